This design comes from an exercise in tuning for small area, a short achievable clock period and few clock cycles on the open sky130 flow, not from production work. RTL that was checked went through simulation tests only; none was proved equivalent to the original. Runs are listed by start time; runs that overlapped did not see each other's results, and the first one shown may already differ from the original design. Some runs may be left out. An edit can pass the tests and still lose a function that they never use. Only the layout flow was run in runs 3 to 7, 9 and 10; the RTL was not checked for function there.

==> design/flow/design.v <==
`timescale 1ns / 1ps
module multiplier(
    input sys_clk,
    input rst_n,
    input enable,
    input is_unsign,
    input mul_low,
    input[31:0] a,
    input[31:0] b,
    output[31:0] result,
    output reg done
);
    reg [63:0] re_unsign;
    reg [63:0] re_sign;
    always @(posedge sys_clk) begin
        if (enable) begin
            re_sign   <= $signed(a) * $signed(b);
            re_unsign <= a * b;
        end
    end
    assign result = is_unsign ? (mul_low ? re_unsign[31:0] : re_unsign[63:32]) : (mul_low ? re_sign[31:0] : re_sign[63:32]);
    always @(posedge sys_clk) begin
        if (!rst_n) begin
            done <= 0;
        end else begin
            done <= enable && !done;
        end
    end
endmodule
`timescale 1ns/1ps
module mdivider (
    input sys_clk,
    input rst_n,
    input [31:0] divisor,
    input [31:0] dividend,
    input enable,
    input unsign,
    input mod,
    output [31:0] result,
    output done
);
    reg [5:0]  cnt;
    reg        busy;
    reg        fin;
    reg [31:0] quo;
    reg [31:0] rem;
    reg [31:0] dsr;
    reg        neg_q;
    reg        neg_r;
    reg        by_zero;
    reg [31:0] raw_dividend;
    wire        a_neg = !unsign && dividend[31];
    wire        b_neg = !unsign && divisor[31];
    wire [31:0] a_abs = a_neg ? -dividend : dividend;
    wire [31:0] b_abs = b_neg ? -divisor : divisor;
    wire [32:0] rem_sh = {rem, quo[31]};
    wire [32:0] diff   = rem_sh - {1'b0, dsr};
    always @(posedge sys_clk) begin
        if (!rst_n || !enable) begin
            cnt  <= 0;
            busy <= 0;
            fin  <= 0;
        end else if (!busy && !fin) begin
            busy    <= 1;
            cnt     <= 0;
            quo     <= a_abs;
            rem     <= 0;
            dsr     <= b_abs;
            neg_q   <= a_neg ^ b_neg;
            neg_r   <= a_neg;
            by_zero <= divisor == 0;
            raw_dividend <= dividend;
        end else if (busy) begin
            if (diff[32]) begin
                rem <= rem_sh[31:0];
                quo <= {quo[30:0], 1'b0};
            end else begin
                rem <= diff[31:0];
                quo <= {quo[30:0], 1'b1};
            end
            cnt <= cnt + 1;
            if (cnt == 6'd31) begin
                busy <= 0;
                fin  <= 1;
            end
        end
    end
    wire [31:0] q_out = by_zero ? 32'hFFFFFFFF : (neg_q ? -quo : quo);
    wire [31:0] r_out = by_zero ? raw_dividend : (neg_r ? -rem : rem);
    wire [63:0] dout  = {q_out, r_out};
    assign result = mod ? dout[31:0] : dout[63:32];
    assign done   = fin;
endmodule
`timescale 1ns / 1ps
module execute(
    input sys_clk,
    input rst_n,
    input [31:0] ins,    
    input [31:0] reg1,   
    input [31:0] reg2,   
    input [31:0] immd,
    input [31:0] next_pc,
    input        alu_src,  
    input       is_link,
    input       is_jump,
    input       is_branch,
    input       is_load_store,
    output reg [31:0] result,
    output reg  do_jump,
    output reg [31:0] j_addr,
    output      stall,             
    input       out_stall          
);
    wire [5:0]  opcode   = ins[31:26];        
    wire [4:0]  rt_id    = ins[20:16];
    wire R_op            = opcode == 6'b0;
    wire [4:0] ins_shamt = ins[10:6];      
    wire [5:0] func      = ins[5:0];            
    wire is_regimm_op    = opcode == 6'b000001;
    wire is_special3     = opcode == 6'b011111;
    wire is_set_op       = opcode[5:1] == 5'b00101 || (R_op && (func[5:1] == 5'b10101));
    wire is_shift        = opcode == 0 && func[5:3] == 3'b000;
    wire calc_addr       = is_load_store;
    wire is_def          = opcode[5:3] == 3'b001 || (R_op && (func[5:3] == 3'b100)) || calc_addr;
    wire is_aui          = opcode == 6'b001111;
    wire [2:0]  def_exe = calc_addr ? 3'b001 : (R_op ? func[2:0] : opcode[2:0]);
    wire [31:0] op2     = alu_src ? immd : reg2;
    wire [31:0] inv_op2 = ~op2 + 1;
    reg [31:0] result_mux;
    always @* begin
        casex (def_exe)
            3'b00x: result_mux = reg1 + op2;   
            3'b01x: result_mux = reg1 + inv_op2;  
            3'b100: result_mux = reg1 & op2;
            3'b101: result_mux = reg1 | op2;
            3'b110: result_mux = reg1 ^ op2;
            3'b111: result_mux = is_aui ? ({immd[15:0], 16'b0} + reg1) : ~ (reg1 | op2);
        endcase
    end
    wire is_special_Rop = R_op && (func == 6'b110101 || func == 6'b110111);
    reg [31:0] special_Rop;
    always @* begin
        if (func[1] ^ (reg2 == 0)) begin
            special_Rop = reg1;
        end else 
            special_Rop = 32'b0;
    end
    reg slt_result;
    always @* begin
        if (R_op) begin
            if (func[0] == 1)  
                slt_result = $unsigned(reg1) < $unsigned(reg2);  
            else
                slt_result = $signed(reg1) < $signed(reg2);      
        end else begin
            if (opcode[0] == 1)  
                slt_result = $unsigned(reg1) < $unsigned(immd);  
            else
                slt_result = $signed(reg1) < $signed(immd);      
        end
    end
    reg [31:0] shift_out;
    wire [4:0] real_shamt = func[5:2] == 4'b0000 ? ins_shamt : reg1[4:0];
    always @* begin
        case (func[1:0])
            2'b00: shift_out = reg2 << real_shamt;   
            2'b01: shift_out = func[5:2] == 4'b0001 ? (reg1 << (ins_shamt[1:0] + 1)) + reg2 : 32'b0;  
            2'b10: shift_out = $unsigned(reg2) >> real_shamt;   
            2'b11: shift_out = $signed(reg2) >>> real_shamt;  
        endcase
    end
    reg [31:0] special3_out;
    wire [4:0] ins_lsb = ins[10:6];
    wire [4:0] ins_msb = ins[15:11];
    integer i;
    always @* begin
        if (func == 6'b000100) begin
            for(i=0;i<32;i=i+1) begin
                if (i < ins_lsb) special3_out[i] = reg2[i];
                else if (i <= ins_msb && i >= ins_lsb) special3_out[i] = reg1[i-ins_lsb];
                else special3_out[i] = reg2[i];
            end
        end else if (func == 6'b000000) begin
            for(i=0;i<32;i=i+1) begin
                if (i <= ins_msb) special3_out[i] = reg1[i + ins_lsb];
                else special3_out[i] = 1'b0;
            end
        end else if (func == 6'b100000) begin
            case (ins_shamt)
                5'b10000 : special3_out = {{24{reg2[7]}}, reg2[7:0]};       
                5'b11000 : special3_out = {{16{reg2[15]}}, reg2[15:0]};     
                default  : special3_out = 32'b0;
            endcase
        end else 
            special3_out = 32'b0;
    end
    wire is_mul         = R_op && func[5:1] == 5'b01100;
    wire mul_unsign     = func[0];
    wire mul_low        = ins_shamt == 5'b00010;
    wire [31:0] mul_out;
    wire        mul_done;
    multiplier mult(
        .sys_clk(sys_clk),
        .rst_n(rst_n),
        .enable(is_mul && !mul_div_done),
        .is_unsign(mul_unsign),
        .mul_low(mul_low),
        .a(reg1),
        .b(reg2),
        .result(mul_out),
        .done(mul_done)
    );
    wire is_div_mod     = R_op && func[5:1] == 5'b01101;
    wire is_div_unsign  = func[0] == 1;
    wire is_mod         = ins_shamt == 5'b00011;
    wire [31:0] div_out;
    wire        div_done;
    mdivider divider(
        .sys_clk(sys_clk),
        .rst_n(rst_n),
        .divisor(reg2),
        .dividend(reg1),
        .enable(is_div_mod && !mul_div_done),
        .unsign(is_div_unsign),
        .mod(is_mod),
        .result(div_out),
        .done(div_done)
    );
    reg         mul_div_done;
    reg [31:0]  mul_div_result;
    always @(posedge sys_clk) begin
        if (!rst_n) begin
           mul_div_done <= 0;
           mul_div_result <= 0; 
        end else begin 
            if (is_mul || is_div_mod) begin
                if (!mul_div_done) begin
                    mul_div_done <= (is_mul && mul_done) || (is_div_mod && div_done);
                    mul_div_result <= is_mul ? mul_out : div_out;
                end else begin
                    if (out_stall) begin
                        mul_div_done <= mul_div_done;
                        mul_div_result <= mul_div_result;
                    end else begin
                        mul_div_done <= 0;
                        mul_div_result <= 0; 
                    end
                end
            end else begin
                mul_div_done <= 0;
                mul_div_result <= 0;
            end
        end
    end
    assign stall = (is_mul || is_div_mod) && !mul_div_done;
    always @* begin
        if (is_set_op)
            result = {31'b0, slt_result};
        else if (is_mul || is_div_mod)
            result = mul_div_result;
        else if (is_def)
            result = result_mux;
        else if (is_shift)
            result = shift_out;
        else if (is_link)
            result = next_pc + 4;
        else if (is_branch)
            result = 0;
        else if (is_special3)
            result = special3_out;
        else if (is_special_Rop)
            result = special_Rop;
        else
            result = 0;
    end
    reg do_branch;
    always @* begin
        if (is_regimm_op) begin
            case (rt_id)
                5'b00000: do_branch = $signed(reg1) < 0;         
                5'b00001: do_branch = $signed(reg1) >= 0;        
                5'b10001: do_branch = 1;                         
                default:  do_branch = 0;                         
            endcase
        end else begin
            case (opcode[1:0])
                2'b00: do_branch = reg1 == reg2;
                2'b01: do_branch = ~(reg1 == reg2);
                2'b10: do_branch = $signed(reg1) <= 0;           
                2'b11: do_branch = $signed(reg1) > 0;            
            endcase
        end
    end
    wire is_jr = R_op && func[5:1] == 5'b00100;
    wire [25:0] ins_j_addr = ins[25:0];
    wire [31:0] jump_addr_ext = {next_pc[31:28], ins_j_addr[25:0] , 2'b0};
    wire [31:0] branch_addr_ext = next_pc + {immd[29:0] , 2'b0};
    always @* begin
        if (is_jump) begin
            do_jump = 1;
            if (is_jr)
                j_addr = reg1;
            else
                j_addr = jump_addr_ext;
        end else if (is_branch && do_branch) begin
            do_jump = 1;
            j_addr = branch_addr_ext;
        end else begin
            do_jump = 0;
            j_addr = 0;
        end
    end
endmodule
`timescale 1ns / 1ps
module idecoder(
    input sys_clk,
    input rst_n,
    input [31:0] ins_i,
    input is_stalling,
    input reg_write_i,
    input [4:0] reg_write_id_i,
    input [31:0] reg_write_data_i,
    output [31:0] ext_immd,
    output is_link,
    output is_jump,         
    output is_branch,       
    output is_sync_ins,
    output [31:0] reg_read1,
    output [31:0] reg_read2,
    output mem_to_reg,   
    output mem_write,    
    output alu_src,      
    output reg_write,    
    output [4:0] reg_dst_id,
    output insert_bubble,
    input id_ex_mem_read,
    input [4:0] id_ex_reg_dst_id
);
    wire [5:0] opcode = ins_i[31:26];        
    wire [4:0] shift_amt = ins_i[10:6];      
    wire [5:0] func = ins_i[5:0];            
    wire R_op = opcode == 6'b0;
    wire J_op = opcode == 6'h2 || opcode == 6'h3;
    wire I_op = !(R_op || J_op);
    wire [4:0] _real_rt_id = ins_i[20:16];
    assign is_jump = opcode[5:1] == 5'b00001 || (R_op && func[5:1]==5'b00100);
    wire is_regimm_op = opcode == 6'b000001;
    wire special_link = is_regimm_op && (_real_rt_id[4:1] == 4'b1000);                       
    wire special_branch = is_regimm_op && (_real_rt_id == 5'b10001 || _real_rt_id == 5'b00001);    
    assign is_link = opcode == 6'h3 || (R_op && func==6'b001001) || special_link;        
    assign is_branch = opcode[5:2] == 4'b0001 || special_branch;
    wire [4:0] rs_id = ins_i[25:21];         
    wire [4:0] rt_id = (opcode == 6'h3 || special_link) ? 5'b11111 : _real_rt_id;  
    wire [4:0] rd_id = ins_i[15:11];         
    assign is_sync_ins = R_op && func == 6'b001111;
    wire is_special3_bshfl = opcode == 6'b011111 && func == 6'b100000;
    wire reg_dst = R_op || is_special3_bshfl;
    assign reg_dst_id = reg_dst ? rd_id : rt_id;
    assign alu_src = I_op & opcode[5:2] != 4'b0001;
    wire zero_ext = opcode[5:2]==4'b0011;
    assign ext_immd = zero_ext ? {16'b0, ins_i[15:0]} : {{16{ins_i[15]}}, ins_i[15:0]};
    assign mem_to_reg = opcode[5:3]==3'b100;  
    assign mem_write = opcode[5:2]==4'b1010 || opcode==6'b101110 || opcode[5:3]==3'b111;
    reg _reg_write_r;
    reg _reg_write_i;
    always @* begin
        casez(func)
            6'b000zzz : _reg_write_r = 1;    
            6'b0010zz : _reg_write_r = 1;    
            6'b0110zz : _reg_write_r = 1;    
            6'b10zzzz : _reg_write_r = 1;    
            6'b1101z1 : _reg_write_r = 1;    
            default   : _reg_write_r = 0;
        endcase
        casez(opcode)
            6'b000011 : _reg_write_i = 1;    
            6'b001zzz : _reg_write_i = 1;    
            6'b100zzz : _reg_write_i = 1;    
            6'b011111 : _reg_write_i = 1;    
            default   : _reg_write_i = 0;
        endcase
    end
    assign reg_write = (R_op && _reg_write_r) || _reg_write_i || special_link;
    reg [31:0] register [0:31];
    wire fwd_rs      = reg_write_i && reg_write_id_i != 5'b0 && reg_write_id_i == rs_id; 
    wire fwd_rt      = reg_write_i && reg_write_id_i != 5'b0 && reg_write_id_i == rt_id; 
    assign reg_read1 = fwd_rs ? reg_write_data_i : register[rs_id];
    assign reg_read2 = fwd_rt ? reg_write_data_i : register[rt_id];
    integer i;
    always @(posedge sys_clk) begin
        if (!rst_n) begin
            for (i = 0; i<32; i=i+1) begin
                register[i] <= 32'h0;
            end 
        end else begin
            register[0] <= 32'b0;
            for (i = 1; i<32; i=i+1) begin
                if (reg_write_i && i==reg_write_id_i && !is_stalling)
                    register[i] <= reg_write_data_i;
                else
                    register[i] <= register[i];
            end
        end
    end
    assign insert_bubble = id_ex_mem_read && id_ex_reg_dst_id != 5'b0 
            && (id_ex_reg_dst_id == rs_id || id_ex_reg_dst_id == rt_id)
            && !(mem_write && rt_id == id_ex_reg_dst_id);
endmodule
`timescale 1ns/1ps
module id_ex(
    input sys_clk,
    input rst_n,
    input id_ex_stall,
    input id_ex_bubble,
    input [31:0]    di_pc,
    input [31:0]    di_next_pc,
    input [31:0]    di_ins,
    input [31:0]    di_ext_immd,
    input           di_is_link,
    input           di_is_jump,
    input           di_is_branch,
    input           di_is_sync,
    input [31:0]    di_reg_read1,
    input [31:0]    di_reg_read2,
    input           di_mem_to_reg,
    input           di_mem_write,
    input           di_alu_src,
    input           di_reg_write,
    input [4:0]     di_reg_dst_id,
    output [31:0]   eo_ins,
    output [31:0]   eo_reg1,
    output [31:0]   eo_reg2,
    output [31:0]   eo_immd,
    output [31:0]   eo_next_pc,
    output          eo_alu_src,
    output          eo_is_link,
    output          eo_is_jump,
    output          eo_is_branch,
    output          eo_is_load_store,
    output          eo_mem_to_reg,
    output          eo_mem_write,
    output          eo_reg_write,
    output [4:0]    eo_reg_dst_id,
    output          eo_is_sync,
    input           fwd_ex_reg_write,
    input [4:0]     fwd_ex_reg_dst_id,
    input [31:0]    fwd_ex_result,
    input           fwd_mem_reg_write,
    input [4:0]     fwd_mem_reg_dst_id,
    input [31:0]    fwd_mem_result
);
    reg   [31:0]    reg_pc;
    reg   [31:0]    reg_next_pc;
    reg   [31:0]    reg_ins;
    reg   [31:0]    reg_ext_immd;
    reg             reg_is_sync;
    reg             reg_is_link;
    reg             reg_is_jump;
    reg             reg_is_branch;
    reg   [31:0]    reg_reg_read1;
    reg   [31:0]    reg_reg_read2;
    reg             reg_mem_to_reg;
    reg             reg_mem_write;
    reg             reg_alu_src;
    reg             reg_reg_write;
    reg   [4:0]     reg_reg_dst_id;
    always @(posedge sys_clk) begin
        if (!rst_n || (id_ex_bubble && !id_ex_stall)) begin
            reg_pc <= 0;
            reg_next_pc <= 0;
            reg_ins <= 0;
            reg_ext_immd <= 0;
            reg_is_sync <= 0;
            reg_is_link <= 0;
            reg_is_jump <= 0;
            reg_is_branch <= 0;
            reg_reg_read1 <= 0;
            reg_reg_read2 <= 0;
            reg_mem_to_reg <= 0;
            reg_mem_write <= 0;
            reg_alu_src <= 0;
            reg_reg_write <= 0;
            reg_reg_dst_id <= 0;
        end else begin
            if (id_ex_stall) begin 
                reg_pc          <= reg_pc        ;
                reg_next_pc     <= reg_next_pc   ;
                reg_ins         <= reg_ins       ;
                reg_ext_immd    <= reg_ext_immd  ;
                reg_is_sync     <= reg_is_sync   ;
                reg_is_link     <= reg_is_link   ;
                reg_is_jump     <= reg_is_jump   ;
                reg_is_branch   <= reg_is_branch ;
                reg_reg_read1   <= reg_reg_read1 ;
                reg_reg_read2   <= reg_reg_read2 ;
                reg_mem_to_reg  <= reg_mem_to_reg;
                reg_mem_write   <= reg_mem_write ;
                reg_alu_src     <= reg_alu_src   ;
                reg_reg_write   <= reg_reg_write ;
                reg_reg_dst_id  <= reg_reg_dst_id;
            end else begin
                reg_pc          <= di_pc;
                reg_next_pc     <= di_next_pc;
                reg_ins         <= di_ins;
                reg_ext_immd    <= di_ext_immd;
                reg_is_sync     <= di_is_sync;
                reg_is_link     <= di_is_link;
                reg_is_jump     <= di_is_jump   ;
                reg_is_branch   <= di_is_branch ;
                reg_reg_read1   <= di_reg_read1;
                reg_reg_read2   <= di_reg_read2;
                reg_mem_to_reg  <= di_mem_to_reg;
                reg_mem_write   <= di_mem_write;
                reg_alu_src     <= di_alu_src;
                reg_reg_write   <= di_reg_write;
                reg_reg_dst_id  <= di_reg_dst_id;
            end
        end
    end
    assign eo_ins    = reg_ins;
    assign eo_reg1   = forward_a_ex ? fwd_ex_result : { forward_a_mem ? fwd_mem_result : reg_reg_read1};
    assign eo_reg2   = forward_b_ex ? fwd_ex_result : { forward_b_mem ? fwd_mem_result : reg_reg_read2};
    assign eo_immd   = reg_ext_immd;
    assign eo_next_pc     = reg_next_pc;
    assign eo_is_link = reg_is_link;
    assign eo_is_jump = reg_is_jump;
    assign eo_is_branch = reg_is_branch;
    assign eo_is_load_store = reg_mem_to_reg || reg_mem_write;  
    assign eo_mem_to_reg    = reg_mem_to_reg;
    assign eo_mem_write     = reg_mem_write ;
    assign eo_alu_src       = reg_alu_src   ;
    assign eo_reg_write     = reg_reg_write ;
    assign eo_reg_dst_id    = reg_reg_dst_id;
    assign eo_is_sync       = reg_is_sync   ;
    wire [4:0] rs_id = reg_ins[25:21];
    wire forward_a_ex = fwd_ex_reg_write 
                            && fwd_ex_reg_dst_id != 5'b0 
                            && rs_id == fwd_ex_reg_dst_id;
    wire forward_a_mem = fwd_mem_reg_write
                            && fwd_mem_reg_dst_id != 5'b0
                            && rs_id == fwd_mem_reg_dst_id;
    wire [4:0] rt_id = reg_ins[20:16];
    wire forward_b_ex = fwd_ex_reg_write 
                            && fwd_ex_reg_dst_id != 5'b0 
                            && rt_id == fwd_ex_reg_dst_id;
    wire forward_b_mem = fwd_mem_reg_write
                            && fwd_mem_reg_dst_id != 5'b0
                            && rt_id == fwd_mem_reg_dst_id;
endmodule
`timescale 1ns/1ps
module ex_mem(
    input sys_clk, 
    input rst_n,
    input ex_mem_stall,
    input [31:0]    ei_result,
    input [31:0]    ei_ins,
    input           ei_is_sync      ,
    input [31:0]    ei_reg_read2    ,
    input           ei_mem_to_reg   ,    
    input           ei_mem_write    ,    
    input           ei_reg_write    ,
    input [4:0]     ei_reg_dst_id   ,
    output          mo_mem_read      ,   
    output          mo_mem_write     ,
    output [31:0]   mo_ex_result     ,   
    output [31:0]   mo_mem_write_data,
    output [1:0]    mo_mem_write_type,
    output          mo_is_sync_ins   ,
    output [4:0]    mo_sync_type     ,
    output [5:0]    mo_opcode       ,
    output          mo_reg_write    ,
    output [4:0]    mo_reg_dst_id   ,
    output          fwd_ex_reg_write,
    output [4:0]    fwd_ex_reg_dst_id,
    output [31:0]   fwd_ex_result,
    input           fwd_mem_reg_write,
    input [4:0]     fwd_mem_reg_dst_id,
    input [31:0]    fwd_mem_result
);
    wire [5:0]  ins_opcode      = ei_ins[31:26];
    wire [4:0]  ins_sync_type   = ei_ins[10:6];
    wire [4:0]  ins_rt_id       = ei_ins[20:16];
    reg [5:0]   reg_opcode      ;
    reg [4:0]   reg_rt_id       ;
    reg [31:0]  reg_result      ;
    reg [31:0]  reg_reg_read2   ;
    reg         reg_mem_to_reg  ;
    reg         reg_mem_write   ;
    reg         reg_reg_write   ;
    reg [4:0]   reg_reg_dst_id  ;
    reg         reg_is_sync     ;
    reg [4:0]   reg_sync_type   ;
    always @(posedge sys_clk) begin
        if (!rst_n) begin
            reg_opcode     <= 0;
            reg_rt_id       <= 0;
            reg_result     <= 0;
            reg_reg_read2  <= 0;
            reg_mem_to_reg <= 0;
            reg_mem_write  <= 0;
            reg_reg_write  <= 0;
            reg_reg_dst_id <= 0;
            reg_is_sync    <= 0;
            reg_sync_type  <= 0;
        end else begin
            if (ex_mem_stall) begin
                reg_opcode     <= reg_opcode     ;
                reg_rt_id      <= reg_rt_id      ;
                reg_result     <= reg_result     ;
                reg_reg_read2  <= reg_reg_read2  ;
                reg_mem_to_reg <= reg_mem_to_reg ;
                reg_mem_write  <= reg_mem_write  ;
                reg_reg_write  <= reg_reg_write  ;
                reg_reg_dst_id <= reg_reg_dst_id ;
                reg_is_sync    <= reg_is_sync   ;
                reg_sync_type  <= reg_sync_type;
            end else begin
                reg_opcode     <= ins_opcode    ;
                reg_rt_id      <= ins_rt_id     ;
                reg_result     <= ei_result     ;
                reg_reg_read2  <= ei_reg_read2  ;
                reg_mem_to_reg <= ei_mem_to_reg ;
                reg_mem_write  <= ei_mem_write  ;
                reg_reg_write  <= ei_reg_write  ;
                reg_reg_dst_id <= ei_reg_dst_id ;
                reg_is_sync    <= ei_is_sync    ;
                reg_sync_type  <= ins_sync_type ;
            end
        end
    end
    assign mo_mem_read      = reg_mem_to_reg;
    assign mo_mem_write     = reg_mem_write;
    assign mo_ex_result     = reg_result;
    assign mo_mem_write_data = foward_mem ? fwd_mem_result : reg_reg_read2;
    assign mo_mem_write_type = reg_opcode[1:0];
    assign mo_is_sync_ins   = reg_is_sync;
    assign mo_sync_type     = reg_sync_type;
    assign mo_opcode        = reg_opcode;
    assign mo_reg_write     = reg_reg_write;
    assign mo_reg_dst_id    = reg_reg_dst_id;
    assign fwd_ex_reg_write = reg_reg_write;
    assign fwd_ex_reg_dst_id = reg_reg_dst_id;
    assign fwd_ex_result    = reg_result;
    assign foward_mem = fwd_mem_reg_write
                        && fwd_mem_reg_dst_id != 5'b0
                        && reg_rt_id == fwd_mem_reg_dst_id
                        && reg_mem_write;
endmodule
`timescale 1ns/1ps
module mem_wb(
    input sys_clk,
    input rst_n,
    input mem_wb_stall,
    input [5:0]     mi_opcode,
    input           mi_mem_to_reg,
    input [31:0]    mi_ex_result,
    input           mi_reg_write,
    input [4:0]     mi_reg_dst_id,
    input [31:0]    mi_mem_read_data,
    output          wbo_reg_write,
    output [4:0]    wbo_reg_dst_id,
    output [31:0]   wbo_reg_wdata,
    output          fwd_mem_reg_write,
    output [4:0]    fwd_mem_reg_dst_id,
    output [31:0]   fwd_mem_result
);
    reg [5:0]       reg_opcode;
    reg             reg_mem_to_reg;
    reg [31:0]      reg_ex_result;
    reg             reg_reg_write;
    reg [4:0]       reg_reg_dst_id;
    reg [31:0]      reg_mem_read_data;
    always @(posedge sys_clk) begin
        if (!rst_n) begin
            reg_opcode          <= 0;
            reg_mem_to_reg      <= 0;
            reg_ex_result       <= 0;
            reg_reg_write       <= 0;
            reg_reg_dst_id      <= 0;
            reg_mem_read_data   <= 0;
        end else begin
            if (mem_wb_stall) begin
                reg_opcode          <= reg_opcode       ;
                reg_mem_to_reg      <= reg_mem_to_reg   ;
                reg_ex_result       <= reg_ex_result    ;
                reg_reg_write       <= reg_reg_write    ;
                reg_reg_dst_id      <= reg_reg_dst_id   ;
                reg_mem_read_data   <= reg_mem_read_data;
            end else begin
                reg_opcode          <= mi_opcode       ;
                reg_mem_to_reg      <= mi_mem_to_reg   ;
                reg_ex_result       <= mi_ex_result    ;
                reg_reg_write       <= mi_reg_write    ;
                reg_reg_dst_id      <= mi_reg_dst_id   ;
                reg_mem_read_data   <= mi_mem_read_data;
            end
        end
    end
    assign wbo_reg_write    = reg_reg_write;
    assign wbo_reg_dst_id   = reg_reg_dst_id;
    assign wbo_reg_wdata    = reg_mem_to_reg ? wb_ext_data : reg_ex_result;
    assign fwd_mem_reg_write    = reg_reg_write;
    assign fwd_mem_reg_dst_id   = reg_reg_dst_id;
    assign fwd_mem_result       = wbo_reg_wdata;
    reg [31:0] wb_ext_data;    
    wire [7:0] wb_byte_extra = reg_mem_read_data[reg_ex_result[1:0] * 8+:8];
    wire [15:0] wb_hw_extra = reg_mem_read_data[reg_ex_result[1] * 16+:16];
    always @* begin
        case(reg_opcode[2:0])
            3'b000: wb_ext_data = {{24{wb_byte_extra[7]}}, wb_byte_extra[7:0]};      
            3'b001: wb_ext_data = {{16{wb_hw_extra[15]}}, wb_hw_extra[15:0]};        
            3'b011: wb_ext_data = reg_mem_read_data;                                        
            3'b100: wb_ext_data = {24'b0, wb_byte_extra[7:0]};                       
            3'b101: wb_ext_data = {16'b0, wb_hw_extra[15:0]};                        
            default:wb_ext_data = reg_mem_read_data;
        endcase
    end
endmodule
`timescale 1ns / 1ps
module ifetch(
    input sys_clk,
    input rst_n,
    input do_jump,
    input [31:0] jump_addr,
    input stall,
    output global_stall,
    input fetch_bubble,
    output [31:0] ins_out,
    output [31:0] pc_out,
    output [31:0] next_pc_out,
    output [31:0] imem_addr,
    input  [31:0] imem_rdata
);
    reg [31:0] pc;
    assign imem_addr    = pc;
    assign ins_out      = imem_rdata;
    assign pc_out       = pc;
    assign next_pc_out  = pc + 4;
    assign global_stall = stall;
    always @(posedge sys_clk) begin
        if (!rst_n) begin
            pc <= 32'hFFFFE000;
        end else begin
            if (pc == 32'h00008000) begin
                pc <= 32'HFFFFE000;
            end else begin
                if (global_stall || fetch_bubble) 
                    pc <= pc;
                else if (do_jump) 
                    pc <= jump_addr;
                else
                    pc <= next_pc_out;
            end
        end
    end
endmodule
`timescale 1ns / 1ps
module cpu_core(
    input           clk,
    input           rst_n,
    output [31:0]   imem_addr,
    input  [31:0]   imem_rdata,
    output [31:0]   dmem_addr,
    output          dmem_we,
    output [3:0]    dmem_wstrb,
    output [31:0]   dmem_wdata,
    input  [31:0]   dmem_rdata
);
    wire sys_clk = clk;
    wire e_stall;
    wire global_stall;
    wire [31:0] f_ins;
    wire [31:0] f_pc;
    wire [31:0] f_next_pc;
    wire [31:0] d_ext_immd; 
    wire d_is_link;
    wire d_is_jump;      
    wire d_is_branch;
    wire d_is_sync;
    wire [31:0] d_reg_read1;
    wire [31:0] d_reg_read2;
    wire d_mem_to_reg;
    wire d_mem_write;
    wire d_alu_src;
    wire d_reg_write;
    wire [4:0] d_reg_dst_id;
    wire [31:0]   e_result;
    wire          e_do_jump;
    wire [31:0]   e_j_addr;
    wire          wb_reg_write;
    wire [4:0]    wb_reg_dst_id;
    wire [31:0]   wb_reg_wdata;
    wire          id_ex_mem_read;
    wire [4:0]    id_ex_reg_dst_id;
    wire          insert_bubble;
    ifetch fetch(
        .sys_clk(sys_clk),
        .rst_n(rst_n),
        .fetch_bubble(insert_bubble),
        .do_jump(e_do_jump),
        .jump_addr(e_j_addr),
        .stall(e_stall),
        .global_stall(global_stall),
        .ins_out(f_ins),
        .pc_out(f_pc),
        .next_pc_out(f_next_pc),
        .imem_addr(imem_addr),
        .imem_rdata(imem_rdata)
    );
    idecoder decoder(
        .sys_clk(sys_clk),
        .rst_n(rst_n),
        .ins_i(f_ins),
        .is_stalling(global_stall),
        .reg_write_i(wb_reg_write),
        .reg_write_id_i(wb_reg_dst_id),
        .reg_write_data_i(wb_reg_wdata),
        .ext_immd(d_ext_immd),
        .is_link(d_is_link),
        .is_jump(d_is_jump),
        .is_branch(d_is_branch),
        .is_sync_ins(d_is_sync),
        .reg_read1(d_reg_read1),
        .reg_read2(d_reg_read2),
        .mem_to_reg(d_mem_to_reg),
        .mem_write(d_mem_write),
        .alu_src(d_alu_src),
        .reg_write(d_reg_write),
        .reg_dst_id(d_reg_dst_id),
        .insert_bubble(insert_bubble),
        .id_ex_mem_read(id_ex_mem_read),
        .id_ex_reg_dst_id(id_ex_reg_dst_id)
    );
    wire [31:0]   ex_ins;
    wire [31:0]   ex_reg1;
    wire [31:0]   ex_reg2;
    wire [31:0]   ex_immd;
    wire [31:0]   ex_next_pc;
    wire          ex_alu_src;
    wire          ex_is_link;
    wire          ex_is_jump;
    wire          ex_is_branch;
    wire          ex_is_load_store;
    wire          eo_mem_to_reg;
    wire          eo_mem_write;
    wire          eo_reg_write;
    wire [4:0]    eo_reg_dst_id;
    wire          eo_is_sync;
    wire          fwd_ex_reg_write;
    wire [4:0]    fwd_ex_reg_dst_id;
    wire [31:0]   fwd_ex_result;
    wire          fwd_mem_reg_write;
    wire [4:0]    fwd_mem_reg_dst_id;
    wire [31:0]   fwd_mem_result;
    assign        id_ex_mem_read    = eo_mem_to_reg;
    assign        id_ex_reg_dst_id  = eo_reg_dst_id;
    id_ex id_exi(
        .sys_clk(sys_clk),
        .rst_n(rst_n),
        .id_ex_stall(global_stall),
        .id_ex_bubble(insert_bubble),
        .di_pc(f_pc),
        .di_next_pc(f_next_pc),
        .di_ins(f_ins),
        .di_ext_immd(d_ext_immd),
        .di_is_link(d_is_link),
        .di_is_jump(d_is_jump),
        .di_is_branch(d_is_branch),
        .di_is_sync(d_is_sync),
        .di_reg_read1(d_reg_read1),
        .di_reg_read2(d_reg_read2),
        .di_mem_to_reg(d_mem_to_reg),
        .di_mem_write(d_mem_write),
        .di_alu_src(d_alu_src),
        .di_reg_write(d_reg_write),
        .di_reg_dst_id(d_reg_dst_id),
        .eo_ins(ex_ins),
        .eo_reg1(ex_reg1),
        .eo_reg2(ex_reg2),
        .eo_immd(ex_immd),
        .eo_next_pc(ex_next_pc),
        .eo_alu_src(ex_alu_src),
        .eo_is_link(ex_is_link),
        .eo_is_jump(ex_is_jump),
        .eo_is_branch(ex_is_branch),
        .eo_is_load_store(ex_is_load_store),
        .eo_mem_to_reg(eo_mem_to_reg),
        .eo_mem_write(eo_mem_write),
        .eo_reg_write(eo_reg_write),
        .eo_reg_dst_id(eo_reg_dst_id),
        .eo_is_sync(eo_is_sync),
        .fwd_ex_reg_write(fwd_ex_reg_write),
        .fwd_ex_reg_dst_id(fwd_ex_reg_dst_id),
        .fwd_ex_result(fwd_ex_result),
        .fwd_mem_reg_write(fwd_mem_reg_write),
        .fwd_mem_reg_dst_id(fwd_mem_reg_dst_id),
        .fwd_mem_result(fwd_mem_result)        
    );
    execute ex(
        .sys_clk(sys_clk),
        .rst_n(rst_n),
        .ins(ex_ins),
        .reg1(ex_reg1),
        .reg2(ex_reg2),
        .immd(ex_immd),
        .next_pc(ex_next_pc),
        .alu_src(ex_alu_src),
        .is_link(ex_is_link),
        .is_jump(ex_is_jump),
        .is_branch(ex_is_branch),
        .is_load_store(ex_is_load_store),
        .result(e_result),
        .do_jump(e_do_jump),
        .j_addr(e_j_addr),
        .stall(e_stall),
        .out_stall(global_stall)
    );
    wire          mo_mem_read      ;
    wire          mo_mem_write     ;
    wire [31:0]   mo_ex_result     ;
    wire [31:0]   mo_mem_write_data;
    wire [1:0]    mo_mem_write_type;
    wire          mo_is_sync_ins   ;
    wire [4:0]    mo_sync_type     ;
    wire [5:0]    mo_opcode       ;
    wire          mo_reg_write    ;
    wire [4:0]    mo_reg_dst_id   ;
    ex_mem ex_memi(
        .sys_clk(sys_clk),
        .rst_n(rst_n),
        .ex_mem_stall(global_stall),
        .ei_result(e_result),
        .ei_ins(ex_ins),
        .ei_is_sync(eo_is_sync),
        .ei_reg_read2(ex_reg2),
        .ei_mem_to_reg(eo_mem_to_reg),
        .ei_mem_write(eo_mem_write),
        .ei_reg_write(eo_reg_write),
        .ei_reg_dst_id(eo_reg_dst_id),
        .mo_mem_read(mo_mem_read),
        .mo_mem_write(mo_mem_write),
        .mo_ex_result(mo_ex_result),
        .mo_mem_write_data(mo_mem_write_data),
        .mo_mem_write_type(mo_mem_write_type),
        .mo_is_sync_ins(mo_is_sync_ins),
        .mo_sync_type(mo_sync_type),
        .mo_opcode(mo_opcode),
        .mo_reg_write(mo_reg_write),
        .mo_reg_dst_id(mo_reg_dst_id),
        .fwd_ex_reg_write(fwd_ex_reg_write),
        .fwd_ex_reg_dst_id(fwd_ex_reg_dst_id),
        .fwd_ex_result(fwd_ex_result),
        .fwd_mem_reg_write(fwd_mem_reg_write),
        .fwd_mem_reg_dst_id(fwd_mem_reg_dst_id),
        .fwd_mem_result(fwd_mem_result)    
    );
    wire [31:0] mem_data_out = dmem_rdata;
    mem_wb mem_wbi(
        .sys_clk(sys_clk),
        .rst_n(rst_n),
        .mem_wb_stall(global_stall),
        .mi_opcode(mo_opcode),
        .mi_mem_to_reg(mo_mem_read),
        .mi_ex_result(mo_ex_result),
        .mi_reg_write(mo_reg_write),
        .mi_reg_dst_id(mo_reg_dst_id),
        .mi_mem_read_data(mem_data_out),
        .wbo_reg_write(wb_reg_write),
        .wbo_reg_dst_id(wb_reg_dst_id),
        .wbo_reg_wdata(wb_reg_wdata),
        .fwd_mem_reg_write(fwd_mem_reg_write),
        .fwd_mem_reg_dst_id(fwd_mem_reg_dst_id),
        .fwd_mem_result(fwd_mem_result)    
    );
    reg [3:0]   w_type;
    reg [31:0]  w_word;
    always @* begin
        casex ({mo_mem_write_type, mo_ex_result[1:0]})
            4'b0000 : w_type = 4'b0001;
            4'b0001 : w_type = 4'b0010;
            4'b0010 : w_type = 4'b0100;
            4'b0011 : w_type = 4'b1000;
            4'b010x : w_type = 4'b0011;
            4'b011x : w_type = 4'b1100;
            4'b10xx : w_type = 4'b0000;
            4'b11xx : w_type = 4'b1111;
            default : w_type = 4'b0000;
        endcase
        casex ({mo_mem_write_type, mo_ex_result[1:0]})
            4'b0000 : w_word = {24'b0, mo_mem_write_data[7:0]};
            4'b0001 : w_word = {16'b0, mo_mem_write_data[7:0], 8'b0};
            4'b0010 : w_word = {8'b0, mo_mem_write_data[7:0], 16'b0};
            4'b0011 : w_word = {mo_mem_write_data[7:0], 24'b0};
            4'b010x : w_word = {16'b0, mo_mem_write_data[15:0]};
            4'b011x : w_word = {mo_mem_write_data[15:0], 16'b0};
            4'b10xx : w_word = 32'b0;
            4'b11xx : w_word = mo_mem_write_data;
            default : w_word = 32'b0;
        endcase
    end
    assign dmem_addr  = mo_ex_result;
    assign dmem_we    = mo_mem_write;
    assign dmem_wstrb = w_type;
    assign dmem_wdata = w_word;
endmodule
==> design/flow/run.sh <==
#!/bin/bash
# synth_recipe.tcl (not shown) runs the flow's synth.tcl, then flattens the netlist and writes it again
# the make line also repeats each setting of config.mk as NAME=value (left out here)
make -C /OpenROAD-flow-scripts/flow DESIGN_CONFIG=/design/flow/config.mk WORK_HOME=/design/flow/orfs CLKGATE_MAP_FILE= SYNTH_SCRIPT=/design/flow/synth_recipe.tcl finish
==> design/flow/config.mk <==
export PLATFORM = sky130hd
export DESIGN_NAME = cpu_core
export DESIGN_NICKNAME = cpu_core
export VERILOG_FILES = /design/flow/design.v
export SDC_FILE = /design/flow/constraint.sdc
export NUM_CORES = 8
export LEC_CHECK = 0
export CAP_MARGIN = 20
export CORE_MARGIN = 2
export CORE_UTILIZATION = 30
export PLACE_DENSITY = 0.5
export SLEW_MARGIN = 20
==> design/flow/constraint.sdc <==
create_clock -name core_clock -period 13.0 [get_ports {clk}]
set_input_delay 2.6000 -clock core_clock [delete_from_list [all_inputs] [get_ports {clk}]]
set_output_delay 2.6000 -clock core_clock [all_outputs]
set_load 0.01 [all_outputs]
==> results.yml, run 1 <==
place:
  port_buffers: 166
  placed_cells: 25239
  place_congestion: 1.05
  hpwl_mm: 659
  dp_slack_ps: 1350
critical_path:
  critPathBufInv: 6
  crit_family: "adder cells"
  start_kind: "register"
  crit_required_ps: 13700
  critPathKind: "register to register"
  max_stage_delay_ps: 880
  path_common_cell: "fa_1"
  r2r_cells: 31
  worstSetupEndpointType: "register"
  critPathArrivalTime_ps: 12780
  worstSetupPathDepth: 31
  path_max_fanout: 37
  cp_slowest_cell: "a211oi_2"
min_path:
  min_path_cells: 1
  min_path_type: "register to register"
synth:
  syn_area_um2: 156000
  ys_seq_area_share_pct: 22.4
  yosys_register_bits: 1618
  async_reset_ff_share_pct: 0
  synth_area_per_cell_um2: 8.24
  synth_edf_count: 257
  ys_types: 117
  synthCells: 18902
  synth_fp_nets: 21164
  ys_warn_count: 11
  ys.flop_type: "dfxtp_1"
layout:
  layout.cells.non_filler: 25681
  multiInputGateArea_um2: 110000
  final_common_cell: "nand2_1"
  seq_area_um2: 35000
  drive_gt1_share_pct: 8.22
  reg_top3: "decoder.register (992), ex.mult.re_unsign (64), ex.mult.re_sign (62)"
  largest_reg_flops: 992
  nets: 20785
  regMostFlops: "decoder.register"
  final_cell_mix: "nand2_1 (3472), inv_1 (1847), fa_1 (1478)"
  syn_to_final_growth_pct: 12.0
  num-fill-cells: 54326
clock_tree:
  cts-buffers-inserted: 196
  hold_buffers: 0
  cts_tree: "done"
  clock-sinks: 1618
  insertion_delay_ps: 1100
  ctsResizeCount: 0
  htreeDepth: 4
  clockBufferDepth: 4
  path_clk_slew_ps: 60
  post_cts_buffers: 0
  clockRootBuffer: "clkbuf_16"
sta:
  hold_ws_ps: 414
  fin_crit_ps: 12070
  rsz0062_at_grt: "false"
  fin_crit_sh_pct: 92.9
  fin_worst_skew_ps: 138
  max_freq_ghz: 0.0828
  slew_headroom_pct: 6.10
  fin_tns_setup_ps: 0
  worst_slack_ps: 925
  hold_violations: 0
  maxSlewViolCount: 0
  setup_violations: 0
  tightestPinTransition_ps: 1410
global_route:
  grt_overflow_total: 0
  grt_usage_pct: 34.7
  grt_pass1_wl_mm: 1280
  antenna_found_initial: 123
  grt_pass1_vias: 150836
  grt_max_degree: 155
die:
  pin_count: 167
  die_h_um: 725
  start_util_pct: 30.1
  die_w_um: 725
  die-area_um2: 525000
  core_area_um2: 517000
  num_rows: 264
routing:
  avgViaCountPerCell: 6.18
  drc: 0
  drt_iter0_drc: 24728
  vias: 158596
  routedWlPerCell_um: 36.9
  drtPass1Iterations: 10
  wl_mm: 947
  ant_nets: 0
outcome:
  status: "complete, no violations"
flow_run:
  cap_violations: 0
==> worst paths after layout <==
| check | start | endpoint | slack, ps |
|---|---|---|---|
| setup / recovery | mem_wbi.reg_ex_result[1] | ex.mult.re_sign[57] | 930 |
| hold / removal | ex.mult.done | ex.mult.done | 410 |
| setup reg to reg | mem_wbi.reg_ex_result[1] | ex.mult.re_sign[57] | 930 |
| hold reg to reg | ex.mult.done | ex.mult.done | 410 |
==> cell usage after synthesis, types with 61 or more instances <==
| cell type | n | area [um2] |
|---|---|---|
| nor3_1 | 261 | 1310 |
| a31oi_1 | 108 | 676 |
| mux4_2 | 104 | 2340 |
| and3_1 | 66 | 413 |
| nor2_1 | 1450 | 5440 |
| nand2_1 | 3498 | 13100 |
| fa_1 | 1478 | 29600 |
| o211a_1 | 79 | 791 |
| a21oi_1 | 661 | 3310 |
| o22ai_1 | 74 | 463 |
| nand2b_1 | 77 | 482 |
| nand3_1 | 293 | 1470 |
| ha_1 | 718 | 8980 |
| xor2_1 | 150 | 1310 |
| clkbuf_1 | 1147 | 4310 |
| a21boi_0 | 1071 | 8040 |
| a211oi_1 | 187 | 1400 |
| edfxtp_1 | 257 | 7720 |
| o21bai_1 | 61 | 458 |
| a22oi_1 | 371 | 2790 |
| nor4_1 | 65 | 407 |
| dfxtp_1 | 1361 | 27200 |
| buf_2 | 68 | 340 |
| a22o_1 | 262 | 2290 |
| mux2i_1 | 294 | 2940 |
| o211ai_1 | 105 | 788 |
| xnor2_1 | 332 | 2910 |
| a21o_1 | 161 | 1210 |
| o21ai_0 | 584 | 2920 |
| a221oi_1 | 315 | 2760 |
| nand4_1 | 177 | 1110 |
| a222oi_1 | 84 | 841 |
| buf_1 | 169 | 634 |
| inv_1 | 1852 | 6950 |
==> metal layers <==
layer	global-route usage, %	part of all wire, %	up-vias
met5	0.327	0.042	-
met4	26.1	9.4	62
met3	13.6	14	3699
met2	49.3	40	12057
met1	42.2	37	78984
li1	-	-	63794
==> logic make-up after synthesis <==
group | count (synthesis) | share of synthesized area (%)
AO/OA/AOI/OAI | 4699 | 21.8
buffers and inverters | 3293 | 8.03
multiplexers | 439 | 3.69
adder cells (fa/ha/maj) | 2196 | 24.8
XOR/XNOR | 482 | 2.71
flip-flops | 1618 | 22.4
AND/OR/NAND/NOR | 6175 | 16.6
==> worst reg2reg max path, delay by kind of cell, from the launching register on <==
family	cells	cell delay, ps
compound gates	11	3050
mux	2	680
fa+ha+maj	9	4440
buf+inv	6	1920
flops	1	850
simple gates	3	780
==> final cells by class <==
type                    count  share of cell area (%)
well taps                6916                    4.96
diodes                     84                   0.121
clock inverters            89                   0.631
inverters                1894                    4.08
multi-input cells       13991                    63.1
flip-flops and latches   1618                    20.1
clock buffers             267                    3.18
repair buffers            822                    3.82
==> metrics by stage <==
stage,area (um2),util (%)
global placement,167000,32.4
CTS,174000,33.7
detailed placement,167000,32.4
finish,174000,33.7
floorplan,156000,-
global route,174000,33.7
Testbench counts, summed over its fixed seeds: cycles 108,697.
Power of run 1 is not shown: the default activity estimate is doubtful for this run.
==> run 2, diff against run 1 <==
==> design/flow/design.v (replaced) <==
`timescale 1ns / 1ps
module md_unit(
    input             clk,
    input             rst_n,
    input             req,       
    input             is_mul,    
    input             uns,       
    input             hi,        
    input      [31:0] a,
    input      [31:0] b,
    output            done,
    output     [31:0] md_out
);
    localparam IDLE = 2'd0, SETUP = 2'd1, ITER = 2'd2, DONE = 2'd3;
    reg [1:0]  phase;
    reg [63:0] P;        
    reg [32:0] X;        
    reg [32:0] Y;        
    reg [4:0]  cnt;
    reg        neg;      
    assign done = (phase == DONE);
    wire [32:0] ax = {~uns & a[31], a};
    wire [32:0] bx = {~uns & b[31], b};
    function [4:0] top_pair;    
        input [32:0] v;
        reg   [36:0] w;
        integer m;
        reg [3:0] idx;
        reg nz;
        begin
            w = {v[32], v[32], v[32], v, 1'b0};
            idx = 4'd0; nz = 1'b0;
            for (m = 0; m < 9; m = m + 1)
                if (!(w[4*m+4 -: 5] == 5'b00000 || w[4*m+4 -: 5] == 5'b11111)) begin
                    idx = m; nz = 1'b1;
                end
            top_pair = {nz, idx};
        end
    endfunction
    wire [4:0] ta = top_pair(ax);
    wire [4:0] tb = top_pair(bx);
    wire       mzero = ~ta[4] | ~tb[4];
    wire       swap  = ta[3:0] < tb[3:0];      
    wire [36:0] yw = {Y[32], Y[32], Y[32], Y, 1'b0};
    wire [4:0]  dw = yw[{cnt[3:0], 2'b00} +: 5];
    function signed [35:0] booth;    
        input [2:0]  t;
        input [32:0] x;
        reg signed [35:0] xs;
        begin
            xs = {{3{x[32]}}, x};
            case (t)
                3'b001, 3'b010: booth = xs;
                3'b011:         booth = xs <<< 1;
                3'b100:         booth = -(xs <<< 1);
                3'b101, 3'b110: booth = -xs;
                default:        booth = 36'sd0;
            endcase
        end
    endfunction
    wire signed [35:0] pp_lo = booth(dw[2:0], X);
    wire signed [35:0] pp_hi = booth(dw[4:2], X);
    wire [63:0] pnext = {P[59:0], 4'b0}
                      + {{28{pp_lo[35]}}, pp_lo}
                      + {{26{pp_hi[35]}}, pp_hi, 2'b0};
    wire        sa_neg = ~uns & a[31];
    wire        sb_neg = ~uns & b[31];
    wire [31:0] a_abs  = sa_neg ? -a : a;
    wire [31:0] b_abs  = sb_neg ? -b : b;
    function [5:0] clz32;
        input [31:0] v;
        integer k;
        reg found;
        begin
            clz32 = 6'd32; found = 1'b0;
            for (k = 31; k >= 0; k = k - 1)
                if (!found && v[k]) begin
                    clz32 = 31 - k; found = 1'b1;
                end
        end
    endfunction
    wire [5:0]  zr = clz32(P[63:32]);
    wire [5:0]  zd = clz32(X[31:0]);
    wire [5:0]  kd = zd - zr;                  
    wire        dsmall = zd < zr;              
    wire [31:0] d_al = X[31:0] << kd[4:0];
    wire [32:0] diff = {1'b0, P[63:32]} - {1'b0, X[31:0]};
    always @(posedge clk) begin
        if (!rst_n) begin
            phase <= IDLE;
        end else begin
            case (phase)
                IDLE: if (req) begin
                    if (is_mul) begin
                        P   <= 64'b0;
                        X   <= swap ? bx : ax;
                        Y   <= swap ? ax : bx;
                        cnt <= {1'b0, swap ? ta[3:0] : tb[3:0]};
                        neg <= 1'b0;
                        phase <= mzero ? DONE : ITER;
                    end else begin
                        P   <= {a_abs, (b == 32'b0) ? 32'hFFFFFFFF : 32'b0};
                        X   <= {1'b0, b_abs};
                        neg <= (b == 32'b0) ? (hi & sa_neg) : (hi ? sa_neg : (sa_neg ^ sb_neg));
                        phase <= (b == 32'b0) ? DONE : SETUP;
                    end
                end
                SETUP: begin
                    X   <= {1'b0, d_al};
                    cnt <= kd[4:0];
                    phase <= dsmall ? DONE : ITER;
                end
                ITER: begin
                    if (is_mul) begin
                        P <= pnext;
                    end else begin
                        P[31:0] <= {P[30:0], ~diff[32]};
                        if (!diff[32]) P[63:32] <= diff[31:0];
                        X <= {1'b0, 1'b0, X[31:1]};
                    end
                    cnt <= cnt - 5'd1;
                    if (cnt == 5'd0) phase <= DONE;
                end
                default: phase <= IDLE;
            endcase
        end
    end
    wire        sel_hi = hi;
    wire [31:0] v = sel_hi ? P[63:32] : P[31:0];
    assign md_out = neg ? -v : v;
endmodule
`timescale 1ns / 1ps
module alu(
    input      [31:0] a,         
    input      [31:0] b,         
    input      [31:0] op2,       
    input      [4:0]  sa,        
    input      [4:0]  rdf,       
    input             sub,       
    input             lsa,       
    input             slt_u,     
    input      [1:0]  lop,       
    input             sh_var,    
    input             sh_left,   
    input             sh_srca,   
    input             sh_ext,    
    input             sh_ins,    
    input             sh_sra,    
    input             sel_nez,   
    input             s_add,
    input             s_slt,
    input             s_log,
    input             s_sh,
    input             s_seb,
    input             s_seh,
    input             s_sel,
    input             s_imm,
    input             s_md,
    input      [31:0] md_out,
    output     [31:0] result
);
    reg [31:0] a_add;
    always @* begin
        if (lsa)
            case (sa[1:0])
                2'd0: a_add = {a[30:0], 1'b0};
                2'd1: a_add = {a[29:0], 2'b0};
                2'd2: a_add = {a[28:0], 3'b0};
                default: a_add = {a[27:0], 4'b0};
            endcase
        else
            a_add = a;
    end
    wire [31:0] b_add = sub ? ~op2 : op2;
    wire [32:0] sum   = {1'b0, a_add} + {1'b0, b_add} + {32'b0, sub};
    wire        lt    = slt_u ? ~sum[32] : ((a[31] ^ op2[31]) ? a[31] : sum[31]);
    reg [31:0] lres;
    always @* begin
        case (lop)
            2'b00: lres = a & op2;
            2'b01: lres = a | op2;
            2'b10: lres = a ^ op2;
            default: lres = ~(a | op2);
        endcase
    end
    wire [31:0] rx  = sh_srca ? a : b;
    wire [4:0]  m   = sh_var ? a[4:0] : sa;
    wire [4:0]  mr  = sh_left ? ~m : m;
    wire [31:0] r0  = mr[0] ? {rx[0],     rx[31:1]}  : rx;
    wire [31:0] r1  = mr[1] ? {r0[1:0],   r0[31:2]}  : r0;
    wire [31:0] r2  = mr[2] ? {r1[3:0],   r1[31:4]}  : r1;
    wire [31:0] r3  = mr[3] ? {r2[7:0],   r2[31:8]}  : r2;
    wire [31:0] r4  = mr[4] ? {r3[15:0],  r3[31:16]} : r3;
    wire [31:0] rot = sh_left ? {r4[0], r4[31:1]} : r4;
    wire [4:0]  nm = ~m;
    reg  [31:0] tm, tr, tm_rev;
    integer i;
    always @* begin
        for (i = 0; i < 32; i = i + 1) begin
            tm[i] = (i <= nm);
            tr[i] = (i <= rdf);
        end
        for (i = 0; i < 32; i = i + 1)
            tm_rev[i] = tm[31 - i];
    end
    wire [31:0] mask = sh_ins ? (tr & tm_rev) : sh_ext ? tr : sh_left ? tm_rev : tm;
    wire [31:0] fill = sh_ins ? b : (sh_sra ? {32{b[31]}} : 32'b0);
    wire [31:0] shres = (rot & mask) | (fill & ~mask);
    wire        bz   = (b == 32'b0);
    wire        selc = sel_nez ? ~bz : bz;
    assign result = ({32{s_add}} & sum[31:0])
                  | ({32{s_slt}} & {31'b0, lt})
                  | ({32{s_log}} & lres)
                  | ({32{s_sh}}  & shres)
                  | ({32{s_seb}} & {{24{b[7]}}, b[7:0]})
                  | ({32{s_seh}} & {{16{b[15]}}, b[15:0]})
                  | ({32{s_sel & selc}} & a)
                  | ({32{s_imm}} & op2)
                  | ({32{s_md}}  & md_out);
endmodule
`timescale 1ns / 1ps
module regfile(
    input             clk,
    input             rst_n,
    input             we,
    input      [4:0]  wa,
    input      [31:0] wd,
    input      [4:0]  ra1,
    input      [4:0]  ra2,
    output     [31:0] rd1,
    output     [31:0] rd2
);
    reg [31:0] r [1:31];
    wire [31:0] wdg = rst_n ? wd : 32'b0;
    integer i;
    always @(posedge clk) begin
        for (i = 1; i < 32; i = i + 1)
            if (!rst_n || (we && wa == i))
                r[i] <= wdg;
    end
    assign rd1 = (ra1 == 5'd0) ? 32'b0 : r[ra1];
    assign rd2 = (ra2 == 5'd0) ? 32'b0 : r[ra2];
endmodule
`timescale 1ns / 1ps
module cpu_core(
    input           clk,
    input           rst_n,
    output [31:0]   imem_addr,
    input  [31:0]   imem_rdata,
    output [31:0]   dmem_addr,
    output          dmem_we,
    output [3:0]    dmem_wstrb,
    output [31:0]   dmem_wdata,
    input  [31:0]   dmem_rdata
);
    wire stall;              
    wire adv = ~stall;       
    reg  [31:0] pc;
    assign imem_addr = pc;
    wire [31:0] ins = imem_rdata;
    wire [5:0]  op  = ins[31:26];
    wire [4:0]  rs  = ins[25:21];
    wire [4:0]  rt  = ins[20:16];
    wire [4:0]  rd  = ins[15:11];
    wire [4:0]  sa  = ins[10:6];
    wire [5:0]  fn  = ins[5:0];
    wire R      = (op == 6'b000000);
    wire J      = (op[5:1] == 5'b00001);
    wire REGIMM = (op == 6'b000001);
    wire SP3    = (op == 6'b011111);
    wire nal_bal = REGIMM && (rt[4:1] == 4'b1000);
    wire bshfl  = SP3 && (fn == 6'b100000);
    reg wr_r, wr_i;
    always @* begin
        casez (fn)
            6'b000???: wr_r = 1'b1;
            6'b0010??: wr_r = 1'b1;
            6'b0110??: wr_r = 1'b1;
            6'b10????: wr_r = 1'b1;
            6'b1101?1: wr_r = 1'b1;
            default:   wr_r = 1'b0;
        endcase
        casez (op)
            6'b000011: wr_i = 1'b1;
            6'b001???: wr_i = 1'b1;
            6'b100???: wr_i = 1'b1;
            6'b011111: wr_i = 1'b1;
            default:   wr_i = 1'b0;
        endcase
    end
    wire [4:0] dst  = (R || bshfl) ? rd : ((op == 6'b000011 || nal_bal) ? 5'd31 : rt);
    wire       d_rw = ((R && wr_r) || wr_i || nal_bal) && (dst != 5'd0);
    wire d_load  = (op[5:3] == 3'b100);
    wire d_store = (op[5:2] == 4'b1010) || (op == 6'b101110) || (op[5:3] == 3'b111);
    wire d_set   = (op[5:1] == 5'b00101) || (R && fn[5:1] == 5'b10101);
    wire d_md    = R && (fn[5:2] == 4'b0110);
    wire d_ismul = ~fn[1];
    wire d_def   = (op[5:3] == 3'b001) || (R && fn[5:3] == 3'b100) || d_load || d_store;
    wire d_shift = R && (fn[5:3] == 3'b000);
    wire d_link  = (op == 6'b000011) || (R && fn == 6'b001001) || nal_bal;
    wire d_sel   = R && (fn == 6'b110101 || fn == 6'b110111);
    wire d_lsa   = R && (fn == 6'b000101);
    wire [2:0] dexe  = (d_load || d_store) ? 3'b001 : (R ? fn[2:0] : op[2:0]);
    wire d_aui   = (op == 6'b001111);
    wire d_logic = dexe[2] && !(dexe == 3'b111 && d_aui);
    wire s_slt = d_set;
    wire s_md  = !d_set && d_md;
    wire s_def = !d_set && !d_md && d_def;
    wire s_add = s_def && !d_logic;
    wire s_log = s_def && d_logic;
    wire s_shf = !d_set && !d_md && !d_def && d_shift;
    wire s_lnk = !d_set && !d_md && !d_def && !d_shift && d_link;
    wire br_or_above = d_set || d_md || d_def || d_shift || d_link
                     || (op[5:2] == 4'b0001) || (REGIMM && (rt == 5'b10001 || rt == 5'b00001));
    wire s_sp3 = !br_or_above && SP3;
    wire s_sel = !br_or_above && !SP3 && d_sel;
    wire sp3_ext = (fn == 6'b000000);
    wire sp3_ins = (fn == 6'b000100);
    wire sp3_seb = bshfl && (sa == 5'b10000);
    wire sp3_seh = bshfl && (sa == 5'b11000);
    wire x_add = s_add || (s_shf && d_lsa);
    wire x_sh  = (s_shf && !d_lsa && fn[1:0] != 2'b01) || (s_sp3 && (sp3_ext || sp3_ins));
    wire x_seb = s_sp3 && sp3_seb;
    wire x_seh = s_sp3 && sp3_seh;
    wire [31:0] pc4 = pc + 32'd4;
    wire [31:0] pc8 = pc + 32'd8;
    wire [31:0] sext = {{16{ins[15]}}, ins[15:0]};
    wire [31:0] zext = {16'b0, ins[15:0]};
    wire        alu_src = (op[5:3] == 3'b001) || op[5] || s_lnk;
    wire [31:0] d_imm = s_lnk ? pc8 :
                        d_aui ? {ins[15:0], 16'b0} :
                        (op[5:2] == 4'b0011) ? zext : sext;
    wire d_beq  = (op == 6'b000100);
    wire d_bne  = (op == 6'b000101);
    wire d_blez = (op == 6'b000110);
    wire d_bgtz = (op == 6'b000111);
    wire d_bgez = REGIMM && (rt == 5'b00001);
    wire d_jr   = R && (fn[5:1] == 5'b00100);
    wire d_jmp  = J || (REGIMM && rt == 5'b10001);    
    wire [31:0] d_target = J ? {pc4[31:28], ins[25:0], 2'b00}
                             : pc4 + {sext[29:0], 2'b00};
    wire        wb_rw;
    wire [4:0]  wb_dst;
    wire [31:0] wb_wd;
    wire [31:0] rf1, rf2;
    regfile rf(
        .clk(clk), .rst_n(rst_n),
        .we(wb_rw), .wa(wb_dst), .wd(wb_wd),
        .ra1(rs), .ra2(rt), .rd1(rf1), .rd2(rf2)
    );
    reg         ex_rw, ex_load;
    reg  [4:0]  ex_dst;
    reg         mm_rw;
    reg  [4:0]  mm_dst;
    wire a1 = ex_rw && ex_dst == rs;
    wire a2 = !a1 && mm_rw && mm_dst == rs;
    wire a3 = !a1 && !a2 && wb_rw && wb_dst == rs;
    wire b1 = ex_rw && ex_dst == rt;
    wire b2 = !b1 && mm_rw && mm_dst == rt;
    wire b3 = !b1 && !b2 && wb_rw && wb_dst == rt;
    wire uses_rt = R || (op[5:1] == 5'b00010) || SP3;
    wire ld_rs   = ex_load && ex_rw && ex_dst == rs && !J;
    wire ld_rt   = ex_load && ex_rw && ex_dst == rt;
    wire bubble  = ld_rs || (ld_rt && uses_rt && !d_store);
    wire d_sdfwd = d_store && ld_rt;           
    reg [31:0] e_rs, e_rt, e_imm, e_target;
    reg [4:0]  e_sa, e_rd;
    reg        e_a1, e_a2, e_a3, e_b1, e_b2, e_b3, e_isrc;
    reg        e_sub, e_lsa, e_sltu, e_shvar, e_shleft, e_shsrca, e_shext, e_shins, e_shsra, e_selnez;
    reg [1:0]  e_lop;
    reg        e_s_add, e_s_slt, e_s_log, e_s_sh, e_s_seb, e_s_seh, e_s_sel, e_s_imm, e_s_md;
    reg        e_md, e_mul, e_uns, e_hi;
    reg        e_beq, e_bne, e_blez, e_bgtz, e_bgez, e_jr, e_jmp;
    reg        e_store, e_sdfwd;
    reg [2:0]  e_ltype;
    always @(posedge clk) begin
        if (!rst_n || (adv && bubble)) begin
            ex_rw <= 1'b0; ex_load <= 1'b0; ex_dst <= 5'd0;
            e_s_md <= 1'b0; e_md <= 1'b0;
            e_beq <= 1'b0; e_bne <= 1'b0; e_blez <= 1'b0; e_bgtz <= 1'b0; e_bgez <= 1'b0;
            e_jr <= 1'b0; e_jmp <= 1'b0;
            e_store <= 1'b0;
        end else if (adv) begin
            ex_rw <= d_rw; ex_load <= d_load; ex_dst <= dst;
            e_s_md <= s_md; e_md <= d_md;
            e_beq <= d_beq; e_bne <= d_bne; e_blez <= d_blez; e_bgtz <= d_bgtz; e_bgez <= d_bgez;
            e_jr <= d_jr; e_jmp <= d_jmp;
            e_store <= d_store;
        end
    end
    always @(posedge clk) begin
        if (adv) begin
            e_rs <= rf1; e_rt <= rf2; e_imm <= d_imm; e_target <= d_target;
            e_sa <= sa; e_rd <= rd;
            e_a1 <= a1; e_a2 <= a2; e_a3 <= a3;
            e_b1 <= b1 && !alu_src; e_b2 <= b2 && !alu_src; e_b3 <= b3 && !alu_src;
            e_isrc <= alu_src;
            e_sub <= (dexe[2:1] == 2'b01) || d_set;
            e_lsa <= d_lsa;
            e_sltu <= R ? fn[0] : op[0];
            e_shvar <= R && (fn[5:2] != 4'b0000);
            e_shleft <= R ? (fn[1:0] == 2'b00) : sp3_ins;
            e_shsrca <= !R;
            e_shext <= !R && sp3_ext;
            e_shins <= !R && sp3_ins;
            e_shsra <= R && fn[1:0] == 2'b11;
            e_selnez <= fn[1];
            e_lop <= dexe[1:0];
            e_s_add <= x_add; e_s_slt <= s_slt; e_s_log <= s_log; e_s_sh <= x_sh;
            e_s_seb <= x_seb; e_s_seh <= x_seh; e_s_sel <= s_sel; e_s_imm <= s_lnk;
            e_mul <= d_ismul; e_uns <= fn[0];
            e_hi <= d_ismul ? (sa != 5'd2) : (sa == 5'd3);
            e_sdfwd <= d_sdfwd;
            e_ltype <= op[2:0];
        end
    end
    reg  [31:0] m_res;       
    reg  [31:0] w_wd;        
    reg  [31:0] w2_wd;       
    wire [31:0] A = ({32{e_a1}} & m_res) | ({32{e_a2}} & w_wd) | ({32{e_a3}} & w2_wd)
                  | ({32{~(e_a1 | e_a2 | e_a3)}} & e_rs);
    wire [31:0] B = ({32{e_b1}} & m_res) | ({32{e_b2}} & w_wd) | ({32{e_b3}} & w2_wd)
                  | ({32{~(e_b1 | e_b2 | e_b3 | e_isrc)}} & e_rt);
    wire [31:0] OP2 = B | ({32{e_isrc}} & e_imm);
    reg         e_sd_b1, e_sd_b2, e_sd_b3;
    always @(posedge clk) if (adv) begin
        e_sd_b1 <= b1; e_sd_b2 <= b2; e_sd_b3 <= b3;
    end
    wire [31:0] SD = ({32{e_sd_b1}} & m_res) | ({32{e_sd_b2}} & w_wd) | ({32{e_sd_b3}} & w2_wd)
                   | ({32{~(e_sd_b1 | e_sd_b2 | e_sd_b3)}} & e_rt);
    wire        md_done;
    wire [31:0] md_out;
    md_unit md(
        .clk(clk), .rst_n(rst_n),
        .req(e_md), .is_mul(e_mul), .uns(e_uns), .hi(e_hi),
        .a(A), .b(SD),
        .done(md_done), .md_out(md_out)
    );
    assign stall = e_md && !md_done;
    wire [31:0] e_result;
    alu alu0(
        .a(A), .b(SD), .op2(OP2), .sa(e_sa), .rdf(e_rd),
        .sub(e_sub), .lsa(e_lsa), .slt_u(e_sltu), .lop(e_lop),
        .sh_var(e_shvar), .sh_left(e_shleft), .sh_srca(e_shsrca), .sh_ext(e_shext),
        .sh_ins(e_shins), .sh_sra(e_shsra), .sel_nez(e_selnez),
        .s_add(e_s_add), .s_slt(e_s_slt), .s_log(e_s_log), .s_sh(e_s_sh),
        .s_seb(e_s_seb), .s_seh(e_s_seh), .s_sel(e_s_sel), .s_imm(e_s_imm),
        .s_md(e_s_md), .md_out(md_out),
        .result(e_result)
    );
    wire a_zero = (A == 32'b0);
    wire eq     = (A == SD);
    wire taken  = e_jmp || e_jr
               || (e_beq && eq) || (e_bne && !eq)
               || (e_blez && (A[31] || a_zero))
               || (e_bgtz && !A[31] && !a_zero)
               || (e_bgez && !A[31]);
    wire [31:0] jtarget = e_jr ? A : e_target;
    always @(posedge clk) begin
        if (!rst_n)
            pc <= 32'hFFFFE000;
        else if (pc == 32'h00008000)
            pc <= 32'hFFFFE000;
        else if (adv && !bubble)
            pc <= taken ? jtarget : pc4;
    end
    reg        m_load, m_store, m_sdfwd;
    reg [31:0] m_sd;
    reg [2:0]  m_ltype;
    always @(posedge clk) begin
        if (!rst_n) begin
            mm_rw <= 1'b0; m_load <= 1'b0; m_store <= 1'b0;
        end else if (adv) begin
            mm_rw <= ex_rw; m_load <= ex_load; m_store <= e_store;
        end
    end
    always @(posedge clk) if (adv) begin
        mm_dst <= ex_dst; m_res <= e_result; m_sd <= SD; m_sdfwd <= e_sdfwd; m_ltype <= e_ltype;
    end
    wire [31:0] sdata = m_sdfwd ? w_wd : m_sd;
    reg  [3:0]  strb;
    reg  [31:0] wword;
    always @* begin
        casez ({m_ltype[1:0], m_res[1:0]})
            4'b0000: begin strb = 4'b0001; wword = {24'b0, sdata[7:0]};        end
            4'b0001: begin strb = 4'b0010; wword = {16'b0, sdata[7:0], 8'b0};  end
            4'b0010: begin strb = 4'b0100; wword = {8'b0, sdata[7:0], 16'b0};  end
            4'b0011: begin strb = 4'b1000; wword = {sdata[7:0], 24'b0};        end
            4'b010?: begin strb = 4'b0011; wword = {16'b0, sdata[15:0]};       end
            4'b011?: begin strb = 4'b1100; wword = {sdata[15:0], 16'b0};       end
            4'b11??: begin strb = 4'b1111; wword = sdata;                      end
            default: begin strb = 4'b0000; wword = 32'b0;                      end
        endcase
    end
    assign dmem_addr  = m_res;
    assign dmem_we    = m_store;
    assign dmem_wstrb = strb;
    assign dmem_wdata = wword;
    wire [7:0]  lbyte = m_res[1] ? (m_res[0] ? dmem_rdata[31:24] : dmem_rdata[23:16])
                                 : (m_res[0] ? dmem_rdata[15:8]  : dmem_rdata[7:0]);
    wire [15:0] lhalf = m_res[1] ? dmem_rdata[31:16] : dmem_rdata[15:0];
    reg  [31:0] ldata;
    always @* begin
        case (m_ltype)
            3'b000:  ldata = {{24{lbyte[7]}}, lbyte};
            3'b001:  ldata = {{16{lhalf[15]}}, lhalf};
            3'b100:  ldata = {24'b0, lbyte};
            3'b101:  ldata = {16'b0, lhalf};
            default: ldata = dmem_rdata;
        endcase
    end
    reg        w_rw;
    reg [4:0]  w_dst;
    always @(posedge clk) begin
        if (!rst_n) begin
            w_rw <= 1'b0;
        end else if (adv) begin
            w_rw <= mm_rw;
        end
    end
    always @(posedge clk) if (adv) begin
        w_dst <= mm_dst; w_wd <= m_load ? ldata : m_res;
        w2_wd <= w_wd;
    end
    assign wb_rw  = w_rw;
    assign wb_dst = w_dst;
    assign wb_wd  = w_wd;
endmodule
==> results.yml, run 2 <==
synth:
  synth_edf_count: 1445
  synthCells: 9373
  ys_warn_count: 37
  synth_mux_area_share_pct: 4.90
  yosys.area_share.simple_pct: 11.6
  ys_seq_area_share_pct: 46.4
  async_reset_ff_share_pct: 0
  synth_area_per_cell_um2: 10.2
  synth_top_family_by_area: "compound AO/OA/AOI/OAI gates"
  synth_top_cells_by_area: "edfxtp_1 (45%), a21oi_1 (3.7%), a22oi_1 (3.2%)"
  synth_adder_area_share_pct: 4.49
  synth_top_area_share_pct: 45.2
  ys.flop_type: "edfxtp_1"
  synth_fp_nets: 9745
  synth.most_common_cell: "edfxtp_1"
  yosys_register_bits: 1500
  synthXorXnorAreaFrac_pct: 3.92
  synth_common_cells: "edfxtp_1 (1445), nand2_1 (748), a21oi_1 (712)"
  yosysTopAreaCell: "edfxtp_1"
  ys_types: 107
  syn_area_um2: 95900
  synth_compound_area_share_pct: 23.8
sta:
  max_freq_ghz: 0.117
  fin_tns_setup_ps: 0
  hold_violations: 0
  slew_headroom_pct: 15.2
  fin_crit_sh_pct: 66.0
  maxSlewViolCount: 0
  tightestPinTransition_ps: 1270
  hold_ws_ps: 420
  setup_violations: 0
  fin_worst_skew_ps: 159
  rsz0062_at_grt: "false"
  fin_crit_ps: 8570
layout:
  postLayoutCellArea_um2: 110000
  multiInputGateArea_um2: 47800
  reg_top3: "rf.r (992), md.P (64)"
  largest_reg_flops: 992
  seq_area_um2: 44500
  nets: 9758
  final_cell_mix: "edfxtp_1 (1445), nand2_1 (748), a21oi_1 (711)"
  drive_gt1_share_pct: 11.0
  regMostFlops: "rf.r"
  final_common_cell: "edfxtp_1"
  num-fill-cells: 31944
  syn_to_final_growth_pct: 14.5
routing:
  avgViaCountPerCell: 6.80
  top_layer: "met5"
  wl_met3_mm: 71.2
  drc: 0
  wl_met2_mm: 243
  ant_nets: 0
  wl_mm: 578
  drt_iter0_drc: 18250
  drtPass1Iterations: 10
  met1_length_mm: 211
  vias: 93323
  routedWlPerCell_um: 42.1
critical_path:
  cp_slowest_cell: "nor3_1"
  path_common_cell: "nand4_1"
  crit_chain: "nor4_2 > nand4_1 > nor3_1 > nand4_1 > or3_1 > nand4b_1 > nor2_2 > o21bai_1 > a21oi_1 > nor3_1 > a31oi_4 > buf_4 > fa_1 > inv_1 > ha_1 > and2_1 > nand4_1 > nor2_1 > nand2_1 > o31ai_1 > o21ai_0 > a21oi_1 > nand2_1 > a211o_1"
  worstSetupEndpointType: "register"
  start_kind: "register"
  max_stage_delay_ps: 850
  critPathKind: "register to register"
  path_max_fanout: 26
  critPathArrivalTime_ps: 9160
  crit_required_ps: 13580
global_route:
  grt_pass1_wl_mm: 768
  grt_usage_pct: 34.2
  grt_max_degree: 131
  grt_overflow_total: 0
  antenna_found_initial: 52
  grt_pass1_vias: 86824
place:
  place_congestion: 1.06
  postPlaceCellArea_um2: 104000
  port_buffers: 166
  hpwl_mm: 386
clock_tree:
  cts_tree: "done"
  htreeDepth: 4
  hold_buffers: 0
  clockRootBuffer: "clkbuf_16"
  insertion_delay_ps: 980
  clockBufferDepth: 4
  clock-sinks: 1500
  cts-buffers-inserted: 177
  post_cts_buffers: 0
  ctsResizeCount: 0
  path_clk_slew_ps: 60
die:
  die-area_um2: 324000
  start_util_pct: 30.2
  die_w_um: 569
  core_area_um2: 318000
  die_h_um: 569
  num_rows: 207
  pin_count: 167
outcome:
  status: "complete, no violations"
min_path:
  min_path_type: "register to register"
flow_run:
  cap_violations: 0
==> run 2: changes by cell type after synthesis, sizes merged, moves of 116 or more <==
cell and delta:
nand2 -2748, inv -1474, fa -1414, dfxtp -1306, edfxtp +1188, a21boi -1047, nor2 -805, clkbuf -552
ha -476, o21ai -130, a211oi -116
==> run 2: routing by layer <==
layer  vias to the layer above  GRT usage, %
met5                         -        0.0446
met4                        24          25.8
met3                      2163          10.3
met2                      8086          50.3
met1                     46440          42.2
li1                      36610             -
==> run 2: logic make-up (layout without fill, tap and decap cells) <==
logic type,after synthesis,count (layout)
AOI/OAI and AO/OA,3231,3231
and+or+nand+nor,2401,2401
DFF,1500,1500
buffers and inverters,1179,1325
xor gates and xnor gates,427,427
muxes,329,329
adders and majority gates,306,306
other,0,31
==> run 2: stage by stage <==
stage                     utilization [%]  std cells  worst slack, ps
after floorplan                         -       9373             2700
after global routing                 34.5      13702             3950
after detailed placement             32.7      13386             4810
after CTS                            34.5      13698             4610
final                                34.5      13730             4430
after global placement               32.7      13386             4790
==> run 2: final timing paths <==
| check | end | cells past startpoint | slack [ps] | from |
|---|---|---|---|---|
| hold reg to reg | m_sdfwd | 0 | 420 | e_sdfwd |
| hold / removal | m_sdfwd | 0 | 420 | e_sdfwd |
| setup reg to reg | md.P[56] | 24 | 4430 | md.X[11] |
| setup / recovery | md.P[56] | 24 | 4430 | md.X[11] |
==> run 2: worst max-delay path: cells and delay by family (launching register included) <==
kind	cells	cell delay, ps
simple gates	13	4390
compound gates	7	1810
fa+ha+maj	2	800
flops	1	640
buf+inv	2	530
==> run 2: cell type report <==
cell class                 count  share of cell area (%)
tap                         4180                    4.76
clock buffer                 207                    4.22
timing repair buffer         584                    4.38
inverter                     429                    1.47
clock inverter               105                    1.03
multi-input combinational   6694                    43.6
sequential                  1500                    40.5
antenna                       31                  0.0706
Testbench counts for the RTL of run 2, summed over its fixed seeds: cycles 84,440.
Power of run 2 is not shown: the default activity estimate is doubtful for this run.
==> run 3, diff against run 2 <==
--- a/design/flow/design.v
+++ b/design/flow/design.v
@@ -147,3 +147,3 @@
     input             sh_ins,    
-    input             sh_sra,    
+    input      [1:0]  sh_fill,   
     input             sel_nez,   
@@ -153,4 +153,2 @@
     input             s_sh,
-    input             s_seb,
-    input             s_seh,
     input             s_sel,
@@ -206,3 +204,12 @@
     wire [31:0] mask = sh_ins ? (tr & tm_rev) : sh_ext ? tr : sh_left ? tm_rev : tm;
-    wire [31:0] fill = sh_ins ? b : (sh_sra ? {32{b[31]}} : 32'b0);
+    reg         fbit;
+    always @* begin
+        case (sh_fill)
+            2'b00: fbit = 1'b0;
+            2'b01: fbit = b[31];
+            2'b10: fbit = b[7];
+            default: fbit = b[15];
+        endcase
+    end
+    wire [31:0] fill = sh_ins ? b : {32{fbit}};
     wire [31:0] shres = (rot & mask) | (fill & ~mask);
@@ -214,4 +221,2 @@
                   | ({32{s_sh}}  & shres)
-                  | ({32{s_seb}} & {{24{b[7]}}, b[7:0]})
-                  | ({32{s_seh}} & {{16{b[15]}}, b[15:0]})
                   | ({32{s_sel & selc}} & a)
@@ -321,5 +326,3 @@
     wire x_add = s_add || (s_shf && d_lsa);
-    wire x_sh  = (s_shf && !d_lsa && fn[1:0] != 2'b01) || (s_sp3 && (sp3_ext || sp3_ins));
-    wire x_seb = s_sp3 && sp3_seb;
-    wire x_seh = s_sp3 && sp3_seh;
+    wire x_sh  = (s_shf && !d_lsa && fn[1:0] != 2'b01) || (s_sp3 && (sp3_ext || sp3_ins || sp3_seb || sp3_seh));
     wire [31:0] pc4 = pc + 32'd4;
@@ -360,6 +363,6 @@
     wire b3 = !b1 && !b2 && wb_rw && wb_dst == rt;
-    wire uses_rt = R || (op[5:1] == 5'b00010) || SP3;
-    wire ld_rs   = ex_load && ex_rw && ex_dst == rs && !J;
-    wire ld_rt   = ex_load && ex_rw && ex_dst == rt;
-    wire bubble  = ld_rs || (ld_rt && uses_rt && !d_store);
+    wire [4:0] rt_id = (op == 6'b000011 || nal_bal) ? 5'd31 : rt;
+    wire ldh     = ex_load && ex_rw;
+    wire ld_rt   = ldh && ex_dst == rt_id;
+    wire bubble  = ldh && (ex_dst == rs || ex_dst == rt_id) && !(d_store && ld_rt);
     wire d_sdfwd = d_store && ld_rt;           
@@ -368,5 +371,6 @@
     reg        e_a1, e_a2, e_a3, e_b1, e_b2, e_b3, e_isrc;
-    reg        e_sub, e_lsa, e_sltu, e_shvar, e_shleft, e_shsrca, e_shext, e_shins, e_shsra, e_selnez;
+    reg        e_sub, e_lsa, e_sltu, e_shvar, e_shleft, e_shsrca, e_shext, e_shins, e_selnez;
+    reg [1:0]  e_fill;
     reg [1:0]  e_lop;
-    reg        e_s_add, e_s_slt, e_s_log, e_s_sh, e_s_seb, e_s_seh, e_s_sel, e_s_imm, e_s_md;
+    reg        e_s_add, e_s_slt, e_s_log, e_s_sh, e_s_sel, e_s_imm, e_s_md;
     reg        e_md, e_mul, e_uns, e_hi;
@@ -393,3 +397,4 @@
             e_rs <= rf1; e_rt <= rf2; e_imm <= d_imm; e_target <= d_target;
-            e_sa <= sa; e_rd <= rd;
+            e_sa <= bshfl ? 5'd0 : sa;
+            e_rd <= sp3_seh ? 5'd15 : (sp3_seb ? 5'd7 : rd);
             e_a1 <= a1; e_a2 <= a2; e_a3 <= a3;
@@ -402,6 +407,6 @@
             e_shleft <= R ? (fn[1:0] == 2'b00) : sp3_ins;
-            e_shsrca <= !R;
-            e_shext <= !R && sp3_ext;
+            e_shsrca <= !R && !bshfl;
+            e_shext <= !R && (sp3_ext || bshfl);
             e_shins <= !R && sp3_ins;
-            e_shsra <= R && fn[1:0] == 2'b11;
+            e_fill <= R ? {1'b0, fn[1:0] == 2'b11} : {bshfl, bshfl && sa[3]};
             e_selnez <= fn[1];
@@ -409,3 +414,3 @@
             e_s_add <= x_add; e_s_slt <= s_slt; e_s_log <= s_log; e_s_sh <= x_sh;
-            e_s_seb <= x_seb; e_s_seh <= x_seh; e_s_sel <= s_sel; e_s_imm <= s_lnk;
+            e_s_sel <= s_sel; e_s_imm <= s_lnk;
             e_mul <= d_ismul; e_uns <= fn[0];
@@ -444,5 +449,5 @@
         .sh_var(e_shvar), .sh_left(e_shleft), .sh_srca(e_shsrca), .sh_ext(e_shext),
-        .sh_ins(e_shins), .sh_sra(e_shsra), .sel_nez(e_selnez),
+        .sh_ins(e_shins), .sh_fill(e_fill), .sel_nez(e_selnez),
         .s_add(e_s_add), .s_slt(e_s_slt), .s_log(e_s_log), .s_sh(e_s_sh),
-        .s_seb(e_s_seb), .s_seh(e_s_seh), .s_sel(e_s_sel), .s_imm(e_s_imm),
+        .s_sel(e_s_sel), .s_imm(e_s_imm),
         .s_md(e_s_md), .md_out(md_out),
@@ -472,7 +477,7 @@
             mm_rw <= 1'b0; m_load <= 1'b0; m_store <= 1'b0;
-        end else if (adv) begin
-            mm_rw <= ex_rw; m_load <= ex_load; m_store <= e_store;
+        end else begin
+            mm_rw <= ex_rw && adv; m_load <= ex_load && adv; m_store <= e_store && adv;
         end
     end
-    always @(posedge clk) if (adv) begin
+    always @(posedge clk) begin
         mm_dst <= ex_dst; m_res <= e_result; m_sd <= SD; m_sdfwd <= e_sdfwd; m_ltype <= e_ltype;
@@ -516,3 +521,3 @@
             w_rw <= 1'b0;
-        end else if (adv) begin
+        end else begin
             w_rw <= mm_rw;
@@ -520,3 +525,3 @@
     end
-    always @(posedge clk) if (adv) begin
+    always @(posedge clk) begin
         w_dst <= mm_dst; w_wd <= m_load ? ldata : m_res;
--- a/design/flow/config.mk
+++ b/design/flow/config.mk
@@ -9,4 +9,5 @@
 export CORE_MARGIN = 2
-export CORE_UTILIZATION = 30
-export PLACE_DENSITY = 0.5
+export CORE_UTILIZATION = 50
+export PLACE_DENSITY = 0.65
+export SETUP_SLACK_MARGIN = 5
 export SLEW_MARGIN = 20
==> results.yml, run 3 <==
global_route:
  grt_pass1_vias: 84339
  grtUsageMet1_pct: 60.1
  grt_overflow_total: 0
  antenna_found_initial: 38
  grt_pass1_wl_mm: 657
  grt_max_degree: 109
  grt_busiest_layer: "met2"
  met3_usage_pct: 23.6
  gr-usage-met2_pct: 65.1
  grt_usage_pct: 48.8
layout:
  num-fill-cells: 15952
  nets: 9623
  reg_top3: "rf.r (992), md.P (64)"
  drive_gt1_share_pct: 9.73
  final_common_cell: "edfxtp_1"
  regMostFlops: "rf.r"
  syn_to_final_growth_pct: 11.8
  final_cell_mix: "edfxtp_1 (1302), a21oi_1 (746), nand2_1 (678)"
  seq_area_um2: 43000
  largest_reg_flops: 992
  multiInputGateArea_um2: 47300
synth:
  syn_area_um2: 93600
  synth_common_cells: "edfxtp_1 (1302), a21oi_1 (747), nor2_1 (698)"
  yosysTopAreaCell: "edfxtp_1"
  synth_top_cells_by_area: "edfxtp_1 (42%), dfxtp_1 (4.2%), a21oi_1 (4.0%)"
  synthCells: 9309
  ys_warn_count: 37
  yosys_register_bits: 1499
  synth_fp_nets: 9681
  ys.flop_type: "edfxtp_1"
  ys_seq_area_share_pct: 46.0
  ys_types: 94
  synth_area_per_cell_um2: 10.1
  async_reset_ff_share_pct: 0
  synth_top_area_share_pct: 41.8
  synth_edf_count: 1302
  synth.most_common_cell: "edfxtp_1"
routing:
  avgViaCountPerCell: 7.76
  wl_mm: 484
  drtPass1Iterations: 14
  routedWlPerCell_um: 40.7
  vias: 92305
  ant_nets: 0
  drt_iter0_drc: 22353
  drc: 0
flow_run:
  cap_violations: 0
sta:
  fin_crit_ps: 7960
  fin_crit_sh_pct: 61.2
  slew_headroom_pct: 9.46
  setup_violations: 0
  maxSlewViolCount: 0
  rsz0062_at_grt: "false"
  tightestPinTransition_ps: 1350
  hold_violations: 0
  fin_worst_skew_ps: 56.8
  fin_tns_setup_ps: 0
  max_freq_ghz: 0.126
place:
  hpwl_mm: 317
  port_buffers: 166
  place_congestion: 1.12
clock_tree:
  cts-buffers-inserted: 161
  htreeDepth: 4
  cts_tree: "done"
  hold_buffers: 0
  insertion_delay_ps: 880
  clock-sinks: 1499
  clockBufferDepth: 3
  clockRootBuffer: "clkbuf_16"
  path_clk_slew_ps: 60
critical_path:
  path_max_fanout: 37
  critPathKind: "register to register"
  crit_required_ps: 13730
  max_stage_delay_ps: 890
  critPathArrivalTime_ps: 8690
  crit_chain: "buf_4 > a222oi_1 > nand2_1 > buf_4 > inv_1 > nor2_1 > mux2_2 > fa_1 > a21o_1 > a21o_1 > a2111oi_1 > o211ai_1 > a311o_1 > a221oi_1 > o31ai_1 > and3_1 > o21ai_0 > a21oi_1 > o311ai_0"
  worstSetupEndpointType: "register"
  start_kind: "register"
  cp_slowest_cell: "a2111oi_1"
  r2r_cells: 19
die:
  die_h_um: 437
  die-area_um2: 191000
  core_area_um2: 186000
  start_util_pct: 50.4
  die_w_um: 437
  pin_count: 167
  num_rows: 158
outcome:
  status: "complete, no violations"
min_path:
  min_path_type: "register to register"
  min_path_cells: 0
## run 3: per-layer routing
metal	part of all wire, %	wire length [um]
met5	0.086	415
met3	18	85300
met2	38	185000
met1	34	164000
met4	10	49000
## run 3: timing repair
| action | CTS | global route |
|---|---|---|
| pin swaps | 1 | 1 |
| gates resized for setup | 3 | 3 |
| cloned | 1 | 0 |
| endpoints found under the setup margin | 21 | 13 |
| setup buffers | 5 | 12 |
## run 3: through the flow
| step | hold WS (ps) | instances | instance area (um2) | utilization, % | worst slack (ps) |
|---|---|---|---|---|---|
| 3_5_place_dp | 331 | 11545 | 99000 | 53.3 | 4060 |
| 2_1_floorplan | 323 | 9309 | 93600 | - | 5540 |
| 4_1_cts | 324 | 11849 | 104000 | 56.2 | 5090 |
| 6_report | 324 | 11899 | 105000 | 56.3 | 5040 |
| 3_3_place_gp | 326 | 11543 | 99000 | 53.3 | 4290 |
| 5_1_grt | 347 | 11869 | 105000 | 56.3 | 5000 |
## run 3: cells by family (layout without fill, tap and decap cells)
family / count (synthesis) / after routing / share of synthesized area (%)
buffers and inverters: 1154 / 1230 / 4.73
muxes: 348 / 348 / 5.05
DFF: 1499 / 1499 / 46.0
other: 0 / 33 / 0
and+or+nand+nor: 2396 / 2396 / 11.9
xor gates and xnor gates: 428 / 428 / 4.01
adders and majority gates: 306 / 306 / 4.61
AOI/OAI and AO/OA: 3178 / 3179 / 23.7
## run 3: layout make-up
type,count,area share (%)
diodes,33,0.0790
well taps,2480,2.97
repair buffers,503,4.05
inverters,429,1.55
clock inverters,91,0.928
clock buffers,207,4.08
flip-flops and latches,1499,41.2
multi-input cells,6657,45.2
## run 3: final timing paths
check / endpoint / startpoint / slack [ps]
worst min-delay path: m_ltype[1] / e_ltype[1] / 320
worst min register to register: m_ltype[1] / e_ltype[1] / 320
worst max-delay path: m_res[0] / e_a1 / 5040
worst max register to register: m_res[0] / e_a1 / 5040
## run 3: critical path, delay by kind of cell (launching register included)
family | cells | cell delay (ps)
muxes | 1 | 370
AOI/OAI and AO/OA | 11 | 4630
DFF | 1 | 350
and+or+nand+nor | 3 | 590
adders and majority gates | 1 | 440
buffers and inverters | 3 | 1400
Power of run 3 is not shown: the default activity estimate is doubtful for this run.
==> run 4, diff against run 3 <==
==> design/flow/design.v (replaced) <==
`timescale 1ns / 1ps
module md_unit(
    input             clk,
    input             rst_n,
    input             req,       
    input             is_mul,    
    input             uns,       
    input             hi,        
    input      [31:0] a,
    input      [31:0] b,
    output            done,
    output     [31:0] md_out
);
    localparam IDLE = 2'd0, SETUP = 2'd1, ITER = 2'd2, DONE = 2'd3;
    reg [1:0]  phase;
    reg [63:0] P;        
    reg [31:0] X;        
    reg [4:0]  cnt;
    reg        swp;      
    assign done = (phase == DONE);
    wire [32:0] ax = {~uns & a[31], a};
    wire [32:0] bx = {~uns & b[31], b};
    function [4:0] top_pair;    
        input [32:0] v;
        reg   [36:0] w;
        integer m;
        reg [3:0] idx;
        reg nz;
        begin
            w = {v[32], v[32], v[32], v, 1'b0};
            idx = 4'd0; nz = 1'b0;
            for (m = 0; m < 9; m = m + 1)
                if (!(w[4*m+4 -: 5] == 5'b00000 || w[4*m+4 -: 5] == 5'b11111)) begin
                    idx = m; nz = 1'b1;
                end
            top_pair = {nz, idx};
        end
    endfunction
    wire [4:0] ta = top_pair(ax);
    wire [4:0] tb = top_pair(bx);
    wire       mzero = ~ta[4] | ~tb[4];
    wire       swap  = ta[3:0] < tb[3:0];      
    wire [32:0] x  = swp ? bx : ax;
    wire [32:0] y  = swp ? ax : bx;
    wire [36:0] yw = {y[32], y[32], y[32], y, 1'b0};
    wire [4:0]  dw = yw[{cnt[3:0], 2'b00} +: 5];
    function [34:0] brow;
        input [2:0]  t;
        input [32:0] xv;
        reg one, two, ng;
        reg [34:0] mag;
        begin
            one = t[1] ^ t[0];
            two = (t[2] & ~t[1] & ~t[0]) | (~t[2] & t[1] & t[0]);
            ng  = t[2] & ~(t[1] & t[0]);
            mag = one ? {xv[32], xv[32], xv} : (two ? {xv[32], xv, 1'b0} : 35'b0);
            brow = mag ^ {35{ng}};
        end
    endfunction
    wire        ng_lo = dw[2] & ~(dw[1] & dw[0]);
    wire        ng_hi = dw[4] & ~(dw[3] & dw[2]);
    wire [34:0] r_lo  = brow(dw[2:0], x);
    wire [34:0] r_hi  = brow(dw[4:2], x);
    wire [63:0] pnext = {P[59:0], 1'b0, ng_hi, 1'b0, ng_lo}
                      + {{29{r_lo[34]}}, r_lo}
                      + {{27{r_hi[34]}}, r_hi, 2'b00};
    wire        a_neg = ~uns & a[31];
    wire        b_neg = ~uns & b[31];
    wire        bz    = (b == 32'b0);
    wire [31:0] a_abs = a_neg ? -a : a;
    wire [31:0] b_abs = b_neg ? -b : b;
    function [5:0] clz32;
        input [31:0] v;
        integer k;
        reg found;
        begin
            clz32 = 6'd32; found = 1'b0;
            for (k = 31; k >= 0; k = k - 1)
                if (!found && v[k]) begin
                    clz32 = 31 - k; found = 1'b1;
                end
        end
    endfunction
    wire [5:0]  zr = clz32(P[63:32]);
    wire [5:0]  zd = clz32(X);
    wire [5:0]  kd = zd - zr;                  
    wire        dsmall = zd < zr;              
    wire [31:0] d_al = X << kd[4:0];
    wire [32:0] diff = {1'b0, P[63:32]} - {1'b0, X};
    always @(posedge clk) begin
        if (!rst_n) begin
            phase <= IDLE;
        end else begin
            case (phase)
                IDLE: if (req) begin
                    if (is_mul) begin
                        P   <= 64'b0;
                        swp <= swap;
                        cnt <= {1'b0, swap ? ta[3:0] : tb[3:0]};
                        phase <= mzero ? DONE : ITER;
                    end else begin
                        P   <= {a_abs, bz ? 32'hFFFFFFFF : 32'b0};
                        X   <= b_abs;
                        phase <= bz ? DONE : SETUP;
                    end
                end
                SETUP: begin
                    X   <= d_al;
                    cnt <= kd[4:0];
                    phase <= dsmall ? DONE : ITER;
                end
                ITER: begin
                    if (is_mul) begin
                        P <= pnext;
                    end else begin
                        P[31:0] <= {P[30:0], ~diff[32]};
                        if (!diff[32]) P[63:32] <= diff[31:0];
                        X <= {1'b0, X[31:1]};
                    end
                    cnt <= cnt - 5'd1;
                    if (cnt == 5'd0) phase <= DONE;
                end
                default: phase <= IDLE;
            endcase
        end
    end
    wire neg = ~is_mul & (hi ? a_neg : ((a_neg ^ b_neg) & ~bz));
    wire [31:0] v = hi ? P[63:32] : P[31:0];
    assign md_out = neg ? -v : v;
endmodule
`timescale 1ns / 1ps
module alu(
    input      [31:0] a,         
    input      [31:0] b,         
    input      [4:0]  sa,        
    input      [4:0]  rdf,       
    input             sub,       
    input             lsa,       
    input             slt_u,     
    input      [1:0]  lop,       
    input             sh_var,    
    input             sh_left,   
    input             sh_srca,   
    input             sh_ext,    
    input             sh_ins,    
    input      [1:0]  sh_fill,   
    input             sel_nez,   
    input             s_add,
    input             s_slt,
    input             s_log,
    input             s_sh,
    input             s_sel,
    input             s_imm,
    input             kill,
    output     [31:0] sum_out,   
    output     [31:0] result
);
    reg [31:0] a_add;
    always @* begin
        if (lsa)
            case (sa[1:0])
                2'd0: a_add = {a[30:0], 1'b0};
                2'd1: a_add = {a[29:0], 2'b0};
                2'd2: a_add = {a[28:0], 3'b0};
                default: a_add = {a[27:0], 4'b0};
            endcase
        else
            a_add = a;
    end
    wire [31:0] b_add = sub ? ~b : b;
    wire [32:0] sum   = {1'b0, a_add} + {1'b0, b_add} + {32'b0, sub};
    wire        lt    = slt_u ? ~sum[32] : ((a[31] ^ b[31]) ? a[31] : sum[31]);
    reg [31:0] lres;
    always @* begin
        case (lop)
            2'b00: lres = a & b;
            2'b01: lres = a | b;
            2'b10: lres = a ^ b;
            default: lres = ~(a | b);
        endcase
    end
    wire [31:0] rx  = sh_srca ? a : b;
    wire [4:0]  m   = sh_var ? a[4:0] : sa;
    wire [4:0]  mr  = sh_left ? ~m : m;
    wire [31:0] r0  = mr[0] ? {rx[0],     rx[31:1]}  : rx;
    wire [31:0] r1  = mr[1] ? {r0[1:0],   r0[31:2]}  : r0;
    wire [31:0] r2  = mr[2] ? {r1[3:0],   r1[31:4]}  : r1;
    wire [31:0] r3  = mr[3] ? {r2[7:0],   r2[31:8]}  : r2;
    wire [31:0] r4  = mr[4] ? {r3[15:0],  r3[31:16]} : r3;
    wire [31:0] rot = sh_left ? {r4[0], r4[31:1]} : r4;
    wire [4:0]  nm = ~m;
    reg  [31:0] tm, tr, tm_rev;
    integer i;
    always @* begin
        for (i = 0; i < 32; i = i + 1) begin
            tm[i] = (i <= nm);
            tr[i] = (i <= rdf);
        end
        for (i = 0; i < 32; i = i + 1)
            tm_rev[i] = tm[31 - i];
    end
    wire [31:0] mask = sh_ins ? (tr & tm_rev) : sh_ext ? tr : sh_left ? tm_rev : tm;
    reg         fbit;
    always @* begin
        case (sh_fill)
            2'b00: fbit = 1'b0;
            2'b01: fbit = b[31];
            2'b10: fbit = b[7];
            default: fbit = b[15];
        endcase
    end
    wire [31:0] fill = sh_ins ? b : {32{fbit}};
    wire [31:0] shres = (rot & mask) | (fill & ~mask);
    wire        bz   = (b == 32'b0);
    wire        selc = sel_nez ? ~bz : bz;
    assign sum_out = sum[31:0];
    assign result = ({32{s_add & ~kill}} & sum[31:0])
                  | ({32{s_slt & ~kill}} & {31'b0, lt})
                  | ({32{s_log & ~kill}} & lres)
                  | ({32{s_sh  & ~kill}} & shres)
                  | ({32{s_sel & ~kill & selc}} & a)
                  | ({32{s_imm & ~kill}} & b);
endmodule
`timescale 1ns / 1ps
module regfile(
    input             clk,
    input             rst_n,
    input             we,
    input      [4:0]  wa,
    input      [31:0] wd,
    input      [4:0]  ra1,
    input      [4:0]  ra2,
    output     [31:0] rd1,
    output     [31:0] rd2
);
    reg [31:0] r [1:31];
    wire [31:0] wdg = rst_n ? wd : 32'b0;
    integer i;
    always @(posedge clk) begin
        for (i = 1; i < 32; i = i + 1)
            if (!rst_n || (we && wa == i))
                r[i] <= wdg;
    end
    assign rd1 = (ra1 == 5'd0) ? 32'b0 : r[ra1];
    assign rd2 = (ra2 == 5'd0) ? 32'b0 : r[ra2];
endmodule
`timescale 1ns / 1ps
module cpu_core(
    input           clk,
    input           rst_n,
    output [31:0]   imem_addr,
    input  [31:0]   imem_rdata,
    output [31:0]   dmem_addr,
    output          dmem_we,
    output [3:0]    dmem_wstrb,
    output [31:0]   dmem_wdata,
    input  [31:0]   dmem_rdata
);
    wire stall;              
    wire adv = ~stall;       
    reg  [31:0] pc;
    assign imem_addr = pc;
    wire [31:0] ins = imem_rdata;
    wire [5:0]  op  = ins[31:26];
    wire [4:0]  rs  = ins[25:21];
    wire [4:0]  rt  = ins[20:16];
    wire [4:0]  rd  = ins[15:11];
    wire [4:0]  sa  = ins[10:6];
    wire [5:0]  fn  = ins[5:0];
    wire R      = (op == 6'b000000);
    wire J      = (op[5:1] == 5'b00001);
    wire REGIMM = (op == 6'b000001);
    wire SP3    = (op == 6'b011111);
    wire nal_bal = REGIMM && (rt[4:1] == 4'b1000);
    wire bshfl  = SP3 && (fn == 6'b100000);
    reg wr_r, wr_i;
    always @* begin
        casez (fn)
            6'b000???: wr_r = 1'b1;
            6'b0010??: wr_r = 1'b1;
            6'b0110??: wr_r = 1'b1;
            6'b10????: wr_r = 1'b1;
            6'b1101?1: wr_r = 1'b1;
            default:   wr_r = 1'b0;
        endcase
        casez (op)
            6'b000011: wr_i = 1'b1;
            6'b001???: wr_i = 1'b1;
            6'b100???: wr_i = 1'b1;
            6'b011111: wr_i = 1'b1;
            default:   wr_i = 1'b0;
        endcase
    end
    wire [4:0] dst  = (R || bshfl) ? rd : ((op == 6'b000011 || nal_bal) ? 5'd31 : rt);
    wire       d_rw = ((R && wr_r) || wr_i || nal_bal) && (dst != 5'd0);
    wire d_load  = (op[5:3] == 3'b100);
    wire d_store = (op[5:2] == 4'b1010) || (op == 6'b101110) || (op[5:3] == 3'b111);
    wire d_set   = (op[5:1] == 5'b00101) || (R && fn[5:1] == 5'b10101);
    wire d_md    = R && (fn[5:2] == 4'b0110);
    wire d_ismul = ~fn[1];
    wire d_def   = (op[5:3] == 3'b001) || (R && fn[5:3] == 3'b100) || d_load || d_store;
    wire d_shift = R && (fn[5:3] == 3'b000);
    wire d_link  = (op == 6'b000011) || (R && fn == 6'b001001) || nal_bal;
    wire d_sel   = R && (fn == 6'b110101 || fn == 6'b110111);
    wire d_lsa   = R && (fn == 6'b000101);
    wire [2:0] dexe  = (d_load || d_store) ? 3'b001 : (R ? fn[2:0] : op[2:0]);
    wire d_aui   = (op == 6'b001111);
    wire d_logic = dexe[2] && !(dexe == 3'b111 && d_aui);
    wire s_slt = d_set;
    wire s_def = !d_set && !d_md && d_def;
    wire s_add = s_def && !d_logic;
    wire s_log = s_def && d_logic;
    wire s_shf = !d_set && !d_md && !d_def && d_shift;
    wire s_lnk = !d_set && !d_md && !d_def && !d_shift && d_link;
    wire br_or_above = d_set || d_md || d_def || d_shift || d_link
                     || (op[5:2] == 4'b0001) || (REGIMM && (rt == 5'b10001 || rt == 5'b00001));
    wire s_sp3 = !br_or_above && SP3;
    wire s_sel = !br_or_above && !SP3 && d_sel;
    wire sp3_ext = (fn == 6'b000000);
    wire sp3_ins = (fn == 6'b000100);
    wire sp3_seb = bshfl && (sa == 5'b10000);
    wire sp3_seh = bshfl && (sa == 5'b11000);
    wire x_add = s_add || (s_shf && d_lsa);
    wire x_sh  = (s_shf && !d_lsa && fn[1:0] != 2'b01) || (s_sp3 && (sp3_ext || sp3_ins || sp3_seb || sp3_seh));
    wire [31:0] pc4 = pc + 32'd4;
    wire [31:0] pc8 = pc + 32'd8;
    wire [31:0] sext = {{16{ins[15]}}, ins[15:0]};
    wire [31:0] zext = {16'b0, ins[15:0]};
    wire        alu_src = (op[5:3] == 3'b001) || op[5] || s_lnk;
    wire [31:0] d_imm = s_lnk ? pc8 :
                        d_aui ? {ins[15:0], 16'b0} :
                        (op[5:2] == 4'b0011) ? zext : sext;
    wire d_beq  = (op == 6'b000100);
    wire d_bne  = (op == 6'b000101);
    wire d_blez = (op == 6'b000110);
    wire d_bgtz = (op == 6'b000111);
    wire d_bgez = REGIMM && (rt == 5'b00001);
    wire d_jr   = R && (fn[5:1] == 5'b00100);
    wire d_jmp  = J || (REGIMM && rt == 5'b10001);    
    wire [31:0] d_target = J ? {pc4[31:28], ins[25:0], 2'b00}
                             : pc4 + {sext[29:0], 2'b00};
    reg         ex_rw;
    reg  [4:0]  ex_dst;
    wire [31:0] wbv;                  
    wire [31:0] rf1, rf2;
    regfile rf(
        .clk(clk), .rst_n(rst_n),
        .we(ex_rw && adv), .wa(ex_dst), .wd(wbv),
        .ra1(rs), .ra2(rt), .rd1(rf1), .rd2(rf2)
    );
    wire byp1 = ex_rw && ex_dst == rs;
    wire byp2 = ex_rw && ex_dst == rt;
    wire [31:0] rsv = byp1 ? wbv : rf1;
    wire [31:0] rtv = byp2 ? wbv : rf2;
    reg         ex_load;
    reg         e_md;
    wire [4:0]  rt_id = (op == 6'b000011 || nal_bal) ? 5'd31 : rt;
    wire        ldh   = ex_load && ex_rw && !e_md;
    wire        wrap  = (pc == 32'h00008000);
    wire        drop  = wrap && ldh && (ex_dst == rs || ex_dst == rt_id)
                      && !(d_store && ex_dst == rt_id);
    reg [31:0] e_a, e_b;
    reg        e_mul, e_uns, e_hi;
    always @(posedge clk) begin
        if (!rst_n) begin
            ex_rw <= 1'b0; ex_dst <= 5'd0; e_md <= 1'b0;
        end else if (adv) begin
            ex_rw <= d_rw && !drop; ex_dst <= dst; e_md <= d_md && !drop;
        end
    end
    always @(posedge clk) if (adv) begin
        e_a <= rsv;
        e_b <= alu_src ? d_imm : rtv;
        e_mul <= d_ismul; e_uns <= fn[0];
        e_hi <= d_ismul ? (sa != 5'd2) : (sa == 5'd3);
    end
    reg [31:0] e_c, e_target;
    reg [4:0]  e_sa, e_rd;
    reg        e_sub, e_lsa, e_sltu, e_shvar, e_shleft, e_shsrca, e_shext, e_shins, e_selnez;
    reg [1:0]  e_fill, e_lop;
    reg        e_s_add, e_s_slt, e_s_log, e_s_sh, e_s_sel, e_s_imm;
    reg        e_beq, e_bne, e_blez, e_bgtz, e_bgez, e_jr, e_jmp, e_store;
    reg [2:0]  e_ltype;
    always @(posedge clk) begin
        if (!rst_n) begin
            ex_load <= 1'b0;
            e_beq <= 1'b0; e_bne <= 1'b0; e_blez <= 1'b0; e_bgtz <= 1'b0; e_bgez <= 1'b0;
            e_jr <= 1'b0; e_jmp <= 1'b0; e_store <= 1'b0;
        end else begin
            ex_load <= d_load;
            e_beq <= d_beq && !drop; e_bne <= d_bne && !drop; e_blez <= d_blez && !drop;
            e_bgtz <= d_bgtz && !drop; e_bgez <= d_bgez && !drop;
            e_jr <= d_jr && !drop; e_jmp <= d_jmp && !drop; e_store <= d_store && !drop;
        end
    end
    always @(posedge clk) begin
        e_c <= rtv; e_target <= d_target;
        e_sa <= bshfl ? 5'd0 : sa;
        e_rd <= sp3_seh ? 5'd15 : (sp3_seb ? 5'd7 : rd);
        e_sub <= (dexe[2:1] == 2'b01) || d_set;
        e_lsa <= d_lsa;
        e_sltu <= R ? fn[0] : op[0];
        e_shvar <= R && (fn[5:2] != 4'b0000);
        e_shleft <= R ? (fn[1:0] == 2'b00) : sp3_ins;
        e_shsrca <= !R && !bshfl;
        e_shext <= !R && (sp3_ext || bshfl);
        e_shins <= !R && sp3_ins;
        e_fill <= R ? {1'b0, fn[1:0] == 2'b11} : {bshfl, bshfl && sa[3]};
        e_selnez <= fn[1];
        e_lop <= dexe[1:0];
        e_s_add <= x_add; e_s_slt <= s_slt; e_s_log <= s_log; e_s_sh <= x_sh;
        e_s_sel <= s_sel; e_s_imm <= s_lnk;
        e_ltype <= op[2:0];
    end
    wire        md_done;
    wire [31:0] md_out;
    md_unit md(
        .clk(clk), .rst_n(rst_n),
        .req(e_md), .is_mul(e_mul), .uns(e_uns), .hi(e_hi),
        .a(e_a), .b(e_b),
        .done(md_done), .md_out(md_out)
    );
    assign stall = e_md && !md_done;
    wire [31:0] alu_out, addr;
    alu alu0(
        .a(e_a), .b(e_b), .sa(e_sa), .rdf(e_rd),
        .sub(e_sub), .lsa(e_lsa), .slt_u(e_sltu), .lop(e_lop),
        .sh_var(e_shvar), .sh_left(e_shleft), .sh_srca(e_shsrca), .sh_ext(e_shext),
        .sh_ins(e_shins), .sh_fill(e_fill), .sel_nez(e_selnez),
        .s_add(e_s_add & ~ex_load), .s_slt(e_s_slt), .s_log(e_s_log), .s_sh(e_s_sh),
        .s_sel(e_s_sel), .s_imm(e_s_imm), .kill(e_md),
        .sum_out(addr), .result(alu_out)
    );
    wire a_zero = (e_a == 32'b0);
    wire eq     = (e_a == e_b);
    wire taken  = !e_md && (e_jmp || e_jr
               || (e_beq && eq) || (e_bne && !eq)
               || (e_blez && (e_a[31] || a_zero))
               || (e_bgtz && !e_a[31] && !a_zero)
               || (e_bgez && !e_a[31]));
    wire [31:0] jtarget = e_jr ? e_a : e_target;
    always @(posedge clk) begin
        if (!rst_n)
            pc <= 32'hFFFFE000;
        else if (wrap)
            pc <= 32'hFFFFE000;
        else if (adv)
            pc <= taken ? jtarget : pc4;
    end
    reg  [3:0]  strb;
    reg  [31:0] wword;
    always @* begin
        casez ({e_ltype[1:0], addr[1:0]})
            4'b0000: begin strb = 4'b0001; wword = {24'b0, e_c[7:0]};        end
            4'b0001: begin strb = 4'b0010; wword = {16'b0, e_c[7:0], 8'b0};  end
            4'b0010: begin strb = 4'b0100; wword = {8'b0, e_c[7:0], 16'b0};  end
            4'b0011: begin strb = 4'b1000; wword = {e_c[7:0], 24'b0};        end
            4'b010?: begin strb = 4'b0011; wword = {16'b0, e_c[15:0]};       end
            4'b011?: begin strb = 4'b1100; wword = {e_c[15:0], 16'b0};       end
            4'b11??: begin strb = 4'b1111; wword = e_c;                      end
            default: begin strb = 4'b0000; wword = 32'b0;                    end
        endcase
    end
    assign dmem_addr  = addr;
    assign dmem_we    = e_store && !e_md;
    assign dmem_wstrb = strb;
    assign dmem_wdata = wword;
    wire [7:0]  lbyte = addr[1] ? (addr[0] ? dmem_rdata[31:24] : dmem_rdata[23:16])
                                : (addr[0] ? dmem_rdata[15:8]  : dmem_rdata[7:0]);
    wire [15:0] lhalf = addr[1] ? dmem_rdata[31:16] : dmem_rdata[15:0];
    reg  [31:0] ldata;
    always @* begin
        case (e_ltype)
            3'b000:  ldata = {{24{lbyte[7]}}, lbyte};
            3'b001:  ldata = {{16{lhalf[15]}}, lhalf};
            3'b100:  ldata = {24'b0, lbyte};
            3'b101:  ldata = {16'b0, lhalf};
            default: ldata = dmem_rdata;
        endcase
    end
    assign wbv = ({32{e_md}} & md_out)
               | ({32{ex_load & ~e_md}} & ldata)
               | alu_out;
endmodule
==> results.yml, run 4 <==
outcome:
  status: "complete, no violations"
synth:
  synth_compound_area_share_pct: 23.4
  synth_top_cells_by_area: "edfxtp_1 (42%), a21oi_1 (3.7%), ha_1 (3.7%)"
  ys_types: 101
  synth_common_cells: "edfxtp_1 (1161), a21oi_1 (624), o21ai_0 (559)"
  async_reset_ff_share_pct: 0
  synth.most_common_cell: "edfxtp_1"
  yosys_register_bits: 1307
  syn_area_um2: 83500
  ys.flop_type: "edfxtp_1"
  ys_seq_area_share_pct: 45.3
  synth_mux_area_share_pct: 6.11
  synth_edf_count: 1161
  synth_fp_nets: 8532
  yosys.area_share.simple_pct: 11.7
  synth_top_family_by_area: "compound AO/OA/AOI/OAI gates"
  synthCells: 8158
  synth_top_area_share_pct: 41.8
  synthXorXnorAreaFrac_pct: 4.21
  synth_area_per_cell_um2: 10.2
  synth_adder_area_share_pct: 5.18
  yosysTopAreaCell: "edfxtp_1"
  ys_warn_count: 37
routing:
  vias: 81321
  routedWlPerCell_um: 41.5
  avgViaCountPerCell: 7.76
  wl_mm: 435
  ant_nets: 0
  drt_iter0_drc: 17759
  drtPass1Iterations: 14
  drc: 0
sta:
  maxSlewViolCount: 0
  setup_violations: 0
  max_freq_ghz: 0.126
  fin_tns_setup_ps: 0
  slew_headroom_pct: 7.99
  fin_crit_sh_pct: 60.9
  hold_violations: 0
  fin_crit_ps: 7910
  hold_ws_ps: 554
  rsz0062_at_grt: "true"
  fin_worst_skew_ps: 55.7
  tightestPinTransition_ps: 1370
layout:
  regMostFlops: "rf.r"
  num-fill-cells: 14250
  seq_area_um2: 37800
  final_cell_mix: "edfxtp_1 (1161), a21oi_1 (622), nand2_1 (545)"
  multiInputGateArea_um2: 43600
  reg_top3: "rf.r (992), md.P (64)"
  layout.cells.non_filler: 10478
  drive_gt1_share_pct: 10.9
  nets: 8517
  largest_reg_flops: 992
  syn_to_final_growth_pct: 12.7
  final_common_cell: "edfxtp_1"
critical_path:
  critPathKind: "register to primary output"
  crit_required_ps: 10400
  start_kind: "register"
  worstSetupEndpointType: "primary output"
  path_max_fanout: 42
  critPathArrivalTime_ps: 5310
clock_tree:
  clockRootBuffer: "clkbuf_16"
  path_clk_slew_ps: 60
  clock-sinks: 1307
  cts-buffers-inserted: 142
  htreeDepth: 4
  insertion_delay_ps: 850
  hold_buffers: 0
  clockBufferDepth: 3
  cts_tree: "done"
global_route:
  grt_pass1_vias: 74295
  grt_pass1_wl_mm: 590
  grt_overflow_total: 0
  grt_usage_pct: 49.5
  grt_max_degree: 97
  antenna_found_initial: 36
die:
  start_util_pct: 50.5
  die_h_um: 413
  num_rows: 149
  core_area_um2: 165000
  pin_count: 167
  die-area_um2: 170000
  die_w_um: 413
flow_run:
  cap_violations: 0
place:
  hpwl_mm: 285
  placed_cells: 10173
  place_congestion: 1.10
  port_buffers: 166
min_path:
  min_path_type: "register to register"
[run 4: cell type report]
cell class / instances / area share, %
tap: 2189 / 2.91
clock buffer: 164 / 3.94
multi-input combinational: 5971 / 46.3
inverter: 239 / 0.967
timing repair buffer: 481 / 4.40
sequential: 1307 / 40.1
clock inverter: 98 / 1.26
antenna: 28 / 0.0744
timing repair inverter: 1 / 0.00532
[run 4: final timing paths]
| path | startpoint | endpoint | slack [ps] | cells after the start |
|---|---|---|---|---|
| worst max-delay path | e_sa[1] | dmem_addr[25] | 5090 | 16 |
| worst min-delay path | e_target[0] | pc[0] | 550 | 2 |
| worst max register to register | md.cnt[1] | md.P[45] | 5210 | 24 |
| worst min register to register | e_target[0] | pc[0] | 550 | 2 |
[run 4: what timing repair did]
item                                    4_1_cts  5_1_grt
pin swaps                                     0        2
gates resized for setup                      32       27
gates cloned                                  1        3
buffers inserted                              4        4
endpoints found under the setup margin       49       34
[run 4: worst max-delay path, stage by stage (launching register included)]
cell,delay (ps)
dfxtp_2,340
buf_12,260
mux2i_1,300
mux2i_1,110
nand2_1,70
o21ai_0,100
ha_1,430
a21o_1,220
a21o_1,190
a21o_1,170
a21o_1,170
a21oi_1,230
nor2_1,140
or3_1,470
nand2_1,110
xnor2_1,400
clkdlybuf4s50_1,700
[run 4: cell families after synthesis]
| logic type | Yosys count |
|---|---|
| compound gates | 2850 |
| simple gates | 2017 |
| flops | 1307 |
| buf+inv | 880 |
| xor+xnor | 400 |
| mux | 396 |
| fa+ha+maj | 308 |
[run 4: routing by layer]
layer | part of all wire (%) | up-vias | GRT usage (%)
met5 | 0.13 | - | 1.13
met4 | 9.3 | 41 | 35.4
met3 | 15 | 2365 | 18.9
met2 | 41 | 7978 | 70.2
met1 | 35 | 39041 | 61.5
li1 | - | 31896 | -
[run 4: stage by stage]
| step | cell area, um2 | util, % | setup slack (ps) |
|---|---|---|---|
| 4_1_cts | 93800 | 56.7 | 5020 |
| 3_3_place_gp | 88700 | 53.6 | 4050 |
| 6_report | 94100 | 56.9 | 5090 |
| 3_5_place_dp | 88700 | 53.7 | 4010 |
| 5_1_grt | 94100 | 56.9 | 4970 |
| 2_1_floorplan | 83500 | - | 5080 |
Power of run 4 is not shown: the default activity estimate is doubtful for this run.
==> run 5, diff against run 4 <==
==> design/flow/flow/run.sh (new file) <==
#!/bin/bash
set -euo pipefail
bash standard.sh SETUP_SLACK_MARGIN=7.5 finish > run_standard.log 2>&1
==> design/flow/standard.sh (new file) <==
#!/bin/bash
# synth_recipe.tcl (not shown) runs the flow's synth.tcl, then flattens the netlist and writes it again
# the make line also repeats each setting of config.mk as NAME=value (left out here)
make -C /OpenROAD-flow-scripts/flow DESIGN_CONFIG=/design/flow/config.mk WORK_HOME=/design/flow/orfs CLKGATE_MAP_FILE= SYNTH_SCRIPT=/design/flow/synth_recipe.tcl "${@:-finish}"
removed: design/flow/run.sh
==> results.yml, run 5 <==
outcome:
  status: "complete, no violations"
critical_path:
  crit_required_ps: 10400
  critPathKind: "register to primary output"
  worstSetupEndpointType: "primary output"
  start_kind: "register"
  path_max_fanout: 14
  critPathArrivalTime_ps: 4520
sta:
  setup_violations: 0
  maxSlewViolCount: 0
  max_freq_ghz: 0.140
  fin_tns_setup_ps: 0
  hold_violations: 0
  slew_headroom_pct: 7.98
  fin_crit_sh_pct: 54.8
  fin_crit_ps: 7120
  tightestPinTransition_ps: 1370
  rsz0062_at_grt: "true"
  fin_worst_skew_ps: 92.2
layout:
  nets: 8966
  final_common_cell: "edfxtp_1"
  largest_reg_flops: 992
  syn_to_final_growth_pct: 22.0
  reg_top3: "rf.r (992), md.P (64)"
  fin_util_pct: 61.6
  regMostFlops: "rf.r"
  drive_gt1_share_pct: 21.1
  num-fill-cells: 13314
  final_cell_mix: "edfxtp_1 (1161), buf_4 (583), a21oi_1 (559)"
synth:
  ys_warn_count: 37
  synthXorXnorAreaFrac_pct: 4.21
  synth_mux_area_share_pct: 6.11
  synth_area_per_cell_um2: 10.2
  synth_top_cells_by_area: "edfxtp_1 (42%), a21oi_1 (3.7%), ha_1 (3.7%)"
  ys_seq_area_share_pct: 45.3
  synth_fp_nets: 8532
  yosys.area_share.simple_pct: 11.7
  ys_types: 101
  synth_edf_count: 1161
  syn_area_um2: 83500
  yosys_register_bits: 1307
  synthCells: 8158
  yosysTopAreaCell: "edfxtp_1"
  ys.flop_type: "edfxtp_1"
  synth_compound_area_share_pct: 23.4
  synth_common_cells: "edfxtp_1 (1161), a21oi_1 (624), o21ai_0 (559)"
  synth.most_common_cell: "edfxtp_1"
  synth_adder_area_share_pct: 5.18
  synth_top_family_by_area: "compound AO/OA/AOI/OAI gates"
  synth_top_area_share_pct: 41.8
  async_reset_ff_share_pct: 0
clock_tree:
  cts_tree: "done"
  clock-sinks: 1307
  path_clk_slew_ps: 60
  insertion_delay_ps: 860
  clockRootBuffer: "clkbuf_16"
  htreeDepth: 4
  cts-buffers-inserted: 144
  clockBufferDepth: 3
routing:
  drt_iter0_drc: 17859
  routedWlPerCell_um: 41.6
  drtPass1Iterations: 14
  avgViaCountPerCell: 7.75
  ant_nets: 0
  wl_mm: 455
  vias: 84701
  drc: 0
global_route:
  grtUsageMet1_pct: 62.3
  gr-usage-met2_pct: 72.3
  grt_pass1_wl_mm: 612
  antenna_found_initial: 44
  grt_overflow_total: 0
  grt_busiest_layer: "met2"
  grt_pass1_vias: 77238
  met3_usage_pct: 21.3
  grt_usage_pct: 51.5
  grt_max_degree: 84
die:
  core_area_um2: 165000
  start_util_pct: 50.5
  pin_count: 167
  num_rows: 149
  die_w_um: 413
  die_h_um: 413
  die-area_um2: 170000
place:
  hpwl_mm: 283
  port_buffers: 166
  place_congestion: 1.12
flow_run:
  cap_violations: 0
min_path:
  min_path_type: "register to register"
-- run 5: cell counts after synthesis --
Identical to the previous run, type by type.
-- run 5: repair_timing --
item,CTS,global route
gates resized for setup,783,332
setup endpoints to repair,1127,555
pin swaps,178,165
buffers inserted,275,166
hold buffers,0,0
hold endpoints to repair,0,0
gates cloned,24,2
-- run 5: logic make-up (layout without fill, tap and decap cells) --
group / Yosys count / after routing
fa+ha+maj: 308 / 308
compound gates: 2850 / 2850
buf+inv: 880 / 1424
simple gates: 2017 / 2023
flops: 1307 / 1307
other cells: 0 / 35
mux: 396 / 396
xor+xnor: 400 / 400
-- run 5: path summary, 6_finish.rpt --
| path | cells past startpoint | slack (ps) | start | to |
|---|---|---|---|---|
| min | 2 | 520 | e_target[1] | pc[1] |
| max | 13 | 5880 | e_a[23] | dmem_addr[31] |
| max reg2reg | 27 | 5970 | e_a[0] | md.P[43] |
| min reg2reg | 2 | 520 | e_target[1] | pc[1] |
-- run 5: critical path: stages, from the launching register on --
cell and delay, ps:
edfxtp_1 320, buf_4 380, inv_1 310, o21ai_1 410
ha_1 370, or2_2 330, a21oi_1 210, a21oi_2 90
and2_1 210, nand3_1 190, nor4_2 80, o41ai_1 310
nor2b_4 300, buf_6 140
-- run 5: layout make-up --
cell class	count	area (um2)	area share (%)
multi-input cells	5977	46900	46.0
well taps	2189	2740	2.69
repair buffers	922	8480	8.33
inverters	239	957	0.940
clock inverters	89	1030	1.01
diodes	35	87.6	0.0860
repair inverters	1	8.76	0.00860
clock buffers	173	3850	3.78
flip-flops and latches	1307	37800	37.1
-- run 5: through the flow --
stage	instance area, um2	setup WS [ps]	instances	hold WS, ps
floorplan	84200	6340	8158	496
detailed placement	89100	4890	10168	529
finish	102000	5880	10932	524
global route	102000	5830	10903	569
CTS	99100	6000	10729	523
global placement	89100	4870	10166	518
-- run 5: layer usage --
| metal | up-vias | part of all wire, % |
|---|---|---|
| li1 | 32831 | - |
| met1 | 40387 | 33 |
| met2 | 8733 | 40 |
| met3 | 2704 | 16 |
| met4 | 46 | 11 |
| met5 | - | 0.085 |
Power of run 5 is not shown: the default activity estimate is doubtful for this run.
==> run 6, diff against run 5 <==
--- a/design/flow/design.v
+++ b/design/flow/design.v
@@ -10,2 +10,3 @@
     input      [31:0] b,
+    input             hold,      
     output            done,
@@ -19,3 +20,4 @@
     reg        swp;      
-    assign done = (phase == DONE);
+    wire fast = (phase == IDLE) && !hold && (is_mul ? mzero : bz);
+    assign done = (phase == DONE) || fast;
     wire [32:0] ax = {~uns & a[31], a};
@@ -43,5 +45,8 @@
     wire [32:0] x  = swp ? bx : ax;
-    wire [32:0] y  = swp ? ax : bx;
-    wire [36:0] yw = {y[32], y[32], y[32], y, 1'b0};
-    wire [4:0]  dw = yw[{cnt[3:0], 2'b00} +: 5];
+    wire        first = (phase == IDLE);
+    wire [32:0] yn = (first ? swap : swp) ? ax : bx;
+    wire [3:0]  in = first ? (swap ? ta[3:0] : tb[3:0]) : (cnt[3:0] - 4'd1);
+    wire [36:0] yw = {yn[32], yn[32], yn[32], yn, 1'b0};
+    wire [4:0]  dwn = yw[{in, 2'b00} +: 5];
+    reg  [4:0]  dw;
     function [34:0] brow;
@@ -63,5 +68,10 @@
     wire [34:0] r_hi  = brow(dw[4:2], x);
-    wire [63:0] pnext = {P[59:0], 1'b0, ng_hi, 1'b0, ng_lo}
-                      + {{29{r_lo[34]}}, r_lo}
-                      + {{27{r_hi[34]}}, r_hi, 2'b00};
+    wire [41:0] plow  = {2'b00, P[35:0], 1'b0, ng_hi, 1'b0, ng_lo}
+                      + {{7{r_lo[34]}}, r_lo}
+                      + {{5{r_hi[34]}}, r_hi, 2'b00};
+    wire [23:0] p_up  = P[59:36];
+    wire [23:0] p_inc = p_up + 24'd1;
+    wire [23:0] p_dec = p_up - 24'd1;
+    wire [23:0] pnup  = plow[41] ? p_dec : (plow[40] ? p_inc : p_up);
+    wire [63:0] pnext = {pnup, plow[39:0]};
     wire        a_neg = ~uns & a[31];
@@ -94,3 +104,3 @@
             case (phase)
-                IDLE: if (req) begin
+                IDLE: if (req && !fast) begin
                     if (is_mul) begin
@@ -99,2 +109,3 @@
                         cnt <= {1'b0, swap ? ta[3:0] : tb[3:0]};
+                        dw  <= dwn;
                         phase <= mzero ? DONE : ITER;
@@ -113,3 +124,4 @@
                     if (is_mul) begin
-                        P <= pnext;
+                        P  <= pnext;
+                        dw <= dwn;
                     end else begin
@@ -128,3 +140,3 @@
     wire [31:0] v = hi ? P[63:32] : P[31:0];
-    assign md_out = neg ? -v : v;
+    assign md_out = fast ? (is_mul ? 32'b0 : (hi ? a : 32'hFFFFFFFF)) : (neg ? -v : v);
 endmodule
@@ -243,4 +255,12 @@
     end
-    assign rd1 = (ra1 == 5'd0) ? 32'b0 : r[ra1];
-    assign rd2 = (ra2 == 5'd0) ? 32'b0 : r[ra2];
+    reg [31:0] o1, o2;
+    always @* begin
+        o1 = 32'b0; o2 = 32'b0;
+        for (i = 1; i < 32; i = i + 1) begin
+            o1 = o1 | ({32{ra1 == i}} & r[i]);
+            o2 = o2 | ({32{ra2 == i}} & r[i]);
+        end
+    end
+    assign rd1 = o1;
+    assign rd2 = o2;
 endmodule
@@ -376,3 +396,3 @@
     end
-    reg [31:0] e_c, e_target;
+    reg [31:0] e_target;              
     reg [4:0]  e_sa, e_rd;
@@ -396,3 +416,3 @@
     always @(posedge clk) begin
-        e_c <= rtv; e_target <= d_target;
+        e_target <= d_store ? rtv : d_target;
         e_sa <= bshfl ? 5'd0 : sa;
@@ -419,3 +439,3 @@
         .req(e_md), .is_mul(e_mul), .uns(e_uns), .hi(e_hi),
-        .a(e_a), .b(e_b),
+        .a(e_a), .b(e_b), .hold(wrap),
         .done(md_done), .md_out(md_out)
@@ -453,9 +473,9 @@
         casez ({e_ltype[1:0], addr[1:0]})
-            4'b0000: begin strb = 4'b0001; wword = {24'b0, e_c[7:0]};        end
-            4'b0001: begin strb = 4'b0010; wword = {16'b0, e_c[7:0], 8'b0};  end
-            4'b0010: begin strb = 4'b0100; wword = {8'b0, e_c[7:0], 16'b0};  end
-            4'b0011: begin strb = 4'b1000; wword = {e_c[7:0], 24'b0};        end
-            4'b010?: begin strb = 4'b0011; wword = {16'b0, e_c[15:0]};       end
-            4'b011?: begin strb = 4'b1100; wword = {e_c[15:0], 16'b0};       end
-            4'b11??: begin strb = 4'b1111; wword = e_c;                      end
+            4'b0000: begin strb = 4'b0001; wword = {24'b0, e_target[7:0]};        end
+            4'b0001: begin strb = 4'b0010; wword = {16'b0, e_target[7:0], 8'b0};  end
+            4'b0010: begin strb = 4'b0100; wword = {8'b0, e_target[7:0], 16'b0};  end
+            4'b0011: begin strb = 4'b1000; wword = {e_target[7:0], 24'b0};        end
+            4'b010?: begin strb = 4'b0011; wword = {16'b0, e_target[15:0]};       end
+            4'b011?: begin strb = 4'b1100; wword = {e_target[15:0], 16'b0};       end
+            4'b11??: begin strb = 4'b1111; wword = e_target;                      end
             default: begin strb = 4'b0000; wword = 32'b0;                    end
==> design/flow/flow/run.sh (replaced) <==
#!/bin/bash
set -euo pipefail
bash standard.sh SETUP_SLACK_MARGIN=8 MATCH_CELL_FOOTPRINT=0 \
  "BUFFER_PORTS_ARGS=-buffer_cell sky130_fd_sc_hd__buf_4" finish > run_standard.log 2>&1
==> results.yml, run 6 <==
global_route:
  grt_overflow_total: 0
  grt_usage_pct: 53.5
  antenna_found_initial: 41
  grt_pass1_vias: 77519
  grt_max_degree: 97
  grt_pass1_wl_mm: 630
sta:
  fin_tns_setup_ps: 0
  slew_headroom_pct: 18.9
  fin_crit_sh_pct: 53.0
  hold_ws_ps: 559
  fin_crit_ps: 6890
  worst_slack_ps: 6110
  hold_violations: 0
  max_freq_ghz: 0.145
  setup_violations: 0
  tightestPinTransition_ps: 1210
  maxSlewViolCount: 0
  rsz0062_at_grt: "true"
  fin_worst_skew_ps: 49.5
clock_tree:
  clockBufferDepth: 3
  htreeDepth: 4
  path_clk_slew_ps: 70
  cts-buffers-inserted: 140
  clock-sinks: 1280
  cts_tree: "done"
  insertion_delay_ps: 860
  clockRootBuffer: "clkbuf_16"
  hold_buffers: 0
synth:
  synth_area_per_cell_um2: 10.1
  syn_area_um2: 83300
  synth_top_cells_by_area: "edfxtp_1 (42%), mux2i_1 (3.8%), a221oi_1 (3.5%)"
  yosys_register_bits: 1280
  async_reset_ff_share_pct: 0
  ys.flop_type: "edfxtp_1"
  ys_types: 107
  ys_warn_count: 5
  synth_top_area_share_pct: 42.0
  synth_common_cells: "edfxtp_1 (1166), nand2_1 (634), clkbuf_1 (556)"
  synth.most_common_cell: "edfxtp_1"
  yosysTopAreaCell: "edfxtp_1"
  synth_fp_nets: 8599
  synth_edf_count: 1166
  synthCells: 8266
  ys_seq_area_share_pct: 44.8
routing:
  drt_iter0_drc: 19579
  ant_nets: 0
  drc: 0
  vias: 86496
  drtPass1Iterations: 15
  wl_mm: 473
  routedWlPerCell_um: 43.4
  avgViaCountPerCell: 7.93
place:
  port_buffers: 166
  place_congestion: 1.10
  hpwl_mm: 297
  dp_slack_ps: 6000
  placed_cells: 10247
layout:
  regMostFlops: "rf.r"
  syn_to_final_growth_pct: 20.7
  final_cell_mix: "edfxtp_1 (1166), buf_4 (646), nand2_1 (611)"
  reg_top3: "rf.r (992), md.P (64)"
  layout.cells.non_filler: 10901
  final_common_cell: "edfxtp_1"
  largest_reg_flops: 992
  nets: 8914
  drive_gt1_share_pct: 21.8
critical_path:
  max_stage_delay_ps: 560
  path_max_fanout: 6
  cp_slowest_cell: "edfxtp_1"
  worstSetupEndpointType: "primary output"
  crit_required_ps: 10400
  critPathArrivalTime_ps: 4290
  crit_chain: "buf_4 > clkinvlp_4 > o21ai_2 > ha_4 > a21o_1 > a21o_1 > a21oi_2 > a2bb2oi_2 > o21ai_4 > o41ai_4 > inv_1 > a31oi_2 > xnor2_2 > buf_4"
  start_kind: "register"
  critPathKind: "register to primary output"
die:
  core_area_um2: 165000
  die_w_um: 412
  die_h_um: 412
  pin_count: 167
  die-area_um2: 170000
  start_util_pct: 50.4
  num_rows: 149
outcome:
  status: "complete, no violations"
flow_run:
  cap_violations: 0
min_path:
  min_path_type: "register to register"
-- run 6: per-layer routing --
layer,vias to the layer above,GRT usage [%],part of all wire (%)
li1,33056,-,-
met1,41069,65.2,33
met2,9430,72.9,39
met3,2896,25.1,18
met4,45,40.4,10
met5,-,1.78,0.16
-- run 6: kinds of logic (layout without fill, tap and decap cells) --
kind of cell / Yosys count / count (layout) / share of synthesized area, %
buf+inv: 924 / 1341 / 4.31
simple gates: 2123 / 2128 / 12.1
xor+xnor: 398 / 398 / 4.21
mux: 432 / 432 / 6.36
compound gates: 2842 / 2843 / 23.9
fa+ha+maj: 267 / 267 / 4.38
flops: 1280 / 1280 / 44.8
other cells: 0 / 23 / 0
-- run 6: through the flow --
step | utilization [%] | cell area [um2]
after floorplan | - | 84000
after global placement | 53.5 | 88400
after detailed placement | 53.6 | 88500
after CTS | 58.9 | 97300
after global routing | 60.8 | 101000
final | 60.9 | 101000
-- run 6: repair_timing --
item                                    4_1_cts  5_1_grt
pin swaps                                   113      159
cloned                                       21        4
buffers inserted                            200      156
endpoints found under the hold margin         0        0
endpoints found under the setup margin     2229     1972
gates resized for setup                     564      417
-- run 6: critical path, delay by kind of cell (launching register included) --
family          cells  cell delay, ps
flops               1             560
xor+xnor            1             150
compound gates      8            1770
fa+ha+maj           1             250
buf+inv             4             720
-- run 6: area by class of cell --
cell class	instances	area, um2
diodes	23	57.6
inverters	246	1040
well taps	2189	2740
repair buffers	844	7870
clock buffers	172	3760
fillers	13695	64600
clock inverters	78	946
multi-input cells	6068	46800
flip-flops and latches	1280	37300
repair inverters	1	8.76
-- run 6: worst paths after layout --
kind / end / slack (ps) / cells past startpoint / from
worst min-delay path: md.phase[0] / 560 / 2 / md.phase[0]
worst max-delay path: dmem_addr[27] / 6110 / 14 / e_a[8]
worst min register to register: md.phase[0] / 560 / 2 / md.phase[0]
worst max register to register: md.P[59] / 7030 / 22 / e_a[10]
Power of run 6 is not shown: the default activity estimate is doubtful for this run.
==> run 7, diff against run 6 <==
--- a/design/flow/design.v
+++ b/design/flow/design.v
@@ -1,2 +1,35 @@
 `timescale 1ns / 1ps
+module bkadd #(parameter N = 32) (
+    input  [N-1:0] a,
+    input  [N-1:0] b,
+    input          cin,
+    output [N-1:0] s
+);
+    localparam L = $clog2(N);
+    reg [N-1:0] G, P;
+    integer i, lv, st;
+    always @* begin
+        G = a & b;
+        P = a ^ b;
+        G[0] = G[0] | (P[0] & cin);
+        for (lv = 0; lv < L; lv = lv + 1) begin
+            st = 1 << lv;
+            for (i = 0; i < N; i = i + 1)
+                if ((i % (2*st)) == 2*st-1) begin
+                    G[i] = G[i] | (P[i] & G[i-st]);
+                    P[i] = P[i] & P[i-st];
+                end
+        end
+        for (lv = L-2; lv >= 0; lv = lv - 1) begin
+            st = 1 << lv;
+            for (i = 0; i < N; i = i + 1)
+                if (i >= 3*st-1 && (i % (2*st)) == st-1) begin
+                    G[i] = G[i] | (P[i] & G[i-st]);
+                    P[i] = P[i] & P[i-st];
+                end
+        end
+    end
+    assign s = (a ^ b) ^ {G[N-2:0], cin};
+endmodule
+`timescale 1ns / 1ps
 module md_unit(
@@ -17,3 +50,3 @@
     reg [63:0] P;        
-    reg [31:0] X;        
+    reg [32:0] X;        
     reg [4:0]  cnt;
@@ -24,2 +57,3 @@
     wire [32:0] bx = {~uns & b[31], b};
+    wire        bz = (b == 32'b0);
     function [4:0] top_pair;    
@@ -42,5 +76,5 @@
     wire [4:0] tb = top_pair(bx);
-    wire       mzero = ~ta[4] | ~tb[4];
+    wire       mzero = (a == 32'b0) | bz;       
     wire       swap  = ta[3:0] < tb[3:0];      
-    wire [32:0] x  = swp ? bx : ax;
+    wire [32:0] x  = X;
     wire        first = (phase == IDLE);
@@ -78,5 +112,5 @@
     wire        b_neg = ~uns & b[31];
-    wire        bz    = (b == 32'b0);
-    wire [31:0] a_abs = a_neg ? -a : a;
-    wire [31:0] b_abs = b_neg ? -b : b;
+    wire [31:0] a_abs, b_abs;
+    bkadd #(32) abs_a(.a(a ^ {32{a_neg}}), .b(32'b0), .cin(a_neg), .s(a_abs));
+    bkadd #(32) abs_b(.a(b ^ {32{b_neg}}), .b(32'b0), .cin(b_neg), .s(b_abs));
     function [5:0] clz32;
@@ -94,7 +128,8 @@
     wire [5:0]  zr = clz32(P[63:32]);
-    wire [5:0]  zd = clz32(X);
+    wire [5:0]  zd = clz32(X[31:0]);
     wire [5:0]  kd = zd - zr;                  
     wire        dsmall = zd < zr;              
-    wire [31:0] d_al = X << kd[4:0];
-    wire [32:0] diff = {1'b0, P[63:32]} - {1'b0, X};
+    wire [31:0] d_al = X[31:0] << kd[4:0];
+    wire [32:0] diff;                
+    bkadd #(33) sub_d(.a({1'b0, P[63:32]}), .b({1'b1, ~X[31:0]}), .cin(1'b1), .s(diff));
     always @(posedge clk) begin
@@ -108,2 +143,3 @@
                         swp <= swap;
+                        X   <= swap ? bx : ax;
                         cnt <= {1'b0, swap ? ta[3:0] : tb[3:0]};
@@ -113,3 +149,3 @@
                         P   <= {a_abs, bz ? 32'hFFFFFFFF : 32'b0};
-                        X   <= b_abs;
+                        X   <= {1'b0, b_abs};
                         phase <= bz ? DONE : SETUP;
@@ -118,3 +154,3 @@
                 SETUP: begin
-                    X   <= d_al;
+                    X   <= {1'b0, d_al};
                     cnt <= kd[4:0];
@@ -129,3 +165,3 @@
                         if (!diff[32]) P[63:32] <= diff[31:0];
-                        X <= {1'b0, X[31:1]};
+                        X <= {2'b0, X[31:1]};
                     end
@@ -140,3 +176,5 @@
     wire [31:0] v = hi ? P[63:32] : P[31:0];
-    assign md_out = fast ? (is_mul ? 32'b0 : (hi ? a : 32'hFFFFFFFF)) : (neg ? -v : v);
+    wire [31:0] vn;
+    bkadd #(32) neg_v(.a(v ^ {32{neg}}), .b(32'b0), .cin(neg), .s(vn));
+    assign md_out = fast ? (is_mul ? 32'b0 : (hi ? a : 32'hFFFFFFFF)) : vn;
 endmodule
@@ -359,7 +397,8 @@
     wire d_jmp  = J || (REGIMM && rt == 5'b10001);    
-    wire [31:0] d_target = J ? {pc4[31:28], ins[25:0], 2'b00}
-                             : pc4 + {sext[29:0], 2'b00};
-    reg         ex_rw;
-    reg  [4:0]  ex_dst;
-    wire [31:0] wbv;                  
+    wire [31:0] br_target;
+    bkadd #(32) tgt(.a(pc4), .b({sext[29:0], 2'b00}), .cin(1'b0), .s(br_target));
+    wire [31:0] d_target = J ? {pc4[31:28], ins[25:0], 2'b00} : br_target;
+    reg         m_rw;
+    reg  [4:0]  m_dst;
+    wire [31:0] m_wd;                 
     wire [31:0] rf1, rf2;
@@ -367,17 +406,21 @@
         .clk(clk), .rst_n(rst_n),
-        .we(ex_rw && adv), .wa(ex_dst), .wd(wbv),
+        .we(m_rw), .wa(m_dst), .wd(m_wd),
         .ra1(rs), .ra2(rt), .rd1(rf1), .rd2(rf2)
     );
-    wire byp1 = ex_rw && ex_dst == rs;
-    wire byp2 = ex_rw && ex_dst == rt;
-    wire [31:0] rsv = byp1 ? wbv : rf1;
-    wire [31:0] rtv = byp2 ? wbv : rf2;
-    reg         ex_load;
-    reg         e_md;
-    wire [4:0]  rt_id = (op == 6'b000011 || nal_bal) ? 5'd31 : rt;
-    wire        ldh   = ex_load && ex_rw && !e_md;
-    wire        wrap  = (pc == 32'h00008000);
-    wire        drop  = wrap && ldh && (ex_dst == rs || ex_dst == rt_id)
-                      && !(d_store && ex_dst == rt_id);
+    wire byp1 = m_rw && m_dst == rs;
+    wire byp2 = m_rw && m_dst == rt;
+    wire [31:0] rsv = byp1 ? m_wd : rf1;
+    wire [31:0] rtv = byp2 ? m_wd : rf2;
+    reg         ex_rw, ex_load, e_md;
+    reg  [4:0]  ex_dst;
+    wire fwa = ex_rw && ex_dst == rs;
+    wire fwb = ex_rw && ex_dst == rt;
+    wire [4:0]  rt_id  = (op == 6'b000011 || nal_bal) ? 5'd31 : rt;
+    wire        ldh    = ex_load && ex_rw && !e_md;
+    wire        bubble = ldh && (ex_dst == rs || ex_dst == rt_id)
+                       && !(d_store && ex_dst == rt_id);
+    wire        wrap   = (pc == 32'h00008000);
+    wire        kill   = bubble;      
     reg [31:0] e_a, e_b;
+    reg        e_fa, e_fb;
     reg        e_mul, e_uns, e_hi;
@@ -387,3 +430,3 @@
         end else if (adv) begin
-            ex_rw <= d_rw && !drop; ex_dst <= dst; e_md <= d_md && !drop;
+            ex_rw <= d_rw && !kill; ex_dst <= dst; e_md <= d_md && !kill;
         end
@@ -393,2 +436,4 @@
         e_b <= alu_src ? d_imm : rtv;
+        e_fa <= fwa;
+        e_fb <= fwb && !alu_src;
         e_mul <= d_ismul; e_uns <= fn[0];
@@ -397,2 +442,3 @@
     reg [31:0] e_target;              
+    reg        e_fc;                  
     reg [4:0]  e_sa, e_rd;
@@ -409,6 +455,6 @@
         end else begin
-            ex_load <= d_load;
-            e_beq <= d_beq && !drop; e_bne <= d_bne && !drop; e_blez <= d_blez && !drop;
-            e_bgtz <= d_bgtz && !drop; e_bgez <= d_bgez && !drop;
-            e_jr <= d_jr && !drop; e_jmp <= d_jmp && !drop; e_store <= d_store && !drop;
+            ex_load <= d_load && !kill;
+            e_beq <= d_beq && !kill; e_bne <= d_bne && !kill; e_blez <= d_blez && !kill;
+            e_bgtz <= d_bgtz && !kill; e_bgez <= d_bgez && !kill;
+            e_jr <= d_jr && !kill; e_jmp <= d_jmp && !kill; e_store <= d_store && !kill;
         end
@@ -417,2 +463,3 @@
         e_target <= d_store ? rtv : d_target;
+        e_fc <= fwb;
         e_sa <= bshfl ? 5'd0 : sa;
@@ -434,2 +481,6 @@
     end
+    reg  [31:0] m_res;
+    wire [31:0] A  = e_fa ? m_res : e_a;
+    wire [31:0] B  = e_fb ? m_res : e_b;
+    wire [31:0] SD = e_fc ? m_wd : e_target;
     wire        md_done;
@@ -439,3 +490,3 @@
         .req(e_md), .is_mul(e_mul), .uns(e_uns), .hi(e_hi),
-        .a(e_a), .b(e_b), .hold(wrap),
+        .a(A), .b(B), .hold(wrap),
         .done(md_done), .md_out(md_out)
@@ -445,3 +496,3 @@
     alu alu0(
-        .a(e_a), .b(e_b), .sa(e_sa), .rdf(e_rd),
+        .a(A), .b(B), .sa(e_sa), .rdf(e_rd),
         .sub(e_sub), .lsa(e_lsa), .slt_u(e_sltu), .lop(e_lop),
@@ -449,3 +500,3 @@
         .sh_ins(e_shins), .sh_fill(e_fill), .sel_nez(e_selnez),
-        .s_add(e_s_add & ~ex_load), .s_slt(e_s_slt), .s_log(e_s_log), .s_sh(e_s_sh),
+        .s_add(e_s_add), .s_slt(e_s_slt), .s_log(e_s_log), .s_sh(e_s_sh),
         .s_sel(e_s_sel), .s_imm(e_s_imm), .kill(e_md),
@@ -453,10 +504,11 @@
     );
-    wire a_zero = (e_a == 32'b0);
-    wire eq     = (e_a == e_b);
+    wire [31:0] e_res = ({32{e_md}} & md_out) | alu_out;
+    wire a_zero = (A == 32'b0);
+    wire eq     = (A == B);
     wire taken  = !e_md && (e_jmp || e_jr
                || (e_beq && eq) || (e_bne && !eq)
-               || (e_blez && (e_a[31] || a_zero))
-               || (e_bgtz && !e_a[31] && !a_zero)
-               || (e_bgez && !e_a[31]));
-    wire [31:0] jtarget = e_jr ? e_a : e_target;
+               || (e_blez && (A[31] || a_zero))
+               || (e_bgtz && !A[31] && !a_zero)
+               || (e_bgez && !A[31]));
+    wire [31:0] jtarget = e_jr ? A : e_target;
     always @(posedge clk) begin
@@ -466,5 +518,18 @@
             pc <= 32'hFFFFE000;
-        else if (adv)
+        else if (adv && !bubble)
             pc <= taken ? jtarget : pc4;
     end
+    reg        m_load, m_store;
+    reg [31:0] m_sd;
+    reg [2:0]  m_ltype;
+    always @(posedge clk) begin
+        if (!rst_n) begin
+            m_rw <= 1'b0; m_load <= 1'b0; m_store <= 1'b0;
+        end else if (adv) begin
+            m_rw <= ex_rw; m_load <= ex_load && !e_md; m_store <= e_store && !e_md;
+        end
+    end
+    always @(posedge clk) if (adv) begin
+        m_dst <= ex_dst; m_res <= e_res; m_sd <= SD; m_ltype <= e_ltype;
+    end
     reg  [3:0]  strb;
@@ -472,23 +537,23 @@
     always @* begin
-        casez ({e_ltype[1:0], addr[1:0]})
-            4'b0000: begin strb = 4'b0001; wword = {24'b0, e_target[7:0]};        end
-            4'b0001: begin strb = 4'b0010; wword = {16'b0, e_target[7:0], 8'b0};  end
-            4'b0010: begin strb = 4'b0100; wword = {8'b0, e_target[7:0], 16'b0};  end
-            4'b0011: begin strb = 4'b1000; wword = {e_target[7:0], 24'b0};        end
-            4'b010?: begin strb = 4'b0011; wword = {16'b0, e_target[15:0]};       end
-            4'b011?: begin strb = 4'b1100; wword = {e_target[15:0], 16'b0};       end
-            4'b11??: begin strb = 4'b1111; wword = e_target;                      end
-            default: begin strb = 4'b0000; wword = 32'b0;                    end
+        casez ({m_ltype[1:0], m_res[1:0]})
+            4'b0000: begin strb = 4'b0001; wword = {24'b0, m_sd[7:0]};        end
+            4'b0001: begin strb = 4'b0010; wword = {16'b0, m_sd[7:0], 8'b0};  end
+            4'b0010: begin strb = 4'b0100; wword = {8'b0, m_sd[7:0], 16'b0};  end
+            4'b0011: begin strb = 4'b1000; wword = {m_sd[7:0], 24'b0};        end
+            4'b010?: begin strb = 4'b0011; wword = {16'b0, m_sd[15:0]};       end
+            4'b011?: begin strb = 4'b1100; wword = {m_sd[15:0], 16'b0};       end
+            4'b11??: begin strb = 4'b1111; wword = m_sd;                      end
+            default: begin strb = 4'b0000; wword = 32'b0;                     end
         endcase
     end
-    assign dmem_addr  = addr;
-    assign dmem_we    = e_store && !e_md;
+    assign dmem_addr  = m_res;
+    assign dmem_we    = m_store;
     assign dmem_wstrb = strb;
     assign dmem_wdata = wword;
-    wire [7:0]  lbyte = addr[1] ? (addr[0] ? dmem_rdata[31:24] : dmem_rdata[23:16])
-                                : (addr[0] ? dmem_rdata[15:8]  : dmem_rdata[7:0]);
-    wire [15:0] lhalf = addr[1] ? dmem_rdata[31:16] : dmem_rdata[15:0];
+    wire [7:0]  lbyte = m_res[1] ? (m_res[0] ? dmem_rdata[31:24] : dmem_rdata[23:16])
+                                 : (m_res[0] ? dmem_rdata[15:8]  : dmem_rdata[7:0]);
+    wire [15:0] lhalf = m_res[1] ? dmem_rdata[31:16] : dmem_rdata[15:0];
     reg  [31:0] ldata;
     always @* begin
-        case (e_ltype)
+        case (m_ltype)
             3'b000:  ldata = {{24{lbyte[7]}}, lbyte};
@@ -500,5 +565,3 @@
     end
-    assign wbv = ({32{e_md}} & md_out)
-               | ({32{ex_load & ~e_md}} & ldata)
-               | alu_out;
+    assign m_wd = m_load ? ldata : m_res;
 endmodule
==> results.yml, run 7 <==
sta:
  fin_crit_ps: 5540
  hold_violations: 0
  setup_violations: 0
  maxSlewViolCount: 0
  fin_crit_sh_pct: 42.6
  max_freq_ghz: 0.180
  rsz0062_at_grt: "true"
  fin_tns_setup_ps: 0
  hold_ws_ps: 413
  fin_worst_skew_ps: 65.9
  tightestPinTransition_ps: 1410
  slew_headroom_pct: 5.31
synth:
  synth_area_per_cell_um2: 10.2
  ys.flop_type: "edfxtp_1"
  yosys_register_bits: 1359
  synth.most_common_cell: "edfxtp_1"
  ys_types: 104
  ys_seq_area_share_pct: 45.7
  synth_fp_nets: 8864
  async_reset_ff_share_pct: 0
  synth_top_cells_by_area: "edfxtp_1 (43%), a22oi_1 (4.0%), ha_1 (3.9%)"
  synth_edf_count: 1241
  synth_common_cells: "edfxtp_1 (1241), nor2_1 (658), nand2_1 (627)"
  synth_top_area_share_pct: 43.0
  ys_warn_count: 7
  syn_area_um2: 86700
  synthCells: 8461
  yosysTopAreaCell: "edfxtp_1"
critical_path:
  crit_required_ps: 13550
  r2r_cells: 27
  path_max_fanout: 6
  start_kind: "register"
  r2r-end: "md.P[58]"
  worstSetupEndpointType: "register"
  critPathArrivalTime_ps: 6090
  critPathKind: "register to register"
  reg2reg_from: "md.dw[1]"
  rrSetupSlack_ps: 7460
die:
  die_w_um: 420
  num_rows: 152
  start_util_pct: 50.4
  die-area_um2: 177000
  core_area_um2: 172000
  die_h_um: 420
  pin_count: 167
routing:
  avgViaCountPerCell: 7.82
  drt_iter0_drc: 20392
  vias: 88195
  routedWlPerCell_um: 42.0
  ant_nets: 0
  wl_mm: 474
  drc: 0
  drtPass1Iterations: 13
outcome:
  status: "complete, no violations"
layout:
  num-fill-cells: 14135
  syn_to_final_growth_pct: 21.3
  drive_gt1_share_pct: 23.2
  regMostFlops: "rf.r"
  final_common_cell: "edfxtp_1"
  seq_area_um2: 39700
  final_cell_mix: "edfxtp_1 (1241), buf_4 (712), nand2_1 (598)"
  largest_reg_flops: 992
  reg_top3: "rf.r (992), md.P (64), md.X (33)"
  multiInputGateArea_um2: 48200
  postLayoutCellArea_um2: 105000
  nets: 9223
place:
  port_buffers: 166
  hpwl_mm: 297
  place_congestion: 1.13
  postPlaceCellArea_um2: 92100
min_path:
  min_path_cells: 0
  min_from: "e_ltype[0]"
  min_path_type: "register to register"
  hold_end: "m_ltype[0]"
global_route:
  grt_pass1_wl_mm: 636
  grt_overflow_total: 0
  grt_max_degree: 117
  grt_pass1_vias: 80532
  grt_usage_pct: 51.5
  antenna_found_initial: 28
clock_tree:
  cts-buffers-inserted: 149
  insertion_delay_ps: 850
  clock-sinks: 1359
  htreeDepth: 4
  clockBufferDepth: 3
  cts_tree: "done"
  path_clk_slew_ps: 80
  clockRootBuffer: "clkbuf_16"
flow_run:
  cap_violations: 0
## run 7: changes by cell type after synthesis, sizes merged, moves of 32 or more
cell / delta
a22oi: +137
nor2: +128
edfxtp: +75
a22o: -72
o21ai: -70
o21a: -51
a221oi: -48
mux2i: -47
a211oi: +46
ha: +41
clkbuf: +32
## run 7: what timing repair did
item                       4_1_cts  5_1_grt
setup endpoints to repair      491      378
resized for setup              526      396
hold buffers                     0        0
setup buffers                  190      193
cloned                          22       10
pin swaps                      192      159
## run 7: critical path, stage by stage (launching register included)
cell	delay, ps
edfxtp_1	400
buf_6	170
buf_6	130
buf_6	110
and3b_2	240
buf_12	140
o21ba_4	220
buf_4	180
buf_4	150
a22oi_2	130
xnor2_1	120
fa_2	370
ha_2	200
a21o_1	170
a21o_1	180
a21oi_1	140
o21ai_0	110
a21oi_1	240
o21bai_2	130
o41ai_4	400
a41oi_4	70
buf_12	170
buf_12	120
a211oi_4	380
clkbuf_16	240
nand2_4	50
mux2i_1	200
nand3_1	100
## run 7: how the worst max path moves through the flow
stage	startpoint	to	slack, ps	depth (start not counted)
final	md.dw[1]	md.P[58]	7460	27
after global placement	e_fa	m_res[31]	6070	23
after CTS	imem_rdata[0]	e_target[31]	7480	21
after floorplan	imem_rdata[0]	e_target[31]	7300	20
after global routing	md.dw[2]	md.P[58]	7260	21
after detailed placement	e_fa	m_res[31]	6020	23
## run 7: through the flow
stage,worst slack [ps],util (%),std cells
after floorplan,7300,-,8461
after global placement,6070,53.6,10560
after detailed placement,6020,53.6,10560
after CTS,7480,59.1,11046
after global routing,7260,61.1,11259
final,7460,61.1,11281
## run 7: area by class of cell
class / count / area share [%]
Antenna cell: 28 / 0.0667
Clock buffer: 173 / 3.75
Clock inverter: 101 / 1.26
Inverter: 278 / 1.07
Multi-Input combinational cell: 6143 / 45.8
Sequential cell: 1359 / 37.7
Tap cell: 2310 / 2.75
Timing Repair Buffer: 888 / 7.54
Timing Repair inverter: 1 / 0.00476
## run 7: kinds of logic after synthesis
kind of cell | synth area share, %
muxes | 6.30
AOI/OAI and AO/OA | 22.1
adders and majority gates | 5.47
and+or+nand+nor | 11.9
xor gates and xnor gates | 4.22
buffers and inverters | 4.33
DFF | 45.7
## run 7: metal layers
metal  global-route usage, %  up-vias  wire length, um
met5                    1.03        -              545
met4                    42.4       30            51800
met3                    21.9     2950            81700
met2                    70.3     9663           186000
met1                    62.8    41850           154000
li1                        -    33702                -
Power of run 7 is not shown: the default activity estimate is doubtful for this run.
==> run 8, diff against run 7 <==
--- a/design/flow/design.v
+++ b/design/flow/design.v
@@ -1,35 +1,2 @@
 `timescale 1ns / 1ps
-module bkadd #(parameter N = 32) (
-    input  [N-1:0] a,
-    input  [N-1:0] b,
-    input          cin,
-    output [N-1:0] s
-);
-    localparam L = $clog2(N);
-    reg [N-1:0] G, P;
-    integer i, lv, st;
-    always @* begin
-        G = a & b;
-        P = a ^ b;
-        G[0] = G[0] | (P[0] & cin);
-        for (lv = 0; lv < L; lv = lv + 1) begin
-            st = 1 << lv;
-            for (i = 0; i < N; i = i + 1)
-                if ((i % (2*st)) == 2*st-1) begin
-                    G[i] = G[i] | (P[i] & G[i-st]);
-                    P[i] = P[i] & P[i-st];
-                end
-        end
-        for (lv = L-2; lv >= 0; lv = lv - 1) begin
-            st = 1 << lv;
-            for (i = 0; i < N; i = i + 1)
-                if (i >= 3*st-1 && (i % (2*st)) == st-1) begin
-                    G[i] = G[i] | (P[i] & G[i-st]);
-                    P[i] = P[i] & P[i-st];
-                end
-        end
-    end
-    assign s = (a ^ b) ^ {G[N-2:0], cin};
-endmodule
-`timescale 1ns / 1ps
 module md_unit(
@@ -50,3 +17,3 @@
     reg [63:0] P;        
-    reg [32:0] X;        
+    reg [31:0] X;        
     reg [4:0]  cnt;
@@ -78,3 +45,3 @@
     wire       swap  = ta[3:0] < tb[3:0];      
-    wire [32:0] x  = X;
+    wire [32:0] x  = swp ? bx : ax;
     wire        first = (phase == IDLE);
@@ -112,5 +79,4 @@
     wire        b_neg = ~uns & b[31];
-    wire [31:0] a_abs, b_abs;
-    bkadd #(32) abs_a(.a(a ^ {32{a_neg}}), .b(32'b0), .cin(a_neg), .s(a_abs));
-    bkadd #(32) abs_b(.a(b ^ {32{b_neg}}), .b(32'b0), .cin(b_neg), .s(b_abs));
+    wire [31:0] a_abs = a_neg ? -a : a;
+    wire [31:0] b_abs = b_neg ? -b : b;
     function [5:0] clz32;
@@ -128,8 +94,7 @@
     wire [5:0]  zr = clz32(P[63:32]);
-    wire [5:0]  zd = clz32(X[31:0]);
+    wire [5:0]  zd = clz32(X);
     wire [5:0]  kd = zd - zr;                  
     wire        dsmall = zd < zr;              
-    wire [31:0] d_al = X[31:0] << kd[4:0];
-    wire [32:0] diff;                
-    bkadd #(33) sub_d(.a({1'b0, P[63:32]}), .b({1'b1, ~X[31:0]}), .cin(1'b1), .s(diff));
+    wire [31:0] d_al = X << kd[4:0];
+    wire [32:0] diff = {1'b0, P[63:32]} - {1'b0, X};
     always @(posedge clk) begin
@@ -143,3 +108,2 @@
                         swp <= swap;
-                        X   <= swap ? bx : ax;
                         cnt <= {1'b0, swap ? ta[3:0] : tb[3:0]};
@@ -149,3 +113,3 @@
                         P   <= {a_abs, bz ? 32'hFFFFFFFF : 32'b0};
-                        X   <= {1'b0, b_abs};
+                        X   <= b_abs;
                         phase <= bz ? DONE : SETUP;
@@ -154,3 +118,3 @@
                 SETUP: begin
-                    X   <= {1'b0, d_al};
+                    X   <= d_al;
                     cnt <= kd[4:0];
@@ -165,3 +129,3 @@
                         if (!diff[32]) P[63:32] <= diff[31:0];
-                        X <= {2'b0, X[31:1]};
+                        X <= {1'b0, X[31:1]};
                     end
@@ -176,5 +140,3 @@
     wire [31:0] v = hi ? P[63:32] : P[31:0];
-    wire [31:0] vn;
-    bkadd #(32) neg_v(.a(v ^ {32{neg}}), .b(32'b0), .cin(neg), .s(vn));
-    assign md_out = fast ? (is_mul ? 32'b0 : (hi ? a : 32'hFFFFFFFF)) : vn;
+    assign md_out = fast ? (is_mul ? 32'b0 : (hi ? a : 32'hFFFFFFFF)) : (neg ? -v : v);
 endmodule
@@ -397,5 +359,4 @@
     wire d_jmp  = J || (REGIMM && rt == 5'b10001);    
-    wire [31:0] br_target;
-    bkadd #(32) tgt(.a(pc4), .b({sext[29:0], 2'b00}), .cin(1'b0), .s(br_target));
-    wire [31:0] d_target = J ? {pc4[31:28], ins[25:0], 2'b00} : br_target;
+    wire [31:0] d_target = J ? {pc4[31:28], ins[25:0], 2'b00}
+                             : pc4 + {sext[29:0], 2'b00};
     reg         m_rw;
==> results.yml, run 8 <==
outcome:
  status: "complete, no violations"
routing:
  vias: 87639
  drtPass1Iterations: 15
  routedWlPerCell_um: 43.6
  avgViaCountPerCell: 7.94
  drt_iter0_drc: 19915
  drc: 0
  wl_mm: 481
  ant_nets: 0
synth:
  synth_top_family_by_area: "compound AO/OA/AOI/OAI gates"
  synthXorXnorAreaFrac_pct: 4.14
  syn_area_um2: 85400
  yosys.area_share.simple_pct: 12.5
  ys_warn_count: 5
  synth_top_cells_by_area: "edfxtp_1 (44%), a22oi_1 (4.6%), a21oi_1 (3.5%)"
  synth.most_common_cell: "edfxtp_1"
  synth_edf_count: 1240
  synth_compound_area_share_pct: 23.2
  ys_types: 106
  ys.flop_type: "edfxtp_1"
  synth_adder_area_share_pct: 4.27
  ys_seq_area_share_pct: 46.4
  synth_common_cells: "edfxtp_1 (1240), nor2_1 (742), a21oi_1 (590)"
  yosysTopAreaCell: "edfxtp_1"
  synth_mux_area_share_pct: 5.36
  synth_top_area_share_pct: 43.6
  yosys_register_bits: 1358
  synth_area_per_cell_um2: 10.2
  synthCells: 8409
  synth_fp_nets: 8742
  async_reset_ff_share_pct: 0
critical_path:
  crit_required_ps: 13580
  start_kind: "register"
  crit_family: "compound AO/OA/AOI/OAI gates"
  max_stage_delay_ps: 600
  cp_slowest_cell: "fa_1"
  path_max_fanout: 4
  critPathKind: "register to register"
  critPathArrivalTime_ps: 6640
  worstSetupEndpointType: "register"
  critPathBufInv: 10
sta:
  fin_tns_setup_ps: 0
  hold_violations: 0
  max_freq_ghz: 0.165
  setup_violations: 0
  rsz0062_at_grt: "true"
  maxSlewViolCount: 0
  fin_crit_ps: 6050
  tightestPinTransition_ps: 1370
  slew_headroom_pct: 7.90
  fin_worst_skew_ps: 51.8
  fin_crit_sh_pct: 46.6
clock_tree:
  insertion_delay_ps: 870
  cts-buffers-inserted: 147
  clockRootBuffer: "clkbuf_16"
  clockBufferDepth: 3
  clock-sinks: 1358
  path_clk_slew_ps: 70
  htreeDepth: 4
  cts_tree: "done"
die:
  core_area_um2: 169000
  num_rows: 151
  die_w_um: 417
  pin_count: 167
  start_util_pct: 50.4
  die-area_um2: 174000
  die_h_um: 417
place:
  port_buffers: 166
  place_congestion: 1.10
  hpwl_mm: 306
layout:
  reg_top3: "rf.r (992), md.P (64)"
  num-fill-cells: 13966
  syn_to_final_growth_pct: 19.6
  final_cell_mix: "edfxtp_1 (1240), nor2_1 (629), buf_4 (627)"
  regMostFlops: "rf.r"
  largest_reg_flops: 992
  multiInputGateArea_um2: 46800
  drive_gt1_share_pct: 20.9
  seq_area_um2: 39600
  final_common_cell: "edfxtp_1"
  nets: 8999
global_route:
  grt_max_degree: 77
  grt_pass1_wl_mm: 645
  grt_pass1_vias: 78848
  antenna_found_initial: 31
  grt_usage_pct: 53.3
  grt_overflow_total: 0
min_path:
  min_path_type: "register to register"
flow_run:
  cap_violations: 0
run 8: final timing paths:
path	slack, ps	endpoint	from	cells past startpoint
setup / recovery	6950	md.P[61]	e_fa	30
hold / removal	400	m_ltype[1]	e_ltype[1]	0
setup reg to reg	6950	md.P[61]	e_fa	30
hold reg to reg	400	m_ltype[1]	e_ltype[1]	0
run 8: area by class of cell:
class                      count  share of cell area (%)
multi-input combinational   6173                    45.8
sequential                  1358                    38.8
timing repair buffer         773                    6.70
clock buffer                 170                    3.76
tap                         2218                    2.72
clock inverter                97                    1.17
inverter                     211                   0.900
antenna                       32                  0.0784
timing repair inverter         2                  0.0123
run 8: worst register-to-register path: cells and delay by family (launching register included):
kind,cells,cell delay [ps]
buffers and inverters,10,1460
AO/OA/AOI/OAI,11,1800
XOR/XNOR,2,190
AND/OR/NAND/NOR,4,890
multiplexers,1,190
adder cells (fa/ha/maj),2,830
flip-flops,1,430
run 8: metal layers:
layer | global-route usage (%) | up-vias | part of all wire, %
li1 | - | 33385 | -
met1 | 63.1 | 41513 | 32
met2 | 73.2 | 9738 | 39
met3 | 23.2 | 2981 | 17
met4 | 46.6 | 22 | 12
met5 | 1.28 | - | 0.081
run 8: per-stage QoR:
step | util (%) | setup slack [ps] | hold slack, ps | cells | cell area, um2
floorplan | - | 7390 | 386 | 8409 | 86100
global placement | 53.6 | 5870 | 388 | 10431 | 90800
detailed placement | 53.6 | 5840 | 389 | 10435 | 90800
CTS | 58.9 | 7100 | 402 | 10908 | 99900
global route | 60.2 | 6800 | 418 | 11007 | 102000
finish | 60.2 | 6950 | 403 | 11034 | 102000
run 8: cells by family (layout without fill, tap and decap cells):
logic type	after synthesis	in the layout
flip-flops	1358	1358
adder cells (fa/ha/maj)	267	267
XOR/XNOR	400	400
AO/OA/AOI/OAI	2860	2863
other	0	32
multiplexers	354	354
buffers and inverters	881	1253
AND/OR/NAND/NOR	2289	2289
run 8: repair_timing:
action	4_1_cts	5_1_grt
hold buffers	0	0
buffers inserted	186	86
endpoints found under the setup margin	929	620
cloned	20	2
pin swaps	128	125
gates resized for setup	503	271
Testbench counts for the RTL of run 8, summed over its fixed seeds: cycles 83,165.
Power of run 8 is not shown: the default activity estimate is doubtful for this run.
==> run 9, diff against run 8 <==
==> design/flow/design.v: back to that of run 7 <==
==> design/flow/flow/run.sh (replaced) <==
#!/bin/bash
set -euo pipefail
bash standard.sh SETUP_SLACK_MARGIN=7.3 MATCH_CELL_FOOTPRINT=0 \
  "BUFFER_PORTS_ARGS=-buffer_cell sky130_fd_sc_hd__buf_2" finish > run_standard.log 2>&1
--- a/design/flow/config.mk
+++ b/design/flow/config.mk
@@ -7,7 +7,8 @@
 export LEC_CHECK = 0
-export CAP_MARGIN = 20
+export CAP_MARGIN = 5
 export CORE_MARGIN = 2
 export CORE_UTILIZATION = 50
+export CTS_BUF_LIST = sky130_fd_sc_hd__clkbuf_4 sky130_fd_sc_hd__clkbuf_8
 export PLACE_DENSITY = 0.65
 export SETUP_SLACK_MARGIN = 5
-export SLEW_MARGIN = 20
+export SLEW_MARGIN = 5
==> results.yml, run 9 <==
outcome:
  status: "complete, but fails checks"
  violations: "max-capacitance violations, max-slew violations"
critical_path:
  worstSetupEndpointType: "register"
  crit_required_ps: 13670
  reg2reg_from: "e_fb"
  path_max_fanout: 18
  r2r_cells: 16
  start_kind: "primary input"
  critPathKind: "primary input to register"
  r2r-end: "m_res[4]"
  critPathArrivalTime_ps: 6690
  rrSetupSlack_ps: 7240
layout:
  nets: 9015
  syn_to_final_growth_pct: 13.7
  final_cell_mix: "edfxtp_1 (1241), nand2_1 (620), nor2_1 (585)"
  largest_reg_flops: 992
  reg_top3: "rf.r (992), md.P (64), md.X (33)"
  regMostFlops: "rf.r"
  final_common_cell: "edfxtp_1"
  drive_gt1_share_pct: 17.5
routing:
  wl_mm: 473
  drtPass1Iterations: 14
  routedWlPerCell_um: 42.5
  ant_nets: 0
  vias: 86536
  avgViaCountPerCell: 7.78
  drc: 0
  drt_iter0_drc: 19161
clock_tree:
  path_clk_slew_ps: 60
  cts-buffers-inserted: 224
  clock-sinks: 1359
  clockBufferDepth: 3
  clockRootBuffer: "clkbuf_8"
  hold_buffers: 0
  cts_tree: "done"
  htreeDepth: 4
  insertion_delay_ps: 1020
min_path:
  min_from: "e_ltype[2]"
  min_path_type: "register to register"
  hold_end: "m_ltype[2]"
  min_path_cells: 0
sta:
  tightestPinTransition_ps: 1590
  rsz0062_at_grt: "true"
  setup_violations: 0
  hold_violations: 0
  fin_crit_ps: 6020
  fin_tns_setup_ps: 0
  maxSlewViolCount: 2
  slew_headroom_pct: -7.02
  max_freq_ghz: 0.166
  fin_crit_sh_pct: 46.3
  fin_worst_skew_ps: 72.5
die:
  core_area_um2: 172000
  die_h_um: 420
  die-area_um2: 177000
  pin_count: 167
  die_w_um: 420
  start_util_pct: 50.4
  num_rows: 152
place:
  hpwl_mm: 297
  port_buffers: 166
  place_congestion: 1.07
synth:
  synth_top_area_share_pct: 43.0
  synth_edf_count: 1241
  ys.flop_type: "edfxtp_1"
  synth_area_per_cell_um2: 10.2
  synth_top_cells_by_area: "edfxtp_1 (43%), a22oi_1 (4.0%), ha_1 (3.9%)"
  syn_area_um2: 86700
  synthCells: 8461
  yosys_register_bits: 1359
  synth.most_common_cell: "edfxtp_1"
  ys_types: 104
  synth_common_cells: "edfxtp_1 (1241), nor2_1 (658), nand2_1 (627)"
  ys_warn_count: 7
  yosysTopAreaCell: "edfxtp_1"
  async_reset_ff_share_pct: 0
  ys_seq_area_share_pct: 45.7
  synth_fp_nets: 8864
flow_run:
  cap_violations: 1
global_route:
  grt_overflow_total: 0
  antenna_found_initial: 39
  grt_pass1_vias: 78769
  grt_max_degree: 84
  grt_usage_pct: 51.7
  grt_pass1_wl_mm: 635
[run 9: cell types whose count changed in the layout (fill, tap and decap cells not counted), sizes merged, moves of 29 or more]
| cell | change |
|---|---|
| a21oi | -64 |
| a22oi | -62 |
| buf | -151 |
| clkbuf | +120 |
| fa | +29 |
| ha | +41 |
| inv | +73 |
| mux2i | +41 |
| nand2 | +54 |
| nand3 | +33 |
| nor2 | -84 |
| o21ai | +40 |
| xor2 | +37 |
[run 9: final cells by class]
| class | instances | area, um2 |
|---|---|---|
| clock buffer | 298 | 3710 |
| fill | 14941 | 73400 |
| multi-input combinational | 6135 | 45500 |
| antenna | 23 | 57.6 |
| sequential | 1359 | 39600 |
| clock inverter | 110 | 1020 |
| tap | 2310 | 2890 |
| inverter | 278 | 1090 |
| timing repair buffer | 614 | 4580 |
[run 9: worst max-delay path, cell delays in order]
cell	delay (ps)
buf_2	430
or2_2	430
nor2_4	60
buf_4	330
buf_4	380
a22o_1	290
a221oi_1	240
nand4_1	160
nor3_1	320
nand3_1	670
o21ai_0	440
o21ai_0	280
[run 9: layer usage]
metal / global-route usage, % / wire [um] / vias up
met4: 40.6 / 48800 / 40
met1: 64.3 / 159000 / 41496
li1: - / - / 33263
met3: 20.5 / 77300 / 2589
met2: 71.2 / 187000 / 9148
met5: 0 / 345 / -
[run 9: worst max-delay path by stage]
stage / slack, ps / cells past startpoint / startpoint / to
floorplan: 7260 / 20 / imem_rdata[0] / e_target[31]
global placement: 5770 / 23 / e_fb / m_res[29]
detailed placement: 5630 / 23 / e_fb / m_res[29]
CTS: 7290 / 7 / m_res[1] / dmem_wdata[28]
global route: 7220 / 23 / pc[11] / e_target[31]
finish: 6980 / 12 / imem_rdata[16] / e_b[24]
[run 9: kinds of logic after synthesis]
logic type	count (synthesis)	synth area share, %
xor+xnor	416	4.22
flops	1359	45.7
fa+ha+maj	337	5.47
mux	417	6.30
buf+inv	974	4.33
simple gates	2208	11.9
compound gates	2750	22.1
[run 9: timing repair]
action / CTS / global route
pin swaps: 22 / 66
gates cloned: 6 / 8
gates resized for setup: 104 / 145
endpoints found under the setup margin: 177 / 153
buffers inserted: 58 / 48
[run 9: stage by stage]
stage          utilization, %  std cells  instance area, um2  setup WS [ps]  hold WS [ps]
2_1_floorplan               -       8461               86800           7260           386
3_3_place_gp             53.2      10575               91500           5770           387
3_5_place_dp             53.2      10575               91500           5630           397
4_1_cts                  56.6      11047               97300           7290           406
5_1_grt                  57.3      11107               98500           7220           411
6_report                 57.3      11127               98500           6980           407
Power of run 9 is not shown: the default activity estimate is doubtful for this run.
==> run 10, diff against run 9 <==
--- a/design/flow/design.v
+++ b/design/flow/design.v
@@ -1,35 +1,2 @@
 `timescale 1ns / 1ps
-module bkadd #(parameter N = 32) (
-    input  [N-1:0] a,
-    input  [N-1:0] b,
-    input          cin,
-    output [N-1:0] s
-);
-    localparam L = $clog2(N);
-    reg [N-1:0] G, P;
-    integer i, lv, st;
-    always @* begin
-        G = a & b;
-        P = a ^ b;
-        G[0] = G[0] | (P[0] & cin);
-        for (lv = 0; lv < L; lv = lv + 1) begin
-            st = 1 << lv;
-            for (i = 0; i < N; i = i + 1)
-                if ((i % (2*st)) == 2*st-1) begin
-                    G[i] = G[i] | (P[i] & G[i-st]);
-                    P[i] = P[i] & P[i-st];
-                end
-        end
-        for (lv = L-2; lv >= 0; lv = lv - 1) begin
-            st = 1 << lv;
-            for (i = 0; i < N; i = i + 1)
-                if (i >= 3*st-1 && (i % (2*st)) == st-1) begin
-                    G[i] = G[i] | (P[i] & G[i-st]);
-                    P[i] = P[i] & P[i-st];
-                end
-        end
-    end
-    assign s = (a ^ b) ^ {G[N-2:0], cin};
-endmodule
-`timescale 1ns / 1ps
 module md_unit(
@@ -43,4 +10,13 @@
     input      [31:0] b,
-    input             hold,      
-    output            done,
+    input      [4:0]  dst,
+    input             rw,
+    input             cancel,    
+    output            fast,      
+    output     [31:0] fast_out,
+    output            busy,
+    output reg [4:0]  q_dst,
+    output reg        q_rw,
+    input             wr_ok,
+    output            wr,        
+    output            ready,     
     output     [31:0] md_out
@@ -51,6 +27,10 @@
     reg [32:0] X;        
+    reg [32:0] Y;        
     reg [4:0]  cnt;
-    reg        swp;      
-    wire fast = (phase == IDLE) && !hold && (is_mul ? mzero : bz);
-    assign done = (phase == DONE) || fast;
+    reg        mul_q, hi_q, neg_q;
+    assign fast     = is_mul ? mzero : bz;
+    assign fast_out = is_mul ? 32'b0 : (hi ? a : 32'hFFFFFFFF);
+    assign busy     = (phase != IDLE);
+    assign wr       = (phase == DONE) && wr_ok;
+    assign ready    = (phase == DONE);
     wire [32:0] ax = {~uns & a[31], a};
@@ -80,3 +60,3 @@
     wire        first = (phase == IDLE);
-    wire [32:0] yn = (first ? swap : swp) ? ax : bx;
+    wire [32:0] yn = first ? (swap ? ax : bx) : Y;
     wire [3:0]  in = first ? (swap ? ta[3:0] : tb[3:0]) : (cnt[3:0] - 4'd1);
@@ -112,5 +92,4 @@
     wire        b_neg = ~uns & b[31];
-    wire [31:0] a_abs, b_abs;
-    bkadd #(32) abs_a(.a(a ^ {32{a_neg}}), .b(32'b0), .cin(a_neg), .s(a_abs));
-    bkadd #(32) abs_b(.a(b ^ {32{b_neg}}), .b(32'b0), .cin(b_neg), .s(b_abs));
+    wire [31:0] a_abs = a_neg ? -a : a;
+    wire [31:0] b_abs = b_neg ? -b : b;
     function [5:0] clz32;
@@ -132,4 +111,3 @@
     wire [31:0] d_al = X[31:0] << kd[4:0];
-    wire [32:0] diff;                
-    bkadd #(33) sub_d(.a({1'b0, P[63:32]}), .b({1'b1, ~X[31:0]}), .cin(1'b1), .s(diff));
+    wire [32:0] diff = {1'b0, P[63:32]} - {1'b0, X[31:0]};    
     always @(posedge clk) begin
@@ -140,13 +118,19 @@
                 IDLE: if (req && !fast) begin
+                    mul_q <= is_mul;
+                    hi_q  <= hi;
+                    q_dst <= dst;
+                    q_rw  <= rw;
                     if (is_mul) begin
                         P   <= 64'b0;
-                        swp <= swap;
                         X   <= swap ? bx : ax;
+                        Y   <= swap ? ax : bx;
                         cnt <= {1'b0, swap ? ta[3:0] : tb[3:0]};
                         dw  <= dwn;
-                        phase <= mzero ? DONE : ITER;
+                        neg_q <= 1'b0;
+                        phase <= ITER;
                     end else begin
-                        P   <= {a_abs, bz ? 32'hFFFFFFFF : 32'b0};
+                        P   <= {a_abs, 32'b0};
                         X   <= {1'b0, b_abs};
-                        phase <= bz ? DONE : SETUP;
+                        neg_q <= hi ? a_neg : (a_neg ^ b_neg);
+                        phase <= SETUP;
                     end
@@ -159,3 +143,3 @@
                 ITER: begin
-                    if (is_mul) begin
+                    if (mul_q) begin
                         P  <= pnext;
@@ -170,11 +154,9 @@
                 end
-                default: phase <= IDLE;
+                default: if (wr_ok) phase <= IDLE;
             endcase
+            if (phase != IDLE && cancel) q_rw <= 1'b0;
         end
     end
-    wire neg = ~is_mul & (hi ? a_neg : ((a_neg ^ b_neg) & ~bz));
-    wire [31:0] v = hi ? P[63:32] : P[31:0];
-    wire [31:0] vn;
-    bkadd #(32) neg_v(.a(v ^ {32{neg}}), .b(32'b0), .cin(neg), .s(vn));
-    assign md_out = fast ? (is_mul ? 32'b0 : (hi ? a : 32'hFFFFFFFF)) : vn;
+    wire [31:0] v = hi_q ? P[63:32] : P[31:0];
+    assign md_out = neg_q ? -v : v;
 endmodule
@@ -316,4 +298,2 @@
 );
-    wire stall;              
-    wire adv = ~stall;       
     reg  [31:0] pc;
@@ -397,4 +377,3 @@
     wire d_jmp  = J || (REGIMM && rt == 5'b10001);    
-    wire [31:0] br_target;
-    bkadd #(32) tgt(.a(pc4), .b({sext[29:0], 2'b00}), .cin(1'b0), .s(br_target));
+    wire [31:0] br_target = pc4 + {sext[29:0], 2'b00};
     wire [31:0] d_target = J ? {pc4[31:28], ins[25:0], 2'b00} : br_target;
@@ -403,2 +382,7 @@
     wire [31:0] m_wd;                 
+    wire        md_wr;
+    wire [4:0]  md_dst;
+    wire        md_busy;
+    wire        md_qrw;
+    wire [31:0] md_out;
     wire [31:0] rf1, rf2;
@@ -406,19 +390,32 @@
         .clk(clk), .rst_n(rst_n),
-        .we(m_rw), .wa(m_dst), .wd(m_wd),
+        .we(m_rw || (md_wr && md_qrw)), .wa(md_wr ? md_dst : m_dst), .wd(md_wr ? md_out : m_wd),
         .ra1(rs), .ra2(rt), .rd1(rf1), .rd2(rf2)
     );
-    wire byp1 = m_rw && m_dst == rs;
-    wire byp2 = m_rw && m_dst == rt;
-    wire [31:0] rsv = byp1 ? m_wd : rf1;
-    wire [31:0] rtv = byp2 ? m_wd : rf2;
+    wire        md_ready;
+    wire byp1  = m_rw && m_dst == rs;
+    wire byp2  = m_rw && m_dst == rt;
+    wire bypq1 = md_ready && md_qrw && md_dst == rs;
+    wire bypq2 = md_ready && md_qrw && md_dst == rt;
+    wire [31:0] rsv = byp1 ? m_wd : (bypq1 ? md_out : rf1);
+    wire [31:0] rtv = byp2 ? m_wd : (bypq2 ? md_out : rf2);
     reg         ex_rw, ex_load, e_md;
     reg  [4:0]  ex_dst;
-    wire fwa = ex_rw && ex_dst == rs;
-    wire fwb = ex_rw && ex_dst == rt;
+    wire        e_fast;               
+    wire        e_rw_now = ex_rw && !(e_md && !e_fast);
+    wire fwa = e_rw_now && ex_dst == rs;
+    wire fwb = e_rw_now && ex_dst == rt;
     wire [4:0]  rt_id  = (op == 6'b000011 || nal_bal) ? 5'd31 : rt;
-    wire        ldh    = ex_load && ex_rw && !e_md;
-    wire        bubble = ldh && (ex_dst == rs || ex_dst == rt_id)
+    wire        ldh    = ex_load && ex_rw;
+    wire        ld_use = ldh && (ex_dst == rs || ex_dst == rt_id)
                        && !(d_store && ex_dst == rt_id);
+    wire        pend = md_busy || (e_md && !e_fast);
+    wire [4:0]  pdst = md_busy ? md_dst : ex_dst;
+    wire        prw  = md_busy ? md_qrw : ex_rw;
+    wire        md_hz = pend && (d_md || (prw && (rs == pdst || rt == pdst) && !md_ready));
+    wire        waw   = pend && prw && d_rw && dst == pdst;
     wire        wrap   = (pc == 32'h00008000);
-    wire        kill   = bubble;      
+    wire        drop   = wrap && (ld_use || e_md);
+    wire        hold   = !drop && (ld_use || md_hz);    
+    wire        kill   = drop || hold;                   
+    wire        cancel = waw && !kill;
     reg [31:0] e_a, e_b;
@@ -426,17 +423,2 @@
     reg        e_mul, e_uns, e_hi;
-    always @(posedge clk) begin
-        if (!rst_n) begin
-            ex_rw <= 1'b0; ex_dst <= 5'd0; e_md <= 1'b0;
-        end else if (adv) begin
-            ex_rw <= d_rw && !kill; ex_dst <= dst; e_md <= d_md && !kill;
-        end
-    end
-    always @(posedge clk) if (adv) begin
-        e_a <= rsv;
-        e_b <= alu_src ? d_imm : rtv;
-        e_fa <= fwa;
-        e_fb <= fwb && !alu_src;
-        e_mul <= d_ismul; e_uns <= fn[0];
-        e_hi <= d_ismul ? (sa != 5'd2) : (sa == 5'd3);
-    end
     reg [31:0] e_target;              
@@ -451,3 +433,3 @@
         if (!rst_n) begin
-            ex_load <= 1'b0;
+            ex_rw <= 1'b0; ex_load <= 1'b0; e_md <= 1'b0;
             e_beq <= 1'b0; e_bne <= 1'b0; e_blez <= 1'b0; e_bgtz <= 1'b0; e_bgez <= 1'b0;
@@ -455,3 +437,3 @@
         end else begin
-            ex_load <= d_load && !kill;
+            ex_rw <= d_rw && !kill; ex_load <= d_load && !kill; e_md <= d_md && !kill;
             e_beq <= d_beq && !kill; e_bne <= d_bne && !kill; e_blez <= d_blez && !kill;
@@ -462,4 +444,11 @@
     always @(posedge clk) begin
-        e_target <= d_store ? rtv : d_target;
+        ex_dst <= dst;
+        e_a <= rsv;
+        e_b <= alu_src ? d_imm : rtv;
+        e_fa <= fwa;
+        e_fb <= fwb && !alu_src;
         e_fc <= fwb;
+        e_mul <= d_ismul; e_uns <= fn[0];
+        e_hi <= d_ismul ? (sa != 5'd2) : (sa == 5'd3);
+        e_target <= d_store ? rtv : d_target;
         e_sa <= bshfl ? 5'd0 : sa;
@@ -485,4 +474,3 @@
     wire [31:0] SD = e_fc ? m_wd : e_target;
-    wire        md_done;
-    wire [31:0] md_out;
+    wire [31:0] md_fast_out;
     md_unit md(
@@ -490,6 +478,7 @@
         .req(e_md), .is_mul(e_mul), .uns(e_uns), .hi(e_hi),
-        .a(A), .b(B), .hold(wrap),
-        .done(md_done), .md_out(md_out)
+        .a(A), .b(B), .dst(ex_dst), .rw(ex_rw && !cancel), .cancel(cancel),
+        .fast(e_fast), .fast_out(md_fast_out),
+        .busy(md_busy), .q_dst(md_dst), .q_rw(md_qrw),
+        .wr_ok(!m_rw), .wr(md_wr), .ready(md_ready), .md_out(md_out)
     );
-    assign stall = e_md && !md_done;
     wire [31:0] alu_out, addr;
@@ -504,6 +493,6 @@
     );
-    wire [31:0] e_res = ({32{e_md}} & md_out) | alu_out;
+    wire [31:0] e_res = ({32{e_md}} & md_fast_out) | alu_out;
     wire a_zero = (A == 32'b0);
     wire eq     = (A == B);
-    wire taken  = !e_md && (e_jmp || e_jr
+    wire taken  = e_jmp || e_jr
                || (e_beq && eq) || (e_bne && !eq)
@@ -511,11 +500,20 @@
                || (e_bgtz && !A[31] && !a_zero)
-               || (e_bgez && !A[31]));
+               || (e_bgez && !A[31]);
     wire [31:0] jtarget = e_jr ? A : e_target;
+    reg         rd_pend;
+    reg  [31:0] rd_tgt;
     always @(posedge clk) begin
-        if (!rst_n)
+        if (!rst_n) begin
             pc <= 32'hFFFFE000;
-        else if (wrap)
+            rd_pend <= 1'b0;
+        end else if (wrap && !hold) begin
             pc <= 32'hFFFFE000;
-        else if (adv && !bubble)
-            pc <= taken ? jtarget : pc4;
+            rd_pend <= 1'b0;
+        end else if (!hold) begin
+            pc <= rd_pend ? rd_tgt : (taken ? jtarget : pc4);
+            rd_pend <= 1'b0;
+        end else if (taken) begin
+            rd_pend <= 1'b1;
+            rd_tgt <= jtarget;
+        end
     end
@@ -527,7 +525,7 @@
             m_rw <= 1'b0; m_load <= 1'b0; m_store <= 1'b0;
-        end else if (adv) begin
-            m_rw <= ex_rw; m_load <= ex_load && !e_md; m_store <= e_store && !e_md;
+        end else begin
+            m_rw <= e_rw_now; m_load <= ex_load; m_store <= e_store;
         end
     end
-    always @(posedge clk) if (adv) begin
+    always @(posedge clk) begin
         m_dst <= ex_dst; m_res <= e_res; m_sd <= SD; m_ltype <= e_ltype;
--- a/design/flow/config.mk
+++ b/design/flow/config.mk
@@ -7,3 +7,3 @@
 export LEC_CHECK = 0
-export CAP_MARGIN = 5
+export CAP_MARGIN = 10
 export CORE_MARGIN = 2
@@ -13,2 +13,2 @@
 export SETUP_SLACK_MARGIN = 5
-export SLEW_MARGIN = 5
+export SLEW_MARGIN = 10
==> results.yml, run 10 <==
outcome:
  status: "complete, no violations"
routing:
  wl_mm: 470
  drc: 0
  avgViaCountPerCell: 7.77
  vias: 89141
  ant_nets: 0
  routedWlPerCell_um: 40.9
  drtPass1Iterations: 17
  drt_iter0_drc: 22218
sta:
  fin_crit_sh_pct: 46.7
  fin_worst_skew_ps: 118
  hold_ws_ps: 326
  tightestPinTransition_ps: 1460
  slew_headroom_pct: 2.16
  setup_violations: 0
  max_freq_ghz: 0.165
  maxSlewViolCount: 0
  rsz0062_at_grt: "true"
  hold_violations: 0
  fin_tns_setup_ps: 0
  worst_slack_ps: 6930
  fin_crit_ps: 6070
clock_tree:
  clockBufferDepth: 3
  path_clk_slew_ps: 70
  clockRootBuffer: "clkbuf_8"
  htreeDepth: 4
  cts_tree: "done"
  clock-sinks: 1433
  hold_buffers: 0
  insertion_delay_ps: 1110
  cts-buffers-inserted: 238
critical_path:
  start_kind: "primary input"
  critPathKind: "primary input to register"
  worstSetupEndpointType: "register"
  critPathArrivalTime_ps: 7100
  path_max_fanout: 18
  crit_required_ps: 14030
layout:
  final_cell_mix: "edfxtp_1 (1173), nor2_1 (765), a21oi_1 (585)"
  regMostFlops: "rf.r"
  nets: 9237
  drive_gt1_share_pct: 15.5
  final_common_cell: "edfxtp_1"
  fin_util_pct: 56.8
  largest_reg_flops: 992
  syn_to_final_growth_pct: 12.8
  reg_top3: "rf.r (992), md.P (64)"
die:
  die_w_um: 425
  pin_count: 167
  die-area_um2: 181000
  core_area_um2: 176000
  num_rows: 154
  start_util_pct: 50.3
  die_h_um: 425
global_route:
  grt_usage_pct: 50.1
  grt_pass1_wl_mm: 637
  grt_pass1_vias: 80970
  grt_max_degree: 92
  grt_overflow_total: 0
  antenna_found_initial: 40
place:
  hpwl_mm: 301
  dp_slack_ps: 5950
  place_congestion: 1.11
  port_buffers: 166
synth:
  synth_area_per_cell_um2: 10.1
  ys_types: 99
  synth_common_cells: "edfxtp_1 (1173), nor2_1 (833), a21oi_1 (603)"
  synth_edf_count: 1173
  async_reset_ff_share_pct: 0
  synth_fp_nets: 9146
  yosys_register_bits: 1433
  synthCells: 8813
  ys_seq_area_share_pct: 45.5
  syn_area_um2: 88800
  synth_top_area_share_pct: 39.7
  ys.flop_type: "edfxtp_1"
  synth_top_cells_by_area: "edfxtp_1 (40%), dfxtp_1 (5.9%), a22oi_1 (4.4%)"
  yosysTopAreaCell: "edfxtp_1"
  ys_warn_count: 5
  synth.most_common_cell: "edfxtp_1"
min_path:
  min_path_type: "register to register"
flow_run:
  cap_violations: 0
-- run 10: changes by cell type after synthesis, moves of 45 or more --
cell / before / now
nand2_1: 627 / 549
a22oi_1: 463 / 518
edfxtp_1: 1241 / 1173
o21ai_1: 0 / 45
nor2_1: 658 / 833
inv_1: 264 / 214
mux2i_1: 252 / 309
dfxtp_1: 118 / 260
a21oi_1: 528 / 603
-- run 10: timing repair --
action,4_1_cts,5_1_grt
buffers inserted,16,22
setup endpoints to repair,203,316
cloned,4,6
resized for setup,42,90
pin swaps,8,23
-- run 10: critical path, stage by stage --
cell	delay, ps
buf_2	530
nand3_1	490
nor2_4	960
buf_4	520
a221oi_1	170
nand4_1	170
nor3_1	60
a21oi_1	660
a21oi_1	400
o221ai_1	290
o21a_1	150
-- run 10: path summary, 6_finish.rpt --
check,startpoint,to,slack [ps],cells past startpoint
worst max-delay path,imem_rdata[18],e_b[4],6930,11
worst min-delay path,e_ltype[1],m_ltype[1],330,0
worst max register to register,m_res[10],m_res[29],7230,18
worst min register to register,e_ltype[1],m_ltype[1],330,0
-- run 10: per-stage QoR --
step / instances / area (um2)
after floorplan: 8813 / 88900
after global placement: 10953 / 93600
after detailed placement: 10953 / 93600
after CTS: 11414 / 99200
after global routing: 11455 / 100000
final: 11479 / 100000
-- run 10: kinds of logic (layout without fill, tap and decap cells) --
kind of cell | Yosys count | count (layout) | synth area share (%)
buffers and inverters | 951 | 1236 | 4.19
adders and majority gates | 267 | 267 | 4.11
DFF | 1433 | 1433 | 45.5
xor gates and xnor gates | 430 | 430 | 4.29
and+or+nand+nor | 2294 | 2299 | 11.9
AOI/OAI and AO/OA | 2970 | 2972 | 23.0
other | 0 | 34 | 0
muxes | 468 | 468 | 6.91
-- run 10: final cells by class --
class	instances	area, um2
clock inverters	128	1340
flip-flops and latches	1433	40500
diodes	34	85.1
repair buffers	544	3880
repair inverters	1	5.00
fillers	15258	76200
multi-input cells	6436	46500
inverters	250	965
clock buffers	313	3950
well taps	2340	2930
-- run 10: per-layer routing --
metal / track usage (%) / wire length, um
met5: 1.69 / 473
met4: 36.8 / 48500
met3: 25.4 / 83100
met2: 67.9 / 182000
met1: 60.6 / 155000
Power of run 10 is not shown: the default activity estimate is doubtful for this run.
==> run 11, diff against run 10 <==
--- a/design/flow/design.v
+++ b/design/flow/design.v
@@ -413,3 +413,7 @@
     wire        prw  = md_busy ? md_qrw : ex_rw;
-    wire        md_hz = pend && (d_md || (prw && (rs == pdst || rt == pdst) && !md_ready));
+    wire        rd_rs = !J;
+    wire        rd_rt = R || (op[5:1] == 5'b00010) || d_store || SP3;
+    wire        md_raw = prw && ((rd_rs && rs == pdst) || (rd_rt && rt == pdst)) && !md_ready;
+    wire        md_full = md_busy ? !md_wr : (e_md && !e_fast);
+    wire        md_hz = pend && md_raw || d_md && md_full;
     wire        waw   = pend && prw && d_rw && dst == pdst;
==> results.yml, run 11 <==
outcome:
  status: "complete, no violations"
routing:
  wl_mm: 475
  vias: 88837
  routedWlPerCell_um: 41.5
  ant_nets: 0
  avgViaCountPerCell: 7.76
  drc: 0
  drt_iter0_drc: 21756
  drtPass1Iterations: 20
layout:
  largest_reg_flops: 992
  syn_to_final_growth_pct: 13.3
  num-fill-cells: 15178
  reg_top3: "rf.r (992), md.P (64)"
  drive_gt1_share_pct: 16.2
  final_cell_mix: "edfxtp_1 (1173), nor2_1 (690), a21oi_1 (618)"
  nets: 9164
  final_common_cell: "edfxtp_1"
  regMostFlops: "rf.r"
critical_path:
  path_max_fanout: 16
  crit_required_ps: 13930
  reg2reg_from: "e_fb"
  critPathArrivalTime_ps: 6900
  worstSetupEndpointType: "register"
  max_stage_delay_ps: 520
  cp_slowest_cell: "buf_2"
  crit_start: "imem_rdata[16]"
  start_kind: "primary input"
  crit_family: "simple AND/OR/NAND/NOR gates"
  critPathBufInv: 3
  path_common_cell: "buf_4"
  crit_chain: "buf_2 > nand2_2 > nor2_4 > buf_4 > buf_4 > a22o_1 > a221oi_1 > nand4_1 > nor3_1 > nor2_1 > mux2i_1 > a21oi_1"
  critPathKind: "primary input to register"
sta:
  max_freq_ghz: 0.167
  fin_crit_ps: 5970
  fin_tns_setup_ps: 0
  maxSlewViolCount: 0
  slew_headroom_pct: 4.07
  tightestPinTransition_ps: 1430
  worst_slack_ps: 7030
  hold_violations: 0
  fin_worst_skew_ps: 96.0
  setup_violations: 0
  rsz0062_at_grt: "true"
  fin_crit_sh_pct: 46.0
place:
  port_buffers: 166
  hpwl_mm: 304
  place_congestion: 1.07
  dp_slack_ps: 5730
synth:
  synth_top_area_share_pct: 39.9
  ys_seq_area_share_pct: 45.8
  synth_fp_nets: 9066
  yosysTopAreaCell: "edfxtp_1"
  ys.flop_type: "edfxtp_1"
  synth_area_per_cell_um2: 10.1
  synth_edf_count: 1173
  synthCells: 8733
  ys_warn_count: 5
  synth_common_cells: "edfxtp_1 (1173), nor2_1 (760), a21oi_1 (642)"
  synth.most_common_cell: "edfxtp_1"
  yosys_register_bits: 1433
  async_reset_ff_share_pct: 0
  ys_types: 94
  synth_top_cells_by_area: "edfxtp_1 (40%), dfxtp_1 (5.9%), a21oi_1 (3.6%)"
  syn_area_um2: 88300
clock_tree:
  cts-buffers-inserted: 237
  htreeDepth: 4
  path_clk_slew_ps: 60
  clockBufferDepth: 3
  insertion_delay_ps: 1100
  clockRootBuffer: "clkbuf_8"
  cts_tree: "done"
  clock-sinks: 1433
flow_run:
  cap_violations: 0
die:
  die-area_um2: 180000
  die_w_um: 424
  die_h_um: 424
  pin_count: 167
  core_area_um2: 176000
  num_rows: 154
  start_util_pct: 50.2
global_route:
  grt_max_degree: 83
  antenna_found_initial: 59
  grt_pass1_vias: 80522
  grt_overflow_total: 0
  grt_usage_pct: 50.9
  grt_pass1_wl_mm: 642
min_path:
  min_path_type: "register to register"
  min_from: "e_ltype[2]"
run 11: final timing paths:
kind | endpoint | slack (ps) | depth (start not counted)
min | m_ltype[2] | 330 | 0
max | e_target[9] | 7030 | 12
min reg2reg | m_ltype[2] | 330 | 0
max reg2reg | md.dw[0] | 7430 | 21
run 11: cells by family (layout without fill, tap and decap cells):
logic type	Yosys count	after routing	synth area share (%)
flip-flops	1433	1433	45.8
adder cells (fa/ha/maj)	267	267	4.13
AO/OA/AOI/OAI	2891	2892	22.8
AND/OR/NAND/NOR	2293	2296	12.2
buffers and inverters	958	1256	4.19
other	0	71	0
multiplexers	457	457	6.54
XOR/XNOR	434	434	4.35
run 11: area by class of cell:
type	instances	area, um2	area share [%]
inverters	246	967	0.967
diodes	71	178	0.178
well taps	2340	2930	2.93
repair buffers	567	4030	4.03
flip-flops and latches	1433	40400	40.4
multi-input cells	6346	46200	46.2
clock buffers	316	3990	3.99
clock inverters	127	1310	1.31
run 11: stage by stage:
| step | std cells | hold WS, ps | cell area [um2] | utilization [%] |
|---|---|---|---|---|
| 3_3_place_gp | 10875 | 311 | 93100 | 53.0 |
| 5_1_grt | 11399 | 334 | 99900 | 56.9 |
| 2_1_floorplan | 8733 | 310 | 88400 | - |
| 3_5_place_dp | 10875 | 313 | 93100 | 53.0 |
| 4_1_cts | 11336 | 328 | 99100 | 56.4 |
| 6_report | 11446 | 329 | 100000 | 56.9 |
run 11: repair_timing:
item                                    CTS  global route
hold buffers                              0             0
cloned                                    3             4
pin swaps                                15            27
buffers inserted                         15            34
resized for setup                        88            91
endpoints found under the setup margin  214           257
hold endpoints to repair                  0             0
run 11: metal layers:
metal	GRT usage, %	part of all wire (%)
met1	61.2	33
met2	67.9	39
met3	25.9	17
met4	39.5	10
met5	4.37	0.32
Testbench counts for the RTL of run 11, summed over its fixed seeds: cycles 76,130.
Power of run 11 is not shown: the default activity estimate is doubtful for this run.
==> run 12, diff against run 11 <==
--- a/design/flow/design.v
+++ b/design/flow/design.v
@@ -394,8 +394,8 @@
     wire        md_ready;
-    wire byp1  = m_rw && m_dst == rs;
-    wire byp2  = m_rw && m_dst == rt;
     wire bypq1 = md_ready && md_qrw && md_dst == rs;
     wire bypq2 = md_ready && md_qrw && md_dst == rt;
-    wire [31:0] rsv = byp1 ? m_wd : (bypq1 ? md_out : rf1);
-    wire [31:0] rtv = byp2 ? m_wd : (bypq2 ? md_out : rf2);
+    wire [31:0] rsv = bypq1 ? md_out : rf1;
+    wire [31:0] rtv = bypq2 ? md_out : rf2;
+    wire fma = m_rw && m_dst == rs;
+    wire fmb = m_rw && m_dst == rt;
     reg         ex_rw, ex_load, e_md;
@@ -425,6 +425,6 @@
     reg [31:0] e_a, e_b;
-    reg        e_fa, e_fb;
+    reg        e_fa, e_fb, e_wa, e_wb;
     reg        e_mul, e_uns, e_hi;
     reg [31:0] e_target;              
-    reg        e_fc;                  
+    reg        e_fc, e_wc;            
     reg [4:0]  e_sa, e_rd;
@@ -454,2 +454,5 @@
         e_fc <= fwb;
+        e_wa <= fma;
+        e_wb <= fmb && !alu_src;
+        e_wc <= fmb;
         e_mul <= d_ismul; e_uns <= fn[0];
@@ -475,5 +478,6 @@
     reg  [31:0] m_res;
-    wire [31:0] A  = e_fa ? m_res : e_a;
-    wire [31:0] B  = e_fb ? m_res : e_b;
-    wire [31:0] SD = e_fc ? m_wd : e_target;
+    reg  [31:0] w_wd;                 
+    wire [31:0] A  = e_fa ? m_res : (e_wa ? w_wd : e_a);
+    wire [31:0] B  = e_fb ? m_res : (e_wb ? w_wd : e_b);
+    wire [31:0] SD = e_fc ? m_wd : (e_wc ? w_wd : e_target);
     wire [31:0] md_fast_out;
@@ -568,2 +572,3 @@
     assign m_wd = m_load ? ldata : m_res;
+    always @(posedge clk) w_wd <= m_wd;
 endmodule
==> results.yml, run 12 <==
outcome:
  status: "complete, no violations"
critical_path:
  crit_required_ps: 13980
  cp_slowest_cell: "nor2_4"
  worstSetupPathDepth: 11
  critPathKind: "primary input to register"
  r2r_cells: 22
  start_kind: "primary input"
  crit_chain: "buf_2 > nand2_1 > nor2_4 > buf_4 > a22o_1 > a221oi_1 > nand4_1 > nor3_1 > a31oi_1 > o22ai_1 > nor2_1"
  critPathBufInv: 2
  path_max_fanout: 19
  crit_family: "simple AND/OR/NAND/NOR gates"
  critPathArrivalTime_ps: 6880
  worstSetupEndpointType: "register"
  max_stage_delay_ps: 860
global_route:
  grt_pass1_wl_mm: 638
  grt_pass1_vias: 81997
  grt_usage_pct: 49.0
  grt_max_degree: 73
  grt_overflow_total: 0
  antenna_found_initial: 29
sta:
  maxSlewViolCount: 0
  hold_violations: 0
  slew_headroom_pct: 6.84
  worst_slack_ps: 7100
  fin_crit_sh_pct: 45.4
  tightestPinTransition_ps: 1390
  fin_worst_skew_ps: 119
  hold_ws_ps: 326
  rsz0062_at_grt: "true"
  fin_tns_setup_ps: 0
  max_freq_ghz: 0.170
  fin_crit_ps: 5900
  setup_violations: 0
layout:
  final_common_cell: "edfxtp_1"
  fin_util_pct: 56.4
  final_cell_mix: "edfxtp_1 (1173), nand2_1 (771), nor2_1 (568)"
  reg_top3: "rf.r (992), md.P (64)"
  regMostFlops: "rf.r"
  nets: 9410
  largest_reg_flops: 992
  syn_to_final_growth_pct: 12.4
  num-fill-cells: 15619
  drive_gt1_share_pct: 16.5
routing:
  routedWlPerCell_um: 40.4
  ant_nets: 0
  drtPass1Iterations: 11
  drc: 0
  avgViaCountPerCell: 7.57
  drt_iter0_drc: 18074
  wl_mm: 471
  vias: 88295
place:
  port_buffers: 166
  hpwl_mm: 308
  place_congestion: 1.07
  dp_slack_ps: 5890
synth:
  synth_top_cells_by_area: "edfxtp_1 (39%), dfxtp_1 (6.5%), mux2i_1 (4.5%)"
  synth_area_per_cell_um2: 10.0
  ys_types: 116
  synth.most_common_cell: "edfxtp_1"
  ys_warn_count: 5
  synth_top_area_share_pct: 39.0
  synth_edf_count: 1173
  synthCells: 8998
  yosysTopAreaCell: "edfxtp_1"
  synth_fp_nets: 9331
  ys_seq_area_share_pct: 45.5
  yosys_register_bits: 1468
  synth_common_cells: "edfxtp_1 (1173), nand2_1 (774), nor2_1 (645)"
  ys.flop_type: "edfxtp_1"
  async_reset_ff_share_pct: 0
  syn_area_um2: 90400
die:
  die-area_um2: 184000
  die_h_um: 429
  start_util_pct: 50.2
  die_w_um: 429
  num_rows: 156
  pin_count: 167
  core_area_um2: 180000
clock_tree:
  clockRootBuffer: "clkbuf_8"
  clockBufferDepth: 4
  cts_tree: "done"
  insertion_delay_ps: 1100
  path_clk_slew_ps: 60
  hold_buffers: 0
  cts-buffers-inserted: 276
  clock-sinks: 1468
  htreeDepth: 5
min_path:
  min_path_cells: 0
  min_path_type: "register to register"
flow_run:
  cap_violations: 0
==> run 12: final timing paths <==
kind,start,to,slack [ps]
setup / recovery,imem_rdata[16],e_b[31],7100
hold reg to reg,e_ltype[0],m_ltype[0],330
setup reg to reg,md.dw[0],md.P[61],7260
hold / removal,e_ltype[0],m_ltype[0],330
==> run 12: kinds of logic (layout without fill, tap and decap cells) <==
group,count (synthesis),after routing,synth area share (%)
fa+ha+maj,267,267,4.03
simple gates,2397,2398,12.4
flops,1468,1468,45.5
other cells,0,37,0
compound gates,2894,2895,22.2
buf+inv,1005,1257,4.57
xor+xnor,416,417,4.05
mux,551,551,7.21
==> run 12: what timing repair did <==
item | in CTS | in global routing
gates resized for setup | 85 | 149
pin swaps | 13 | 62
buffers inserted | 47 | 52
endpoints found under the setup margin | 291 | 168
cloned | 2 | 3
==> run 12: per-layer routing <==
metal	track usage, %	share of wire [%]
met3	18.3	15
met2	70.8	41
met5	0.338	0.027
met4	42.0	11
met1	57.3	33
==> run 12: worst reg2reg max path: stages, from the launching register on <==
cell       delay (ps)
edfxtp_1          470
or3b_4            440
o21a_4            140
nor2_4            230
a22oi_2            90
xnor2_1           210
fa_1              490
ha_4              280
a21o_1            180
a21o_1            200
a2111oi_4         330
a21boi_4          270
nor3_4             70
o211ai_1          190
buf_4             170
a211oi_4           90
o21ai_1           160
or4b_4            520
a211oi_4          330
buf_4             180
a32oi_2            60
or4_1             430
nand3_1            80
==> run 12: layout make-up <==
| class | instances | area (um2) | share of cell area [%] |
|---|---|---|---|
| multi-input combinational | 6528 | 47200 | 46.4 |
| sequential | 1468 | 41200 | 40.5 |
| clock buffer | 358 | 4520 | 4.45 |
| timing repair buffer | 547 | 3900 | 3.83 |
| tap | 2370 | 2970 | 2.92 |
| inverter | 255 | 1040 | 1.02 |
| clock inverter | 96 | 795 | 0.782 |
| antenna | 37 | 92.6 | 0.0911 |
| timing repair inverter | 1 | 7.51 | 0.00739 |
==> run 12: through the flow <==
step / instances / cell area (um2)
global placement: 11062 / 94400
CTS: 11565 / 100000
detailed placement: 11062 / 94400
finish: 11660 / 102000
floorplan: 8998 / 90500
global route: 11629 / 102000
Testbench counts for the RTL of run 12, summed over its fixed seeds: cycles 76,130.
Power of run 12 is not shown: the default activity estimate is doubtful for this run.
==> run 13, diff against run 12 <==
--- a/design/flow/config.mk
+++ b/design/flow/config.mk
@@ -9,5 +9,5 @@
 export CORE_MARGIN = 2
-export CORE_UTILIZATION = 50
+export CORE_UTILIZATION = 45
 export CTS_BUF_LIST = sky130_fd_sc_hd__clkbuf_4 sky130_fd_sc_hd__clkbuf_8
-export PLACE_DENSITY = 0.65
+export PLACE_DENSITY = 0.55
 export SETUP_SLACK_MARGIN = 5
==> results.yml, run 13 <==
outcome:
  status: "complete, but fails checks"
  violations: "max-capacitance violations, max-slew violations"
clock_tree:
  cts_tree: "done"
  path_clk_slew_ps: 70
  cts-buffers-inserted: 281
  clockRootBuffer: "clkbuf_8"
  clock-sinks: 1468
  htreeDepth: 5
  clockBufferDepth: 4
  hold_buffers: 0
  insertion_delay_ps: 1090
die:
  start_util_pct: 45.3
  core_area_um2: 200000
  num_rows: 164
  die_w_um: 452
  die_h_um: 452
  pin_count: 167
  die-area_um2: 205000
critical_path:
  cp_slowest_cell: "nor3_1"
  critPathKind: "primary input to register"
  crit_chain: "buf_2 > nand2b_1 > nor2_4 > buf_4 > a22o_1 > a221oi_1 > nand4_1 > nor3_1 > a21oi_1"
  crit_required_ps: 13830
  start_kind: "primary input"
  path_max_fanout: 20
  worstSetupEndpointType: "register"
  max_stage_delay_ps: 1170
  critPathArrivalTime_ps: 6640
place:
  port_buffers: 166
  postPlaceCellArea_um2: 95000
  hpwl_mm: 324
  place_congestion: 1.03
global_route:
  grt_pass1_vias: 80988
  grt_max_degree: 71
  grt_pass1_wl_mm: 671
  grt_usage_pct: 47.1
  antenna_found_initial: 38
  grt_overflow_total: 0
synth:
  synth_area_per_cell_um2: 10.0
  synth.most_common_cell: "edfxtp_1"
  synth_compound_area_share_pct: 22.2
  yosysTopAreaCell: "edfxtp_1"
  synth_edf_count: 1173
  syn_area_um2: 90400
  async_reset_ff_share_pct: 0
  synth_common_cells: "edfxtp_1 (1173), nand2_1 (774), nor2_1 (645)"
  synthXorXnorAreaFrac_pct: 4.05
  synth_fp_nets: 9331
  ys_types: 116
  synth_mux_area_share_pct: 7.21
  synth_top_area_share_pct: 39.0
  ys_warn_count: 5
  yosys_register_bits: 1468
  synth_top_cells_by_area: "edfxtp_1 (39%), dfxtp_1 (6.5%), mux2i_1 (4.5%)"
  ys.flop_type: "edfxtp_1"
  synth_top_family_by_area: "compound AO/OA/AOI/OAI gates"
  synthCells: 8998
  ys_seq_area_share_pct: 45.5
  synth_adder_area_share_pct: 4.03
  yosys.area_share.simple_pct: 12.4
sta:
  fin_tns_setup_ps: 0
  hold_ws_ps: 326
  fin_worst_skew_ps: 93.8
  slew_headroom_pct: -2.27
  tightestPinTransition_ps: 1520
  fin_crit_ps: 5820
  maxSlewViolCount: 2
  fin_crit_sh_pct: 44.8
  max_freq_ghz: 0.172
  setup_violations: 0
  hold_violations: 0
  rsz0062_at_grt: "true"
layout:
  reg_top3: "rf.r (992), md.P (64)"
  nets: 9487
  postLayoutCellArea_um2: 103000
  regMostFlops: "rf.r"
  num-fill-cells: 18169
  final_cell_mix: "edfxtp_1 (1173), nand2_1 (770), nor2_1 (566)"
  drive_gt1_share_pct: 17.7
  syn_to_final_growth_pct: 14.1
  fin_util_pct: 51.7
  largest_reg_flops: 992
  final_common_cell: "edfxtp_1"
routing:
  drtPass1Iterations: 12
  wl_mm: 500
  vias: 88520
  drc: 0
  routedWlPerCell_um: 41.6
  avgViaCountPerCell: 7.37
  ant_nets: 0
  drt_iter0_drc: 16824
flow_run:
  cap_violations: 1
min_path:
  min_path_type: "register to register"
## run 13: changes by cell type in the layout (fill, tap and decap cells not counted), sizes merged, moves of 2 or more
cell	delta
inv	+2
clkinvlp	-2
buf	+65
clkbuf	+26
diode	-12
clkinv	-11
## run 13: worst paths after layout
kind | startpoint | to | slack [ps] | cells past startpoint
worst max register to register | md.dw[0] | md.P[61] | 7210 | 23
worst max-delay path | imem_rdata[24] | e_a[24] | 7180 | 9
worst min register to register | e_ltype[0] | m_ltype[0] | 330 | 0
worst min-delay path | e_ltype[0] | m_ltype[0] | 330 | 0
## run 13: cell type report
type	count	area [um2]	area share (%)
multi-input combinational	6529	47500	46.1
sequential	1468	41200	39.9
clock buffer	379	4770	4.62
timing repair buffer	617	4540	4.40
tap	2656	3320	3.22
inverter	255	1040	1.01
clock inverter	85	766	0.742
antenna	25	62.6	0.0606
timing repair inverter	2	10.0	0.00970
## run 13: cells by family (layout without fill, tap and decap cells)
logic type	Yosys count	after routing
buffers and inverters	1005	1338
other	0	25
AO/OA/AOI/OAI	2894	2896
AND/OR/NAND/NOR	2397	2398
multiplexers	551	551
flip-flops	1468	1468
XOR/XNOR	416	417
adder cells (fa/ha/maj)	267	267
## run 13: metrics by stage
| stage | setup WS, ps | instances |
|---|---|---|
| 2_1_floorplan | 6590 | 8998 |
| 4_1_cts | 7200 | 11893 |
| 3_3_place_gp | 5710 | 11376 |
| 5_1_grt | 7060 | 11992 |
| 6_report | 7180 | 12016 |
| 3_5_place_dp | 5640 | 11376 |
## run 13: critical path: cells and delay by family
family	cells	cell delay, ps
AO/OA/AOI/OAI	3	830
buffers and inverters	2	720
AND/OR/NAND/NOR	4	2440
## run 13: what timing repair did
action / 4_1_cts / 5_1_grt
endpoints found under the setup margin: 360 / 241
pin swaps: 39 / 59
cloned: 4 / 6
resized for setup: 129 / 157
buffers inserted: 49 / 82
## run 13: layer usage
metal	up-vias	global-route usage (%)	part of all wire (%)
li1	34985	-	-
met1	42930	59.4	36
met2	8264	66.7	41
met3	2309	16.8	14
met4	32	33.8	9.0
met5	-	0.163	0.057
Power of run 13 is not shown: the default activity estimate is doubtful for this run.
==> run 14, diff against run 13 <==
--- a/design/flow/config.mk
+++ b/design/flow/config.mk
@@ -9,5 +9,7 @@
 export CORE_MARGIN = 2
-export CORE_UTILIZATION = 45
+export CORE_UTILIZATION = 50
 export CTS_BUF_LIST = sky130_fd_sc_hd__clkbuf_4 sky130_fd_sc_hd__clkbuf_8
-export PLACE_DENSITY = 0.55
+export CTS_CLUSTER_DIAMETER = 60
+export CTS_CLUSTER_SIZE = 12
+export PLACE_DENSITY = 0.65
 export SETUP_SLACK_MARGIN = 5
==> results.yml, run 14 <==
outcome:
  status: "complete, no violations"
clock_tree:
  path_clk_slew_ps: 90
  cts_tree: "done"
  clock-sinks: 1468
  hold_buffers: 0
  cts-buffers-inserted: 165
  htreeDepth: 4
  clockBufferDepth: 3
  clockRootBuffer: "clkbuf_8"
  insertion_delay_ps: 1040
synth:
  ys.flop_type: "edfxtp_1"
  synth_common_cells: "edfxtp_1 (1173), nand2_1 (774), nor2_1 (645)"
  synth_fp_nets: 9331
  synth.most_common_cell: "edfxtp_1"
  ys_warn_count: 5
  ys_seq_area_share_pct: 45.5
  synthCells: 8998
  yosysTopAreaCell: "edfxtp_1"
  syn_area_um2: 90400
  ys_types: 116
  synth_top_cells_by_area: "edfxtp_1 (39%), dfxtp_1 (6.5%), mux2i_1 (4.5%)"
  async_reset_ff_share_pct: 0
  synth_area_per_cell_um2: 10.0
  synth_edf_count: 1173
  yosys_register_bits: 1468
  synth_top_area_share_pct: 39.0
routing:
  ant_nets: 0
  routedWlPerCell_um: 41.0
  wl_mm: 469
  vias: 87421
  drtPass1Iterations: 14
  drt_iter0_drc: 18411
  avgViaCountPerCell: 7.65
  drc: 0
critical_path:
  crit_start: "imem_rdata[16]"
  crit_required_ps: 13930
  critPathArrivalTime_ps: 6820
  worstSetupEndpointType: "register"
  start_kind: "primary input"
  reg2reg_from: "e_wb"
  path_max_fanout: 19
  critPathKind: "primary input to register"
layout:
  drive_gt1_share_pct: 14.9
  final_common_cell: "edfxtp_1"
  final_cell_mix: "edfxtp_1 (1173), nand2_1 (771), nor2_1 (566)"
  regMostFlops: "rf.r"
  nets: 9294
  syn_to_final_growth_pct: 9.98
  largest_reg_flops: 992
  reg_top3: "rf.r (992), md.P (64)"
sta:
  fin_worst_skew_ps: 90.9
  rsz0062_at_grt: "true"
  slew_headroom_pct: 3.24
  setup_violations: 0
  fin_crit_sh_pct: 45.3
  max_freq_ghz: 0.170
  fin_tns_setup_ps: 0
  tightestPinTransition_ps: 1440
  hold_violations: 0
  fin_crit_ps: 5890
  maxSlewViolCount: 0
die:
  die-area_um2: 184000
  core_area_um2: 180000
  pin_count: 167
  start_util_pct: 50.2
  die_w_um: 429
  die_h_um: 429
  num_rows: 156
global_route:
  grt_overflow_total: 0
  grt_pass1_vias: 81159
  antenna_found_initial: 36
  grt_usage_pct: 48.7
  grt_max_degree: 73
  grt_pass1_wl_mm: 634
min_path:
  min_from: "e_ltype[0]"
  min_path_type: "register to register"
place:
  place_congestion: 1.07
  port_buffers: 166
  hpwl_mm: 308
flow_run:
  cap_violations: 0
-- run 14: worst max-delay path, stage by stage --
cell      delay (ps)
buf_2            510
nand2_1          610
nor2_4           820
buf_4            640
a22o_1           230
a221oi_1          60
nand4_1          180
nor3_1            70
a31oi_1          480
o22ai_1          340
nor2_1           190
-- run 14: per-stage QoR --
| stage | setup WS, ps | util [%] | std cells | hold WS, ps | area (um2) |
|---|---|---|---|---|---|
| 2_1_floorplan | 6590 | - | 8998 | 310 | 90500 |
| 3_3_place_gp | 5970 | 52.4 | 11062 | 313 | 94400 |
| 3_5_place_dp | 5890 | 52.4 | 11062 | 316 | 94400 |
| 4_1_cts | 7270 | 54.5 | 11364 | 328 | 98300 |
| 5_1_grt | 7150 | 55.2 | 11422 | 330 | 99400 |
| 6_report | 7110 | 55.2 | 11435 | 329 | 99500 |
-- run 14: area by class of cell --
type	instances	area, um2
fillers	15769	80700
multi-input cells	6529	47200
flip-flops and latches	1468	41200
repair buffers	541	3850
well taps	2370	2970
clock buffers	186	2440
inverters	255	1030
clock inverters	62	713
diodes	23	57.6
repair inverters	1	7.51
-- run 14: what timing repair did --
action | CTS | global route
endpoints found under the setup margin | 288 | 209
gates resized for setup | 87 | 150
cloned | 2 | 5
setup buffers | 52 | 39
pin swaps | 13 | 57
-- run 14: final timing paths --
kind                            slack (ps)         end  cells past startpoint
worst min-delay path                   330  m_ltype[0]                      0
worst min register to register         330  m_ltype[0]                      0
worst max-delay path                  7110     e_b[31]                     11
worst max register to register        7170       pc[4]                     15
-- run 14: routing by layer --
| layer | vias up | wire length [um] | track usage, % |
|---|---|---|---|
| met4 | 24 | 51400 | 41.2 |
| met1 | 41420 | 154000 | 57.3 |
| met2 | 8698 | 192000 | 70.3 |
| met5 | - | 258 | 0.208 |
| met3 | 2770 | 71600 | 18.1 |
| li1 | 34509 | - | - |
-- run 14: logic make-up (layout without fill, tap and decap cells) --
family | count (synthesis) | in the layout | synth area share [%]
AOI/OAI and AO/OA | 2894 | 2895 | 22.2
buffers and inverters | 1005 | 1045 | 4.57
xor gates and xnor gates | 416 | 417 | 4.05
muxes | 551 | 551 | 7.21
adders and majority gates | 267 | 267 | 4.03
other | 0 | 23 | 0
DFF | 1468 | 1468 | 45.5
and+or+nand+nor | 2397 | 2399 | 12.4
Power of run 14 is not shown: the default activity estimate is doubtful for this run.
==> run 15, diff against run 14 <==
==> design/flow/flow/run.sh (replaced) <==
#!/bin/bash
set -euo pipefail
bash standard.sh SETUP_SLACK_MARGIN=7.6 MATCH_CELL_FOOTPRINT=0 \
  "BUFFER_PORTS_ARGS=-buffer_cell sky130_fd_sc_hd__buf_2" finish > run_standard.log 2>&1
==> results.yml, run 15 <==
outcome:
  status: "complete, no violations"
synth:
  synth_common_cells: "edfxtp_1 (1173), nand2_1 (774), nor2_1 (645)"
  ys_types: 116
  synthCells: 8998
  synth_area_per_cell_um2: 10.0
  synth_fp_nets: 9331
  syn_area_um2: 90400
  yosys_register_bits: 1468
  async_reset_ff_share_pct: 0
  ys.flop_type: "edfxtp_1"
  ys_warn_count: 5
  ys_seq_area_share_pct: 45.5
  synth_top_cells_by_area: "edfxtp_1 (39%), dfxtp_1 (6.5%), mux2i_1 (4.5%)"
  synth_edf_count: 1173
  synth_top_area_share_pct: 39.0
  synth.most_common_cell: "edfxtp_1"
  yosysTopAreaCell: "edfxtp_1"
clock_tree:
  hold_buffers: 0
  clockBufferDepth: 3
  cts-buffers-inserted: 159
  clockRootBuffer: "clkbuf_8"
  cts_tree: "done"
  clock-sinks: 1468
  insertion_delay_ps: 1050
  htreeDepth: 4
  path_clk_slew_ps: 100
layout:
  largest_reg_flops: 992
  reg_top3: "rf.r (992), md.P (64)"
  syn_to_final_growth_pct: 11.7
  final_cell_mix: "edfxtp_1 (1173), nand2_1 (766), nor2_1 (562)"
  drive_gt1_share_pct: 16.8
  regMostFlops: "rf.r"
  final_common_cell: "edfxtp_1"
  layout.cells.non_filler: 11528
  nets: 9389
  postLayoutCellArea_um2: 101000
place:
  dp_slack_ps: 5350
  hpwl_mm: 307
  postPlaceCellArea_um2: 94400
  port_buffers: 166
  placed_cells: 11060
  place_congestion: 1.09
die:
  num_rows: 156
  core_area_um2: 180000
  start_util_pct: 50.2
  die-area_um2: 184000
  pin_count: 167
  die_h_um: 429
  die_w_um: 429
global_route:
  grt_pass1_vias: 80955
  grt_max_degree: 73
  grt_usage_pct: 48.9
  grt_overflow_total: 0
  antenna_found_initial: 34
  grt_pass1_wl_mm: 636
critical_path:
  path_max_fanout: 7
  start_kind: "register"
  critPathArrivalTime_ps: 6450
  crit_required_ps: 13760
  critPathKind: "register to register"
  worstSetupEndpointType: "register"
routing:
  vias: 87873
  avgViaCountPerCell: 7.62
  drc: 0
  drtPass1Iterations: 11
  drt_iter0_drc: 17936
  ant_nets: 0
  wl_mm: 469
  routedWlPerCell_um: 40.7
sta:
  worst_slack_ps: 7310
  fin_worst_skew_ps: 88.4
  max_freq_ghz: 0.176
  maxSlewViolCount: 0
  tightestPinTransition_ps: 1400
  fin_tns_setup_ps: 0
  hold_violations: 0
  fin_crit_sh_pct: 43.7
  setup_violations: 0
  rsz0062_at_grt: "true"
  slew_headroom_pct: 6.85
  fin_crit_ps: 5690
flow_run:
  cap_violations: 0
min_path:
  min_path_type: "register to register"
run 15: cell counts after synthesis:
No cell type changed its count.
run 15: kinds of logic (layout without fill, tap and decap cells):
group                    count (synthesis)  after routing  synth area share (%)
multiplexers                           551            551                  7.21
buffers and inverters                 1005           1136                  4.57
AND/OR/NAND/NOR                       2397           2399                  12.4
XOR/XNOR                               416            417                  4.05
adder cells (fa/ha/maj)                267            267                  4.03
AO/OA/AOI/OAI                         2894           2896                  22.2
flip-flops                            1468           1468                  45.5
other                                    0             24                     0
run 15: timing repair:
action                     in CTS  in global routing
hold endpoints to repair        0                  0
setup buffers                  98                 90
resized for setup             217                200
cloned                          6                  8
setup endpoints to repair     403                330
pin swaps                      54                 63
run 15: metal layers:
metal | track usage [%] | share of wire (%)
met4 | 42.3 | 11
met3 | 17.0 | 15
met5 | 0.156 | 0.022
met1 | 57.5 | 33
met2 | 71.3 | 41
run 15: critical path, cell delays in order (launching register included):
cell and delay, ps:
edfxtp_1 470, or3b_4 410, o21a_1 150, nor2_4 170, buf_12 140, clkbuf_16 140, a22oi_1 70, xnor2_1 230
fa_1 500, ha_4 330, inv_1 70, o21ai_2 230, a21boi_4 100, nor3_4 170, o211ai_1 120, buf_4 170
a211oi_4 350, nor3_2 70, or4b_4 570, a211oi_4 390, buf_6 210, a22oi_2 90, mux2i_1 120, nand3b_1 150
run 15: path summary, 6_finish.rpt:
| check | startpoint | endpoint | slack, ps | cells past startpoint |
|---|---|---|---|---|
| worst max register to register | md.dw[1] | md.P[63] | 7310 | 23 |
| worst min-delay path | e_ltype[1] | m_ltype[1] | 340 | 0 |
| worst max-delay path | md.dw[1] | md.P[63] | 7310 | 23 |
| worst min register to register | e_ltype[1] | m_ltype[1] | 340 | 0 |
run 15: cell type report:
| cell class | count | area (um2) |
|---|---|---|
| Tap cell | 2370 | 2970 |
| Timing Repair inverter | 1 | 7.51 |
| Clock inverter | 45 | 467 |
| Multi-Input combinational cell | 6530 | 47900 |
| Clock buffer | 194 | 2470 |
| Timing Repair Buffer | 641 | 4900 |
| Inverter | 255 | 1070 |
| Fill cell | 15774 | 79200 |
| Sequential cell | 1468 | 41200 |
| Antenna cell | 24 | 60.1 |
run 15: per-stage QoR:
| stage | utilization [%] | hold slack [ps] |
|---|---|---|
| finish | 56.1 | 335 |
| detailed placement | 52.4 | 322 |
| floorplan | - | 310 |
| global placement | 52.4 | 325 |
| CTS | 55.0 | 338 |
| global route | 56.0 | 345 |
Power of run 15 is not shown: the default activity estimate is doubtful for this run.
==> run 16, diff against run 15 <==
--- a/design/flow/design.v
+++ b/design/flow/design.v
@@ -394,8 +394,8 @@
     wire        md_ready;
+    wire byp1  = m_rw && m_dst == rs;
+    wire byp2  = m_rw && m_dst == rt;
     wire bypq1 = md_ready && md_qrw && md_dst == rs;
     wire bypq2 = md_ready && md_qrw && md_dst == rt;
-    wire [31:0] rsv = bypq1 ? md_out : rf1;
-    wire [31:0] rtv = bypq2 ? md_out : rf2;
-    wire fma = m_rw && m_dst == rs;
-    wire fmb = m_rw && m_dst == rt;
+    wire [31:0] rsv = byp1 ? m_wd : (bypq1 ? md_out : rf1);
+    wire [31:0] rtv = byp2 ? m_wd : (bypq2 ? md_out : rf2);
     reg         ex_rw, ex_load, e_md;
@@ -425,6 +425,6 @@
     reg [31:0] e_a, e_b;
-    reg        e_fa, e_fb, e_wa, e_wb;
+    reg        e_fa, e_fb;
     reg        e_mul, e_uns, e_hi;
     reg [31:0] e_target;              
-    reg        e_fc, e_wc;            
+    reg        e_fc;                  
     reg [4:0]  e_sa, e_rd;
@@ -454,5 +454,2 @@
         e_fc <= fwb;
-        e_wa <= fma;
-        e_wb <= fmb && !alu_src;
-        e_wc <= fmb;
         e_mul <= d_ismul; e_uns <= fn[0];
@@ -478,6 +475,5 @@
     reg  [31:0] m_res;
-    reg  [31:0] w_wd;                 
-    wire [31:0] A  = e_fa ? m_res : (e_wa ? w_wd : e_a);
-    wire [31:0] B  = e_fb ? m_res : (e_wb ? w_wd : e_b);
-    wire [31:0] SD = e_fc ? m_wd : (e_wc ? w_wd : e_target);
+    wire [31:0] A  = e_fa ? m_res : e_a;
+    wire [31:0] B  = e_fb ? m_res : e_b;
+    wire [31:0] SD = e_fc ? m_wd : e_target;
     wire [31:0] md_fast_out;
@@ -572,3 +568,2 @@
     assign m_wd = m_load ? ldata : m_res;
-    always @(posedge clk) w_wd <= m_wd;
 endmodule
==> results.yml, run 16 <==
layout:
  syn_to_final_growth_pct: 12.8
  final_cell_mix: "edfxtp_1 (1173), nor2_1 (683), a21oi_1 (610)"
  num-fill-cells: 15276
  seq_area_um2: 40500
  reg_top3: "rf.r (992), md.P (64)"
  multiInputGateArea_um2: 47000
  final_common_cell: "edfxtp_1"
  drive_gt1_share_pct: 17.1
  nets: 9178
  largest_reg_flops: 992
  regMostFlops: "rf.r"
die:
  die_w_um: 424
  core_area_um2: 176000
  die-area_um2: 180000
  die_h_um: 424
  start_util_pct: 50.2
  num_rows: 154
  pin_count: 167
sta:
  fin_crit_sh_pct: 44.6
  hold_violations: 0
  rsz0062_at_grt: "true"
  maxSlewViolCount: 0
  setup_violations: 0
  slew_headroom_pct: 6.46
  fin_tns_setup_ps: 0
  tightestPinTransition_ps: 1400
  fin_worst_skew_ps: 94.8
  fin_crit_ps: 5790
  max_freq_ghz: 0.173
global_route:
  grt_usage_pct: 50.8
  grt_overflow_total: 0
  grt_pass1_vias: 80048
  antenna_found_initial: 54
  grt_pass1_wl_mm: 641
  grt_max_degree: 83
critical_path:
  r2r-end: "md.P[49]"
  crit_start: "imem_rdata[24]"
  critPathKind: "primary input to register"
  critPathCapture: "e_a[10]"
  reg2reg_from: "md.dw[1]"
  crit_required_ps: 13870
  worstSetupEndpointType: "register"
  critPathArrivalTime_ps: 6660
  rrSetupSlack_ps: 7340
  r2r_cells: 22
  start_kind: "primary input"
  path_max_fanout: 20
routing:
  vias: 88566
  drt_iter0_drc: 21139
  ant_nets: 0
  drc: 0
  wl_mm: 475
  avgViaCountPerCell: 7.82
  routedWlPerCell_um: 41.9
  drtPass1Iterations: 20
min_path:
  min_path_type: "register to register"
  min_path_cells: 0
clock_tree:
  clockBufferDepth: 3
  clock-sinks: 1433
  clockRootBuffer: "clkbuf_8"
  cts-buffers-inserted: 160
  htreeDepth: 4
  hold_buffers: 0
  path_clk_slew_ps: 90
  insertion_delay_ps: 1070
  cts_tree: "done"
flow_run:
  cap_violations: 0
synth:
  synth.most_common_cell: "edfxtp_1"
  yosysTopAreaCell: "edfxtp_1"
  ys_warn_count: 5
  ys_types: 94
  synth_edf_count: 1173
  synth_fp_nets: 9066
  synth_common_cells: "edfxtp_1 (1173), nor2_1 (760), a21oi_1 (642)"
  synth_top_area_share_pct: 39.9
  synthCells: 8733
  synth_area_per_cell_um2: 10.1
  synth_top_cells_by_area: "edfxtp_1 (40%), dfxtp_1 (5.9%), a21oi_1 (3.6%)"
  ys_seq_area_share_pct: 45.8
  ys.flop_type: "edfxtp_1"
  async_reset_ff_share_pct: 0
  syn_area_um2: 88300
  yosys_register_bits: 1433
place:
  hpwl_mm: 304
  place_congestion: 1.07
  port_buffers: 166
outcome:
  status: "complete, no violations"
-- run 16: how the worst min path moves through the flow --
stage / startpoint / end / slack (ps)
after CTS: e_ltype[0] / m_ltype[0] / 330
after global placement: e_ltype[0] / m_ltype[0] / 310
after global routing: e_ltype[0] / m_ltype[0] / 340
final: e_ltype[0] / m_ltype[0] / 330
after floorplan: e_ltype[0] / m_ltype[0] / 310
after detailed placement: e_ltype[0] / m_ltype[0] / 310
-- run 16: what timing repair did --
item	CTS	global route
setup buffers	64	75
gates resized for setup	189	159
gates cloned	12	8
setup endpoints to repair	491	366
pin swaps	69	73
-- run 16: layout make-up --
type                       count  area share, %
multi-input combinational   6352           47.2
sequential                  1433           40.6
timing repair buffer         652           4.99
tap                         2340           2.94
clock buffer                 201           2.56
inverter                     246          0.979
clock inverter                54          0.554
antenna                       52          0.131
-- run 16: cells by family (layout without fill, tap and decap cells) --
| group | count (synthesis) | count (layout) | share of synthesized area, % |
|---|---|---|---|
| buf+inv | 958 | 1153 | 4.19 |
| other cells | 0 | 52 | 0 |
| fa+ha+maj | 267 | 267 | 4.13 |
| compound gates | 2891 | 2893 | 22.8 |
| simple gates | 2293 | 2301 | 12.2 |
| xor+xnor | 434 | 434 | 4.35 |
| flops | 1433 | 1433 | 45.8 |
| mux | 457 | 457 | 6.54 |
-- run 16: worst max-delay path, cell delays in order --
cell	delay, ps
buf_2	490
nand2_1	650
nor2_4	870
buf_4	660
a22o_1	220
a221oi_1	50
nand3_1	140
nor2_1	70
nand4_1	130
o22ai_1	270
o21ai_0	460
-- run 16: per-layer routing --
layer	part of all wire (%)	global-route usage, %	wire length [um]
met2	39	69.1	185000
met4	10	38.2	49400
met1	33	61.5	158000
met5	0.25	2.88	1200
met3	17	24.7	81200
-- run 16: stage by stage --
| stage | hold WS [ps] | std cells | cell area (um2) | utilization (%) | setup slack (ps) |
|---|---|---|---|---|---|
| floorplan | 310 | 8733 | 88500 | - | 7480 |
| global placement | 311 | 10861 | 93100 | 53.0 | 5750 |
| detailed placement | 314 | 10861 | 93100 | 53.0 | 5630 |
| CTS | 330 | 11192 | 98000 | 55.8 | 7460 |
| global route | 338 | 11291 | 99500 | 56.6 | 7210 |
| finish | 332 | 11330 | 99600 | 56.7 | 7210 |
Testbench counts for the RTL of run 16, summed over its fixed seeds: cycles 76,130.
Power of run 16 is not shown: the default activity estimate is doubtful for this run.
==> run 17, diff against run 16 <==
==> design/flow/flow/run.sh (replaced) <==
#!/bin/bash
set -euo pipefail
bash standard.sh SETUP_SLACK_MARGIN=7.3 MATCH_CELL_FOOTPRINT=0 \
  "BUFFER_PORTS_ARGS=-buffer_cell sky130_fd_sc_hd__buf_2" finish > run_standard.log 2>&1
==> results.yml, run 17 <==
routing:
  avgViaCountPerCell: 7.85
  vias: 88293
  wl_mm: 474
  drt_iter0_drc: 20813
  drtPass1Iterations: 17
  routedWlPerCell_um: 42.1
  drc: 0
  ant_nets: 0
synth:
  async_reset_ff_share_pct: 0
  yosys_register_bits: 1433
  syn_area_um2: 88300
  synth_common_cells: "edfxtp_1 (1173), nor2_1 (760), a21oi_1 (642)"
  yosys.area_share.simple_pct: 12.2
  ys_warn_count: 5
  synth_top_cells_by_area: "edfxtp_1 (40%), dfxtp_1 (5.9%), a21oi_1 (3.6%)"
  synth_fp_nets: 9066
  yosysTopAreaCell: "edfxtp_1"
  synthXorXnorAreaFrac_pct: 4.35
  ys_seq_area_share_pct: 45.8
  ys_types: 94
  synth_mux_area_share_pct: 6.54
  synth_top_area_share_pct: 39.9
  synth_area_per_cell_um2: 10.1
  synth.most_common_cell: "edfxtp_1"
  ys.flop_type: "edfxtp_1"
  synthCells: 8733
  synth_adder_area_share_pct: 4.13
  synth_compound_area_share_pct: 22.8
  synth_edf_count: 1173
  synth_top_family_by_area: "compound AO/OA/AOI/OAI gates"
layout:
  largest_reg_flops: 992
  fin_util_pct: 55.8
  reg_top3: "rf.r (992), md.P (64)"
  drive_gt1_share_pct: 15.2
  final_common_cell: "edfxtp_1"
  final_cell_mix: "edfxtp_1 (1173), nor2_1 (691), a21oi_1 (617)"
  syn_to_final_growth_pct: 11.1
  nets: 9098
  num-fill-cells: 15354
  regMostFlops: "rf.r"
global_route:
  antenna_found_initial: 59
  grt_pass1_wl_mm: 639
  grt_pass1_vias: 79573
  gr-usage-met2_pct: 68.1
  grt_usage_pct: 50.7
  grt_overflow_total: 0
  grtUsageMet1_pct: 61.2
  grt_busiest_layer: "met2"
  grt_max_degree: 83
  met3_usage_pct: 25.6
flow_run:
  cap_violations: 0
clock_tree:
  hold_buffers: 0
  cts-buffers-inserted: 162
  insertion_delay_ps: 1090
  htreeDepth: 4
  cts_tree: "done"
  clockRootBuffer: "clkbuf_8"
  clockBufferDepth: 3
  clock-sinks: 1433
  path_clk_slew_ps: 80
sta:
  tightestPinTransition_ps: 1390
  fin_tns_setup_ps: 0
  fin_crit_ps: 6030
  maxSlewViolCount: 0
  max_freq_ghz: 0.166
  worst_slack_ps: 6970
  fin_crit_sh_pct: 46.4
  slew_headroom_pct: 7.00
  fin_worst_skew_ps: 138
  rsz0062_at_grt: "true"
  setup_violations: 0
  hold_violations: 0
critical_path:
  critPathKind: "primary input to register"
  start_kind: "primary input"
  max_stage_delay_ps: 860
  critPathArrivalTime_ps: 7050
  crit_chain: "buf_2 > nand2_2 > nor2_4 > buf_4 > a221oi_1 > nand4_1 > nor3_1 > a21oi_1 > a21oi_2 > nor2_1 > a311oi_1 > a21oi_1"
  crit_family: "compound AO/OA/AOI/OAI gates"
  crit_required_ps: 14020
  critPathBufInv: 2
  path_max_fanout: 24
  cp_slowest_cell: "a21oi_1"
  worstSetupEndpointType: "register"
  path_common_cell: "a21oi_1"
min_path:
  min_path_type: "register to register"
die:
  die_w_um: 424
  core_area_um2: 176000
  pin_count: 167
  die_h_um: 424
  die-area_um2: 180000
  num_rows: 154
  start_util_pct: 50.2
place:
  place_congestion: 1.07
  hpwl_mm: 304
  port_buffers: 166
  dp_slack_ps: 5730
outcome:
  status: "complete, no violations"
[run 17: cell counts after synthesis]
Identical to the previous run, type by type.
[run 17: per-layer routing]
| metal | vias to the layer above | routed length, um |
|---|---|---|
| met3 | 3003 | 82500 |
| met1 | 41965 | 158000 |
| met2 | 9363 | 183000 |
| met5 | - | 1280 |
| li1 | 33893 | - |
| met4 | 69 | 49100 |
[run 17: area by class of cell]
type | instances | area, um2 | share of cell area (%)
Sequential cell | 1433 | 40400 | 41.2
Clock inverter | 64 | 860 | 0.876
Tap cell | 2340 | 2930 | 2.98
Clock buffer | 196 | 2500 | 2.55
Timing Repair Buffer | 576 | 4140 | 4.22
Antenna cell | 50 | 125 | 0.128
Inverter | 246 | 970 | 0.988
Multi-Input combinational cell | 6346 | 46200 | 47.0
[run 17: final timing paths]
| kind | from | to | slack, ps | cells past startpoint |
|---|---|---|---|---|
| setup reg to reg | e_fb | md.dw[0] | 7250 | 21 |
| setup / recovery | imem_rdata[16] | e_b[3] | 6970 | 12 |
| hold / removal | e_ltype[0] | m_ltype[0] | 330 | 0 |
| hold reg to reg | e_ltype[0] | m_ltype[0] | 330 | 0 |
[run 17: timing repair]
| action | in CTS | in global routing |
|---|---|---|
| gates resized for setup | 88 | 90 |
| pin swaps | 15 | 25 |
| endpoints found under the setup margin | 209 | 294 |
| cloned | 3 | 3 |
| setup buffers | 15 | 44 |
[run 17: cells by family after synthesis]
| logic type | Yosys count |
|---|---|
| AO/OA/AOI/OAI | 2891 |
| AND/OR/NAND/NOR | 2293 |
| flip-flops | 1433 |
| buffers and inverters | 958 |
| multiplexers | 457 |
| XOR/XNOR | 434 |
| adder cells (fa/ha/maj) | 267 |
[run 17: metrics by stage]
step | hold slack, ps | cell area (um2) | instances
floorplan | 310 | 88400 | 8733
global placement | 311 | 93100 | 10875
detailed placement | 313 | 93100 | 10875
CTS | 333 | 97100 | 11153
global route | 342 | 98000 | 11214
finish | 333 | 98100 | 11251
Power of run 17 is not shown: the default activity estimate is doubtful for this run.

==> port drivers added, routing unchanged <==
The results above use ideal ports. As a check the final layouts listed here were re-extracted and re-timed, cells and wires unchanged.
Step 1 assumes that a clkbuf_16 drives the clock port and a buf_2 every other input.
Step 2 times the ports against the registers' clock, not the clock port: input delays grow and output delays shrink by t, the midpoint of the rising clock arrivals with the driver on.
Slacks: ideal ports / drivers / drivers and shift; pairs: ideal ports / drivers.
| run | shift t [ns] | setup slack, ns | worst setup path after step 2 |
|---|---|---|---|
| run 1 | 1.154 | 0.925 / 0.925 / 0.925 | register to register |
| run 2 | 1.017 | 4.426 / 4.426 / 4.426 | register to register |
| run 3 | 0.948 | 5.041 / 5.041 / 5.041 | register to register |
| run 4 | 0.915 | 5.088 / 5.000 / 4.821 | input to register |
| run 5 | 0.899 | 5.877 / 5.787 / 5.967 | register to register |
| run 6 | 0.930 | 6.108 / 6.016 / 6.845 | input to register |
| run 7 | 0.915 | 7.459 / 7.459 / 6.711 | input to register |
| run 8 | 0.942 | 6.946 / 6.946 / 6.561 | input to register |
| run 9 | 1.081 | 6.982 / 7.052 / 5.971 | input to register |
| run 10 | 1.154 | 6.929 / 6.995 / 5.841 | input to register |
| run 11 | 1.144 | 7.025 / 6.960 / 5.816 | input to register |
| run 12 | 1.132 | 7.103 / 7.140 / 6.008 | input to register |
| run 13 | 1.130 | 7.182 / 7.193 / 6.063 | input to register |
| run 14 | 1.093 | 7.110 / 7.154 / 6.061 | input to register |
| run 15 | 1.092 | 7.313 / 7.313 / 6.349 | input to register |
| run 16 | 1.105 | 7.208 / 7.263 / 6.158 | input to register |
| run 17 | 1.127 | 6.966 / 6.897 / 5.770 | input to register |
The setup slack of run 11, which loses most, moves by -0.065 ns with the drivers and by -1.209 ns with both steps.
